From an optimization exercise on the open Yosys and OpenROAD flow, aimed at a short achievable clock period and few clock cycles; shortcuts taken in it are not production practice.
In this exercise RTL edits were held to simulation tests only and were not proved equivalent to the original.
Runs are listed by start time; runs that overlapped did not see each other's results, and the first one shown may already differ from the original design.
Some runs may be left out. An edit can pass the tests and still lose a function that they never use.
Power is estimated from default activity; no workload was simulated.

--- config.mk ---
export PLATFORM = sky130hd
export DESIGN_NAME = cpu
export DESIGN_NICKNAME = cpu
export VERILOG_FILES = /design/flow/design.v
export SDC_FILE = /design/flow/constraint.sdc
export NUM_CORES = 4
export LEC_CHECK = 0
export CAP_MARGIN = 20
export CORE_MARGIN = 2
export CORE_UTILIZATION = 40
export SLEW_MARGIN = 20
--- constraint.sdc ---
create_clock -name core_clock -period 10.0 [get_ports {clk}]
set_input_delay 2.0000 -clock core_clock [delete_from_list [all_inputs] [get_ports {clk}]]
set_output_delay 2.0000 -clock core_clock [all_outputs]
set_load 0.01 [all_outputs]
--- design.v ---
module sign_extend #(
  parameter IW = 12,
  parameter OW = 32
)(
  input [IW - 1:0] data_in,
  output wire [OW - 1:0] data_out
);
  localparam DIFF = OW - IW;
  assign data_out = {{DIFF{data_in[IW - 1]}}, data_in};
endmodule
module alu #(parameter W = 32)(
  a, b, s, op, cout
);
  input [W-1:0] a, b;
  input [1:0] op;
  output reg [W-1:0] s;
  output reg cout;
  always @ (*) begin 
    casez(op)
      2'b00: begin   
        s <= a ^ b;
        cout <= 1'b0;
      end 
      2'b01 : begin   
        {cout, s} <= a + b;
      end 
      2'b10 : begin   
        cout <= 1'b0;
        s <= ~b;
      end
      default: {cout, s} <={(W + 1){1'b0}};
    endcase
  end
endmodule
module data_reverser #(parameter W = 32)(
  input [W-1:0] x, 
  output wire [W-1:0] y
);
genvar i;
generate 
  if(W % 2)
    assign y[(W / 2) + 1] = x[(W / 2) + 1];
  for(i = 0; i < W/2; i = i + 1) begin : gen
    assign y[i] = x[W - 1 - i];
    assign y[W - 1 - i] = x[i];
  end
endgenerate
endmodule
module conditional_data_reverser #(parameter W = 32) (
  input [W-1:0] x,
  input rev,
  output wire [W-1:0] y
);
  wire [W-1:0] reversed;
  data_reverser #(.W(W)) rev_mod(
    .x(x), .y(reversed)
  );
  assign y = rev ? reversed : x;
endmodule
module barrel_shift #(parameter W = 32)(
  data_in, data_out, shamt, op 
);
  localparam SHAMT_W = $clog2(W);
  input [W-1:0] data_in;
  input [SHAMT_W-1:0] shamt;
  input [2:0] op;
  output wire [W-1:0] data_out;
  wire [W - 1:0] layers[0:SHAMT_W];
  wire rotate, right, arithmetic;
  wire sign, fill_sign;
  assign {rotate, right, arithmetic} = op;
  assign sign = data_in[W - 1];
  assign fill_sign = arithmetic & right & sign;
  conditional_data_reverser #(.W(W)) reverser1(
    .x(data_in), .rev(right), .y(layers[0])
  );
  conditional_data_reverser #(.W(W)) reverser2(
    .x(layers[SHAMT_W]), .rev(right), .y(data_out)
  );
  genvar i, j;
  generate
    for(i = 0; i < SHAMT_W; i = i + 1) begin : layer_gen
      for(j = 0; j < W; j = j + 1) begin : mux_gen 
        localparam LAYER_SHIFT = 2 ** i;
        localparam NORMAL_IDX = j - LAYER_SHIFT;
        localparam ROTATE_IDX = W + NORMAL_IDX;
        wire temp;
        if(j >= LAYER_SHIFT) begin 
          assign temp = layers[i][j - LAYER_SHIFT];
        end else begin 
          assign temp = rotate ? layers[i][W + NORMAL_IDX] : fill_sign;
        end
        assign layers[i + 1][j] = shamt[i] ? temp : layers[i][j];
      end
    end
  endgenerate
endmodule
module register_file(
  clk, write,
  src_sel, dest_sel, 
  dest_in,
  src_out, dest_out
);
  localparam W = 32;
  localparam NUM_REG = 16;
  localparam SEL_SIZE = $clog2(NUM_REG);
  input clk, write;
  input [SEL_SIZE-1:0] src_sel, dest_sel;
  input [W-1:0] dest_in;
  output wire [W-1:0] dest_out, src_out;
  reg [W - 1:0] registers[0:NUM_REG - 1];
  assign src_out = registers[src_sel];
  assign dest_out = registers[dest_sel];
  always @ (posedge clk) begin 
    if(write) begin 
      registers[dest_sel] <= dest_in;
    end
  end
endmodule
`default_nettype wire
module cpu #(
  parameter PC_INITIAL = 12'h0F
)
(
  input clk,
  input rst,
  output reg mem_write,
  output reg [31:0] to_mem,
  output reg [11:0] mem_addr,
  input [31:0] from_mem,
  output reg halted
);
  localparam A = 12;
  localparam W = 32;
  localparam CARRY_BIT = 0;
  localparam PARITY_BIT = 1;
  localparam EVEN_BIT = 2;
  localparam NEGATIVE_BIT = 3;
  localparam ZERO_BIT = 4;
  localparam S_FETCH = 2'd0;
  localparam S_DECODE = 2'd1;
  localparam S_EXEC = 2'd2;
  localparam S_LOAD = 2'd3;
  reg [A - 1:0] pc;
  reg [4:0] PSR;
  reg halt;
  reg [W - 1:0] instruction;
  reg [1:0] state;
  wire [A - 1:0] branch_destination;
  wire [7:0] PSR_branch_vector;
  wire [3:0] opcode, CC;
  wire src_type, dest_type;
  wire [11:0] src_addr, dest_addr;
  wire alu_use_imm;
  reg rf_write;
  reg [1:0] writeback_sel;
  reg set_psr, clear_psr, clear_psr_carry;
  reg branch_op;
  reg shift_rotate;
  reg [1:0] alu_op;
  reg store_op;
  wire branch_vector_sel;
  wire in_exec = (state == S_EXEC);
  wire in_load = (state == S_LOAD);
  wire mem_load = (opcode == 4'b0001) & !src_type;
  wire commit = (in_exec & !mem_load) | in_load;
  always @ (posedge clk) begin
    if(rst) begin
      state <= S_FETCH;
      pc <= PC_INITIAL;
      halted <= 1'b0;
    end else begin
      case(state)
        S_FETCH: state <= S_DECODE;
        S_DECODE: begin
          instruction <= from_mem;
          state <= S_EXEC;
        end
        S_EXEC: begin
          if(halt) begin
            halted <= 1'b1;
          end else begin
            if(branch_op & branch_vector_sel) begin
              pc <= branch_destination;
            end else begin
              pc <= pc + 12'b1;
            end
            state <= mem_load ? S_LOAD : S_FETCH;
          end
        end
        S_LOAD: state <= S_FETCH;
      endcase
    end
  end
  assign branch_vector_sel = PSR_branch_vector[CC[2:0]];
  assign branch_destination = dest_addr;
  assign PSR_branch_vector[0] = 1'b1;
  assign PSR_branch_vector[1] = PSR[1];
  assign PSR_branch_vector[2] = PSR[2];
  assign PSR_branch_vector[3] = PSR[0];
  assign PSR_branch_vector[4] = PSR[3];
  assign PSR_branch_vector[5] = PSR[4];
  assign PSR_branch_vector[6] = !PSR[0];
  assign PSR_branch_vector[7] = !PSR[3];
  wire [W-1:0] immediate_ext;
  wire [W - 1:0] alu_b_selected;
  always @ (*) begin
    if(in_exec & store_op) begin  
      mem_addr = dest_addr;
      to_mem = alu_b_selected;
      mem_write = 1'b1;
    end else if(in_exec) begin  
      mem_addr = src_addr;
      to_mem = 32'b0;
      mem_write = 1'b0;
    end else begin  
      mem_addr = pc;
      to_mem = 32'b0;
      mem_write = 1'b0;
    end
  end
  assign {opcode, CC, src_addr, dest_addr} = instruction;
  assign src_type = instruction[27];
  assign dest_type = instruction[26];
  sign_extend #(.IW(12), .OW(32)) imm_extender(
    .data_in(src_addr), .data_out(immediate_ext)
  );
  always @ (*) begin 
    casez(opcode)
      4'b0000: begin  
        halt = 1'b0;
        rf_write = 1'b0;
        set_psr = 1'b0;
        clear_psr_carry = 1'b0;
        clear_psr = 1'b0;
        branch_op = 1'b0;
        shift_rotate = 1'b0;
        store_op = 1'b0;
        writeback_sel = 2'b00;
        alu_op = 2'b00;
      end
      4'b0001: begin  
        halt = 1'b0;
        rf_write = 1'b1;
        set_psr = 1'b1;
        clear_psr_carry = 1'b1;
        clear_psr = 1'b0;
        branch_op = 1'b0;
        shift_rotate = 1'b0;
        store_op = 1'b0;
        if(src_type) begin   
          writeback_sel = 2'b10;
        end else begin   
          writeback_sel = 2'b11;
        end
        alu_op = 2'b00;
      end
      4'b0010: begin  
        halt = 1'b0;
        rf_write = 1'b0;
        set_psr = 1'b0;
        clear_psr_carry = 1'b0;
        clear_psr = 1'b1;
        branch_op = 1'b0;
        shift_rotate = 1'b0;
        store_op = 1'b1;
        writeback_sel = 2'b00;
        alu_op = 2'b00;
      end
      4'b0011: begin  
        halt = 1'b0;
        rf_write = 1'b0;
        set_psr = 1'b0;
        clear_psr_carry = 1'b0;
        clear_psr = 1'b0;
        branch_op = 1'b1;
        shift_rotate = 1'b0;
        store_op = 1'b0;
        writeback_sel = 2'b00;
        alu_op = 2'b00;
      end
      4'b0100: begin  
        halt = 1'b0;
        rf_write = 1'b1;
        set_psr = 1'b1;
        clear_psr_carry = 1'b1;
        clear_psr = 1'b0;
        branch_op = 1'b0;
        shift_rotate = 1'b0;
        store_op = 1'b0;
        writeback_sel = 2'b00;
        alu_op = 2'b00; 
      end 
      4'b0101: begin  
        halt = 1'b0;
        rf_write = 1'b1;
        set_psr = 1'b1;
        clear_psr_carry = 1'b0;
        clear_psr = 1'b0;
        branch_op = 1'b0;
        shift_rotate = 1'b0;
        store_op = 1'b0;
        writeback_sel = 2'b00;
        alu_op = 2'b01;
      end
      4'b0110 : begin  
        halt = 1'b0;
        rf_write = 1'b1;
        set_psr = 1'b1;
        clear_psr_carry = 1'b1;
        clear_psr = 1'b0;
        branch_op = 1'b0;
        shift_rotate = 1'b1;
        store_op = 1'b0;
        writeback_sel = 2'b01;
        alu_op = 2'b00;
      end
      4'b0111 : begin  
        halt = 1'b0;
        rf_write = 1'b1;
        set_psr = 1'b1;
        clear_psr_carry = 1'b1;
        clear_psr = 1'b0;
        branch_op = 1'b0;
        shift_rotate = 1'b0;
        store_op = 1'b0;
        writeback_sel = 2'b01;  
        alu_op = 2'b00;
      end
      4'b1001 : begin   
        halt = 1'b0;
        rf_write = 1'b1;
        set_psr = 1'b1;
        clear_psr_carry = 1'b1;
        clear_psr = 1'b0;
        branch_op = 1'b0;
        shift_rotate = 1'b0;
        store_op = 1'b0;
        writeback_sel = 2'b00;
        alu_op = 2'b10;  
      end
      4'b1000 : begin   
        halt = 1'b1;
        rf_write = 1'b0;
        set_psr = 1'b0;
        clear_psr_carry = 1'b0;
        clear_psr = 1'b0;
        branch_op = 1'b0;
        shift_rotate = 1'b0;
        store_op = 1'b0;
        writeback_sel = 2'b00;
        alu_op = 2'b00;
      end
      default : begin 
        halt = 1'b0;
        rf_write = 1'b0;
        set_psr = 1'b0;
        clear_psr_carry = 1'b0;
        clear_psr = 1'b0;
        branch_op = 1'b0;
        shift_rotate = 1'b0;
        store_op = 1'b0;
        writeback_sel = 2'b00;
        alu_op = 2'b00;
      end
    endcase
  end
  wire [W-1:0] src_out, dest_out;
  reg [W-1:0] writeback_selected;
  register_file rf(
    .clk(clk), .write(rf_write & commit & !rst), .src_sel(src_addr[3:0]), .dest_sel(dest_addr[3:0]),
    .dest_in(writeback_selected),
    .src_out(src_out), .dest_out(dest_out)
  );
  wire [W-1:0] alu_out, shift_out;
  wire alu_cout;
  assign alu_use_imm = src_type;
  assign alu_b_selected = alu_use_imm ? immediate_ext: src_out;
  alu #(.W(W)) alu(
    .a(dest_out), .b(alu_b_selected), .op(alu_op),
    .cout(alu_cout), .s(alu_out)
  );
  reg shift_right;
  reg [4:0] shamt;
  always @ (*) begin
    if($signed(src_addr) >= 0) begin
      if($signed(src_addr) > 16) begin
        shamt = 5'd16;
      end else begin
        shamt = src_addr[4:0];
      end
      shift_right = 1'b1;
    end else begin
      if($signed(src_addr) < -16) begin
        shamt = 5'd16;
      end else begin
        shamt = (~src_addr[4:0] + 5'b1);
      end
      shift_right = 1'b0;
    end
  end
  barrel_shift #(.W(W)) shifter(
    .data_in(dest_out), .shamt(shamt), .op({shift_rotate, shift_right, 1'b0}),
    .data_out(shift_out)
  );
  always @ (*) begin
    casez(writeback_sel)
      2'b00: writeback_selected = alu_out;
      2'b01: writeback_selected = shift_out;
      2'b10: writeback_selected = immediate_ext;
      2'b11: writeback_selected = from_mem;
    endcase
  end
  always @ (posedge clk) begin
    if(!rst & commit) begin
      if(set_psr) begin
        if(clear_psr_carry) begin
          PSR[CARRY_BIT] <= 1'b0;
        end else begin
          PSR[CARRY_BIT] <= alu_cout;
        end
        PSR[PARITY_BIT] <= ^writeback_selected;
        PSR[EVEN_BIT] <= !writeback_selected[0];
        PSR[NEGATIVE_BIT] <= writeback_selected[W - 1];
        PSR[ZERO_BIT] <= (writeback_selected == {W{1'b0}});
      end else if(clear_psr) begin
        PSR <= 5'b0;
      end
    end
  end
endmodule
--- run.sh ---
#!/bin/bash
# synth_recipe.tcl (not shown) runs the flow's synth.tcl, then flattens the netlist and writes it again
# the make line also repeats each setting of config.mk as NAME=value (left out here)
make -C /OpenROAD-flow-scripts/flow DESIGN_CONFIG=/design/flow/config.mk WORK_HOME=/design/flow/orfs CLKGATE_MAP_FILE= SYNTH_SCRIPT=/design/flow/synth_recipe.tcl finish
==> results.cfg, run 1 <==
[run_status]
status = timing/DRC/antenna clean

[floorplan]
dieArea_um2 = 87100
rows = 106
die_x_um = 295
initial_utilization_pct = 40.4
coreArea_um2 = 83800
die_y_um = 295
io_pins = 80

[synth]
synth_compound_area_share_pct = 12.4
synth_ff_type = edfxtp_1
yosysSeqAreaShare_pct = 50.0
synthCells = 2467
syn_area_per_cell_um2 = 13.7
yosys-mux-area-fraction_pct = 24.5
yosys_warnings = 4
synth_area_um2 = 33900
synth_xor_xnor_area_share_pct = 0.439
synthAdderAreaFrac_pct = 1.91
ys_types = 89
ys_seq_elements = 572
synth_edf_count = 549
async_reset_ff_share_pct = 0
synth_top_family_by_area = multiplexers
synth_fp_nets = 2552
synth-simple-area-share_pct = 7.74

[worst_setup_path]
worstPathRequired_ns = 10.39
cp-end-kind = flip-flop
startpoint_type = flip-flop
cp_top_family = compound AO/OA/AOI/OAI gates
crit_slowest_cell = dfxtp_4
crit_chain = buf_12, mux4_2, mux4_2, mux2i_1, inv_1, ha_1, and2_1, and4_1, and3_1, nand4_1, a21oi_1, nor2_1, o311ai_0, o21ai_0, ha_1, xnor2_1, xnor2_1, xnor2_1, xnor2_1, nor2_1
cp.arrival_ns = 8.03
crit_path_max_incr_delay_ns = 0.89
cp_num_buf_inv = 2
crit_top_cell = xnor2_1
cp_max_fo = 66
crit_type = reg2reg

[sta]
period_minus_slack_ns = 7.64
relSlewSlack_pct = 18.2
timing.final.crit_share_pct = 76.4
fmax_mhz = 131
slew_violations = 0
fin_skew_ns = 0.0535
hold_violations = 0
finalSetupViolations = 0
worst_pin_slew_ns = 1.22
grt_setup_unrepaired = no
fin_tns_setup_ns = 0

[job]
maxCapViolCount = 0

[clocking]
cts_buffers = 61
clk_pin_slew_ns = 0.07
holdBufCountCts = 0
cts_max_path_buffers = 3
cts_root_buf = clkbuf_16
ctsResizeCount = 0
clock_sinks = 572
htreeDepth = 2
clk_latency_ns = 0.65
cts_setup_buffers = 0
cts_tree = yes

[worst_hold_path]
hp-class = reg2reg

[global_routing]
grt_overflow = 0
grt_pass1_wl_mm = 191
grt_pass1_vias = 24800
grt_usage_pct = 31.2
grt_max_degree = 129
antenna_found_initial = 4

[power_and_ir_drop]
ir_drop_v = 0.000140
leakage_uw = 0.0125
p_per_area_nw_per_um2 = 174

[routing]
dr.pass1.iters = 5
ant_nets = 0
drt-vias-per-instance = 6.88
drc_errors = 0
wire_per_inst_um = 36.8
drt-initial-drc-count = 3419
finalWirelength_mm = 136
vias = 25400

[finish]
area_growth_pct = 12.4
fin_nets = 2592
fin_util_pct = 45.4
drive_gt1_share_pct = 22.9
fill_cells = 7469

[placement]
hpwl_mm = 94.7
numPortBuffers = 79
gp_congestion = 1.04
[report_power, final]
| part | switching [µW] | internal, µW | total, µW |
|---|---|---|---|
| combinational | 1070 | 601 | 1670 |
| clock | 952 | 1190 | 2140 |
| sequential | 48.2 | 2770 | 2820 |
| total | 2070 | 4560 | 6630 |
[placed cells by master (no fill, tap or decap), types with 19 or more instances in the layout]
cell             count
a211oi_1            23
a21o_1              35
a21oi_1            118
a221oi_1            23
a22oi_1             46
and2_1              36
and3_1              19
buf_4               81
clkbuf_16           61
clkdlybuf4s50_1     79
edfxtp_1           549
ha_1                50
inv_1               67
mux2_2              23
mux2i_1             83
mux4_2             317
nand2_1            138
nand2b_1            24
nand3_1             51
nor2_1             139
nor3_1              37
o211ai_1            23
o21ai_0            114
o221ai_1            19
o22ai_1             22
[metrics by stage]
stage / total power (µW) / area, µm² / setup WS, ns / std cells / hold WS (ns)
after CTS: 6620 / 38100 / 2.18 / 3690 / 0.486
after floorplan: 3870 / 33900 / 3.10 / 2467 / 0.438
after global routing: 6830 / 38100 / 1.83 / 3691 / 0.509
after global placement: 4490 / 36200 / 2.13 / 3577 / 0.469
after detailed placement: 4490 / 36200 / 2.15 / 3577 / 0.466
final: 6630 / 38100 / 2.36 / 3693 / 0.492
[cell usage after synthesis (24+ instances only)]
| cell type | n | share of area, % |
|---|---|---|
| nand2_1 | 138 | 1.5 |
| a211oi_1 | 26 | 0.58 |
| buf_1 | 36 | 0.40 |
| a21oi_1 | 118 | 1.7 |
| a221oi_1 | 24 | 0.62 |
| nor2_1 | 152 | 1.7 |
| clkbuf_1 | 118 | 1.3 |
| edfxtp_1 | 549 | 49 |
| mux4_2 | 317 | 21 |
| and2_1 | 36 | 0.66 |
| mux2i_1 | 85 | 2.5 |
| inv_1 | 67 | 0.74 |
| a22oi_1 | 47 | 1.0 |
| o21ai_0 | 115 | 1.7 |
| nand2b_1 | 24 | 0.44 |
| nor3_1 | 42 | 0.62 |
| nand3_1 | 51 | 0.75 |
| ha_1 | 50 | 1.8 |
| a21o_1 | 35 | 0.78 |
[sequential cells by signal, indices dropped and copies added, names as in the netlist, named ones only]
register	flops
PSR	5
halted	1
instruction	32
pc	12
rf.registers	512
state	2
[final timing paths]
kind	from	end	slack, ns	cells after the start
worst min register to register	state[0]	state[0]	0.49	1
worst max-delay path	flip-flop	PSR[1]	2.36	20
worst max register to register	flip-flop	PSR[1]	2.36	20
worst min-delay path	state[0]	state[0]	0.49	1
[kinds of logic after synthesis]
logic type / Yosys count
simple gates: 543
compound gates: 602
xor+xnor: 17
flops: 572
mux: 427
buf+inv: 255
fa+ha+maj: 51
[area by class of cell]
| type | count | area (µm²) | area share (%) |
|---|---|---|---|
| clock inverters | 33 | 269 | 0.706 |
| repair buffers | 164 | 1460 | 3.84 |
| well taps | 1134 | 1420 | 3.72 |
| diodes | 2 | 5.00 | 0.0131 |
| flip-flops and latches | 572 | 17000 | 44.5 |
| clock buffers | 80 | 1610 | 4.22 |
| multi-input cells | 1640 | 16100 | 42.3 |
| inverters | 68 | 255 | 0.670 |
[metal layers]
| layer | share of wire [%] | wire length [µm] | GRT usage, % |
|---|---|---|---|
| met1 | 40 | 53800 | 43.2 |
| met2 | 46 | 62300 | 48.6 |
| met3 | 8.7 | 11900 | 4.29 |
| met4 | 5.9 | 7970 | 15.7 |
| met5 | 0 | 0 | 0 |
Testbench counts, summed over its fixed seeds: cycles 194,672.
==> run 2, diff against run 1 <==
==> design.v (replaced) <==
`default_nettype wire
module cpu #(
  parameter PC_INITIAL = 12'h0F
)
(
  input clk,
  input rst,
  output reg mem_write,
  output reg [31:0] to_mem,
  output reg [11:0] mem_addr,
  input [31:0] from_mem,
  output reg halted
);
  reg [31:0] rf [0:15];
  reg [31:0] res;       
  reg        cflag;     
  reg        pk_fetch;  
  reg        pk_load;   
  reg        d_valid;   
  reg        ld_data;   
  reg [11:0] pc_d;      
  reg [11:0] fpc;       
  reg [15:0] ld_rd;     
  reg        ir_valid;
  reg        ir_ldimm, ir_ldmem, ir_st, ir_br, ir_xor, ir_add, ir_rot, ir_shf,
             ir_hlt, ir_cmp, ir_we;
  reg        ir_s;
  reg [2:0]  ir_cc;
  reg [11:0] ir_src, ir_dst;
  reg [15:0] ir_rd, ir_rs;
  reg [4:0]  ir_amt;    
  reg [31:0] ir_mask;   
  wire [3:0]  d_op  = from_mem[31:28];
  wire        d_s   = from_mem[27];
  wire [11:0] d_src = from_mem[23:12];
  wire [11:0] d_dst = from_mem[11:0];
  wire d_is_ld  = (d_op == 4'b0001);
  wire d_is_st  = (d_op == 4'b0010);
  wire d_is_br  = (d_op == 4'b0011);
  wire d_is_xor = (d_op == 4'b0100);
  wire d_is_add = (d_op == 4'b0101);
  wire d_is_rot = (d_op == 4'b0110);
  wire d_is_shf = (d_op == 4'b0111);
  wire d_is_hlt = (d_op == 4'b1000);
  wire d_is_cmp = (d_op == 4'b1001);
  wire [15:0] d_rd1h = 16'b1 << d_dst[3:0];
  wire [15:0] d_rs1h = 16'b1 << d_src[3:0];
  wire        d_right = !d_src[11];
  wire [11:0] d_neg   = -d_src;
  wire [11:0] d_mag   = d_right ? d_src : d_neg;
  wire [4:0]  d_k     = (d_mag > 12'd16) ? 5'd16 : d_mag[4:0];
  wire [4:0]  d_amt   = d_right ? d_k : (5'd0 - d_k);
  wire [31:0] d_mask  = d_right ? (32'hFFFFFFFF >> d_k) : (32'hFFFFFFFF << d_k);
  reg [31:0] a_val, rs_val;
  integer k;
  always @(*) begin
    a_val = 32'b0;
    rs_val = 32'b0;
    for (k = 0; k < 16; k = k + 1) begin
      a_val  = a_val  | ({32{ir_rd[k]}} & rf[k]);
      rs_val = rs_val | ({32{ir_rs[k]}} & rf[k]);
    end
  end
  wire [31:0] imm   = {{20{ir_src[11]}}, ir_src};
  wire [31:0] b_val = ir_s ? imm : rs_val;
  wire [31:0] sum;
  wire        carry;
  prefix_add32 adder(.a(a_val), .b(b_val), .s(sum), .co(carry));
  wire [31:0] rot = (a_val >> ir_amt) | (a_val << (6'd32 - {1'b0, ir_amt}));
  wire [31:0] result = ({32{ir_ldimm}} & b_val)
                     | ({32{ir_xor}}   & (a_val ^ b_val))
                     | ({32{ir_add}}   & sum)
                     | ({32{ir_rot}}   & rot)
                     | ({32{ir_shf}}   & rot & ir_mask)
                     | ({32{ir_cmp}}   & ~b_val);
  wire f_p = ^res;
  wire f_e = !res[0];
  wire f_n = res[31];
  wire f_z = (res == 32'b0);
  reg cond;
  always @(*) begin
    case (ir_cc)
      3'd0: cond = 1'b1;
      3'd1: cond = f_p;
      3'd2: cond = f_e;
      3'd3: cond = cflag;
      3'd4: cond = f_n;
      3'd5: cond = f_z;
      3'd6: cond = !cflag;
      default: cond = !f_n;
    endcase
  end
  wire stall   = pk_load | ld_data;            
  wire e_go    = ir_valid & !stall & !halted;
  wire e_taken = e_go & ir_br & cond;
  wire e_store = e_go & ir_st;
  wire e_load  = e_go & ir_ldmem;
  wire e_halt  = e_go & ir_hlt;
  wire squash  = e_taken | e_halt;
  wire d_ok     = d_valid & !halted & !squash;
  wire ir_free  = !ir_valid | e_go;
  wire d_issue  = d_ok & d_is_ld & !d_s & ir_free & !e_store & !e_load & !stall;
  wire d_accept = d_ok & !d_issue & ir_free;
  wire d_replay = d_ok & !d_issue & !ir_free;
  always @(posedge clk) begin
    if (rst) begin
      mem_addr  <= PC_INITIAL;
      mem_write <= 1'b0;
      pk_fetch  <= 1'b1;
      pk_load   <= 1'b0;
      d_valid   <= 1'b0;
      ld_data   <= 1'b0;
      fpc       <= PC_INITIAL + 12'd1;
      ir_valid  <= 1'b0;
      halted    <= 1'b0;
    end else begin
      d_valid <= pk_fetch & !squash & !d_replay & !halted;
      ld_data <= pk_load;
      pc_d    <= mem_addr;
      if (e_halt)
        halted <= 1'b1;
      mem_write <= 1'b0;
      pk_fetch  <= 1'b0;
      pk_load   <= 1'b0;
      if (halted | e_halt) begin
      end else if (e_taken) begin
        mem_addr <= ir_dst;
        fpc      <= ir_dst + 12'd1;
        pk_fetch <= 1'b1;
      end else if (e_store) begin
        mem_addr  <= ir_dst;
        to_mem    <= b_val;
        mem_write <= 1'b1;
      end else if (e_load) begin
        mem_addr <= ir_src;
        pk_load  <= 1'b1;
        ld_rd    <= ir_rd;
      end else if (d_issue) begin
        mem_addr <= d_src;
        pk_load  <= 1'b1;
        ld_rd    <= d_rd1h;
      end else if (d_replay) begin
        mem_addr <= pc_d;
        fpc      <= pc_d + 12'd1;
        pk_fetch <= 1'b1;
      end else begin
        mem_addr <= fpc;
        fpc      <= fpc + 12'd1;
        pk_fetch <= 1'b1;
      end
      if (d_accept) begin
        ir_valid <= 1'b1;
        ir_ldimm <= d_is_ld & d_s;
        ir_ldmem <= d_is_ld & !d_s;
        ir_st    <= d_is_st;
        ir_br    <= d_is_br;
        ir_xor   <= d_is_xor;
        ir_add   <= d_is_add;
        ir_rot   <= d_is_rot;
        ir_shf   <= d_is_shf;
        ir_hlt   <= d_is_hlt;
        ir_cmp   <= d_is_cmp;
        ir_we    <= (d_is_ld & d_s) | d_is_xor | d_is_add | d_is_rot | d_is_shf | d_is_cmp;
        ir_s     <= d_s;
        ir_cc    <= from_mem[26:24];
        ir_src   <= d_src;
        ir_dst   <= d_dst;
        ir_rd    <= d_rd1h;
        ir_rs    <= d_rs1h;
        ir_amt   <= d_amt;
        ir_mask  <= d_mask;
      end else if (ir_free) begin
        ir_valid <= 1'b0;
      end
    end
  end
  always @(posedge clk) begin
    if (!rst) begin
      if (ld_data) begin
        res   <= from_mem;
        cflag <= 1'b0;
      end else if (e_go & ir_we) begin
        res   <= result;
        cflag <= ir_add & carry;
      end else if (e_go & ir_st) begin
        res   <= 32'd3;
        cflag <= 1'b0;
      end
    end
  end
  genvar g;
  generate
    for (g = 0; g < 16; g = g + 1) begin : regs
      always @(posedge clk) begin
        if (!rst) begin
          if (ld_data & ld_rd[g])
            rf[g] <= from_mem;
          else if (e_go & ir_we & ir_rd[g])
            rf[g] <= result;
        end
      end
    end
  endgenerate
endmodule
module prefix_add32(
  input [31:0] a,
  input [31:0] b,
  output [31:0] s,
  output co
);
  wire [31:0] g0 = a & b;
  wire [31:0] p0 = a ^ b;
  wire [31:0] g [0:5];
  wire [31:0] p [0:5];
  assign g[0] = g0;
  assign p[0] = p0;
  genvar i, j;
  generate
    for (i = 0; i < 5; i = i + 1) begin : lvl
      for (j = 0; j < 32; j = j + 1) begin : col
        if (j >= (1 << i)) begin : cmb
          assign g[i+1][j] = g[i][j] | (p[i][j] & g[i][j - (1 << i)]);
          assign p[i+1][j] = p[i][j] & p[i][j - (1 << i)];
        end else begin : pass
          assign g[i+1][j] = g[i][j];
          assign p[i+1][j] = p[i][j];
        end
      end
    end
  endgenerate
  assign s  = p0 ^ {g[5][30:0], 1'b0};
  assign co = g[5][31];
endmodule
--- a/config.mk
+++ b/config.mk
@@ -5,7 +5,9 @@
 export SDC_FILE = /design/flow/constraint.sdc
 export NUM_CORES = 4
 export LEC_CHECK = 0
+export ABC_CLOCK_PERIOD_IN_PS = 3000
 export CAP_MARGIN = 20
 export CORE_MARGIN = 2
 export CORE_UTILIZATION = 40
+export SETUP_SLACK_MARGIN = 5
 export SLEW_MARGIN = 20
==> results.cfg, run 2 <==
[run_status]
status = timing/DRC/antenna clean

[routing]
ant_nets = 0
wire_per_inst_um = 36.7
dr.pass1.iters = 10
drt-initial-drc-count = 8395
drt-vias-per-instance = 7.14
drc_errors = 0
finalWirelength_mm = 209
vias = 40600

[synth]
synth_ff_type = edfxtp_1
yosysSeqAreaShare_pct = 49.1
synth_fp_nets = 4205
syn_area_per_cell_um2 = 10.9
post-synth-top-count-cell = edfxtp_1
synthCells = 4117
ys_seq_elements = 744
yosysTopAreaCell = edfxtp_1
synth_edf_count = 713
ys_top_cells_by_count = 713 x edfxtp_1, 388 x nor2_1, 362 x a21oi_1
synth_top_area_share_pct = 47.7
ys_types = 101
yosys_warnings = 3
async_reset_ff_share_pct = 0
synthTopCellsByArea = edfxtp_1 48%, mux2_2 7.6%, a21oi_1 4.0%, nor2_1 3.2%, a22o_1 3.1%
synth_area_um2 = 44900

[sta]
period_minus_slack_ns = 5.36
fin_tns_setup_ns = 0
finalSetupViolations = 0
timing.final.crit_share_pct = 53.6
worst_pin_slew_ns = 1.22
fmax_mhz = 187
relSlewSlack_pct = 18.1
grt_setup_unrepaired = yes
fin_skew_ns = 0.0391
slew_violations = 0
hold_violations = 0

[clocking]
holdBufCountCts = 0
cts_max_path_buffers = 3
cts_buffers = 81
cts_tree = yes
clk_latency_ns = 0.68
clk_pin_slew_ns = 0.06
htreeDepth = 3
cts_root_buf = clkbuf_16
clock_sinks = 744

[worst_setup_path]
worstPathRequired_ns = 10.40
cp.arrival_ns = 5.77
cp_max_fo = 12
startpoint_type = flip-flop
crit_top_cell = buf_4
crit_type = reg2reg
crit_chain = buf_4, buf_4, buf_6, a221oi_2, nand4_1, mux2_4, ha_4, o21a_1, o21a_1, a311o_1, a221oi_4, o21ai_4, a41oi_4, o21a_2, o2111ai_4, buf_4, buf_16, mux2_2
cp-end-kind = flip-flop
crit_slowest_cell = nand4_1
crit_path_max_incr_delay_ns = 0.58

[floorplan]
initial_utilization_pct = 40.4
die_x_um = 339
io_pins = 80
rows = 122
coreArea_um2 = 111000
dieArea_um2 = 115000
die_y_um = 339

[power_and_ir_drop]
p_switching_uw = 2680
p_per_area_nw_per_um2 = 165
p_int_uw = 6020
p_total_uw = 8700
power_frac_clock_pct = 34.2
p_comb_share_pct = 23.2
ir_drop_v = 0.000113
p_sw_share_pct = 30.8
sequentialPowerShare_pct = 42.7
leakage_uw = 0.0179

[finish]
seq_area_um2 = 22000
final_common_cell = edfxtp_1
fill_cells = 9939
multi_input_area_um2 = 22100
final_cell_mix = 713 x edfxtp_1, 363 x nor2_1, 328 x a21oi_1
largest_reg_flops = 512
final_design_area_no_fill_um2 = 52800
fin_nets = 4223
drive_gt1_share_pct = 24.1
area_growth_pct = 17.7

[job]
maxCapViolCount = 0

[global_routing]
grt_max_degree = 69
grt_overflow = 0
antenna_found_initial = 11
grt_pass1_wl_mm = 286
grt_pass1_vias = 37700
grt_usage_pct = 34.7

[placement]
numPortBuffers = 79
post_dp_cell_area_um2 = 47100
hpwl_mm = 120
gp_congestion = 1.03

[worst_hold_path]
hp-class = reg2reg
==> run 2: path summary, 6_finish.rpt <==
kind / slack (ns) / start / cells past startpoint / endpoint
max: 4.64 / ir_rs[12] / 18 / rf[12][29]
max reg2reg: 4.64 / ir_rs[12] / 18 / rf[12][29]
min reg2reg: 0.46 / pk_fetch / 1 / d_valid
min: 0.46 / pk_fetch / 1 / d_valid
==> run 2: metal layers <==
layer  share of wire (%)  global-route usage, %
met4                 8.6                   23.7
met2                  42                   51.1
met5               0.046                  0.792
met1                  34                   43.1
met3                  15                   11.5
==> run 2: cells by family (layout without fill, tap and decap cells) <==
family	count (synthesis)	after routing	share of synthesized area (%)
AOI/OAI and AO/OA	1273	1279	20.3
xor gates and xnor gates	65	65	1.27
adders and majority gates	63	63	1.73
buffers and inverters	547	620	5.15
DFF	744	744	49.1
muxes	464	464	12.5
other	0	4	0
and+or+nand+nor	961	961	9.88
==> run 2: through the flow <==
stage	utilization, %	setup WS (ns)	instances	hold slack, ns
after floorplan	-	5.05	4117	0.442
after global placement	42.4	3.64	5400	0.450
after detailed placement	42.4	3.77	5400	0.461
after CTS	46.6	4.82	5646	0.464
after global routing	47.6	4.69	5685	0.482
final	47.6	4.64	5688	0.459
==> run 2: area by class of cell <==
type	count	area share (%)
Multi-Input combinational cell	2832	41.9
Inverter	104	0.744
Antenna cell	4	0.0190
Clock buffer	102	4.13
Sequential cell	744	41.7
Clock inverter	42	0.642
Tap cell	1488	3.53
Timing Repair Buffer	372	7.27
==> run 2: power groups by stage <==
stage	Clock (µW)	Combinational (µW)	Sequential [µW]
5_1_grt	3080	2070	3720
2_1_floorplan	0	1060	3740
3_3_place_gp	0	1610	3780
3_5_place_dp	0	1630	3780
4_1_cts	2960	1830	3710
6_report	2970	2020	3710
==> run 2: what timing repair did <==
action                                  CTS  global route
endpoints found under the setup margin  520           369
resized for setup                       240           149
setup buffers                            88            29
pin swaps                                43            49
gates cloned                             14             7
==> run 2: worst max-delay path, delay by kind of cell, from the launching register on <==
| kind | cells | cell delay (ns) |
|---|---|---|
| and+or+nand+nor | 1 | 0.58 |
| muxes | 2 | 0.79 |
| buffers and inverters | 5 | 0.90 |
| DFF | 1 | 0.51 |
| adders and majority gates | 1 | 0.26 |
| AOI/OAI and AO/OA | 9 | 2.06 |
Testbench counts for the RTL of run 2, summed over its fixed seeds: cycles 89,550.
==> run 3, diff against run 2 <==
--- a/config.mk
+++ b/config.mk
@@ -9,5 +9,4 @@
 export CAP_MARGIN = 20
 export CORE_MARGIN = 2
 export CORE_UTILIZATION = 40
-export SETUP_SLACK_MARGIN = 5
 export SLEW_MARGIN = 20
==> results.cfg, run 3 <==
[worst_setup_path]
cp.arrival_ns = 7.10
crit_type = reg2reg
startpoint_type = flip-flop
rrSetupSlack_ns = 3.31
worstPathRequired_ns = 10.41
cp-end-kind = flip-flop
cp_max_fo = 24

[synth]
synthCells = 4117
yosysSeqAreaShare_pct = 49.1
post-synth-top-count-cell = edfxtp_1
synth_fp_nets = 4205
async_reset_ff_share_pct = 0
syn_area_per_cell_um2 = 10.9
ys_seq_elements = 744
synth_area_um2 = 44900
ys_top_cells_by_count = 713 x edfxtp_1, 388 x nor2_1, 362 x a21oi_1
synth_edf_count = 713
ys_types = 101
yosysTopAreaCell = edfxtp_1
synthTopCellsByArea = edfxtp_1 48%, mux2_2 7.6%, a21oi_1 4.0%, nor2_1 3.2%, a22o_1 3.1%
yosys_warnings = 3
synth_ff_type = edfxtp_1
synth_top_area_share_pct = 47.7

[power_and_ir_drop]
leakage_uw = 0.0166
p_per_area_nw_per_um2 = 176
ir_drop_v = 0.000118

[routing]
vias = 39100
dr_wl_met2_mm = 87.4
met1_length_mm = 70.7
dr.pass1.iters = 9
route.met3.wl_mm = 28.4
highest_layer = met5
finalWirelength_mm = 201
drt-vias-per-instance = 7.03
drc_errors = 0
ant_nets = 0
wire_per_inst_um = 36.2
drt-initial-drc-count = 7336

[floorplan]
initial_utilization_pct = 40.4
coreArea_um2 = 111000
io_pins = 80
die_x_um = 339
rows = 122
die_y_um = 339
dieArea_um2 = 115000

[sta]
timing.final.crit_share_pct = 66.9
grt_setup_unrepaired = no
finalSetupViolations = 0
period_minus_slack_ns = 6.69
relSlewSlack_pct = 7.72
fin_skew_ns = 0.0357
fin_tns_setup_ns = 0
fmax_mhz = 149
hold_violations = 0
worst_pin_slew_ns = 1.37
slew_violations = 0

[clocking]
cts_setup_buffers = 0
ctsResizeCount = 0
cts_buffers = 82
clk_latency_ns = 0.67
cts_root_buf = clkbuf_16
htreeDepth = 3
clock_sinks = 744
cts_max_path_buffers = 3
clk_pin_slew_ns = 0.06
holdBufCountCts = 0
cts_tree = yes

[global_routing]
grt_usage_pct = 33.9
grt_overflow = 0
grt_max_degree = 68
grt_pass1_wl_mm = 280
antenna_found_initial = 5
grt_pass1_vias = 36900

[job]
maxCapViolCount = 0

[placement]
gp_congestion = 1.01
hpwl_mm = 123
numPortBuffers = 79

[finish]
final_cell_mix = 713 x edfxtp_1, 369 x nor2_1, 360 x a21oi_1
final_common_cell = edfxtp_1
largest_reg_flops = 512
fin_nets = 4089
drive_gt1_share_pct = 18.6
fin_util_pct = 45.1
area_growth_pct = 11.5

[worst_hold_path]
hp-class = reg2reg

[run_status]
status = timing/DRC/antenna clean
==> run 3: cell counts after synthesis <==
Identical to the previous run, type by type.
==> run 3: power by group <==
group / total, µW / internal (µW) / switching (µW)
Sequential: 3720 / 3630 / 91.9
Clock: 3350 / 1960 / 1390
Combinational: 1720 / 592 / 1130
Total: 8790 / 6180 / 2610
==> run 3: path summary, 6_finish.rpt <==
kind | from | endpoint | cells past startpoint
hold reg to reg | mem_addr[9] | pc_d[9] | 0
setup reg to reg | ir_rs[11] | rf[5][28] | 15
hold / removal | mem_addr[9] | pc_d[9] | 0
setup / recovery | ir_rs[11] | rf[5][28] | 15
==> run 3: per-stage QoR <==
stage	instances	area (µm²)	hold WS [ns]	worst slack [ns]	power, µW
after floorplan	4117	44900	0.442	2.22	4800
after CTS	5555	50000	0.473	3.70	8720
after global routing	5557	50000	0.492	3.34	8980
final	5558	50000	0.478	3.31	8790
after global placement	5402	47100	0.447	3.44	5400
after detailed placement	5403	47100	0.455	3.42	5420
==> run 3: cell families (layout without fill, tap and decap cells) <==
| logic type | after synthesis | count (layout) | share of synthesized area [%] |
|---|---|---|---|
| adders and majority gates | 63 | 63 | 1.73 |
| DFF | 744 | 744 | 49.1 |
| xor gates and xnor gates | 65 | 65 | 1.27 |
| buffers and inverters | 547 | 499 | 5.15 |
| and+or+nand+nor | 961 | 961 | 9.88 |
| AOI/OAI and AO/OA | 1273 | 1273 | 20.3 |
| muxes | 464 | 464 | 12.5 |
| other | 0 | 1 | 0 |
==> run 3: area by class of cell <==
type	instances	area, µm²
Timing Repair Buffer	243	2020
Tap cell	1488	1860
Sequential cell	744	22000
Fill cell	10300	60900
Inverter	104	390
Antenna cell	1	2.50
Clock buffer	92	2160
Clock inverter	60	753
Multi-Input combinational cell	2826	20800
==> run 3: critical path, stage by stage (launching register included) <==
cell and delay [ns]:
edfxtp_1 0.69, buf_4 0.45, a22oi_1 0.28, nand4_1 0.11, nor3_1 1.05, a21oi_1 0.44, ha_1 0.39, a21o_1 0.23
a21oi_1 0.14, o21bai_1 0.11, nand4_1 0.13, a31oi_1 0.12, a2111oi_0 1.00, nor4_1 0.10, nand3b_1 0.66, mux2_2 0.53
==> run 3: metal layers <==
metal,vias to the layer above,GRT usage (%)
met5,-,0
met4,2,20.5
met3,892,11.1
met2,3517,51.4
met1,18900,41.8
li1,15800,-
==> run 4, diff against run 3 <==
==> design.v (replaced) <==
`default_nettype wire
module cpu #(
  parameter PC_INITIAL = 12'h0F
)
(
  input clk,
  input rst,
  output reg mem_write,
  output reg [31:0] to_mem,
  output reg [11:0] mem_addr,
  input [31:0] from_mem,
  output reg halted
);
  reg [31:0] rf [0:15];
  reg [31:0] res;       
  reg        cflag;     
  reg        pk_fetch;  
  reg        pk_load;   
  reg        d_valid;   
  reg        ld_data;   
  reg [11:0] pc_d;      
  reg [11:0] fpc;       
  reg [15:0] ld_rd;     
  reg        r_valid;
  reg        r_ldimm, r_ldmem, r_st, r_br, r_xor, r_add, r_rot, r_shf,
             r_hlt, r_cmp, r_we, r_pred;
  reg        r_s;
  reg [2:0]  r_cc;
  reg [11:0] r_src, r_dst, r_pc;
  reg [15:0] r_rd, r_rs;
  reg        e_valid;
  reg        e_ldimm, e_st, e_br, e_xor, e_add, e_rot, e_shf, e_hlt, e_cmp,
             e_we, e_pred;
  reg [2:0]  e_cc;
  reg [11:0] e_dst, e_fall;
  reg [15:0] e_rd;
  reg [31:0] e_a, e_b;
  reg [4:0]  e_amt;     
  reg [31:0] e_mask;    
  wire [31:0] sum;
  wire        carry;
  prefix_add32 adder(.a(e_a), .b(e_b), .s(sum), .co(carry));
  wire [31:0] rot = (e_a >> e_amt) | (e_a << (6'd32 - {1'b0, e_amt}));
  wire [31:0] result = ({32{e_ldimm}} & e_b)
                     | ({32{e_xor}}   & (e_a ^ e_b))
                     | ({32{e_add}}   & sum)
                     | ({32{e_rot}}   & rot)
                     | ({32{e_shf}}   & rot & e_mask)
                     | ({32{e_cmp}}   & ~e_b);
  wire f_p = ^res;
  wire f_e = !res[0];
  wire f_n = res[31];
  wire f_z = (res == 32'b0);
  reg cond;
  always @(*) begin
    case (e_cc)
      3'd0: cond = 1'b1;
      3'd1: cond = f_p;
      3'd2: cond = f_e;
      3'd3: cond = cflag;
      3'd4: cond = f_n;
      3'd5: cond = f_z;
      3'd6: cond = !cflag;
      default: cond = !f_n;
    endcase
  end
  wire e_go       = e_valid & !halted;
  wire e_redirect = e_go & e_br & (cond != e_pred);
  wire [11:0] e_target = cond ? e_dst : e_fall;
  wire e_store    = e_go & e_st;
  wire e_halt     = e_go & e_hlt;
  wire e_wr       = e_go & e_we;
  wire squash     = e_redirect | e_halt | halted;
  wire stall = pk_load | ld_data;              
  reg [31:0] rd_rf, rs_rf;
  integer k;
  always @(*) begin
    rd_rf = 32'b0;
    rs_rf = 32'b0;
    for (k = 0; k < 16; k = k + 1) begin
      rd_rf = rd_rf | ({32{r_rd[k]}} & rf[k]);
      rs_rf = rs_rf | ({32{r_rs[k]}} & rf[k]);
    end
  end
  wire byp_a = e_wr & |(e_rd & r_rd);
  wire byp_b = e_wr & |(e_rd & r_rs);
  wire [31:0] a_val = byp_a ? result : rd_rf;
  wire [31:0] rs_val = byp_b ? result : rs_rf;
  wire [31:0] imm = {{20{r_src[11]}}, r_src};
  wire [31:0] b_val = r_s ? imm : rs_val;
  wire        r_right = !r_src[11];
  wire [11:0] r_mag   = r_right ? r_src : (12'd0 - r_src);
  wire [4:0]  r_k     = (r_mag > 12'd16) ? 5'd16 : r_mag[4:0];
  wire [4:0]  r_amt   = r_right ? r_k : (5'd0 - r_k);
  wire [31:0] r_mask  = r_right ? (32'hFFFFFFFF >> r_k) : (32'hFFFFFFFF << r_k);
  wire port_e  = e_redirect | e_store | e_halt | halted;
  wire r_issue = r_valid & r_ldmem & !stall & !port_e & !squash;
  wire r_adv   = r_valid & !stall & !r_ldmem & !squash;    
  wire r_free  = !r_valid | r_adv | r_issue;
  wire [3:0]  d_op  = from_mem[31:28];
  wire        d_s   = from_mem[27];
  wire [2:0]  d_cc  = from_mem[26:24];
  wire [11:0] d_src = from_mem[23:12];
  wire [11:0] d_dst = from_mem[11:0];
  wire d_is_ld  = (d_op == 4'b0001);
  wire d_is_st  = (d_op == 4'b0010);
  wire d_is_br  = (d_op == 4'b0011);
  wire d_is_xor = (d_op == 4'b0100);
  wire d_is_add = (d_op == 4'b0101);
  wire d_is_rot = (d_op == 4'b0110);
  wire d_is_shf = (d_op == 4'b0111);
  wire d_is_hlt = (d_op == 4'b1000);
  wire d_is_cmp = (d_op == 4'b1001);
  wire d_ok     = d_valid & !squash;
  wire port_r   = port_e | r_issue;
  wire d_issue  = d_ok & d_is_ld & !d_s & r_free & !port_r & !stall &
                  !(r_valid & r_st);
  wire d_pred   = d_ok & d_is_br & r_free & !port_r &
                  ((d_cc == 3'd0) | (d_dst <= pc_d));
  wire d_accept = d_ok & !d_issue & r_free;
  wire d_drop   = d_ok & !d_issue & !r_free;    
  wire d_replay = d_drop & !port_r;
  always @(posedge clk) begin
    if (rst) begin
      mem_addr  <= PC_INITIAL;
      mem_write <= 1'b0;
      pk_fetch  <= 1'b1;
      pk_load   <= 1'b0;
      d_valid   <= 1'b0;
      ld_data   <= 1'b0;
      fpc       <= PC_INITIAL + 12'd1;
      r_valid   <= 1'b0;
      e_valid   <= 1'b0;
      halted    <= 1'b0;
    end else begin
      d_valid <= pk_fetch & !squash & !d_pred & !d_drop;
      ld_data <= pk_load & !squash;
      pc_d    <= mem_addr;
      if (e_halt)
        halted <= 1'b1;
      mem_write <= 1'b0;
      pk_fetch  <= 1'b0;
      pk_load   <= 1'b0;
      if (halted | e_halt) begin
      end else if (e_redirect) begin
        mem_addr <= e_target;
        fpc      <= e_target + 12'd1;
        pk_fetch <= 1'b1;
      end else if (e_store) begin
        if (d_drop) fpc <= pc_d;
        mem_addr  <= e_dst;
        to_mem    <= e_b;
        mem_write <= 1'b1;
      end else if (r_issue) begin
        if (d_drop) fpc <= pc_d;
        mem_addr <= r_src;
        pk_load  <= 1'b1;
        ld_rd    <= r_rd;
      end else if (d_issue) begin
        mem_addr <= d_src;
        pk_load  <= 1'b1;
        ld_rd    <= 16'b1 << d_dst[3:0];
      end else if (d_pred) begin
        mem_addr <= d_dst;
        fpc      <= d_dst + 12'd1;
        pk_fetch <= 1'b1;
      end else if (d_replay) begin
        mem_addr <= pc_d;
        fpc      <= pc_d + 12'd1;
        pk_fetch <= 1'b1;
      end else begin
        mem_addr <= fpc;
        fpc      <= fpc + 12'd1;
        pk_fetch <= 1'b1;
      end
      if (d_accept) begin
        r_valid <= 1'b1;
        r_ldimm <= d_is_ld & d_s;
        r_ldmem <= d_is_ld & !d_s;
        r_st    <= d_is_st;
        r_br    <= d_is_br;
        r_xor   <= d_is_xor;
        r_add   <= d_is_add;
        r_rot   <= d_is_rot;
        r_shf   <= d_is_shf;
        r_hlt   <= d_is_hlt;
        r_cmp   <= d_is_cmp;
        r_we    <= (d_is_ld & d_s) | d_is_xor | d_is_add | d_is_rot | d_is_shf | d_is_cmp;
        r_pred  <= d_pred;
        r_s     <= d_s;
        r_cc    <= d_cc;
        r_src   <= d_src;
        r_dst   <= d_dst;
        r_pc    <= pc_d;
        r_rd    <= 16'b1 << d_dst[3:0];
        r_rs    <= 16'b1 << d_src[3:0];
      end else if (r_free | squash) begin
        r_valid <= 1'b0;
      end
      e_valid <= r_adv;
      if (r_adv) begin
        e_ldimm <= r_ldimm;
        e_st    <= r_st;
        e_br    <= r_br;
        e_xor   <= r_xor;
        e_add   <= r_add;
        e_rot   <= r_rot;
        e_shf   <= r_shf;
        e_hlt   <= r_hlt;
        e_cmp   <= r_cmp;
        e_we    <= r_we;
        e_pred  <= r_pred;
        e_cc    <= r_cc;
        e_dst   <= r_dst;
        e_fall  <= r_pc + 12'd1;
        e_rd    <= r_rd;
        e_a     <= a_val;
        e_b     <= b_val;
        e_amt   <= r_amt;
        e_mask  <= r_mask;
      end
    end
  end
  always @(posedge clk) begin
    if (!rst) begin
      if (ld_data) begin
        res   <= from_mem;
        cflag <= 1'b0;
      end else if (e_wr) begin
        res   <= result;
        cflag <= e_add & carry;
      end else if (e_store) begin
        res   <= 32'd3;
        cflag <= 1'b0;
      end
    end
  end
  genvar g;
  generate
    for (g = 0; g < 16; g = g + 1) begin : regs
      always @(posedge clk) begin
        if (!rst) begin
          if (ld_data & ld_rd[g])
            rf[g] <= from_mem;
          else if (e_wr & e_rd[g])
            rf[g] <= result;
        end
      end
    end
  endgenerate
endmodule
module prefix_add32(
  input [31:0] a,
  input [31:0] b,
  output [31:0] s,
  output co
);
  wire [31:0] g0 = a & b;
  wire [31:0] p0 = a ^ b;
  wire [31:0] g [0:5];
  wire [31:0] p [0:5];
  assign g[0] = g0;
  assign p[0] = p0;
  genvar i, j;
  generate
    for (i = 0; i < 5; i = i + 1) begin : lvl
      for (j = 0; j < 32; j = j + 1) begin : col
        if (j >= (1 << i)) begin : cmb
          assign g[i+1][j] = g[i][j] | (p[i][j] & g[i][j - (1 << i)]);
          assign p[i+1][j] = p[i][j] & p[i][j - (1 << i)];
        end else begin : pass
          assign g[i+1][j] = g[i][j];
          assign p[i+1][j] = p[i][j];
        end
      end
    end
  endgenerate
  assign s  = p0 ^ {g[5][30:0], 1'b0};
  assign co = g[5][31];
endmodule
--- a/config.mk
+++ b/config.mk
@@ -9,4 +9,5 @@
 export CAP_MARGIN = 20
 export CORE_MARGIN = 2
 export CORE_UTILIZATION = 40
+export SETUP_SLACK_MARGIN = 5
 export SLEW_MARGIN = 20
==> results.cfg, run 4 <==
[worst_setup_path]
crit_type = in2reg
startpoint_type = primary input
cp.arrival_ns = 5.50
cp-end-kind = flip-flop
worstPathRequired_ns = 10.53
cp_max_fo = 27

[synth]
synth_xor_xnor_area_share_pct = 1.03
synth_area_um2 = 49200
syn_area_per_cell_um2 = 10.6
yosys_warnings = 3
synth_ff_type = edfxtp_1
yosysSeqAreaShare_pct = 52.8
synth_top_area_share_pct = 51.5
synth_fp_nets = 4742
synth_compound_area_share_pct = 21.1
synth-simple-area-share_pct = 10.9
async_reset_ff_share_pct = 0
synthCells = 4637
synthTopCellsByArea = edfxtp_1 51%, a21oi_1 5.5%, mux2_2 4.4%, a22oi_1 4.2%, nor2_1 4.1%
ys_types = 89
yosys-mux-area-fraction_pct = 8.21
synth_top_family_by_area = compound AO/OA/AOI/OAI gates
yosysTopAreaCell = edfxtp_1
synthAdderAreaFrac_pct = 1.82
ys_seq_elements = 876
post-synth-top-count-cell = edfxtp_1
ys_top_cells_by_count = 844 x edfxtp_1, 543 x a21oi_1, 540 x nor2_1
synth_edf_count = 844

[finish]
area_growth_pct = 12.8
final_common_cell = edfxtp_1
drive_gt1_share_pct = 14.1
fin_nets = 4650
largest_reg_flops = 512
fin_util_pct = 45.5
antenna_cells = 0
final_cell_mix = 844 x edfxtp_1, 536 x nor2_1, 523 x a21oi_1

[sta]
timing.final.crit_share_pct = 49.7
fin_tns_setup_ns = 0
whs_ns = 0.413
fin_skew_ns = 0.0515
relSlewSlack_pct = 16.5
fmax_mhz = 201
slew_violations = 0
period_minus_slack_ns = 4.97
worst_pin_slew_ns = 1.24
grt_setup_unrepaired = yes
finalSetupViolations = 0
hold_violations = 0

[placement]
gp_congestion = 0.964
numPortBuffers = 79
hpwl_mm = 125

[routing]
drt-vias-per-instance = 6.96
drt-initial-drc-count = 8729
dr.pass1.iters = 10
finalWirelength_mm = 221
drc_errors = 0
ant_nets = 0
vias = 43500
wire_per_inst_um = 35.3

[floorplan]
io_pins = 80
initial_utilization_pct = 40.4
die_y_um = 355
dieArea_um2 = 126000
coreArea_um2 = 122000
rows = 128
die_x_um = 355

[global_routing]
grt_usage_pct = 33.9
grt_overflow = 0
antenna_found_initial = 15
grt_max_degree = 156
grt_pass1_wl_mm = 305
grt_pass1_vias = 40400

[power_and_ir_drop]
p_per_area_nw_per_um2 = 160
p_total_uw = 8870
leakage_uw = 0.0185
ir_drop_v = 0.000145

[clocking]
cts_root_buf = clkbuf_16
clk_latency_ns = 0.72
clock_sinks = 876
cts_tree = yes
cts_max_path_buffers = 3
htreeDepth = 3
clk_pin_slew_ns = 0.06
cts_buffers = 98

[run_status]
status = timing/DRC/antenna clean

[job]
maxCapViolCount = 0

[worst_hold_path]
hp-class = reg2reg
-- run 4: report_power, final --
| group | switching (µW) | internal (µW) |
|---|---|---|
| clock | 1590 | 2040 |
| sequential | 74.0 | 4120 |
| combinational | 731 | 322 |
| total | 2390 | 6480 |
-- run 4: worst paths after layout --
kind	cells past startpoint	start	slack, ns	end
max reg2reg	14	e_a[1]	5.16	e_a[19]
min reg2reg	0	r_br	0.41	e_br
min	0	r_br	0.41	e_br
max	15	from_mem[1]	5.03	fpc[10]
-- run 4: layout make-up --
| class | instances | area, µm² |
|---|---|---|
| fill | 11200 | 66400 |
| sequential | 876 | 26000 |
| multi-input combinational | 3232 | 21900 |
| clock buffer | 125 | 2630 |
| timing repair buffer | 254 | 2170 |
| tap | 1625 | 2030 |
| clock inverter | 57 | 495 |
| inverter | 83 | 328 |
-- run 4: logic make-up after synthesis --
group,count (synthesis)
AO/OA/AOI/OAI,1550
XOR/XNOR,58
adder cells (fa/ha/maj),71
buffers and inverters,531
flip-flops,876
multiplexers,340
AND/OR/NAND/NOR,1211
-- run 4: through the flow --
stage	worst slack [ns]	instances	cell area, µm²
6_report	5.03	6252	55500
5_1_grt	4.92	6252	55500
4_1_cts	5.02	6242	55200
3_5_place_dp	3.99	6056	52000
3_3_place_gp	4.03	6056	52000
2_1_floorplan	3.61	4637	49300
-- run 4: timing repair --
action                     CTS  global route
pin swaps                    3             7
gates cloned                 1             1
setup buffers                3             8
hold buffers                 0             0
resized for setup           21            30
setup endpoints to repair   10           201
-- run 4: metal layers --
metal	wire, µm	global-route usage [%]	share of wire (%)
met5	118	0	0.053
met3	35500	12.9	16
met1	78600	43.7	36
met4	14600	18.3	6.6
met2	91800	49.1	42
-- run 4: worst max-delay path, stage by stage --
cell	delay [ns]
clkdlybuf4s50_1	0.46
buf_4	0.40
ha_1	0.33
nor2b_1	0.13
o211ai_1	0.16
a21oi_1	0.12
a211oi_2	0.22
o2111a_2	0.31
nand3_4	0.20
a31oi_4	0.30
ha_1	0.22
inv_1	0.11
nor3_1	0.26
xnor2_1	0.16
o22ai_1	0.08
Testbench counts for the RTL of run 4, summed over its fixed seeds: cycles 92,720.
==> run 5, diff against run 4 <==
--- a/design.v
+++ b/design.v
@@ -21,6 +21,10 @@
   reg [11:0] pc_d;      
   reg [11:0] fpc;       
   reg [15:0] ld_rd;     
+  reg        d_bpred;   
+  reg [15:0] btb_v;
+  reg [7:0]  btb_tag [0:15];
+  reg [11:0] btb_tgt [0:15];
   reg        r_valid;
   reg        r_ldimm, r_ldmem, r_st, r_br, r_xor, r_add, r_rot, r_shf,
              r_hlt, r_cmp, r_we, r_pred;
@@ -32,7 +36,7 @@
   reg        e_ldimm, e_st, e_br, e_xor, e_add, e_rot, e_shf, e_hlt, e_cmp,
              e_we, e_pred;
   reg [2:0]  e_cc;
-  reg [11:0] e_dst, e_fall;
+  reg [11:0] e_dst, e_fall, e_pc, e_dst1, e_fall1;
   reg [15:0] e_rd;
   reg [31:0] e_a, e_b;
   reg [4:0]  e_amt;     
@@ -40,7 +44,8 @@
   wire [31:0] sum;
   wire        carry;
   prefix_add32 adder(.a(e_a), .b(e_b), .s(sum), .co(carry));
-  wire [31:0] rot = (e_a >> e_amt) | (e_a << (6'd32 - {1'b0, e_amt}));
+  wire [63:0] rot2 = {e_a, e_a} >> e_amt;
+  wire [31:0] rot = rot2[31:0];
   wire [31:0] result = ({32{e_ldimm}} & e_b)
                      | ({32{e_xor}}   & (e_a ^ e_b))
                      | ({32{e_add}}   & sum)
@@ -65,12 +70,14 @@
     endcase
   end
   wire e_go       = e_valid & !halted;
-  wire e_redirect = e_go & e_br & (cond != e_pred);
-  wire [11:0] e_target = cond ? e_dst : e_fall;
+  wire e_redirect = e_go & e_br & (cond != e_pred);     
+  wire [11:0] e_target  = cond ? e_dst : e_fall;
+  wire [11:0] e_target1 = cond ? e_dst1 : e_fall1;
   wire e_store    = e_go & e_st;
   wire e_halt     = e_go & e_hlt;
   wire e_wr       = e_go & e_we;
-  wire squash     = e_redirect | e_halt | halted;
+  wire stop       = e_halt | halted;
+  wire squash     = e_redirect | stop;
   wire stall = pk_load | ld_data;              
   reg [31:0] rd_rf, rs_rf;
   integer k;
@@ -93,9 +100,9 @@
   wire [4:0]  r_k     = (r_mag > 12'd16) ? 5'd16 : r_mag[4:0];
   wire [4:0]  r_amt   = r_right ? r_k : (5'd0 - r_k);
   wire [31:0] r_mask  = r_right ? (32'hFFFFFFFF >> r_k) : (32'hFFFFFFFF << r_k);
-  wire port_e  = e_redirect | e_store | e_halt | halted;
-  wire r_issue = r_valid & r_ldmem & !stall & !port_e & !squash;
-  wire r_adv   = r_valid & !stall & !r_ldmem & !squash;    
+  wire port_e  = e_store | stop;
+  wire r_issue = r_valid & r_ldmem & !stall & !port_e;
+  wire r_adv   = r_valid & !stall & !r_ldmem;           
   wire r_free  = !r_valid | r_adv | r_issue;
   wire [3:0]  d_op  = from_mem[31:28];
   wire        d_s   = from_mem[27];
@@ -111,15 +118,60 @@
   wire d_is_shf = (d_op == 4'b0111);
   wire d_is_hlt = (d_op == 4'b1000);
   wire d_is_cmp = (d_op == 4'b1001);
-  wire d_ok     = d_valid & !squash;
+  wire d_ok     = d_valid & !stop;
   wire port_r   = port_e | r_issue;
-  wire d_issue  = d_ok & d_is_ld & !d_s & r_free & !port_r & !stall &
-                  !(r_valid & r_st);
-  wire d_pred   = d_ok & d_is_br & r_free & !port_r &
-                  ((d_cc == 3'd0) | (d_dst <= pc_d));
-  wire d_accept = d_ok & !d_issue & r_free;
-  wire d_drop   = d_ok & !d_issue & !r_free;    
+  wire d_take   = d_ok & r_free;                
+  wire d_drop   = d_ok & !r_free;               
   wire d_replay = d_drop & !port_r;
+  wire q_issue  = d_take & !port_r & !stall & !(r_valid & r_st);
+  wire q_pred   = d_take & !port_r & !d_bpred;
+  wire d_issue  = q_issue & (from_mem[31:27] == 5'b00010);
+  wire d_le     = (d_dst <= pc_d);
+  wire d_pred   = q_pred & d_is_br & ((d_cc == 3'd0) | d_le);
+  wire [3:0]  f_idx = mem_addr[3:0];
+  wire        f_hit = pk_fetch & btb_v[f_idx] & (btb_tag[f_idx] == mem_addr[11:4]);
+  wire [11:0] f_tgt = btb_tgt[f_idx];
+  wire [11:0] fpc_p1   = fpc + 12'd1;
+  wire [11:0] pcd_p1   = pc_d + 12'd1;
+  wire [11:0] ftgt_p1  = f_tgt + 12'd1;
+  wire [11:0] ddst_p1  = d_dst + 12'd1;
+  reg [11:0] q_addr, q_fpc;
+  reg        q_fetch, q_load, q_bpred;
+  always @(*) begin
+    q_addr  = fpc;
+    q_fpc   = fpc;
+    q_fetch = 1'b0;
+    q_load  = 1'b0;
+    q_bpred = 1'b0;
+    if (stop) begin
+      q_addr = mem_addr;
+    end else if (e_store) begin
+      q_addr = e_dst;
+      if (d_drop) q_fpc = pc_d;
+    end else if (r_issue) begin
+      q_addr = r_src;
+      q_load = 1'b1;
+      if (d_drop) q_fpc = pc_d;
+    end else if (d_replay) begin
+      q_addr  = pc_d;
+      q_fpc   = pcd_p1;
+      q_fetch = 1'b1;
+    end else if (f_hit) begin
+      q_addr  = f_tgt;
+      q_fpc   = ftgt_p1;
+      q_fetch = 1'b1;
+      q_bpred = 1'b1;
+    end else begin
+      q_addr  = fpc;
+      q_fpc   = fpc_p1;
+      q_fetch = 1'b1;
+    end
+  end
+  wire [11:0] n_addr  = d_issue ? d_src : d_pred ? d_dst : q_addr;
+  wire [11:0] n_fpc   = d_issue ? fpc : d_pred ? ddst_p1 : q_fpc;
+  wire        n_fetch = !d_issue & (d_pred | q_fetch);
+  wire        n_load  = d_issue | q_load;
+  wire        n_bpred = !d_issue & !d_pred & q_bpred;
   always @(posedge clk) begin
     if (rst) begin
       mem_addr  <= PC_INITIAL;
@@ -132,49 +184,32 @@
       r_valid   <= 1'b0;
       e_valid   <= 1'b0;
       halted    <= 1'b0;
+      d_bpred   <= 1'b0;
     end else begin
       d_valid <= pk_fetch & !squash & !d_pred & !d_drop;
       ld_data <= pk_load & !squash;
       pc_d    <= mem_addr;
       if (e_halt)
         halted <= 1'b1;
-      mem_write <= 1'b0;
-      pk_fetch  <= 1'b0;
-      pk_load   <= 1'b0;
-      if (halted | e_halt) begin
-      end else if (e_redirect) begin
+      mem_write <= e_store;
+      if (e_store)
+        to_mem <= e_b;
+      if (e_redirect) begin
         mem_addr <= e_target;
-        fpc      <= e_target + 12'd1;
-        pk_fetch <= 1'b1;
-      end else if (e_store) begin
-        if (d_drop) fpc <= pc_d;
-        mem_addr  <= e_dst;
-        to_mem    <= e_b;
-        mem_write <= 1'b1;
-      end else if (r_issue) begin
-        if (d_drop) fpc <= pc_d;
-        mem_addr <= r_src;
-        pk_load  <= 1'b1;
-        ld_rd    <= r_rd;
-      end else if (d_issue) begin
-        mem_addr <= d_src;
-        pk_load  <= 1'b1;
-        ld_rd    <= 16'b1 << d_dst[3:0];
-      end else if (d_pred) begin
-        mem_addr <= d_dst;
-        fpc      <= d_dst + 12'd1;
-        pk_fetch <= 1'b1;
-      end else if (d_replay) begin
-        mem_addr <= pc_d;
-        fpc      <= pc_d + 12'd1;
+        fpc      <= e_target1;
         pk_fetch <= 1'b1;
+        pk_load  <= 1'b0;
+        d_bpred  <= 1'b0;
       end else begin
-        mem_addr <= fpc;
-        fpc      <= fpc + 12'd1;
-        pk_fetch <= 1'b1;
+        mem_addr <= n_addr;
+        fpc      <= n_fpc;
+        pk_fetch <= n_fetch;
+        pk_load  <= n_load;
+        d_bpred  <= n_bpred;
       end
-      if (d_accept) begin
-        r_valid <= 1'b1;
+      if (!stall)
+        ld_rd <= r_issue ? r_rd : (16'b1 << d_dst[3:0]);
+      if (d_take) begin
         r_ldimm <= d_is_ld & d_s;
         r_ldmem <= d_is_ld & !d_s;
         r_st    <= d_is_st;
@@ -186,7 +221,7 @@
         r_hlt   <= d_is_hlt;
         r_cmp   <= d_is_cmp;
         r_we    <= (d_is_ld & d_s) | d_is_xor | d_is_add | d_is_rot | d_is_shf | d_is_cmp;
-        r_pred  <= d_pred;
+        r_pred  <= d_pred | d_bpred;
         r_s     <= d_s;
         r_cc    <= d_cc;
         r_src   <= d_src;
@@ -194,10 +229,9 @@
         r_pc    <= pc_d;
         r_rd    <= 16'b1 << d_dst[3:0];
         r_rs    <= 16'b1 << d_src[3:0];
-      end else if (r_free | squash) begin
-        r_valid <= 1'b0;
       end
-      e_valid <= r_adv;
+      r_valid <= !squash & ((d_take & !d_issue) | (r_valid & !r_free));
+      e_valid <= r_adv & !squash;
       if (r_adv) begin
         e_ldimm <= r_ldimm;
         e_st    <= r_st;
@@ -212,7 +246,10 @@
         e_pred  <= r_pred;
         e_cc    <= r_cc;
         e_dst   <= r_dst;
+        e_dst1  <= r_dst + 12'd1;
         e_fall  <= r_pc + 12'd1;
+        e_fall1 <= r_pc + 12'd2;
+        e_pc    <= r_pc;
         e_rd    <= r_rd;
         e_a     <= a_val;
         e_b     <= b_val;
@@ -222,6 +259,18 @@
     end
   end
   always @(posedge clk) begin
+    if (!rst & e_go & e_br) begin
+      btb_tag[e_pc[3:0]] <= e_pc[11:4];
+      btb_tgt[e_pc[3:0]] <= e_dst;
+    end
+  end
+  always @(posedge clk) begin
+    if (rst)
+      btb_v <= 16'b0;
+    else if (e_go & e_br)
+      btb_v[e_pc[3:0]] <= cond;
+  end
+  always @(posedge clk) begin
     if (!rst) begin
       if (ld_data) begin
         res   <= from_mem;
==> flow/run.sh (new file) <==
#!/bin/bash
set -euo pipefail
MARGIN=$(cat flow/margin.txt)
bash standard.sh SETUP_SLACK_MARGIN=$MARGIN finish > standard_flow.log 2>&1
==> flow/margin.txt (new file) <==
6.5
==> standard.sh (new file) <==
#!/bin/bash
# synth_recipe.tcl (not shown) runs the flow's synth.tcl, then flattens the netlist and writes it again
# the make line also repeats each setting of config.mk as NAME=value (left out here)
make -C /OpenROAD-flow-scripts/flow DESIGN_CONFIG=/design/flow/config.mk WORK_HOME=/design/flow/orfs CLKGATE_MAP_FILE= SYNTH_SCRIPT=/design/flow/synth_recipe.tcl "${@:-finish}"
removed: run.sh
==> results.cfg, run 5 <==
[synth]
synth-simple-area-share_pct = 8.21
synth_top_family_by_area = compound AO/OA/AOI/OAI gates
synthTopCellsByArea = edfxtp_1 57%, mux4_2 4.4%, mux2_2 4.3%, a21oi_1 3.7%, a22oi_1 3.2%
syn_area_per_cell_um2 = 12.4
yosysSeqAreaShare_pct = 58.9
ys_seq_elements = 1252
yosys-mux-area-fraction_pct = 10.7
async_reset_ff_share_pct = 0
ys_top_cells_by_count = 1199 x edfxtp_1, 512 x nor2_1, 471 x a21oi_1
synth_top_area_share_pct = 57.2
synth_xor_xnor_area_share_pct = 1.25
synth_compound_area_share_pct = 15.8
synthCells = 5066
post-synth-top-count-cell = edfxtp_1
synth_fp_nets = 5182
ys_types = 97
synth_area_um2 = 62900
synthAdderAreaFrac_pct = 1.64
synth_ff_type = edfxtp_1
synth_edf_count = 1199
yosys_warnings = 3
yosysTopAreaCell = edfxtp_1

[finish]
fin_nets = 5435
final_common_cell = edfxtp_1
fill_cells = 13300
final_design_area_no_fill_um2 = 77500
instances_no_fill = 7490
area_growth_pct = 23.2
drive_gt1_share_pct = 30.1
final_cell_mix = 1199 x edfxtp_1, 477 x nor2_1, 278 x buf_4
largest_reg_flops = 512

[sta]
grt_setup_unrepaired = yes
period_minus_slack_ns = 3.99
whs_ns = 0.413
fin_skew_ns = 0.0368
finalSetupViolations = 0
timing.final.crit_share_pct = 39.9
hold_violations = 0
worst_pin_slew_ns = 1.52
relSlewSlack_pct = -2.39
fin_tns_setup_ns = 0
slew_violations = 7
fmax_mhz = 251

[floorplan]
die_x_um = 401
die_y_um = 401
rows = 145
dieArea_um2 = 160000
initial_utilization_pct = 40.3
io_pins = 80
coreArea_um2 = 156000

[worst_setup_path]
crit_slowest_cell = edfxtp_1
cp_top_family = compound AO/OA/AOI/OAI gates
crit_top_cell = buf_4
cp.arrival_ns = 4.54
cp_num_buf_inv = 4
crit_chain = ha_2, fa_2, a21o_1, a21oi_2, o21bai_2, a2111oi_4, buf_4, nor2_4, a211oi_4, buf_4, buf_6, o31ai_4, nand3b_1, a21boi_4, o221ai_4, buf_8, mux2_4
worstPathRequired_ns = 10.54
cp-end-kind = flip-flop
startpoint_type = flip-flop
cp_max_fo = 5
crit_type = reg2reg
crit_path_max_incr_delay_ns = 0.42

[routing]
finalWirelength_mm = 263
wire_per_inst_um = 35.1
ant_nets = 0
drt-vias-per-instance = 6.82
dr.pass1.iters = 8
drt-initial-drc-count = 8884
drc_errors = 0
vias = 51100

[power_and_ir_drop]
p_comb_share_pct = 16.7
power_frac_clock_pct = 37.5
p_sw_share_pct = 27.8
p_per_area_nw_per_um2 = 170
sequentialPowerShare_pct = 45.8
leakage_uw = 0.0263
p_int_uw = 9500
ir_drop_v = 0.000173
p_switching_uw = 3660

[global_routing]
grt_overflow = 0
grt_pass1_wl_mm = 361
grt_max_degree = 62
grt_pass1_vias = 47800
grt_usage_pct = 31.4
antenna_found_initial = 10

[clocking]
cts_max_path_buffers = 3
htreeDepth = 4
cts_root_buf = clkbuf_16
clock_sinks = 1252
cts_buffers = 135
cts_tree = yes
clk_pin_slew_ns = 0.06
clk_latency_ns = 0.81
holdBufCountCts = 0

[placement]
hpwl_mm = 139
post_dp_cell_area_um2 = 66100
gp_congestion = 0.946
placed_cells = 6908
numPortBuffers = 79

[worst_hold_path]
hp-class = reg2reg

[job]
maxCapViolCount = 1

[run_status]
status = finished with violations
failed_checks = max-capacitance violations, max-slew violations
-- run 5: cell types whose count changed in the layout (fill, tap and decap cells not counted), moves of 40 or more --
cell,change
a21oi_1,-261
a21oi_2,+172
buf_12,+54
buf_4,+112
buf_6,+121
clkbuf_16,+40
clkdlybuf4s50_1,-60
edfxtp_1,+355
mux2_4,+49
mux4_2,+92
nand2_1,-47
nor2_1,-59
nor3_1,-42
o21ai_0,-48
-- run 5: what timing repair did --
| action | CTS | global route |
|---|---|---|
| pin swaps | 146 | 111 |
| buffers inserted | 222 | 63 |
| endpoints found under the setup margin | 696 | 975 |
| cloned | 36 | 11 |
| resized for setup | 756 | 339 |
-- run 5: cell type report --
class	count	area, µm²	area share, %
Sequential cell	1252	37100	47.9
Multi-Input combinational cell	3273	26900	34.7
Timing Repair Buffer	571	6350	8.20
Clock buffer	168	3550	4.58
Tap cell	2058	2570	3.32
Clock inverter	77	666	0.859
Inverter	86	335	0.433
Antenna cell	5	12.5	0.0161
-- run 5: worst paths after layout --
path                    end  cells after the start     from  slack, ns
setup / recovery  rf[6][24]                     17   e_b[0]       6.01
hold / removal      e_cc[0]                      0  r_cc[0]       0.41
setup reg to reg  rf[6][24]                     17   e_b[0]       6.01
hold reg to reg     e_cc[0]                      0  r_cc[0]       0.41
-- run 5: cells by family after synthesis --
group / count (synthesis)
buffers and inverters: 550
multiplexers: 485
AND/OR/NAND/NOR: 1154
XOR/XNOR: 88
flip-flops: 1252
AO/OA/AOI/OAI: 1455
adder cells (fa/ha/maj): 82
-- run 5: layer usage --
metal / part of all wire [%] / wire length, µm / track usage, %
met3: 14 / 38000 / 8.98
met5: 0.013 / 34 / 0
met1: 35 / 91100 / 40.2
met2: 43 / 112000 / 46.6
met4: 8.4 / 22100 / 20.5
-- run 5: power by group through the flow --
stage          sequential (µW)  combinational, µW  clock [µW]
2_1_floorplan             6060               1100           0
3_3_place_gp              6150               1580           0
3_5_place_dp              6150               1600           0
4_1_cts                   6020               2010        4950
5_1_grt                   6040               2260        5140
6_report                  6030               2200        4930
-- run 5: metrics by stage --
step	util [%]	worst slack (ns)	total power, µW
floorplan	-	4.49	7150
global placement	42.3	4.04	7730
detailed placement	42.3	4.02	7750
CTS	48.3	6.10	13000
global route	49.6	5.92	13400
finish	49.6	6.01	13200
Testbench counts for the RTL of run 5, summed over its fixed seeds: cycles 88,592.
==> run 6, diff against run 5 <==
--- a/design.v
+++ b/design.v
@@ -16,7 +16,9 @@
   reg        cflag;     
   reg        pk_fetch;  
   reg        pk_load;   
+  reg        dk_fetch;  
   reg        d_valid;   
+  reg        d_ic;      
   reg        ld_data;   
   reg [11:0] pc_d;      
   reg [11:0] fpc;       
@@ -25,6 +27,11 @@
   reg [15:0] btb_v;
   reg [7:0]  btb_tag [0:15];
   reg [11:0] btb_tgt [0:15];
+  reg [63:0] ic_v;
+  reg [5:0]  ic_tag [0:63];
+  reg [31:0] ic_data [0:63];
+  reg [31:0] ic_q;      
+  reg        ic_hit;    
   reg        r_valid;
   reg        r_ldimm, r_ldmem, r_st, r_br, r_xor, r_add, r_rot, r_shf,
              r_hlt, r_cmp, r_we, r_pred;
@@ -78,7 +85,7 @@
   wire e_wr       = e_go & e_we;
   wire stop       = e_halt | halted;
   wire squash     = e_redirect | stop;
-  wire stall = pk_load | ld_data;              
+  wire stall = pk_load;
   reg [31:0] rd_rf, rs_rf;
   integer k;
   always @(*) begin
@@ -89,10 +96,12 @@
       rs_rf = rs_rf | ({32{r_rs[k]}} & rf[k]);
     end
   end
-  wire byp_a = e_wr & |(e_rd & r_rd);
-  wire byp_b = e_wr & |(e_rd & r_rs);
-  wire [31:0] a_val = byp_a ? result : rd_rf;
-  wire [31:0] rs_val = byp_b ? result : rs_rf;
+  wire byp_a  = e_wr & |(e_rd & r_rd);
+  wire byp_b  = e_wr & |(e_rd & r_rs);
+  wire ldb_a  = ld_data & |(ld_rd & r_rd);
+  wire ldb_b  = ld_data & |(ld_rd & r_rs);
+  wire [31:0] a_val  = ldb_a ? from_mem : byp_a ? result : rd_rf;
+  wire [31:0] rs_val = ldb_b ? from_mem : byp_b ? result : rs_rf;
   wire [31:0] imm = {{20{r_src[11]}}, r_src};
   wire [31:0] b_val = r_s ? imm : rs_val;
   wire        r_right = !r_src[11];
@@ -104,11 +113,12 @@
   wire r_issue = r_valid & r_ldmem & !stall & !port_e;
   wire r_adv   = r_valid & !stall & !r_ldmem;           
   wire r_free  = !r_valid | r_adv | r_issue;
-  wire [3:0]  d_op  = from_mem[31:28];
-  wire        d_s   = from_mem[27];
-  wire [2:0]  d_cc  = from_mem[26:24];
-  wire [11:0] d_src = from_mem[23:12];
-  wire [11:0] d_dst = from_mem[11:0];
+  wire [31:0] d_ins = d_ic ? ic_q : from_mem;
+  wire [3:0]  d_op  = d_ins[31:28];
+  wire        d_s   = d_ins[27];
+  wire [2:0]  d_cc  = d_ins[26:24];
+  wire [11:0] d_src = d_ins[23:12];
+  wire [11:0] d_dst = d_ins[11:0];
   wire d_is_ld  = (d_op == 4'b0001);
   wire d_is_st  = (d_op == 4'b0010);
   wire d_is_br  = (d_op == 4'b0011);
@@ -125,21 +135,47 @@
   wire d_replay = d_drop & !port_r;
   wire q_issue  = d_take & !port_r & !stall & !(r_valid & r_st);
   wire q_pred   = d_take & !port_r & !d_bpred;
-  wire d_issue  = q_issue & (from_mem[31:27] == 5'b00010);
-  wire d_le     = (d_dst <= pc_d);
-  wire d_pred   = q_pred & d_is_br & ((d_cc == 3'd0) | d_le);
+  wire i_issue  = d_ic & q_issue & (ic_q[31:27] == 5'b00010);
+  wire i_pred   = d_ic & q_pred & (ic_q[31:28] == 4'b0011) &
+                  ((ic_q[26:24] == 3'd0) | (ic_q[11:0] <= pc_d));
+  wire m_issue  = !d_ic & q_issue & (from_mem[31:27] == 5'b00010);
+  wire m_pred   = !d_ic & q_pred & (from_mem[31:28] == 4'b0011) &
+                  ((from_mem[26:24] == 3'd0) | (from_mem[11:0] <= pc_d));
+  wire d_issue  = i_issue | m_issue;
+  wire d_pred   = i_pred | m_pred;
   wire [3:0]  f_idx = mem_addr[3:0];
   wire        f_hit = pk_fetch & btb_v[f_idx] & (btb_tag[f_idx] == mem_addr[11:4]);
   wire [11:0] f_tgt = btb_tgt[f_idx];
+  wire [5:0]  c_idx = fpc[5:0];
+  wire        ic_go = (pk_load | mem_write) & !halted & ic_hit;
   wire [11:0] fpc_p1   = fpc + 12'd1;
+  wire [11:0] fpc_p2   = fpc + 12'd2;
   wire [11:0] pcd_p1   = pc_d + 12'd1;
   wire [11:0] ftgt_p1  = f_tgt + 12'd1;
-  wire [11:0] ddst_p1  = d_dst + 12'd1;
+  wire [11:0] idst_p1  = ic_q[11:0] + 12'd1;
+  wire [11:0] mdst_p1  = from_mem[11:0] + 12'd1;
+  wire [11:0] fa       = ic_go ? fpc_p1 : fpc;    
+  wire [11:0] fa_p1    = ic_go ? fpc_p2 : fpc_p1;
+  function hit_next;
+    input [11:0] x;
+    begin
+      if (mem_write && mem_addr[5:0] == x[5:0])
+        hit_next = 1'b0;
+      else if (dk_fetch && pc_d[5:0] == x[5:0])
+        hit_next = (pc_d[11:6] == x[11:6]);
+      else
+        hit_next = ic_v[x[5:0]] && (ic_tag[x[5:0]] == x[11:6]);
+    end
+  endfunction
+  wire hn_pcd  = hit_next(pc_d);
+  wire hn_fpc  = hit_next(fpc);
+  wire hn_fpc1 = hit_next(fpc_p1);
+  wire ic_hit_n = d_drop ? hn_pcd : (ic_go ? hn_fpc1 : hn_fpc);
   reg [11:0] q_addr, q_fpc;
   reg        q_fetch, q_load, q_bpred;
   always @(*) begin
-    q_addr  = fpc;
-    q_fpc   = fpc;
+    q_addr  = fa;
+    q_fpc   = fa;
     q_fetch = 1'b0;
     q_load  = 1'b0;
     q_bpred = 1'b0;
@@ -152,6 +188,13 @@
       q_addr = r_src;
       q_load = 1'b1;
       if (d_drop) q_fpc = pc_d;
+    end else if (i_issue) begin
+      q_addr = ic_q[23:12];
+      q_load = 1'b1;
+    end else if (i_pred) begin
+      q_addr  = ic_q[11:0];
+      q_fpc   = idst_p1;
+      q_fetch = 1'b1;
     end else if (d_replay) begin
       q_addr  = pc_d;
       q_fpc   = pcd_p1;
@@ -162,23 +205,26 @@
       q_fetch = 1'b1;
       q_bpred = 1'b1;
     end else begin
-      q_addr  = fpc;
-      q_fpc   = fpc_p1;
+      q_addr  = fa;
+      q_fpc   = fa_p1;
       q_fetch = 1'b1;
     end
   end
-  wire [11:0] n_addr  = d_issue ? d_src : d_pred ? d_dst : q_addr;
-  wire [11:0] n_fpc   = d_issue ? fpc : d_pred ? ddst_p1 : q_fpc;
-  wire        n_fetch = !d_issue & (d_pred | q_fetch);
-  wire        n_load  = d_issue | q_load;
-  wire        n_bpred = !d_issue & !d_pred & q_bpred;
+  wire [11:0] n_addr  = m_issue ? from_mem[23:12] : m_pred ? from_mem[11:0] : q_addr;
+  wire [11:0] n_fpc   = m_issue ? fa : m_pred ? mdst_p1 : q_fpc;
+  wire        n_fetch = !m_issue & (m_pred | q_fetch);
+  wire        n_load  = m_issue | q_load;
+  wire        n_bpred = !m_issue & !m_pred & q_bpred;
   always @(posedge clk) begin
     if (rst) begin
       mem_addr  <= PC_INITIAL;
       mem_write <= 1'b0;
       pk_fetch  <= 1'b1;
       pk_load   <= 1'b0;
+      dk_fetch  <= 1'b0;
       d_valid   <= 1'b0;
+      d_ic      <= 1'b0;
+      ic_hit    <= 1'b0;
       ld_data   <= 1'b0;
       fpc       <= PC_INITIAL + 12'd1;
       r_valid   <= 1'b0;
@@ -186,9 +232,12 @@
       halted    <= 1'b0;
       d_bpred   <= 1'b0;
     end else begin
-      d_valid <= pk_fetch & !squash & !d_pred & !d_drop;
-      ld_data <= pk_load & !squash;
-      pc_d    <= mem_addr;
+      d_valid  <= (pk_fetch | ic_go) & !squash & !d_pred & !d_drop;
+      d_ic     <= ic_go;
+      ic_hit   <= ic_hit_n;
+      dk_fetch <= pk_fetch;
+      ld_data  <= pk_load & !squash;
+      pc_d     <= ic_go ? fpc : mem_addr;
       if (e_halt)
         halted <= 1'b1;
       mem_write <= e_store;
@@ -259,6 +308,21 @@
     end
   end
   always @(posedge clk) begin
+    ic_q <= ic_data[c_idx];
+    if (dk_fetch) begin
+      ic_tag[pc_d[5:0]]  <= pc_d[11:6];
+      ic_data[pc_d[5:0]] <= from_mem;
+    end
+  end
+  always @(posedge clk) begin
+    if (rst)
+      ic_v <= 64'b0;
+    else if (mem_write)
+      ic_v[mem_addr[5:0]] <= 1'b0;
+    else if (dk_fetch)
+      ic_v[pc_d[5:0]] <= 1'b1;
+  end
+  always @(posedge clk) begin
     if (!rst & e_go & e_br) begin
       btb_tag[e_pc[3:0]] <= e_pc[11:4];
       btb_tgt[e_pc[3:0]] <= e_dst;
--- a/config.mk
+++ b/config.mk
@@ -6,8 +6,8 @@
 export NUM_CORES = 4
 export LEC_CHECK = 0
 export ABC_CLOCK_PERIOD_IN_PS = 3000
-export CAP_MARGIN = 20
+export CAP_MARGIN = 30
 export CORE_MARGIN = 2
 export CORE_UTILIZATION = 40
 export SETUP_SLACK_MARGIN = 5
-export SLEW_MARGIN = 20
+export SLEW_MARGIN = 30
==> results.cfg, run 6 <==
[finish]
instances_no_fill = 16900
fin_nets = 11000
largest_reg_flops = 2048
final_cell_mix = 3631 x edfxtp_1, 964 x mux4_2, 526 x nor2_1
area_growth_pct = 17.7
final_common_cell = edfxtp_1
drive_gt1_share_pct = 30.4

[routing]
finalWirelength_mm = 639
drc_errors = 0
ant_nets = 0
dr.pass1.iters = 10
drt-vias-per-instance = 6.66
wire_per_inst_um = 37.8
vias = 113000
drt-initial-drc-count = 20500

[clocking]
clk_latency_ns = 1.04
cts_max_path_buffers = 4
cts_tree = yes
cts_buffers = 391
htreeDepth = 5
clk_pin_slew_ns = 0.07
holdBufCountCts = 0
clock_sinks = 3789
cts_root_buf = clkbuf_16

[sta]
fin_tns_setup_ns = 0
whs_ns = 0.414
fin_skew_ns = 0.0750
grt_setup_unrepaired = yes
period_minus_slack_ns = 4.04
slew_violations = 0
timing.final.crit_share_pct = 40.4
relSlewSlack_pct = 24.2
fmax_mhz = 248
hold_violations = 0
finalSetupViolations = 0
worst_pin_slew_ns = 1.14

[floorplan]
coreArea_um2 = 426000
io_pins = 80
rows = 240
initial_utilization_pct = 40.1
die_x_um = 658
die_y_um = 658
dieArea_um2 = 432000

[synth]
ys_top_cells_by_count = 3631 x edfxtp_1, 961 x mux4_2, 641 x nor2_1
synth_fp_nets = 10600
synth_edf_count = 3631
ys_seq_elements = 3789
yosys_warnings = 3
yosysTopAreaCell = edfxtp_1
post-synth-top-count-cell = edfxtp_1
synth_area_um2 = 171000
yosysSeqAreaShare_pct = 65.7
synth_top_area_share_pct = 63.8
synthTopCellsByArea = edfxtp_1 64%, mux4_2 13%, mux2_2 2.5%, mux2i_1 2.5%, dfxtp_1 1.9%
async_reset_ff_share_pct = 0
ys_types = 93
synth_ff_type = edfxtp_1
syn_area_per_cell_um2 = 16.3
synthCells = 10500

[global_routing]
grt_max_degree = 120
grt_pass1_wl_mm = 868
antenna_found_initial = 38
grt_pass1_vias = 108000
grt_usage_pct = 28.4
grt_overflow = 0

[placement]
placed_cells = 15800
gp_congestion = 0.936
numPortBuffers = 79
hpwl_mm = 352

[worst_setup_path]
r2r_start = fpc[0]
crit_type = reg2reg
worstPathRequired_ns = 10.92
cp-end-kind = flip-flop
cp_max_fo = 8
r2r_end = ic_hit
rrSetupSlack_ns = 5.96
startpoint_type = flip-flop
cp.arrival_ns = 4.96
rr_worst_depth = 12

[power_and_ir_drop]
p_per_area_nw_per_um2 = 186
leakage_uw = 0.0637
ir_drop_v = 0.000143

[worst_hold_path]
hold_end = e_cmp
whs_path_depth = 0
hp-class = reg2reg
hp-start = r_cmp

[run_status]
status = timing/DRC/antenna clean

[job]
maxCapViolCount = 0
-- run 6: layout make-up --
cell class / instances / area [µm²]
Tap cell: 5687 / 7120
Fill cell: 35800 / 225000
Multi-Input combinational cell: 5745 / 59000
Timing Repair inverter: 1 / 7.51
Clock inverter: 215 / 2260
Antenna cell: 17 / 42.5
Inverter: 126 / 502
Sequential cell: 3789 / 112000
Timing Repair Buffer: 820 / 9430
Clock buffer: 512 / 10600
-- run 6: cell families after synthesis --
logic type / count (synthesis) / synth area share [%]
fa+ha+maj: 102 / 0.751
flops: 3789 / 65.7
xor+xnor: 211 / 1.09
simple gates: 1590 / 4.21
buf+inv: 956 / 2.28
mux: 1784 / 18.0
compound gates: 2046 / 8.04
-- run 6: report_power, final --
part	switching (µW)	internal (µW)	leakage (µW)
registers	345	17600	0.0340
logic	2800	1890	0.0235
clock network	6450	8380	0.00625
total	9600	27800	0.0637
-- run 6: worst max-delay path by stage --
stage / startpoint / to / slack, ns / depth (start not counted)
floorplan: rst / e_valid / 1.30 / 3
global placement: fpc[0] / ic_q[14] / 4.15 / 8
detailed placement: fpc[1] / ic_hit / 4.23 / 12
CTS: flip-flop / ic_hit / 5.88 / 8
global route: fpc[0] / ic_hit / 5.89 / 12
finish: fpc[0] / ic_hit / 5.96 / 12
-- run 6: stage by stage --
step / power (µW) / instance area [µm²] / util, % / setup WS (ns)
2_1_floorplan: 20600 / 171000 / - / 1.30
3_3_place_gp: 22200 / 179000 / 42.0 / 4.15
3_5_place_dp: 22200 / 180000 / 42.1 / 4.23
4_1_cts: 37200 / 197000 / 46.3 / 5.88
5_1_grt: 38300 / 201000 / 47.2 / 5.89
6_report: 37400 / 201000 / 47.2 / 5.96
-- run 6: routing by layer --
metal	global-route usage (%)	wire (µm)	up-vias
met3	6.60	80900	2143
met4	14.8	40800	18
li1	-	-	43600
met5	0.0887	413	-
met1	37.9	232000	58000
met2	43.4	285000	8937
-- run 6: timing repair --
action | CTS | global route
resized for setup | 792 | 492
pin swaps | 115 | 155
hold endpoints to repair | 0 | 0
setup endpoints to repair | 2461 | 963
setup buffers | 217 | 105
cloned | 33 | 32
-- run 6: worst max-delay path: stages, from the launching register on --
cell       delay, ns
dfxtp_4         0.40
ha_4            0.46
clkbuf_16       0.24
mux4_1          0.56
mux4_2          0.47
a2111oi_1       0.48
buf_4           0.23
a31oi_1         0.08
xnor2_1         0.17
or4_1           0.50
o41ai_2         0.07
o311ai_1        0.15
a31oi_1         0.14
Testbench counts for the RTL of run 6, summed over its fixed seeds: cycles 83,514.
==> run 7, diff against run 6 <==
==> flow/margin.txt (replaced) <==
6.0
==> results.cfg, run 7 <==
[run_status]
status = timing/DRC/antenna clean

[sta]
fin_tns_setup_ns = 0
hold_violations = 0
period_minus_slack_ns = 4.24
relSlewSlack_pct = 26.5
worst_pin_slew_ns = 1.10
fmax_mhz = 236
timing.final.crit_share_pct = 42.4
grt_setup_unrepaired = yes
fin_skew_ns = 0.0710
slew_violations = 0
finalSetupViolations = 0

[placement]
numPortBuffers = 79
hpwl_mm = 353
gp_congestion = 0.956

[routing]
finalWirelength_mm = 624
ant_nets = 0
drt-vias-per-instance = 6.66
wire_per_inst_um = 37.5
drc_errors = 0
vias = 111000
drt-initial-drc-count = 19200
dr.pass1.iters = 9

[finish]
fin_util_pct = 45.7
largest_reg_flops = 2048
final_cell_mix = 3631 x edfxtp_1, 962 x mux4_2, 559 x nor2_1
area_growth_pct = 14.1
fin_nets = 10800
drive_gt1_share_pct = 24.9
fill_cells = 36300
final_common_cell = edfxtp_1

[global_routing]
grt_max_degree = 98
grt_overflow = 0
grt_pass1_wl_mm = 853
grt_usage_pct = 27.9
antenna_found_initial = 42
grt_pass1_vias = 106000

[synth]
ys_top_cells_by_count = 3631 x edfxtp_1, 961 x mux4_2, 641 x nor2_1
yosysTopAreaCell = edfxtp_1
synthTopCellsByArea = edfxtp_1 64%, mux4_2 13%, mux2_2 2.5%, mux2i_1 2.5%, dfxtp_1 1.9%
synth_fp_nets = 10600
synth_area_um2 = 171000
synthCells = 10500
synth_ff_type = edfxtp_1
ys_types = 93
ys_seq_elements = 3789
synth_edf_count = 3631
syn_area_per_cell_um2 = 16.3
yosys_warnings = 3
async_reset_ff_share_pct = 0
yosysSeqAreaShare_pct = 65.7
synth_top_area_share_pct = 63.8
post-synth-top-count-cell = edfxtp_1

[clocking]
clk_latency_ns = 1.01
cts_buffers = 393
cts_root_buf = clkbuf_16
cts_max_path_buffers = 4
holdBufCountCts = 0
clock_sinks = 3789
htreeDepth = 5
cts_tree = yes
clk_pin_slew_ns = 0.06

[floorplan]
dieArea_um2 = 432000
die_y_um = 658
coreArea_um2 = 426000
initial_utilization_pct = 40.1
io_pins = 80
rows = 240
die_x_um = 658

[worst_setup_path]
crit_chain = buf_4, inv_1, nand3_4, buf_4, o221ai_1, a31oi_1, o21ai_0, o211ai_1, o21ai_0, xor2_1, nor4_1, nand4_1, a31oi_1
crit_path_max_incr_delay_ns = 0.62
cp.arrival_ns = 5.13
cp-end-kind = flip-flop
worstPathRequired_ns = 10.89
cp_num_buf_inv = 3
crit_slowest_cell = buf_4
crit_type = reg2reg
startpoint_type = flip-flop
cp_max_fo = 25
cp_top_family = compound AO/OA/AOI/OAI gates

[power_and_ir_drop]
ir_drop_v = 0.000132
p_switching_uw = 9340
power_frac_clock_pct = 40.1
leakage_uw = 0.0610
sequentialPowerShare_pct = 48.2
p_int_uw = 27800
p_sw_share_pct = 25.1
p_comb_share_pct = 11.7
p_per_area_nw_per_um2 = 190

[job]
maxCapViolCount = 0

[worst_hold_path]
hp-class = reg2reg
-- run 7: logic make-up (layout without fill, tap and decap cells) --
family                     after synthesis  in the layout  synth area share (%)
xor gates and xnor gates               211            211                  1.09
buffers and inverters                  956           1428                  2.28
muxes                                 1784           1784                  18.0
AOI/OAI and AO/OA                     2046           2046                  8.04
adders and majority gates              102            102                 0.751
DFF                                   3789           3789                  65.7
other                                    0             11                     0
and+or+nand+nor                       1590           1590                  4.21
-- run 7: repair_timing --
action                                  4_1_cts  5_1_grt
pin swaps                                     6       14
endpoints found under the setup margin      486      161
cloned                                        6       15
resized for setup                           183      104
buffers inserted                             53       43
-- run 7: worst reg2reg max path, stage by stage (launching register included) --
cell      delay [ns]
dfxtp_4         0.42
buf_4           0.22
inv_1           0.23
nand3_4         0.51
buf_4           0.64
o221ai_1        0.22
a31oi_1         0.18
o21ai_0         0.10
o211ai_1        0.48
o21ai_0         0.30
xor2_1          0.21
nor4_1          0.30
nand4_1         0.15
a31oi_1         0.21
-- run 7: area by class of cell --
type                       count  area (µm²)  area share [%]
clock buffer                 505       10700            5.48
multi-input combinational   5733       56300            28.9
timing repair buffer         579        5910            3.03
antenna                       11        27.5          0.0141
tap                         5687        7120            3.65
timing repair inverter         2        12.5         0.00642
sequential                  3789      112000            57.6
clock inverter               216        2180            1.12
inverter                     126         492           0.252
-- run 7: power groups by stage --
stage / clock, µW / combinational (µW) / sequential [µW]
6_report: 14900 / 4360 / 17900
5_1_grt: 15600 / 4500 / 17900
4_1_cts: 15000 / 4120 / 17900
3_5_place_dp: 0 / 3950 / 18300
3_3_place_gp: 0 / 3920 / 18300
2_1_floorplan: 0 / 2540 / 18000
-- run 7: per-layer routing --
metal	GRT usage (%)	routed length, µm
met3	7.17	79000
met4	13.1	35900
met1	37.4	230000
met5	0	97
met2	42.7	279000
-- run 7: stage by stage --
stage          setup slack (ns)  std cells  power, µW  area (µm²)  hold slack (ns)
6_report                   5.76      16600      37100      195000            0.435
5_1_grt                    5.79      16600      38000      195000            0.427
2_1_floorplan              1.30      10500      20600      171000            0.400
4_1_cts                    5.72      16600      37000      194000            0.424
3_3_place_gp               4.21      15800      22200      179000            0.417
3_5_place_dp               4.32      15800      22200      179000            0.406
-- run 7: path summary, 6_finish.rpt --
kind | cells past startpoint | to | startpoint | slack, ns
max | 13 | ic_hit | fpc[1] | 5.76
min | 0 | e_pred | r_pred | 0.44
max reg2reg | 13 | ic_hit | fpc[1] | 5.76
min reg2reg | 0 | e_pred | r_pred | 0.44
==> run 8, diff against run 7 <==
--- a/design.v
+++ b/design.v
@@ -39,6 +39,9 @@
   reg [2:0]  r_cc;
   reg [11:0] r_src, r_dst, r_pc;
   reg [15:0] r_rd, r_rs;
+  reg        w_wr;
+  reg [15:0] w_rd;
+  reg [31:0] w_data;
   reg        e_valid;
   reg        e_ldimm, e_st, e_br, e_xor, e_add, e_rot, e_shf, e_hlt, e_cmp,
              e_we, e_pred;
@@ -53,12 +56,12 @@
   prefix_add32 adder(.a(e_a), .b(e_b), .s(sum), .co(carry));
   wire [63:0] rot2 = {e_a, e_a} >> e_amt;
   wire [31:0] rot = rot2[31:0];
-  wire [31:0] result = ({32{e_ldimm}} & e_b)
+  wire [31:0] other  = ({32{e_ldimm}} & e_b)
                      | ({32{e_xor}}   & (e_a ^ e_b))
-                     | ({32{e_add}}   & sum)
                      | ({32{e_rot}}   & rot)
                      | ({32{e_shf}}   & rot & e_mask)
                      | ({32{e_cmp}}   & ~e_b);
+  wire [31:0] result = e_add ? sum : other;
   wire f_p = ^res;
   wire f_e = !res[0];
   wire f_n = res[31];
@@ -100,8 +103,12 @@
   wire byp_b  = e_wr & |(e_rd & r_rs);
   wire ldb_a  = ld_data & |(ld_rd & r_rd);
   wire ldb_b  = ld_data & |(ld_rd & r_rs);
-  wire [31:0] a_val  = ldb_a ? from_mem : byp_a ? result : rd_rf;
-  wire [31:0] rs_val = ldb_b ? from_mem : byp_b ? result : rs_rf;
+  wire bypw_a = w_wr & |(w_rd & r_rd);
+  wire bypw_b = w_wr & |(w_rd & r_rs);
+  wire [31:0] a_old  = ldb_a ? from_mem : bypw_a ? w_data : rd_rf;
+  wire [31:0] rs_old = ldb_b ? from_mem : bypw_b ? w_data : rs_rf;
+  wire [31:0] a_val  = byp_a ? result : a_old;
+  wire [31:0] rs_val = byp_b ? result : rs_old;
   wire [31:0] imm = {{20{r_src[11]}}, r_src};
   wire [31:0] b_val = r_s ? imm : rs_val;
   wire        r_right = !r_src[11];
@@ -169,8 +176,7 @@
   endfunction
   wire hn_pcd  = hit_next(pc_d);
   wire hn_fpc  = hit_next(fpc);
-  wire hn_fpc1 = hit_next(fpc_p1);
-  wire ic_hit_n = d_drop ? hn_pcd : (ic_go ? hn_fpc1 : hn_fpc);
+  wire ic_hit_n = d_drop ? hn_pcd : (!ic_go & hn_fpc);
   reg [11:0] q_addr, q_fpc;
   reg        q_fetch, q_load, q_bpred;
   always @(*) begin
@@ -199,22 +205,20 @@
       q_addr  = pc_d;
       q_fpc   = pcd_p1;
       q_fetch = 1'b1;
-    end else if (f_hit) begin
-      q_addr  = f_tgt;
-      q_fpc   = ftgt_p1;
-      q_fetch = 1'b1;
-      q_bpred = 1'b1;
     end else begin
       q_addr  = fa;
       q_fpc   = fa_p1;
       q_fetch = 1'b1;
     end
   end
-  wire [11:0] n_addr  = m_issue ? from_mem[23:12] : m_pred ? from_mem[11:0] : q_addr;
-  wire [11:0] n_fpc   = m_issue ? fa : m_pred ? mdst_p1 : q_fpc;
+  wire        q_seq   = !(stop | e_store | r_issue | i_issue | i_pred | d_replay);
+  wire        f_use   = q_seq & f_hit;
+  wire [11:0] n_addr  = m_issue ? from_mem[23:12] : m_pred ? from_mem[11:0] :
+                        f_use ? f_tgt : q_addr;
+  wire [11:0] n_fpc   = m_issue ? fa : m_pred ? mdst_p1 : f_use ? ftgt_p1 : q_fpc;
   wire        n_fetch = !m_issue & (m_pred | q_fetch);
   wire        n_load  = m_issue | q_load;
-  wire        n_bpred = !m_issue & !m_pred & q_bpred;
+  wire        n_bpred = !m_issue & !m_pred & f_use;
   always @(posedge clk) begin
     if (rst) begin
       mem_addr  <= PC_INITIAL;
@@ -229,6 +233,7 @@
       fpc       <= PC_INITIAL + 12'd1;
       r_valid   <= 1'b0;
       e_valid   <= 1'b0;
+      w_wr      <= 1'b0;
       halted    <= 1'b0;
       d_bpred   <= 1'b0;
     end else begin
@@ -281,33 +286,36 @@
       end
       r_valid <= !squash & ((d_take & !d_issue) | (r_valid & !r_free));
       e_valid <= r_adv & !squash;
-      if (r_adv) begin
-        e_ldimm <= r_ldimm;
-        e_st    <= r_st;
-        e_br    <= r_br;
-        e_xor   <= r_xor;
-        e_add   <= r_add;
-        e_rot   <= r_rot;
-        e_shf   <= r_shf;
-        e_hlt   <= r_hlt;
-        e_cmp   <= r_cmp;
-        e_we    <= r_we;
-        e_pred  <= r_pred;
-        e_cc    <= r_cc;
-        e_dst   <= r_dst;
-        e_dst1  <= r_dst + 12'd1;
-        e_fall  <= r_pc + 12'd1;
-        e_fall1 <= r_pc + 12'd2;
-        e_pc    <= r_pc;
-        e_rd    <= r_rd;
-        e_a     <= a_val;
-        e_b     <= b_val;
-        e_amt   <= r_amt;
-        e_mask  <= r_mask;
-      end
+      w_wr    <= e_wr;
     end
   end
   always @(posedge clk) begin
+    w_rd    <= e_rd;
+    w_data  <= result;
+    e_ldimm <= r_ldimm;
+    e_st    <= r_st;
+    e_br    <= r_br;
+    e_xor   <= r_xor;
+    e_add   <= r_add;
+    e_rot   <= r_rot;
+    e_shf   <= r_shf;
+    e_hlt   <= r_hlt;
+    e_cmp   <= r_cmp;
+    e_we    <= r_we;
+    e_pred  <= r_pred;
+    e_cc    <= r_cc;
+    e_dst   <= r_dst;
+    e_dst1  <= r_dst + 12'd1;
+    e_fall  <= r_pc + 12'd1;
+    e_fall1 <= r_pc + 12'd2;
+    e_pc    <= r_pc;
+    e_rd    <= r_rd;
+    e_a     <= a_val;
+    e_b     <= b_val;
+    e_amt   <= r_amt;
+    e_mask  <= r_mask;
+  end
+  always @(posedge clk) begin
     ic_q <= ic_data[c_idx];
     if (dk_fetch) begin
       ic_tag[pc_d[5:0]]  <= pc_d[11:6];
@@ -355,8 +363,8 @@
         if (!rst) begin
           if (ld_data & ld_rd[g])
             rf[g] <= from_mem;
-          else if (e_wr & e_rd[g])
-            rf[g] <= result;
+          else if (w_wr & w_rd[g])
+            rf[g] <= w_data;
         end
       end
     end
==> flow/margin.txt (replaced) <==
6.5
==> results.cfg, run 8 <==
[run_status]
status = timing/DRC/antenna clean

[routing]
wire_per_inst_um = 36.8
drt-initial-drc-count = 17300
route.met3.wl_mm = 67.9
dr.pass1.iters = 9
ant_nets = 0
drc_errors = 0
drt-vias-per-instance = 6.58
highest_layer = met5
met1_length_mm = 228
vias = 107000
finalWirelength_mm = 600
dr_wl_met2_mm = 272

[floorplan]
dieArea_um2 = 424000
die_x_um = 651
io_pins = 80
rows = 237
initial_utilization_pct = 40.2
coreArea_um2 = 417000
die_y_um = 651

[synth]
ys_seq_elements = 3838
synth_fp_nets = 10400
yosys_warnings = 3
synthAdderAreaFrac_pct = 0.773
synth_ff_type = edfxtp_1
synth_edf_count = 3441
ys_types = 81
synth-simple-area-share_pct = 4.05
syn_area_per_cell_um2 = 16.3
post-synth-top-count-cell = edfxtp_1
synth_area_um2 = 168000
async_reset_ff_share_pct = 0
ys_top_cells_by_count = 3441 x edfxtp_1, 832 x mux4_2, 608 x mux2_2
yosys-mux-area-fraction_pct = 17.9
synth_compound_area_share_pct = 7.81
synthTopCellsByArea = edfxtp_1 62%, mux4_2 11%, dfxtp_1 4.7%, mux2_2 4.1%, mux2i_1 2.6%
synth_xor_xnor_area_share_pct = 0.904
synthCells = 10300
yosysTopAreaCell = edfxtp_1
synth_top_area_share_pct = 61.6
yosysSeqAreaShare_pct = 66.4
synth_top_family_by_area = multiplexers

[sta]
hold_violations = 0
slew_violations = 0
timing.final.ws_setup_ns = 6.26
grt_setup_unrepaired = yes
timing.final.crit_share_pct = 37.4
fmax_mhz = 267
worst_pin_slew_ns = 1.05
period_minus_slack_ns = 3.74
fin_skew_ns = 0.0923
relSlewSlack_pct = 29.6
finalSetupViolations = 0
fin_tns_setup_ns = 0

[placement]
hpwl_mm = 342
numPortBuffers = 79
dp_slack_ns = 4.34
post_dp_cell_area_um2 = 176000
gp_congestion = 0.955

[global_routing]
antenna_found_initial = 35
grt_max_degree = 90
grt_pass1_wl_mm = 824
grt_pass1_vias = 104000
grt_usage_pct = 27.3
grt_overflow = 0

[clocking]
cts_buffers = 395
htreeDepth = 5
cts_max_path_buffers = 4
clk_pin_slew_ns = 0.06
holdBufCountCts = 0
cts_tree = yes
clk_latency_ns = 1.01
cts_root_buf = clkbuf_16
clock_sinks = 3838

[finish]
final_common_cell = edfxtp_1
largest_reg_flops = 2048
final_design_area_no_fill_um2 = 193000
fin_nets = 10600
area_growth_pct = 14.9
drive_gt1_share_pct = 27.5
final_cell_mix = 3441 x edfxtp_1, 832 x mux4_2, 606 x mux2_2

[power_and_ir_drop]
p_per_area_nw_per_um2 = 198
leakage_uw = 0.0620
ir_drop_v = 0.000139

[worst_setup_path]
r2r_start = fpc[1]
cp.arrival_ns = 1.74
startpoint_type = flip-flop
crit_path_max_incr_delay_ns = 0.54
cp_num_buf_inv = 1
cp_max_fo = 1
rr_worst_depth = 10
r2r_end = ic_hit
worstPathRequired_ns = 8.00
crit_type = reg2out
crit_slowest_cell = edfxtp_1
cp_top_family = flip-flops
rrSetupSlack_ns = 6.32
crit_chain = buf_2
cp-end-kind = primary output

[worst_hold_path]
hp-start = r_cc[2]
whs_path_depth = 0
hold_end = e_cc[2]
hp-class = reg2reg

[job]
maxCapViolCount = 0
==> run 8: cell types whose count changed in the layout (fill, tap and decap cells not counted), moves of 131 or more <==
| cell | before | now |
|---|---|---|
| nor2_1 | 559 | 302 |
| mux2_2 | 384 | 606 |
| a21oi_1 | 529 | 312 |
| dfxtp_1 | 137 | 350 |
| a22oi_1 | 308 | 163 |
| edfxtp_1 | 3631 | 3441 |
| nand2_1 | 361 | 492 |
==> run 8: stage by stage <==
| stage | util [%] | power [µW] | hold slack [ns] | instances |
|---|---|---|---|---|
| finish | 46.2 | 38200 | 0.344 | 16300 |
| global placement | 42.2 | 23200 | 0.326 | 15400 |
| CTS | 45.8 | 38100 | 0.344 | 16200 |
| detailed placement | 42.3 | 23200 | 0.331 | 15400 |
| global route | 46.2 | 39100 | 0.344 | 16300 |
| floorplan | - | 21300 | 0.323 | 10300 |
==> run 8: worst max-delay path by stage <==
stage	from	to	slack, ns	cells past startpoint
floorplan	rst	r_add	5.88	5
global placement	from_mem[8]	mem_addr[7]	4.16	12
detailed placement	from_mem[28]	mem_addr[4]	4.34	9
CTS	flip-flop	ic_hit	6.15	10
global route	to_mem[6]	to_mem[6]	6.26	1
finish	to_mem[6]	to_mem[6]	6.26	1
==> run 8: layout make-up <==
cell class	instances	area, µm²
Clock inverter	199	1970
Inverter	124	514
Fill cell	35400	224000
Clock buffer	537	11000
Timing Repair Buffer	602	6150
Sequential cell	3838	111000
Multi-Input combinational cell	5501	54700
Antenna cell	17	42.5
Tap cell	5497	6880
==> run 8: power breakdown <==
group	internal (µW)	total [µW]	switching, µW	leakage [µW]
clock network	8490	14900	6390	0.00631
registers	17800	18300	541	0.0343
logic	2060	4990	2930	0.0213
total	28400	38200	9860	0.0620
==> run 8: repair_timing <==
item / CTS / global route
endpoints found under the setup margin: 998 / 462
pin swaps: 20 / 46
setup buffers: 69 / 66
endpoints found under the hold margin: 0 / 0
resized for setup: 434 / 181
cloned: 12 / 13
==> run 8: routing by layer <==
layer,vias up,track usage (%)
met5,-,0
met4,10,11.7
met3,1805,6.21
met2,7632,42.5
met1,55800,36.9
li1,42200,-
==> run 8: logic make-up (layout without fill, tap and decap cells) <==
family,Yosys count,count (layout)
muxes,1875,1875
DFF,3838,3838
adders and majority gates,103,103
other,0,17
and+or+nand+nor,1467,1468
AOI/OAI and AO/OA,1881,1882
xor gates and xnor gates,173,173
buffers and inverters,927,1462
Testbench counts for the RTL of run 8, summed over its fixed seeds: cycles 83,961.
==> run 9, diff against run 8 <==
--- a/design.v
+++ b/design.v
@@ -27,9 +27,9 @@
   reg [15:0] btb_v;
   reg [7:0]  btb_tag [0:15];
   reg [11:0] btb_tgt [0:15];
-  reg [63:0] ic_v;
-  reg [5:0]  ic_tag [0:63];
-  reg [31:0] ic_data [0:63];
+  reg [31:0] ic_v;
+  reg [6:0]  ic_tag [0:31];
+  reg [31:0] ic_data [0:31];
   reg [31:0] ic_q;      
   reg        ic_hit;    
   reg        r_valid;
@@ -153,7 +153,7 @@
   wire [3:0]  f_idx = mem_addr[3:0];
   wire        f_hit = pk_fetch & btb_v[f_idx] & (btb_tag[f_idx] == mem_addr[11:4]);
   wire [11:0] f_tgt = btb_tgt[f_idx];
-  wire [5:0]  c_idx = fpc[5:0];
+  wire [4:0]  c_idx = fpc[4:0];
   wire        ic_go = (pk_load | mem_write) & !halted & ic_hit;
   wire [11:0] fpc_p1   = fpc + 12'd1;
   wire [11:0] fpc_p2   = fpc + 12'd2;
@@ -166,12 +166,12 @@
   function hit_next;
     input [11:0] x;
     begin
-      if (mem_write && mem_addr[5:0] == x[5:0])
+      if (mem_write && mem_addr[4:0] == x[4:0])
         hit_next = 1'b0;
-      else if (dk_fetch && pc_d[5:0] == x[5:0])
-        hit_next = (pc_d[11:6] == x[11:6]);
+      else if (dk_fetch && pc_d[4:0] == x[4:0])
+        hit_next = (pc_d[11:5] == x[11:5]);
       else
-        hit_next = ic_v[x[5:0]] && (ic_tag[x[5:0]] == x[11:6]);
+        hit_next = ic_v[x[4:0]] && (ic_tag[x[4:0]] == x[11:5]);
     end
   endfunction
   wire hn_pcd  = hit_next(pc_d);
@@ -318,17 +318,17 @@
   always @(posedge clk) begin
     ic_q <= ic_data[c_idx];
     if (dk_fetch) begin
-      ic_tag[pc_d[5:0]]  <= pc_d[11:6];
-      ic_data[pc_d[5:0]] <= from_mem;
+      ic_tag[pc_d[4:0]]  <= pc_d[11:5];
+      ic_data[pc_d[4:0]] <= from_mem;
     end
   end
   always @(posedge clk) begin
     if (rst)
-      ic_v <= 64'b0;
+      ic_v <= 32'b0;
     else if (mem_write)
-      ic_v[mem_addr[5:0]] <= 1'b0;
+      ic_v[mem_addr[4:0]] <= 1'b0;
     else if (dk_fetch)
-      ic_v[pc_d[5:0]] <= 1'b1;
+      ic_v[pc_d[4:0]] <= 1'b1;
   end
   always @(posedge clk) begin
     if (!rst & e_go & e_br) begin
==> flow/margin.txt (replaced) <==
7.0
--- a/config.mk
+++ b/config.mk
@@ -8,6 +8,6 @@
 export ABC_CLOCK_PERIOD_IN_PS = 3000
 export CAP_MARGIN = 30
 export CORE_MARGIN = 2
-export CORE_UTILIZATION = 40
+export CORE_UTILIZATION = 50
 export SETUP_SLACK_MARGIN = 5
 export SLEW_MARGIN = 30
==> results.cfg, run 9 <==
[run_status]
status = timing/DRC/antenna clean

[sta]
whs_ns = 0.343
grt_setup_unrepaired = yes
fin_tns_setup_ns = 0
timing.final.crit_share_pct = 37.5
fmax_mhz = 267
hold_violations = 0
period_minus_slack_ns = 3.75
slew_violations = 0
finalSetupViolations = 0
relSlewSlack_pct = 26.3
timing.final.ws_setup_ns = 6.25
worst_pin_slew_ns = 1.10
fin_skew_ns = 0.0555

[power_and_ir_drop]
power_frac_clock_pct = 39.1
p_comb_share_pct = 15.2
ir_drop_v = 0.000183
p_int_uw = 20500
sequentialPowerShare_pct = 45.7
p_per_area_nw_per_um2 = 197
p_switching_uw = 7340
p_total_uw = 27800
p_sw_share_pct = 26.4
leakage_uw = 0.0473

[finish]
fin_nets = 8558
final_cell_mix = 2257 x edfxtp_1, 508 x mux2_2, 458 x nand2_1
final_common_cell = edfxtp_1
instances_no_fill = 11800
drive_gt1_share_pct = 29.9
fill_cells = 18200
multi_input_area_um2 = 44200
seq_area_um2 = 75200
largest_reg_flops = 1024
area_growth_pct = 18.4

[routing]
drc_errors = 0
drt-initial-drc-count = 14300
drt-vias-per-instance = 7.11
wire_per_inst_um = 38.4
dr.pass1.iters = 9
vias = 84000
ant_nets = 0
finalWirelength_mm = 453

[global_routing]
grt_max_degree = 83
grt_usage_pct = 36.4
grt_pass1_wl_mm = 622
grt_pass1_vias = 79300
grt_overflow = 0
antenna_found_initial = 25

[worst_setup_path]
cp.arrival_ns = 4.52
startpoint_type = primary input
crit_type = in2reg
cp-end-kind = flip-flop
cp-startpoint = from_mem[5]
rrSetupSlack_ns = 6.52
r2r_start = pc_d[11]
worstPathRequired_ns = 10.77
rr_worst_depth = 14
cp_max_fo = 5

[clocking]
clock_sinks = 2621
cts_root_buf = clkbuf_16
clk_latency_ns = 0.94
clk_pin_slew_ns = 0.07
cts_tree = yes
htreeDepth = 5
cts_max_path_buffers = 4
cts_buffers = 300

[floorplan]
initial_utilization_pct = 50.2
die_x_um = 492
dieArea_um2 = 242000
die_y_um = 492
io_pins = 80
rows = 179
coreArea_um2 = 237000

[worst_hold_path]
hp-class = reg2reg
hp-start = r_cc[2]
whs_path_depth = 0

[synth]
ys_top_cells_by_count = 2257 x edfxtp_1, 511 x mux2_2, 502 x nand2_1
synthCells = 8084
yosysTopAreaCell = edfxtp_1
ys_types = 91
synth_top_area_share_pct = 56.8
synth_fp_nets = 8221
post-synth-top-count-cell = edfxtp_1
synth_area_um2 = 119000
yosys_warnings = 3
synth_ff_type = edfxtp_1
async_reset_ff_share_pct = 0
synth_edf_count = 2257
yosysSeqAreaShare_pct = 63.0
ys_seq_elements = 2621
synthTopCellsByArea = edfxtp_1 57%, mux4_2 8.2%, dfxtp_1 6.1%, mux2_2 4.8%, mux2i_1 3.4%
syn_area_per_cell_um2 = 14.7

[job]
maxCapViolCount = 0

[placement]
hpwl_mm = 249
placed_cells = 10900
numPortBuffers = 79
gp_congestion = 0.988
dp_slack_ns = 4.56
run 9: cells by family after synthesis:
logic type	synth area share, %
adders and majority gates	1.09
AOI/OAI and AO/OA	10.2
xor gates and xnor gates	1.25
DFF	63.0
muxes	16.8
buffers and inverters	2.64
and+or+nand+nor	5.09
run 9: through the flow:
stage	instance area (µm²)	util (%)
floorplan	120000	-
global placement	124000	52.4
detailed placement	124000	52.4
CTS	139000	58.4
global route	141000	59.5
finish	141000	59.5
run 9: timing repair:
action / 4_1_cts / 5_1_grt
buffers inserted: 185 / 112
resized for setup: 769 / 337
cloned: 31 / 13
hold buffers: 0 / 0
pin swaps: 114 / 127
setup endpoints to repair: 2322 / 778
run 9: final timing paths:
check | to
worst max-delay path | mem_addr[6]
worst min-delay path | e_cc[2]
worst max register to register | flip-flop
worst min register to register | e_cc[2]
run 9: final cells by class:
class / instances / area share [%]
timing repair buffer: 684 / 5.46
clock inverter: 109 / 0.817
sequential: 2621 / 53.2
antenna: 10 / 0.0177
timing repair inverter: 1 / 0.00532
tap: 3167 / 2.81
clock buffer: 410 / 5.93
multi-input combinational: 4685 / 31.3
inverter: 128 / 0.399
run 9: critical path, cell delays in order:
cell and delay (ns):
buf_12 0.10, buf_12 0.13, ha_4 0.27, nand3_2 0.10, nor3_4 0.22, a21o_1 0.18
a31oi_2 0.05, buf_6 0.15, or3_4 0.41, buf_12 0.16, buf_12 0.13, and2_4 0.16
nand2_4 0.10, nor2_4 0.04, a32oi_2 0.21, a221oi_2 0.09
run 9: metal layers:
layer  routed length, µm  share of wire, %  track usage, %  vias up
li1                    -                 -               -    33000
met1              170000                38            49.9    42900
met2              198000                44            53.9     6501
met3               56600                12            9.80     1594
met4               28000               6.2            17.7       16
met5                 348             0.077           0.783        -
run 9: power groups by stage:
stage / registers (µW) / logic, µW / clock network, µW
3_5_place_dp: 13000 / 3410 / 0
5_1_grt: 12700 / 4390 / 11300
3_3_place_gp: 13000 / 3370 / 0
4_1_cts: 12700 / 3920 / 10900
6_report: 12700 / 4220 / 10900
2_1_floorplan: 12600 / 2380 / 0
Testbench counts for the RTL of run 9, summed over its fixed seeds: cycles 83,955.
==> run 10, diff against run 9 <==
--- a/design.v
+++ b/design.v
@@ -46,7 +46,7 @@
   reg        e_ldimm, e_st, e_br, e_xor, e_add, e_rot, e_shf, e_hlt, e_cmp,
              e_we, e_pred;
   reg [2:0]  e_cc;
-  reg [11:0] e_dst, e_fall, e_pc, e_dst1, e_fall1;
+  reg [11:0] e_dst, e_fall, e_pc, e_dst1, e_fall1, e_dst2, e_fall2;
   reg [15:0] e_rd;
   reg [31:0] e_a, e_b;
   reg [4:0]  e_amt;     
@@ -81,8 +81,19 @@
   end
   wire e_go       = e_valid & !halted;
   wire e_redirect = e_go & e_br & (cond != e_pred);     
-  wire [11:0] e_target  = cond ? e_dst : e_fall;
-  wire [11:0] e_target1 = cond ? e_dst1 : e_fall1;
+  wire        ht_dst  = ic_v[e_dst[4:0]] && (ic_tag[e_dst[4:0]] == e_dst[11:5]);
+  wire        ht_fall = ic_v[e_fall[4:0]] && (ic_tag[e_fall[4:0]] == e_fall[11:5]);
+  wire [31:0] hd_dst  = ic_data[e_dst[4:0]];
+  wire [31:0] hd_fall = ic_data[e_fall[4:0]];
+  wire [11:0] ta_dst  = ht_dst ? e_dst1 : e_dst;
+  wire [11:0] ta_fall = ht_fall ? e_fall1 : e_fall;
+  wire [11:0] tf_dst  = ht_dst ? e_dst2 : e_dst1;
+  wire [11:0] tf_fall = ht_fall ? e_fall2 : e_fall1;
+  wire [11:0] e_target = cond ? e_dst : e_fall;
+  wire        t_hit    = cond ? ht_dst : ht_fall;
+  wire [11:0] t_addr   = cond ? ta_dst : ta_fall;
+  wire [11:0] t_fpc    = cond ? tf_dst : tf_fall;
+  wire [31:0] t_ins    = cond ? hd_dst : hd_fall;
   wire e_store    = e_go & e_st;
   wire e_halt     = e_go & e_hlt;
   wire e_wr       = e_go & e_we;
@@ -151,8 +162,11 @@
   wire d_issue  = i_issue | m_issue;
   wire d_pred   = i_pred | m_pred;
   wire [3:0]  f_idx = mem_addr[3:0];
-  wire        f_hit = pk_fetch & btb_v[f_idx] & (btb_tag[f_idx] == mem_addr[11:4]);
-  wire [11:0] f_tgt = btb_tgt[f_idx];
+  wire        f_hitm = btb_v[f_idx] & (btb_tag[f_idx] == mem_addr[11:4]);
+  wire [3:0]  g_idx = fpc[3:0];
+  wire        f_hitc = btb_v[g_idx] & (btb_tag[g_idx] == fpc[11:4]);
+  wire        f_hit = pk_fetch ? f_hitm : (ic_go & f_hitc);
+  wire [11:0] f_tgt = pk_fetch ? btb_tgt[f_idx] : btb_tgt[g_idx];
   wire [4:0]  c_idx = fpc[4:0];
   wire        ic_go = (pk_load | mem_write) & !halted & ic_hit;
   wire [11:0] fpc_p1   = fpc + 12'd1;
@@ -237,20 +251,20 @@
       halted    <= 1'b0;
       d_bpred   <= 1'b0;
     end else begin
-      d_valid  <= (pk_fetch | ic_go) & !squash & !d_pred & !d_drop;
-      d_ic     <= ic_go;
+      d_valid  <= e_redirect ? t_hit : ((pk_fetch | ic_go) & !stop & !d_pred & !d_drop);
+      d_ic     <= e_redirect | ic_go;
       ic_hit   <= ic_hit_n;
-      dk_fetch <= pk_fetch;
+      dk_fetch <= pk_fetch & !e_redirect;
       ld_data  <= pk_load & !squash;
-      pc_d     <= ic_go ? fpc : mem_addr;
+      pc_d     <= e_redirect ? e_target : ic_go ? fpc : mem_addr;
       if (e_halt)
         halted <= 1'b1;
       mem_write <= e_store;
       if (e_store)
         to_mem <= e_b;
       if (e_redirect) begin
-        mem_addr <= e_target;
-        fpc      <= e_target1;
+        mem_addr <= t_addr;
+        fpc      <= t_fpc;
         pk_fetch <= 1'b1;
         pk_load  <= 1'b0;
         d_bpred  <= 1'b0;
@@ -306,8 +320,10 @@
     e_cc    <= r_cc;
     e_dst   <= r_dst;
     e_dst1  <= r_dst + 12'd1;
+    e_dst2  <= r_dst + 12'd2;
     e_fall  <= r_pc + 12'd1;
     e_fall1 <= r_pc + 12'd2;
+    e_fall2 <= r_pc + 12'd3;
     e_pc    <= r_pc;
     e_rd    <= r_rd;
     e_a     <= a_val;
@@ -316,7 +332,7 @@
     e_mask  <= r_mask;
   end
   always @(posedge clk) begin
-    ic_q <= ic_data[c_idx];
+    ic_q <= e_redirect ? t_ins : ic_data[c_idx];
     if (dk_fetch) begin
       ic_tag[pc_d[4:0]]  <= pc_d[11:5];
       ic_data[pc_d[4:0]] <= from_mem;
==> flow/margin.txt (replaced) <==
6.5
--- a/config.mk
+++ b/config.mk
@@ -8,6 +8,6 @@
 export ABC_CLOCK_PERIOD_IN_PS = 3000
 export CAP_MARGIN = 30
 export CORE_MARGIN = 2
-export CORE_UTILIZATION = 50
+export CORE_UTILIZATION = 40
 export SETUP_SLACK_MARGIN = 5
 export SLEW_MARGIN = 30
==> results.cfg, run 10 <==
[run_status]
status = timing/DRC/antenna clean

[global_routing]
grt_pass1_vias = 103000
grt_usage_pct = 32.3
antenna_found_initial = 44
grt_max_degree = 120
grt_overflow = 0
grt_pass1_wl_mm = 828

[finish]
final_design_area_no_fill_um2 = 168000
fin_nets = 10000
final_common_cell = edfxtp_1
area_growth_pct = 16.3
fill_cells = 30800
largest_reg_flops = 1024
final_cell_mix = 2257 x edfxtp_1, 1331 x mux4_2, 645 x nand2_1
drive_gt1_share_pct = 35.3

[clocking]
cts_buffers = 300
clk_latency_ns = 0.98
cts_max_path_buffers = 4
clock_sinks = 2643
cts_tree = yes
cts_root_buf = clkbuf_16
holdBufCountCts = 0
htreeDepth = 5
clk_pin_slew_ns = 0.06

[routing]
vias = 106000
wire_per_inst_um = 40.4
ant_nets = 0
drc_errors = 0
drt-vias-per-instance = 7.12
drt-initial-drc-count = 20200
finalWirelength_mm = 604
dr.pass1.iters = 14

[sta]
fin_skew_ns = 0.0834
fmax_mhz = 263
period_minus_slack_ns = 3.80
finalSetupViolations = 0
relSlewSlack_pct = 21.3
fin_tns_setup_ns = 0
timing.final.crit_share_pct = 38.0
worst_pin_slew_ns = 1.18
hold_violations = 0
whs_ns = 0.320
grt_setup_unrepaired = yes
slew_violations = 0

[worst_setup_path]
r2r_end = mem_addr[1]
crit_chain = buf_6, buf_12, ha_4, nand2_2, nor3_4, a21o_1, o31a_1, a41oi_4, buf_4, and4_4, nor2_4, buf_6, a221oi_2, a311oi_2
cp-startpoint = from_mem[11]
cp_max_fo = 7
worstPathRequired_ns = 10.75
endpoint = mem_addr[2]
crit_top_cell = buf_6
crit_path_max_incr_delay_ns = 0.32
crit_slowest_cell = o31a_1
cp.arrival_ns = 4.56
rrSetupSlack_ns = 6.20
cp-end-kind = flip-flop
startpoint_type = primary input
r2r_start = e_fall[3]
rr_worst_depth = 14
crit_type = in2reg

[power_and_ir_drop]
p_sw_share_pct = 29.6
power_frac_clock_pct = 36.9
p_comb_share_pct = 20.5
p_per_area_nw_per_um2 = 181
p_int_uw = 21400
p_total_uw = 30400
sequentialPowerShare_pct = 42.6
ir_drop_v = 0.000127
leakage_uw = 0.0554
p_switching_uw = 9000

[worst_hold_path]
hp-class = reg2reg

[synth]
post-synth-top-count-cell = edfxtp_1
yosysTopAreaCell = edfxtp_1
async_reset_ff_share_pct = 0
yosysSeqAreaShare_pct = 52.4
synth_fp_nets = 9863
synth_ff_type = edfxtp_1
ys_types = 102
yosys_warnings = 3
synthCells = 9724
synth_edf_count = 2257
ys_seq_elements = 2643
ys_top_cells_by_count = 2257 x edfxtp_1, 1331 x mux4_2, 676 x nand2_1
synth_top_area_share_pct = 47.0
syn_area_per_cell_um2 = 14.8
synthTopCellsByArea = edfxtp_1 47%, mux4_2 21%, dfxtp_1 5.4%, mux2_2 4.5%, mux2i_1 3.0%
synth_area_um2 = 144000

[floorplan]
die_y_um = 604
dieArea_um2 = 365000
initial_utilization_pct = 40.2
die_x_um = 604
io_pins = 80
rows = 220
coreArea_um2 = 359000

[placement]
gp_congestion = 0.985
numPortBuffers = 79
hpwl_mm = 343
post_dp_cell_area_um2 = 151000

[job]
maxCapViolCount = 0
-- run 10: cell types whose count changed in the layout (fill, tap and decap cells not counted), sizes merged, moves of 78 or more --
cell	before	now
nand2	502	676
buf	646	724
nor2	424	345
o21ai	308	396
nand3	84	165
mux4	449	1338
-- run 10: routing by layer --
layer	track usage, %	part of all wire, %
met3	9.61	14
met4	19.1	7.3
met5	0	0.018
met2	47.8	43
met1	42.2	35
-- run 10: what timing repair did --
item                       4_1_cts  5_1_grt
resized for setup              695      176
pin swaps                       68       37
cloned                          44        5
setup endpoints to repair     1559      496
buffers inserted               208       59
-- run 10: layout make-up --
| cell class | count | area, µm² | share of cell area, % |
|---|---|---|---|
| inverters | 148 | 644 | 0.384 |
| repair buffers | 761 | 8910 | 5.32 |
| well taps | 4773 | 5970 | 3.56 |
| clock inverters | 172 | 1700 | 1.01 |
| multi-input cells | 6044 | 66600 | 39.7 |
| diodes | 18 | 45.0 | 0.0269 |
| clock buffers | 380 | 8100 | 4.84 |
| flip-flops and latches | 2643 | 75700 | 45.1 |
-- run 10: power groups by stage --
stage                     logic, µW  registers [µW]  clock network, µW
after floorplan                3700           12800                  0
after global placement         5190           13200                  0
after detailed placement       5250           13200                  0
after CTS                      5950           12900              11300
after global routing           6400           12900              11700
final                          6240           12900              11200
-- run 10: worst min-delay path by stage --
stage | end | startpoint | slack (ns) | cells past startpoint
after floorplan | e_add | r_add | 0.32 | 0
after global placement | e_xor | r_xor | 0.33 | 0
after detailed placement | e_hlt | r_hlt | 0.33 | 0
after CTS | e_cc[1] | r_cc[1] | 0.33 | 0
after global routing | e_cc[1] | r_cc[1] | 0.35 | 0
final | e_cc[1] | r_cc[1] | 0.32 | 0
-- run 10: through the flow --
| stage | cells | setup WS (ns) | util, % |
|---|---|---|---|
| global route | 14900 | 6.14 | 46.7 |
| finish | 14900 | 6.20 | 46.7 |
| floorplan | 9724 | 5.96 | - |
| CTS | 14900 | 6.29 | 46.3 |
| global placement | 14000 | 3.97 | 42.0 |
| detailed placement | 14100 | 4.02 | 42.1 |
-- run 10: logic make-up after synthesis --
logic type,after synthesis,share of synthesized area [%]
buf+inv,1042,3.13
compound gates,1782,8.78
simple gates,1586,5.00
xor+xnor,207,1.26
fa+ha+maj,105,0.917
flops,2643,52.4
mux,2359,28.5
-- run 10: worst max-delay path, delay by kind of cell --
family          cells  cell delay [ns]
compound gates      5             1.13
fa+ha+maj           1             0.25
buf+inv             4             0.64
simple gates        4             0.51
Testbench counts for the RTL of run 10, summed over its fixed seeds: cycles 81,722.
==> run 11, diff against run 10 <==
==> flow/margin.txt (replaced) <==
7.5
--- a/config.mk
+++ b/config.mk
@@ -8,6 +8,6 @@
 export ABC_CLOCK_PERIOD_IN_PS = 3000
 export CAP_MARGIN = 30
 export CORE_MARGIN = 2
-export CORE_UTILIZATION = 40
+export CORE_UTILIZATION = 45
 export SETUP_SLACK_MARGIN = 5
 export SLEW_MARGIN = 30
==> results.cfg, run 11 <==
[sta]
timing.final.ws_setup_ns = 6.28
slew_violations = 0
fmax_mhz = 269
grt_setup_unrepaired = yes
worst_pin_slew_ns = 1.19
whs_ns = 0.340
relSlewSlack_pct = 20.4
period_minus_slack_ns = 3.72
fin_tns_setup_ns = 0
timing.final.crit_share_pct = 37.2
fin_skew_ns = 0.0705
finalSetupViolations = 0
hold_violations = 0

[global_routing]
grt_overflow = 0
met1_usage_pct = 49.1
antenna_found_initial = 40
grt_pass1_vias = 107000
busiest_layer = met2
grt_pass1_wl_mm = 871
grt_usage_pct = 38.6
grt_max_degree = 65
use_met3_pct = 14.3
use_met2_pct = 55.8

[synth]
syn_area_per_cell_um2 = 14.8
ys_seq_elements = 2643
yosys_warnings = 3
yosysTopAreaCell = edfxtp_1
async_reset_ff_share_pct = 0
ys_top_cells_by_count = 2257 x edfxtp_1, 1331 x mux4_2, 676 x nand2_1
synth_fp_nets = 9863
post-synth-top-count-cell = edfxtp_1
yosysSeqAreaShare_pct = 52.4
synth_edf_count = 2257
synthTopCellsByArea = edfxtp_1 47%, mux4_2 21%, dfxtp_1 5.4%, mux2_2 4.5%, mux2i_1 3.0%
synth_top_area_share_pct = 47.0
synthCells = 9724
ys_types = 102
synth_ff_type = edfxtp_1
synth_area_um2 = 144000

[power_and_ir_drop]
power_frac_clock_pct = 35.5
leakage_uw = 0.0620
p_int_uw = 22300
p_sw_share_pct = 29.9
p_comb_share_pct = 23.7
sequentialPowerShare_pct = 40.9
p_per_area_nw_per_um2 = 174
p_total_uw = 31800
p_switching_uw = 9490
ir_drop_v = 0.000145

[clocking]
htreeDepth = 5
holdBufCountCts = 0
cts_max_path_buffers = 4
cts_root_buf = clkbuf_16
cts_buffers = 300
clk_pin_slew_ns = 0.06
clock_sinks = 2643
cts_tree = yes
clk_latency_ns = 0.96

[routing]
dr.pass1.iters = 10
vias = 113000
finalWirelength_mm = 656
drt-vias-per-instance = 7.49
drc_errors = 0
drt-initial-drc-count = 21700
wire_per_inst_um = 43.7
ant_nets = 0

[worst_setup_path]
cp-end-kind = flip-flop
worstPathRequired_ns = 10.81
cp.arrival_ns = 4.52
startpoint_type = flip-flop
crit_type = reg2reg
cp_max_fo = 38

[finish]
final_cell_mix = 2257 x edfxtp_1, 1332 x mux4_2, 596 x nand2_1
final_common_cell = edfxtp_1
fin_util_pct = 57.5
area_growth_pct = 26.9
drive_gt1_share_pct = 44.2
fin_nets = 10700
largest_reg_flops = 1024

[placement]
hpwl_mm = 340
gp_congestion = 0.973
numPortBuffers = 79
dp_slack_ns = 3.95

[floorplan]
initial_utilization_pct = 45.3
dieArea_um2 = 325000
coreArea_um2 = 318000
die_x_um = 570
rows = 207
die_y_um = 570
io_pins = 80

[job]
maxCapViolCount = 0

[run_status]
status = timing/DRC/antenna clean

[worst_hold_path]
hp-class = reg2reg
==> run 11: cell counts after synthesis <==
Identical to the previous run, type by type.
==> run 11: cells by family (layout without fill, tap and decap cells) <==
kind of cell / Yosys count / after routing / share of synthesized area [%]
XOR/XNOR: 207 / 207 / 1.26
adder cells (fa/ha/maj): 105 / 105 / 0.917
multiplexers: 2359 / 2359 / 28.5
AND/OR/NAND/NOR: 1586 / 1596 / 5.00
flip-flops: 2643 / 2643 / 52.4
buffers and inverters: 1042 / 2128 / 3.13
AO/OA/AOI/OAI: 1782 / 1788 / 8.78
other: 0 / 24 / 0
==> run 11: power by group through the flow <==
stage / clock [µW] / combinational, µW / sequential, µW
6_report: 11300 / 7520 / 13000
5_1_grt: 11700 / 7640 / 13000
4_1_cts: 11200 / 6840 / 12900
3_5_place_dp: 0 / 5310 / 13200
3_3_place_gp: 0 / 5260 / 13200
2_1_floorplan: 0 / 3940 / 12800
==> run 11: through the flow <==
step / std cells / instance area [µm²]
global route: 15000 / 183000
floorplan: 9724 / 148000
CTS: 14700 / 177000
detailed placement: 13500 / 151000
finish: 15000 / 183000
global placement: 13400 / 151000
==> run 11: repair_timing <==
item | CTS | global route
gates cloned | 160 | 61
setup endpoints to repair | 2664 | 1527
buffers inserted | 583 | 200
pin swaps | 297 | 214
gates resized for setup | 1744 | 620
==> run 11: worst paths after layout <==
path,startpoint,end,slack [ns],cells after the start
setup / recovery,pc_d[4],mem_addr[4],6.28,15
hold / removal,r_cc[0],e_cc[0],0.34,0
setup reg to reg,pc_d[4],mem_addr[4],6.28,15
hold reg to reg,r_cc[0],e_cc[0],0.34,0
==> run 11: routing by layer <==
metal,routed length [µm],vias to the layer above
li1,-,41900
met4,54100,20
met5,237,-
met2,276000,10900
met3,106000,2934
met1,219000,56800
==> run 11: worst max-delay path: stages (launching register included) <==
cell	delay [ns]
edfxtp_1	0.46
clkinvlp_4	0.22
ha_1	0.32
and3_1	0.15
nand4_1	0.17
a21o_1	0.24
a32o_1	0.28
buf_12	0.19
nor4_4	0.30
and4_1	0.27
a32oi_4	0.15
buf_12	0.21
buf_4	0.14
o211a_1	0.14
nor3_1	0.19
o21ai_1	0.09
==> run 11: final cells by class <==
class / instances / area, µm²
Inverter: 148 / 749
Sequential cell: 2643 / 75700
Fill cell: 23800 / 135000
Timing Repair inverter: 2 / 16.3
Clock buffer: 395 / 8300
Clock inverter: 155 / 1480
Antenna cell: 24 / 60.1
Timing Repair Buffer: 1428 / 20900
Multi-Input combinational cell: 6055 / 70500
Tap cell: 4180 / 5230
==> run 12, diff against run 11 <==
--- a/design.v
+++ b/design.v
@@ -27,6 +27,7 @@
   reg [15:0] btb_v;
   reg [7:0]  btb_tag [0:15];
   reg [11:0] btb_tgt [0:15];
+  reg [11:0] btb_tgt1 [0:15];   
   reg [31:0] ic_v;
   reg [6:0]  ic_tag [0:31];
   reg [31:0] ic_data [0:31];
@@ -172,7 +173,7 @@
   wire [11:0] fpc_p1   = fpc + 12'd1;
   wire [11:0] fpc_p2   = fpc + 12'd2;
   wire [11:0] pcd_p1   = pc_d + 12'd1;
-  wire [11:0] ftgt_p1  = f_tgt + 12'd1;
+  wire [11:0] ftgt_p1  = pk_fetch ? btb_tgt1[f_idx] : btb_tgt1[g_idx];
   wire [11:0] idst_p1  = ic_q[11:0] + 12'd1;
   wire [11:0] mdst_p1  = from_mem[11:0] + 12'd1;
   wire [11:0] fa       = ic_go ? fpc_p1 : fpc;    
@@ -350,6 +351,7 @@
     if (!rst & e_go & e_br) begin
       btb_tag[e_pc[3:0]] <= e_pc[11:4];
       btb_tgt[e_pc[3:0]] <= e_dst;
+      btb_tgt1[e_pc[3:0]] <= e_dst1;
     end
   end
   always @(posedge clk) begin
==> results.cfg, run 12 <==
[floorplan]
initial_utilization_pct = 45.2
dieArea_um2 = 343000
coreArea_um2 = 337000
io_pins = 80
die_x_um = 586
rows = 213
die_y_um = 586

[sta]
slew_violations = 0
fin_skew_ns = 0.0743
timing.final.crit_share_pct = 38.0
relSlewSlack_pct = 24.3
fmax_mhz = 263
period_minus_slack_ns = 3.80
grt_setup_unrepaired = yes
whs_ns = 0.322
fin_tns_setup_ns = 0
finalSetupViolations = 0
worst_pin_slew_ns = 1.13
hold_violations = 0

[worst_hold_path]
whs_path_depth = 0
hp-start = r_hlt
hold_end = e_hlt
hp-class = reg2reg

[synth]
synth_area_um2 = 152000
synth_top_area_share_pct = 48.3
post-synth-top-count-cell = edfxtp_1
synthTopCellsByArea = edfxtp_1 48%, mux4_2 21%, dfxtp_1 5.1%, mux2_2 4.2%, mux2i_1 3.1%
async_reset_ff_share_pct = 0
yosysSeqAreaShare_pct = 53.4
synth_edf_count = 2449
yosys_warnings = 3
yosysTopAreaCell = edfxtp_1
synth_fp_nets = 10100
ys_seq_elements = 2835
ys_types = 99
synthCells = 9999
syn_area_per_cell_um2 = 15.2
ys_top_cells_by_count = 2449 x edfxtp_1, 1452 x mux4_2, 620 x nand2_1
synth_ff_type = edfxtp_1

[finish]
fin_nets = 10800
fin_util_pct = 55.7
final_common_cell = edfxtp_1
fill_cells = 26100
final_design_area_no_fill_um2 = 188000
largest_reg_flops = 1024
drive_gt1_share_pct = 42.6
final_cell_mix = 2449 x edfxtp_1, 1453 x mux4_2, 550 x nand2_1
area_growth_pct = 23.3

[global_routing]
grt_pass1_vias = 110000
grt_overflow = 0
grt_pass1_wl_mm = 903
grt_max_degree = 91
grt_usage_pct = 38.0
antenna_found_initial = 54

[routing]
vias = 115000
finalWirelength_mm = 671
drt-initial-drc-count = 21100
wire_per_inst_um = 43.5
drt-vias-per-instance = 7.45
ant_nets = 0
dr.pass1.iters = 10
drc_errors = 0

[clocking]
cts_max_path_buffers = 4
cts_tree = yes
holdBufCountCts = 0
clock_sinks = 2835
htreeDepth = 5
cts_root_buf = clkbuf_16
clk_latency_ns = 0.99
cts_buffers = 318
clk_pin_slew_ns = 0.06

[power_and_ir_drop]
ir_drop_v = 0.000134
leakage_uw = 0.0627
p_per_area_nw_per_um2 = 175

[worst_setup_path]
startpoint_type = flip-flop
cp-end-kind = flip-flop
cp.arrival_ns = 4.68
r2r_start = pk_load
worstPathRequired_ns = 10.87
r2r_end = mem_addr[11]
cp_max_fo = 25
rrSetupSlack_ns = 6.20
cp-startpoint = pk_load
crit_type = reg2reg
rr_worst_depth = 13

[placement]
gp_congestion = 0.996
post_dp_cell_area_um2 = 159000
hpwl_mm = 359
numPortBuffers = 79

[run_status]
status = timing/DRC/antenna clean

[job]
maxCapViolCount = 0
-- run 12: worst max-delay path by stage --
stage,end,slack (ns),cells past startpoint
finish,mem_addr[11],6.20,13
floorplan,r_add,5.29,3
CTS,mem_addr[3],6.37,15
detailed placement,flip-flop,4.29,15
global route,mem_addr[5],6.17,15
global placement,fpc[0],4.16,14
-- run 12: per-layer routing --
layer  part of all wire (%)  wire [µm]  GRT usage [%]
met1                     34     229000           49.4
met2                     42     281000           54.2
met5                  0.042        283              0
met3                     16     107000           13.9
met4                    8.0      53900           23.5
-- run 12: critical path, stage by stage (launching register included) --
cell and delay (ns):
dfxtp_2 0.52, o21ai_1 0.22, nor2_2 0.11, buf_4 0.39
inv_4 0.23, nor2_1 0.37, nand3_1 0.21, xor2_2 0.25
a211oi_1 0.36, a211oi_1 0.09, o311a_4 0.42, o21ai_4 0.13
o2111ai_2 0.13, a221oi_2 0.25
-- run 12: area by class of cell --
| class | instances | area [µm²] | share of cell area (%) |
|---|---|---|---|
| Multi-Input combinational cell | 6117 | 72600 | 38.7 |
| Clock buffer | 425 | 8720 | 4.64 |
| Timing Repair Buffer | 1215 | 16900 | 8.98 |
| Timing Repair inverter | 1 | 7.51 | 0.00400 |
| Inverter | 136 | 652 | 0.347 |
| Antenna cell | 18 | 45.0 | 0.0240 |
| Sequential cell | 2835 | 81500 | 43.4 |
| Clock inverter | 160 | 1670 | 0.890 |
| Tap cell | 4515 | 5650 | 3.01 |
-- run 12: stage by stage --
| stage | std cells | setup slack [ns] | power (µW) |
|---|---|---|---|
| detailed placement | 14000 | 4.29 | 19400 |
| CTS | 15200 | 6.37 | 32200 |
| global route | 15400 | 6.17 | 33400 |
| finish | 15400 | 6.20 | 32800 |
| floorplan | 9999 | 5.29 | 17600 |
| global placement | 14000 | 4.16 | 19400 |
-- run 12: kinds of logic after synthesis --
family          after synthesis  synth area share [%]
fa+ha+maj                   106                 0.876
buf+inv                    1059                  2.90
compound gates             1835                  8.46
mux                        2505                  28.9
simple gates               1444                  4.26
xor+xnor                    215                  1.24
flops                      2835                  53.4
-- run 12: power breakdown --
part | internal (µW) | total, µW | switching [µW]
registers | 13200 | 13900 | 665
clock network | 6880 | 12000 | 5120
logic | 3160 | 6920 | 3760
total | 23300 | 32800 | 9540
-- run 12: timing repair --
item                       4_1_cts  5_1_grt
buffers inserted               475      161
setup endpoints to repair     3072     1396
gates resized for setup       1612      513
cloned                         112       29
pin swaps                      268      205
Testbench counts for the RTL of run 12, summed over its fixed seeds: cycles 81,722.
==> run 13, diff against run 12 <==
--- a/design.v
+++ b/design.v
@@ -133,6 +133,19 @@
   wire r_adv   = r_valid & !stall & !r_ldmem;           
   wire r_free  = !r_valid | r_adv | r_issue;
   wire [31:0] d_ins = d_ic ? ic_q : from_mem;
+  function le12;
+    input [11:0] x;
+    input [11:0] y;
+    reg [11:0] lt, eq;
+    integer i;
+    begin
+      lt = ~x & y;
+      eq = ~(x ^ y);
+      le12 = 1'b1;
+      for (i = 0; i < 12; i = i + 1)
+        le12 = lt[i] | (eq[i] & le12);
+    end
+  endfunction
   wire [3:0]  d_op  = d_ins[31:28];
   wire        d_s   = d_ins[27];
   wire [2:0]  d_cc  = d_ins[26:24];
@@ -156,10 +169,10 @@
   wire q_pred   = d_take & !port_r & !d_bpred;
   wire i_issue  = d_ic & q_issue & (ic_q[31:27] == 5'b00010);
   wire i_pred   = d_ic & q_pred & (ic_q[31:28] == 4'b0011) &
-                  ((ic_q[26:24] == 3'd0) | (ic_q[11:0] <= pc_d));
+                  ((ic_q[26:24] == 3'd0) | le12(ic_q[11:0], pc_d));
   wire m_issue  = !d_ic & q_issue & (from_mem[31:27] == 5'b00010);
   wire m_pred   = !d_ic & q_pred & (from_mem[31:28] == 4'b0011) &
-                  ((from_mem[26:24] == 3'd0) | (from_mem[11:0] <= pc_d));
+                  ((from_mem[26:24] == 3'd0) | le12(from_mem[11:0], pc_d));
   wire d_issue  = i_issue | m_issue;
   wire d_pred   = i_pred | m_pred;
   wire [3:0]  f_idx = mem_addr[3:0];
==> results.cfg, run 13 <==
[run_status]
status = timing/DRC/antenna clean

[global_routing]
grt_usage_pct = 37.7
grt_pass1_wl_mm = 896
grt_max_degree = 63
busiest_layer = met2
grt_pass1_vias = 110000
use_met2_pct = 55.0
antenna_found_initial = 42
use_met3_pct = 13.4
met1_usage_pct = 48.3
grt_overflow = 0

[routing]
ant_nets = 0
wire_per_inst_um = 43.0
drt-initial-drc-count = 21500
dr.pass1.iters = 10
drc_errors = 0
finalWirelength_mm = 673
drt-vias-per-instance = 7.41
vias = 116000

[power_and_ir_drop]
p_switching_uw = 9250
sequentialPowerShare_pct = 42.5
p_per_area_nw_per_um2 = 172
p_total_uw = 32400
leakage_uw = 0.0637
power_frac_clock_pct = 37.7
p_sw_share_pct = 28.5
p_comb_share_pct = 19.8
ir_drop_v = 0.000143
p_int_uw = 23100

[synth]
post-synth-top-count-cell = edfxtp_1
synthCells = 10200
ys_top_cells_by_count = 2449 x edfxtp_1, 1456 x mux4_2, 794 x nand2_1
yosys_warnings = 3
synth_top_area_share_pct = 48.4
ys_types = 92
synth_area_um2 = 152000
yosysTopAreaCell = edfxtp_1
synth_fp_nets = 10400
syn_area_per_cell_um2 = 14.9
synth_edf_count = 2449
synthTopCellsByArea = edfxtp_1 48%, mux4_2 22%, dfxtp_1 5.1%, mux2i_1 3.0%, mux2_2 3.0%
yosysSeqAreaShare_pct = 53.4
ys_seq_elements = 2835
async_reset_ff_share_pct = 0
synth_ff_type = edfxtp_1

[floorplan]
rows = 213
die_x_um = 585
coreArea_um2 = 337000
die_y_um = 585
dieArea_um2 = 343000
initial_utilization_pct = 45.2
io_pins = 80

[placement]
gp_congestion = 0.974
placed_cells = 14200
numPortBuffers = 79
hpwl_mm = 349

[sta]
fmax_mhz = 259
worst_pin_slew_ns = 1.09
relSlewSlack_pct = 27.2
slew_violations = 0
timing.final.crit_share_pct = 38.7
finalSetupViolations = 0
fin_tns_setup_ns = 0
period_minus_slack_ns = 3.87
hold_violations = 0
grt_setup_unrepaired = yes
fin_skew_ns = 0.0895

[finish]
drive_gt1_share_pct = 40.5
instances_no_fill = 15600
area_growth_pct = 23.9
largest_reg_flops = 1024
final_common_cell = edfxtp_1
final_cell_mix = 2449 x edfxtp_1, 1457 x mux4_2, 692 x nand2_1
fin_nets = 11000

[worst_setup_path]
crit_slowest_cell = or4b_4
cp_top_family = simple AND/OR/NAND/NOR gates
crit_type = reg2reg
cp_num_buf_inv = 2
worstPathRequired_ns = 10.83
startpoint_type = flip-flop
cp.arrival_ns = 4.70
cp-end-kind = flip-flop
crit_top_cell = nand2_2
crit_chain = buf_8, nand2_2, o22ai_1, nor4b_1, or4b_4, nand2_2, nor4_4, o21ai_4, buf_12, nand3b_1, a31oi_2, a2111oi_2
cp_max_fo = 18
crit_path_max_incr_delay_ns = 0.60

[worst_hold_path]
hp-class = reg2reg

[clocking]
clock_sinks = 2835
cts_buffers = 317
cts_tree = yes
holdBufCountCts = 0
cts_max_path_buffers = 4
cts_root_buf = clkbuf_16
clk_pin_slew_ns = 0.06
clk_latency_ns = 0.98
htreeDepth = 5

[job]
maxCapViolCount = 0
-- run 13: cell types whose count changed after synthesis, moves of 21 or more --
cell / before / now
nand2_1: 620 / 794
xnor2_1: 128 / 107
a22o_1: 293 / 261
nor2_1: 360 / 332
a211oi_1: 75 / 52
buf_2: 172 / 123
o22ai_1: 74 / 42
clkbuf_1: 588 / 654
mux2_2: 574 / 408
o21ai_0: 389 / 635
a22oi_1: 71 / 158
nand3_1: 95 / 73
and3_1: 48 / 74
a221oi_1: 287 / 264
-- run 13: cell families after synthesis --
kind of cell / after synthesis / synth area share, %
compound gates: 2025 / 8.98
xor+xnor: 191 / 1.10
fa+ha+maj: 103 / 0.852
buf+inv: 1071 / 2.90
flops: 2835 / 53.4
mux: 2335 / 27.8
simple gates: 1659 / 4.95
-- run 13: final timing paths --
| kind | start | endpoint | slack (ns) | depth (start not counted) |
|---|---|---|---|---|
| setup / recovery | fpc[2] | fpc[1] | 6.13 | 12 |
| hold / removal | r_cc[0] | e_cc[0] | 0.33 | 0 |
| setup reg to reg | fpc[2] | fpc[1] | 6.13 | 12 |
| hold reg to reg | r_cc[0] | e_cc[0] | 0.33 | 0 |
-- run 13: per-stage QoR --
stage	worst slack (ns)	hold slack [ns]	cell area [µm²]	utilization, %
6_report	6.13	0.327	188000	56.0
3_5_place_dp	4.34	0.327	159000	47.3
4_1_cts	6.37	0.323	183000	54.4
3_3_place_gp	4.24	0.325	159000	47.2
2_1_floorplan	5.32	0.323	156000	-
5_1_grt	6.15	0.339	188000	56.0
-- run 13: power by group through the flow --
stage               sequential, µW  clock [µW]  combinational [µW]
global placement             14100           0                4730
global route                 13800       12700                6550
CTS                          13700       12200                5930
detailed placement           14100           0                4790
finish                       13800       12200                6420
floorplan                    13600           0                3580
-- run 13: metal layers --
| layer | share of wire, % | up-vias |
|---|---|---|
| met5 | 0.12 | - |
| li1 | - | 43400 |
| met1 | 34 | 59000 |
| met2 | 43 | 10700 |
| met3 | 16 | 2760 |
| met4 | 8.0 | 50 |
-- run 13: cell type report --
cell class | count | area, µm²
Sequential cell | 2835 | 81500
Antenna cell | 22 | 55.1
Clock inverter | 159 | 1970
Clock buffer | 420 | 8650
Inverter | 127 | 726
Fill cell | 25900 | 148000
Multi-Input combinational cell | 6315 | 71800
Timing Repair inverter | 1 | 7.51
Tap cell | 4515 | 5650
Timing Repair Buffer | 1242 | 18100
-- run 13: what timing repair did --
item	4_1_cts	5_1_grt
gates resized for setup	1640	523
pin swaps	246	221
gates cloned	125	65
buffers inserted	455	170
setup endpoints to repair	2885	1370
Testbench counts for the RTL of run 13, summed over its fixed seeds: cycles 81,722.

## separate check: timing with driven ports
Ports are ideal in the flow. The routed layouts listed here were re-timed in OpenROAD. Step 1 sets driving cells, clkbuf_16 on the clock port and buf_2 on the other inputs (assumed; they add their load-dependent delay and slew). Step 2 adds t to the input delays and takes it off the output delays; t is the mean of the earliest and latest rising clock arrival at the registers after step 1. Input paths then give back, and output paths get back, about the clock's delay inside the block. Three values: ideal, step 1, step 2; two values: the first two.
| run | t, ns | setup slack, ns | cell pins on the clock port's net |
|---|---|---|---|
| run 1 | 0.693 | 2.364 / 2.364 / 2.364 | 1 |
| run 2 | 0.738 | 4.639 / 4.639 / 4.367 | 1 |
| run 3 | 0.725 | 3.305 / 3.305 / 3.305 | 1 |
| run 4 | 0.776 | 5.033 / 5.081 / 4.306 | 1 |
| run 5 | 0.875 | 6.009 / 6.009 / 5.230 | 1 |
| run 6 | 1.109 | 5.960 / 5.960 / 5.044 | 1 |
| run 7 | 1.087 | 5.758 / 5.758 / 4.953 | 1 |
| run 8 | 1.080 | 6.258 / 6.144 / 5.091 | 1 |
| run 9 | 1.017 | 6.255 / 6.262 / 5.245 | 1 |
| run 10 | 1.056 | 6.196 / 6.195 / 5.138 | 1 |
| run 11 | 1.034 | 6.285 / 6.285 / 5.279 | 1 |
| run 12 | 1.060 | 6.196 / 6.196 / 5.205 | 1 |
| run 13 | 1.060 | 6.133 / 6.133 / 5.361 | 1 |
The setup slack of run 8, which loses most, moves by -0.114 ns with the drivers and by -1.167 ns with both steps.
